Background: an optimization exercise with open tools, aiming at small area. Do not read the settings as production practice. Where RTL was checked, it was by simulation tests only, not by an equivalence proof against the original. Order is by start time. A run may have started before the one above it ended, and the first run may already hold edits. Not every run is shown, and edits may drop behaviour that the tests do not exercise. Only the layout flow was run in runs 1, 2 and 7; the RTL was not checked for function there. No activity file was given, so power comes from the tool's default toggle rates.

==> design/flow/config.mk <==
export PLATFORM = sky130hd
export DESIGN_NAME = TopVGAGame
export DESIGN_NICKNAME = TopVGAGame
export VERILOG_FILES = /design/flow/design.v
export SDC_FILE = /design/flow/constraint.sdc
export NUM_CORES = 4
export LEC_CHECK = 0
export CAP_MARGIN = 20
export CORE_MARGIN = 2
export CORE_UTILIZATION = 40
export SLEW_MARGIN = 20
==> design/flow/constraint.sdc <==
create_clock -name core_clock -period 15.4 [get_ports {CLK_65MHz}]
set_input_delay 3.0800 -clock core_clock [delete_from_list [all_inputs] [get_ports {CLK_65MHz}]]
set_output_delay 3.0800 -clock core_clock [all_outputs]
set_load 0.01 [all_outputs]
==> design/flow/design.v <==
`timescale 1ns / 1ps
module Freqdiv(
    input Clk,
    input Clear,
    output Tick
    );
    reg [13:0] present_state,next_state;
    always@(posedge Clk)
       if(Clear)
          present_state<=0;
       else
          present_state<=next_state;
    always@(*)
       next_state=present_state+1;
    assign Tick=(present_state==14'h3FFF);
endmodule
`timescale 1ns / 1ps
module PBdeb(
    input Clk,
    input Clear,
    input Tick,
    input reset_pb,
    output reset_deb
    );
    reg FF1,FF2,FF3;
    always@(posedge Clk)
        if(Clear)
            FF1<=0;
        else if(Tick)
            FF1<=reset_pb;
    always@(posedge Clk)
        if(Clear)
            FF2<=0;
        else if(Tick)
            FF2<=FF1;
    always@(posedge Clk)
        if(Clear)
            FF3<=0;
        else if(Tick)
            FF3<=FF2;
    assign reset_deb=FF1 & FF2 & (~FF3);
endmodule
`timescale 1ns / 1ps
module VGA_CTRL(
    input CLK_65MHz,
    input Clear,
    output reg HSync, 
    output reg VSync,
    output reg VideoOn,
    output [16:0] HCount,  
    output [16:0] VCount
    );
    parameter HPIXELS = 1344; 
    parameter VLINES = 806;
    parameter HBP = 296;  
    parameter HFP = 1320; 
    parameter VBP = 35;  
    parameter VFP = 803;  
    parameter HSP = 136; 
    parameter VSP = 6;  
    reg [16:0]  H_present_state, H_next_state;
    always@(posedge CLK_65MHz)
        if(Clear)
            H_present_state <= 0;
        else
            H_present_state <= H_next_state;
     always@(*)
     begin
        if(H_present_state == HPIXELS-1)
            H_next_state = 0;
        else
            H_next_state = H_present_state + 1;
     end       
    assign HCount = H_present_state;
    always@(*)
        if(H_present_state < HSP)
            HSync = 0;
        else
            HSync = 1;
     reg VSync_flag;
     always@(*)
     begin
        if(H_present_state == HPIXELS-1)
            VSync_flag = 1;
        else
            VSync_flag = 0;
     end     
     reg [16:0] V_present_state, V_next_state;
     always@(posedge CLK_65MHz)
        if(Clear)
            V_present_state <= 0;
        else
            V_present_state <= V_next_state;
     always@(*)
     begin
        if(VSync_flag)
            if(V_present_state == VLINES-1)
                V_next_state = 0;
            else
                V_next_state = V_present_state + 1;             
       else
            V_next_state = V_present_state;
     end       
     assign VCount = V_present_state;
    always@(*)
        if(V_present_state < VSP)
            VSync = 0;
        else
            VSync = 1;
     always@(*)
     begin
        if((H_present_state > HBP) && (H_present_state < HFP) && (V_present_state > VBP)&& (V_present_state < VFP))
            VideoOn = 1;
        else
            VideoOn = 0;
     end
endmodule
`timescale 1ns / 1ps
module VGA_Graphic(
    input CLK_65MHz,
    input Clear,
    input GameOn,
    input VideoOn,
    input GameStartdb,
    input Bar_up,
    input Bar_down,
    input [16:0] HCount,
    input [16:0] VCount,
    output reg [3:0] Red,
    output reg [3:0] Green,
    output reg [3:0] Blue
    );
    parameter HPIXELS = 1344; 
    parameter VLINES = 806;
    parameter HBP = 296;  
    parameter HFP = 1320; 
    parameter VBP = 35;  
    parameter VFP = 803;  
    parameter HSP = 136; 
    parameter VSP = 6;  
    reg game_stop;
    reg refresh_time;
    reg WallOn;
    parameter WALL_R = 1080;
    parameter WALL_L = 1040;   
    always@(*)
    begin
        if(HCount > WALL_L && HCount < WALL_R)
            WallOn = 1;
        else 
            WallOn = 0;
    end
    reg BarOn;
    parameter BAR_L = 300;
    parameter BAR_R = 320;
    parameter BAR_U = 100;
    parameter BAR_S = 200;
    parameter BAR_Vel = 3;
    parameter dec=50;
    reg [16:0]  Bar_v_PS;  
    reg [16:0]  Bar_v_NS;  
    reg [16:0]  Bar_s_PS;
    reg [16:0]  Bar_s_NS;
    always@(*)
    begin
        if((HCount>BAR_L)&&(HCount<BAR_R)&&(VCount>Bar_v_PS)&&(VCount<Bar_v_PS+Bar_s_NS))
            BarOn=1;
        else
            BarOn=0;
    end
    always@(posedge CLK_65MHz) 
    if(Clear)
    begin
        Bar_v_PS<=BAR_U;
    end
    else
    begin
        Bar_v_PS<=Bar_v_NS;
    end
    always@(*)
    begin
      if(HIT_Counter_NS==2)
        Bar_s_NS = Bar_s_PS-dec;
      else if(GameStartdb == 1)
        Bar_s_NS = BAR_S;
      else if(game_stop)
        Bar_s_NS = BAR_S;
      else
        Bar_s_NS=Bar_s_PS;
    end
    always@(posedge CLK_65MHz)
    begin
        if(Clear)
                begin
                    Bar_s_PS <= BAR_S;
                end
            else
                begin
                    Bar_s_PS <= Bar_s_NS;
                end
    end
    always@(*)
    begin
      if(game_stop||~GameOn)
        Bar_v_NS=BAR_U;
      else if((Bar_up==1)&&(refresh_time==1) && (Bar_v_PS>VBP))
        Bar_v_NS=Bar_v_PS-BAR_Vel;
      else if((Bar_down==1)&&(refresh_time==1)&&(Bar_v_PS+Bar_s_NS<VFP))
        Bar_v_NS=Bar_v_PS+BAR_Vel;
      else 
        Bar_v_NS=Bar_v_PS;
    end
    reg BallOn;
    parameter BALL_L = 450;
    parameter BALL_U = 200;
    parameter BALL_S = 31;
    parameter BALL_Vel = 5;
    reg [16:0] Ball_h_PS, Ball_v_PS;  
    reg [16:0] Ball_h_NS, Ball_v_NS;  
    reg [16:0] Ball_hdir_PS, Ball_vdir_PS;  
    reg [16:0] Ball_hdir_NS, Ball_vdir_NS;  
    always@(*)
    begin
        if((HCount > Ball_h_PS) && (HCount < Ball_h_PS + BALL_S) && (VCount > Ball_v_PS) && (VCount < Ball_v_PS+BALL_S))
            BallOn = 1;
        else 
            BallOn = 0;
    end
    always@(posedge CLK_65MHz)
    begin
            if(Clear)
                begin
                    Ball_h_PS <= BALL_L;
                    Ball_v_PS <= BALL_U;
                end
            else
                begin
                    Ball_h_PS <= Ball_h_NS;
                    Ball_v_PS <= Ball_v_NS;
                end
    end
    always@(*)
    begin
        refresh_time = ((HCount ==0) && (VCount==0));
    end
    always@(*)
    begin
        if((refresh_time == 1) && (game_stop==0))
            begin
                Ball_h_NS = Ball_h_PS + Ball_hdir_PS;
                Ball_v_NS = Ball_v_PS + Ball_vdir_PS;
            end
       else if(game_stop)
            begin
                Ball_h_NS = BALL_L;
                Ball_v_NS = BALL_U;
            end
        else
            begin
                Ball_h_NS = Ball_h_PS;
                Ball_v_NS = Ball_v_PS;
            end
    end
   always@(posedge CLK_65MHz)
   begin
        if(Clear)
            begin
                Ball_hdir_PS <= BALL_Vel;
                Ball_vdir_PS <= BALL_Vel;
            end
        else
            begin
                Ball_hdir_PS <= Ball_hdir_NS;
                Ball_vdir_PS <= Ball_vdir_NS;
            end
   end
   reg[3:0] Ball_vel_PS,Ball_vel_NS;
   always@(*)
   begin
        if(Ball_h_PS+BALL_S >= WALL_L)
            begin
                Ball_hdir_NS = -Ball_vel_PS;
                Ball_vdir_NS = Ball_vdir_PS;
            end
        else if((Ball_h_PS <= BAR_R)&&(~((Ball_v_PS>Bar_v_PS+Bar_s_NS)||(Ball_v_PS+BALL_S<Bar_v_PS))))
            begin
                Ball_hdir_NS = Ball_vel_PS;
                Ball_vdir_NS = Ball_vdir_PS;
            end
        else if(Ball_v_PS <= VBP)
            begin
                Ball_hdir_NS = Ball_hdir_PS;
                Ball_vdir_NS = BALL_Vel;
            end
        else if(Ball_v_PS + BALL_S>= VFP)
            begin
                Ball_hdir_NS = Ball_hdir_PS;
                Ball_vdir_NS = -BALL_Vel;
            end
         else
            begin
                Ball_hdir_NS = Ball_hdir_PS;
                Ball_vdir_NS = Ball_vdir_PS;
            end
   end
   always@(posedge CLK_65MHz)
   begin
        if(Clear)
            Ball_vel_PS<=BALL_Vel;
        else
            Ball_vel_PS<=Ball_vel_NS;
   end
   reg [5:0] HIT_Counter_PS,HIT_Counter_NS;
   always@(posedge CLK_65MHz)
   begin
        if(Clear)
            HIT_Counter_PS <=0;
        else
            HIT_Counter_PS <= HIT_Counter_NS;
   end
   always@(*)
   begin
          if(HIT_Counter_PS==2)
                Ball_vel_NS=Ball_vel_PS+2;
          else if(game_stop)
                Ball_vel_NS = BALL_Vel;
          else if(GameStartdb)
                Ball_vel_NS =BALL_Vel;
          else
                Ball_vel_NS=Ball_vel_PS;
   end
   always@(*)
   begin
          if(HIT_Counter_PS>=2)
                HIT_Counter_NS=0;
          else if((Ball_h_PS+BALL_S >= WALL_L)  && (refresh_time==1))
                HIT_Counter_NS = HIT_Counter_PS +1;
          else if(game_stop)
                HIT_Counter_NS = 0;
          else if(GameStartdb)
                HIT_Counter_NS =0;
          else
                HIT_Counter_NS=HIT_Counter_PS;
   end
   always@(posedge CLK_65MHz)
   begin
        if(Clear)
            game_stop <=1;
        else if((Ball_h_PS <= BAR_R)&&((Ball_v_PS>Bar_v_PS+Bar_s_NS)||(Ball_v_PS+BALL_S<Bar_v_PS)))
            begin
               game_stop <=1;
            end
        else if(GameStartdb == 1)
            game_stop <= 0;
        else if(GameOn==0)
            game_stop<=1;
   end
   always@(*)
    begin
        Red = 4'b0000; 
        Green = 4'b0000; 
        Blue = 4'b0000;
        if (VideoOn == 1 && GameOn == 1 && BallOn==1)   
        begin
            Red = 4'b1111; 
            Green = 4'b0000; 
            Blue = 4'b0000;
        end   
        else if (VideoOn == 1 && GameOn == 1 && BarOn==1)   
        begin
            Red = 4'b0000; 
            Green = 4'b0000; 
            Blue = 4'b1111;
        end   
        else if (VideoOn == 1 && GameOn == 1 && WallOn==1)   
        begin
            Red = 4'b0000; 
            Green = 4'b0000; 
            Blue = 4'b1111;
        end     
        else if (VideoOn == 1 && GameOn == 1)   
        begin
            Red = 4'b1111; 
            Green = 4'b1111; 
            Blue = 4'b0000;
        end
        else if (VideoOn == 1)  
        begin
            Red = 4'b1111; 
            Green = 4'b1111; 
            Blue = 4'b1111;
        end
    end 
endmodule
`timescale 1ns / 1ps
module TopVGAGame(
    input CLK_65MHz,
    input Clear,
    input GameOn,
    input GameStart,
    input Bar_up,
    input Bar_down,
    output HSync,
    output VSync,
    output [3:0] Red,
    output [3:0] Green,
    output [3:0] Blue
    );
    wire [16:0] HCount,VCount;
    wire Tick, GameStartdb, VideoOn;
    localparam HPIXELS = 168, VLINES = 101, HBP = 37, HFP = 165, VBP = 4, VFP = 100, HSP = 17, VSP = 1;
    Freqdiv F1(.Clk(CLK_65MHz),.Clear(Clear),.Tick(Tick));
    PBdeb P1(.Clk(CLK_65MHz),.Clear(Clear),.Tick(Tick),.reset_pb(GameStart),.reset_deb(GameStartdb));
    VGA_CTRL #(.HPIXELS(HPIXELS),.VLINES(VLINES),.HBP(HBP),.HFP(HFP),.VBP(VBP),.VFP(VFP),.HSP(HSP),.VSP(VSP))
    V1(.CLK_65MHz(CLK_65MHz), .Clear(Clear), .HSync(HSync), .VSync(VSync),
    .VideoOn(VideoOn),.HCount(HCount),.VCount(VCount));
    VGA_Graphic #(.HPIXELS(HPIXELS),.VLINES(VLINES),.HBP(HBP),.HFP(HFP),.VBP(VBP),.VFP(VFP),.HSP(HSP),.VSP(VSP),
                  .WALL_R(135),.WALL_L(130),.BAR_L(37),.BAR_R(40),.BAR_U(12),.BAR_S(25),.BAR_Vel(6),.dec(6),
                  .BALL_L(56),.BALL_U(25),.BALL_S(4),.BALL_Vel(5))
    V2(.CLK_65MHz(CLK_65MHz),.Clear(Clear),.GameOn(GameOn),.GameStartdb(GameStartdb),
                         .VideoOn(VideoOn),.Bar_up(Bar_up),.Bar_down(Bar_down),.HCount(HCount), .VCount(VCount), .Red(Red),
                         .Green(Green),.Blue(Blue));
    endmodule
==> design/flow/run.sh <==
#!/bin/bash
# synth_recipe.tcl (not shown) runs the flow's synth.tcl, then flattens the netlist and writes it again
# the make line also repeats each setting of config.mk as NAME=value (left out here)
make -C /OpenROAD-flow-scripts/flow DESIGN_CONFIG=/design/flow/config.mk WORK_HOME=/design/flow/orfs CLKGATE_MAP_FILE= SYNTH_SCRIPT=/design/flow/synth_recipe.tcl finish
==> metrics.yaml, run 1 <==
run_status:
  status: "finished clean"
clock_network:
  htreeDepth: 4
  clk_pin_slew_ns: 0.07
  cts_made_buffers: 17
  ctsHoldBuffers: 0
  post_cts_resized: 0
  max-clock-path-buffers: 2
  clock_sinks: 138
  tritoncts: "done"
  post-cts-setup-buffer-count: 0
  worst_skew_pair.late_latency_ns: 0.45
  cts.root.buffer_cell: "sky130_fd_sc_hd__clkbuf_16"
detailed_routing:
  drt-vias-per-instance: 5.611
  detail_route.wirelength_microns: 35400
  drtPass1Iterations: 6
  drt_first_iter_violations: 736
  drc: 0
  detailroute.via_count: 11370
  route.antenna.remaining_nets: 0
  avgRoutedWirePerCell_microns: 17.47
synthesis:
  synth_top_family_by_area: "simple AND/OR/NAND/NOR gates"
  seq_area_frac_synth_pct: 21.60
  synthDominantCellAreaShare_pct: 21.60
  post-synth-top-area-cell: "sky130_fd_sc_hd__dfxtp_1"
  synth-adder-area-share_pct: 20.66
  synth-warning-count: 4
  synth.area.top_cells: "sky130_fd_sc_hd__dfxtp_1 22%, sky130_fd_sc_hd__ha_1 20%, sky130_fd_sc_hd__xnor2_1 4.8%"
  yosys.cell_types.count: 80
  postSynthCellCount: 1620
  yosys_most_used_dff: "sky130_fd_sc_hd__dfxtp_1"
  number_of_synthesized_register_bits: 138
  synth_enable_flop_cells: 0
  muxShareOfSynthArea_pct: 2.563
  synth_xor_xnor_area_share_pct: 8.216
  share_of_flip_flops_with_an_asynchronous_set_or_reset_pct: 0
  netlist_area_sq_um: 12790
  postSynthAreaPerCell_sq_um: 7.896
  post_synth_and_or_nand_nor_area_fraction_pct: 23.74
  synth_compound_gate_area_share_pct: 18.22
placement:
  numPortBuffers: 19
  gp_congestion: 0.9298
  placedCellCount: 1995
  sum_of_net_half_perimeters_after_detailed_placement_microns: 27580
critical_path:
  critPathRequiredTime_ns: 12.32
  critical_path_fanout_max: 35
  critical_path.endpoint_type: "output pin"
  ws_path_type: "flop to output pin"
  worstSetupStartpointType: "flop"
  arrival_ns: 8.94
floorplan:
  fp.coreArea_sq_um: 31560
  die_area_sq_um: 33430
  ioPinCount: 20
  rows: 65
  die_height_microns: 182.8
  floorplan.die.width_microns: 182.8
  initial_core_util_pct: 40.54
sta:
  worst_hold_margin_ns: 0.4459
  max_freq_ghz: 0.08317
  totalNegativeSetupSlack_ns: 0
  maxSlewViolCount: 0
  finalSetupViolations: 0
  worst_slew_pin_slew_ns: 1.055
  maxSlewHeadroom_pct: 29.16
  number_of_failing_hold_endpoints_at_the_final_stage: 0
  final_period_demand_of_the_worst_path_ns: 12.02
  setup_repair_after_global_routing_missed_its_margin: "false"
  finClkSkew_ns: 0.01288
  timing.final.crit_share_pct: 78.08
global_routing:
  gr_util_all_layers_pct: 21.44
  grt_remaining_overflow: 0
  grt_start_max_net_pins: 36
  antenna_found_initial: 0
  grt_first_pass_wirelength_microns: 57150
  grt_pass1_vias: 10820
power_and_ir_drop:
  post-layout-total-power_uw: 831.0
  max-vdd-ir-drop_uv: 76.74
  power.static_leakage_uw: 0.006000
  cellPowerDensity_nw_per_um2: 59.90
finish:
  fin_nets: 1826
  final_cell_count_no_fill: 2027
  diodes: 0
  layout_commonest_cell: "sky130_fd_sc_hd__ha_1"
  register_area_sq_um: 2763
  multi_input_comb_area_sq_um: 9413
  area_growth_syn_to_layout_pct: 8.461
  layout.filler_cells: 3161
  post_route_cells_drive_above_1_share_pct: 4.862
  most-common-layout-cells: "204 x sky130_fd_sc_hd__ha_1, 153 x sky130_fd_sc_hd__nor2_1, 138 x sky130_fd_sc_hd__dfxtp_1"
job:
  max-cap-violations: 0
hold_path:
  hold_path.class: "flop to flop"
[sequential cells by signal (all words and copies together) (netlist names)]
name	count
P1.FF3	1
V2.Bar_v_PS	16
V2.Bar_s_PS	17
V2.HIT_Counter_PS	6
V1.H_present_state	17
V2.Ball_vdir_PS	2
P1.FF1	1
V2.Ball_v_PS	17
V2.Ball_h_PS	17
V1.V_present_state	17
F1.present_state	14
V2.game_stop	1
V2.Ball_vel_PS	4
V2.Ball_hdir_PS	7
P1.FF2	1
[metrics by stage]
step / area (sq um) / setup slack [ns] / util, %
floorplan: 12800 / 5.917 / -
global placement: 13300 / 4.175 / 42.14
detailed placement: 13300 / 3.909 / 42.15
CTS: 13870 / 3.396 / 43.96
global route: 13870 / 2.538 / 43.97
finish: 13870 / 3.376 / 43.97
[area by class of cell]
cell class                 instances  area share, %
clock buffer                      18          3.165
clock inverter                    14         0.9469
inverter                         102          2.759
multi-input combinational       1327          67.84
sequential                       138          19.91
tap                              402          3.625
timing repair buffer              26          1.749
[Yosys cell counts, types with 26 or more instances]
master and count:
sky130_fd_sc_hd__ha_1 204, sky130_fd_sc_hd__xnor2_1 70, sky130_fd_sc_hd__o21ai_0 67, sky130_fd_sc_hd__inv_1 102
sky130_fd_sc_hd__dfxtp_1 138, sky130_fd_sc_hd__nand2_1 136, sky130_fd_sc_hd__clkbuf_1 38, sky130_fd_sc_hd__nor3_1 34
sky130_fd_sc_hd__a21o_1 35, sky130_fd_sc_hd__nand4_1 35, sky130_fd_sc_hd__nor2_1 154, sky130_fd_sc_hd__mux2i_1 26
sky130_fd_sc_hd__a21oi_1 120, sky130_fd_sc_hd__nand3_1 81, sky130_fd_sc_hd__xor2_1 50
[path summary, 6_finish.rpt]
| kind | start | to | slack, ns | depth (start not counted) |
|---|---|---|---|---|
| max | V1.V_present_state[12] | Red[2] | 3.38 | 22 |
| max reg2reg | V1.V_present_state[12] | V2.Ball_vdir_PS[2] | 7.38 | 24 |
| min | F1.present_state[0] | F1.present_state[0] | 0.45 | 1 |
| min reg2reg | F1.present_state[0] | F1.present_state[0] | 0.45 | 1 |
[metal layers]
| metal | vias to the layer above | track usage, % | routed length, microns |
|---|---|---|---|
| met5 | - | 0 | 0 |
| li1 | 5824 | - | - |
| met4 | 0 | 6.560 | 853 |
| met2 | 220 | 36.58 | 16520 |
| met3 | 50 | 3.276 | 1316 |
| met1 | 5279 | 27.92 | 16710 |
[cell families after synthesis]
kind of cell               after synthesis
muxes                                   32
xor gates and xnor gates               120
adders and majority gates              209
and+or+nand+nor                        606
DFF                                    138
other                                    1
AOI/OAI and AO/OA                      357
buffers and inverters                  157
[worst max-delay path: stages (launching register included)]
cell and delay [ns]:
sky130_fd_sc_hd__dfxtp_1 0.42, sky130_fd_sc_hd__nor4_1 0.48, sky130_fd_sc_hd__nand4_1 0.35, sky130_fd_sc_hd__or4_1 0.57, sky130_fd_sc_hd__buf_4 0.27, sky130_fd_sc_hd__nor3_4 0.67, sky130_fd_sc_hd__nand3_1 0.43, sky130_fd_sc_hd__o211ai_1 0.28
sky130_fd_sc_hd__o31ai_1 0.12, sky130_fd_sc_hd__ha_1 0.36, sky130_fd_sc_hd__and2_1 0.20, sky130_fd_sc_hd__o2bb2ai_1 0.25, sky130_fd_sc_hd__o21bai_1 0.16, sky130_fd_sc_hd__a2111oi_4 0.45, sky130_fd_sc_hd__nor4_1 0.10, sky130_fd_sc_hd__nor3b_1 0.50
sky130_fd_sc_hd__ha_1 0.35, sky130_fd_sc_hd__and4_1 0.19, sky130_fd_sc_hd__a2111oi_0 0.40, sky130_fd_sc_hd__nand4b_1 0.14, sky130_fd_sc_hd__a2111oi_1 0.83, sky130_fd_sc_hd__o21ai_0 0.36, sky130_fd_sc_hd__clkdlybuf4s50_1 0.58
[where the power goes]
group	internal, uW	total (uW)	switching [uW]
clock network	217	410	193
registers	358	361	2.49
logic	22.1	60.3	38.2
total	598	831	233
==> run 2: changes to the inputs <==
==> design/flow/design.v (replaced) <==
module Freqdiv(
    input Clk,
    input Clear,
    output Tick
    );
    reg [13:0] cnt;
    always @(posedge Clk)
        if (Clear) cnt <= 14'd0;
        else       cnt <= cnt + 14'd1;
    assign Tick = &cnt;
endmodule
module PBdeb(
    input Clk,
    input Clear,
    input Tick,
    input reset_pb,
    output reset_deb
    );
    reg FF1, FF2, FF3;
    always @(posedge Clk)
        if (Clear) begin
            FF1 <= 1'b0; FF2 <= 1'b0; FF3 <= 1'b0;
        end else if (Tick) begin
            FF1 <= reset_pb; FF2 <= FF1; FF3 <= FF2;
        end
    assign reset_deb = FF1 & FF2 & ~FF3;
endmodule
module VGA_CTRL(
    input CLK_65MHz,
    input Clear,
    output HSync,
    output VSync,
    output VideoOn,
    output reg [7:0] HCount,
    output reg [6:0] VCount
    );
    wire hend = (HCount == 8'd167);
    always @(posedge CLK_65MHz)
        if (Clear | hend) HCount <= 8'd0;
        else              HCount <= HCount + 8'd1;
    always @(posedge CLK_65MHz)
        if (Clear)     VCount <= 7'd0;
        else if (hend) VCount <= (VCount == 7'd100) ? 7'd0 : VCount + 7'd1;
    assign HSync = (HCount >= 8'd17);
    assign VSync = (VCount != 7'd0);
    assign VideoOn = (HCount > 8'd37) && (HCount < 8'd165) && (VCount > 7'd4) && (VCount < 7'd100);
endmodule
module VGA_Graphic(
    input CLK_65MHz,
    input Clear,
    input GameOn,
    input VideoOn,
    input GameStartdb,
    input Bar_up,
    input Bar_down,
    input [7:0] HCount,
    input [6:0] VCount,
    output [3:0] Red,
    output [3:0] Green,
    output [3:0] Blue
    );
    reg        game_stop;
    reg [6:0]  bv;
    reg [15:0] bs;
    reg [7:0]  bh;
    reg [16:0] bvp;
    reg        hneg, vneg;
    reg [2:0]  hmag, vel;
    reg [1:0]  hit;
    wire refresh = (HCount == 8'd0) && (VCount == 7'd0);
    wire atwall  = (bh >= 8'd126);
    wire atbar   = (bh <= 8'd40);
    wire hit2   = (hit == 2'd1) && atwall && refresh;
    reg [1:0] hit_ns;
    always @(*)
        if (hit[1])                         hit_ns = 2'd0;
        else if (atwall && refresh)         hit_ns = hit + 2'd1;
        else if (game_stop || GameStartdb)  hit_ns = 2'd0;
        else                                hit_ns = hit;
    reg [15:0] bs_ns;
    always @(*)
        if (hit2)                           bs_ns = bs - 16'd3;
        else if (GameStartdb || game_stop)  bs_ns = 16'd12;
        else                                bs_ns = bs;
    wire [15:0] sh = {9'd0, bv} + bs_ns;      
    wire [16:0] sbot = {sh, 1'b1};
    wire [7:0]  btop = {bv, 1'b0};
    reg [6:0] bv_ns;
    always @(*)
        if (game_stop || !GameOn)                       bv_ns = 7'd6;
        else if (Bar_up && refresh && (bv > 7'd2))      bv_ns = bv - 7'd3;
        else if (Bar_down && refresh && (sbot < 17'd100)) bv_ns = bv + 7'd3;
        else                                            bv_ns = bv;
    wire miss = (bvp > sbot) || ({1'b0, bvp} + 18'd4 < {10'd0, btop});
    wire [3:0] hstep = {1'b0, hmag, 1'b1};
    wire [3:0] vstep = {1'b0, vel, 1'b1};
    always @(posedge CLK_65MHz) begin
        if (Clear) begin
            bh <= 8'd56; bvp <= 17'd25;
        end else if (game_stop) begin
            bh <= 8'd56; bvp <= 17'd25;
        end else if (refresh) begin
            bh  <= hneg ? bh - hstep : bh + hstep;
            bvp <= vneg ? bvp - 17'd5 : bvp + 17'd5;
        end
    end
    always @(posedge CLK_65MHz) begin
        if (Clear) begin
            hneg <= 1'b0; hmag <= 3'd2; vneg <= 1'b0;
        end else if (atwall) begin
            hneg <= 1'b1; hmag <= vel;
        end else if (atbar && !miss) begin
            hneg <= 1'b0; hmag <= vel;
        end else if (bvp <= 17'd4)
            vneg <= 1'b0;
        else if (bvp >= 17'd96)
            vneg <= 1'b1;
    end
    always @(posedge CLK_65MHz) begin
        if (Clear) vel <= 3'd2;
        else if (hit == 2'd2) vel <= vel + 3'd1;
        else if (game_stop || GameStartdb) vel <= 3'd2;
    end
    always @(posedge CLK_65MHz) begin
        if (Clear) begin
            hit <= 2'd0; bs <= 16'd12; bv <= 7'd6;
        end else begin
            hit <= hit_ns; bs <= bs_ns; bv <= bv_ns;
        end
    end
    always @(posedge CLK_65MHz)
        if (Clear)                 game_stop <= 1'b1;
        else if (atbar && miss)    game_stop <= 1'b1;
        else if (GameStartdb)      game_stop <= 1'b0;
        else if (!GameOn)          game_stop <= 1'b1;
    wire [7:0] hd = HCount - bh;
    wire ball_h_on = (hd >= 8'd1) && (hd <= 8'd3) && (HCount > bh);
    wire ball_v_on = (bvp < {10'd0, VCount}) && ({10'd0, VCount} < bvp + 17'd4);
    wire BallOn = ball_h_on && ball_v_on;
    wire BarOn  = (HCount > 8'd37) && (HCount < 8'd40) && ({1'b0, VCount} > btop) && ({10'd0, VCount} < sbot);
    wire WallOn = (HCount > 8'd130) && (HCount < 8'd135);
    wire R = VideoOn & (~GameOn | BallOn | ~(BarOn | WallOn));
    wire G = VideoOn & (~GameOn | ~(BallOn | BarOn | WallOn));
    wire B = VideoOn & (~GameOn | (~BallOn & (BarOn | WallOn)));
    assign Red = {4{R}};
    assign Green = {4{G}};
    assign Blue = {4{B}};
endmodule
module TopVGAGame(
    input CLK_65MHz,
    input Clear,
    input GameOn,
    input GameStart,
    input Bar_up,
    input Bar_down,
    output HSync,
    output VSync,
    output [3:0] Red,
    output [3:0] Green,
    output [3:0] Blue
    );
    wire [7:0] HCount;
    wire [6:0] VCount;
    wire Tick, GameStartdb, VideoOn;
    Freqdiv F1(.Clk(CLK_65MHz), .Clear(Clear), .Tick(Tick));
    PBdeb P1(.Clk(CLK_65MHz), .Clear(Clear), .Tick(Tick), .reset_pb(GameStart), .reset_deb(GameStartdb));
    VGA_CTRL V1(.CLK_65MHz(CLK_65MHz), .Clear(Clear), .HSync(HSync), .VSync(VSync),
                .VideoOn(VideoOn), .HCount(HCount), .VCount(VCount));
    VGA_Graphic V2(.CLK_65MHz(CLK_65MHz), .Clear(Clear), .GameOn(GameOn), .VideoOn(VideoOn),
                   .GameStartdb(GameStartdb), .Bar_up(Bar_up), .Bar_down(Bar_down),
                   .HCount(HCount), .VCount(VCount), .Red(Red), .Green(Green), .Blue(Blue));
endmodule
==> metrics.yaml, run 2 <==
synthesis:
  synthDominantCellAreaShare_pct: 23.55
  seq_area_frac_synth_pct: 23.55
  synth_common_cells: "102 x sky130_fd_sc_hd__ha_1, 91 x sky130_fd_sc_hd__dfxtp_1, 89 x sky130_fd_sc_hd__nor2_1, 75 x sky130_fd_sc_hd__nand2_1, 72 x sky130_fd_sc_hd__a21oi_1"
  yosysMostFrequentCell: "sky130_fd_sc_hd__ha_1"
  synth_enable_flop_cells: 0
  yosys_most_used_dff: "sky130_fd_sc_hd__dfxtp_1"
  share_of_flip_flops_with_an_asynchronous_set_or_reset_pct: 0
  netlist_area_sq_um: 7735
  number_of_synthesized_register_bits: 91
  synth-warning-count: 4
  postSynthAreaPerCell_sq_um: 7.950
  post-synth-top-area-cell: "sky130_fd_sc_hd__dfxtp_1"
  yosys.cell_types.count: 69
  synth.area.top_cells: "sky130_fd_sc_hd__dfxtp_1 24%, sky130_fd_sc_hd__ha_1 16%, sky130_fd_sc_hd__a21oi_1 4.7%"
  postSynthCellCount: 973
detailed_routing:
  detailroute.via_count: 6623
  drt_first_iter_violations: 475
  route.antenna.remaining_nets: 0
  avgRoutedWirePerCell_microns: 15.21
  drc: 0
  drtPass1Iterations: 6
  detail_route.wirelength_microns: 18720
  drt-vias-per-instance: 5.380
sta:
  maxSlewHeadroom_pct: 34.57
  worst_slew_pin_slew_ns: 0.9692
  maxSlewViolCount: 0
  final_period_demand_of_the_worst_path_ns: 9.171
  finalSetupViolations: 0
  max_freq_ghz: 0.1090
  finClkSkew_ns: 0.01079
  setup_repair_after_global_routing_missed_its_margin: "false"
  number_of_failing_hold_endpoints_at_the_final_stage: 0
  timing.final.crit_share_pct: 59.55
  totalNegativeSetupSlack_ns: 0
placement:
  numPortBuffers: 19
  sum_of_net_half_perimeters_after_detailed_placement_microns: 14080
  gp_congestion: 0.8804
  placedCellCount: 1215
  dpl_cell_area_sq_um: 8059
finish:
  largest_registers: "V2.bvp: 17 flops, V2.bs: 16 flops, F1.cnt: 14 flops"
  area_growth_syn_to_layout_pct: 8.686
  largest-register: "V2.bvp"
  fin_nets: 1079
  layout.filler_cells: 1848
  layout_commonest_cell: "sky130_fd_sc_hd__ha_1"
  utilization_pct: 44.64
  post-route-cell-area_sq_um: 8407
  diodes: 0
  final_cell_count_no_fill: 1231
  most-common-layout-cells: "102 x sky130_fd_sc_hd__ha_1, 91 x sky130_fd_sc_hd__dfxtp_1, 89 x sky130_fd_sc_hd__nor2_1"
  post_route_cells_drive_above_1_share_pct: 4.634
  largest_register_ff_count: 17
global_routing:
  grt_first_pass_wirelength_microns: 31480
  grt_pass1_vias: 6216
  gr_util_all_layers_pct: 19.15
  antenna_found_initial: 0
  grt_remaining_overflow: 0
  grt_start_max_net_pins: 52
clock_network:
  ctsHoldBuffers: 0
  htreeDepth: 3
  post-cts-setup-buffer-count: 0
  worst_skew_pair.late_latency_ns: 0.35
  clock_sinks: 91
  cts_made_buffers: 9
  max-clock-path-buffers: 2
  clk_pin_slew_ns: 0.07
  post_cts_resized: 0
  tritoncts: "done"
  cts.root.buffer_cell: "sky130_fd_sc_hd__clkbuf_16"
critical_path:
  critical_path_fanout_max: 28
  worstSetupStartpointType: "flop"
  ws_path_type: "flop to output pin"
  arrival_ns: 6.09
  critical_path.endpoint_type: "output pin"
  critPathRequiredTime_ns: 12.32
run_status:
  status: "finished clean"
power_and_ir_drop:
  max-vdd-ir-drop_uv: 37.18
  post-layout-total-power_uw: 541.2
  power.static_leakage_uw: 0.003436
  cellPowerDensity_nw_per_um2: 64.38
floorplan:
  die_area_sq_um: 20470
  floorplan.die.width_microns: 143.1
  initial_core_util_pct: 41.08
  ioPinCount: 20
  fp.coreArea_sq_um: 18830
  rows: 50
  die_height_microns: 143.1
job:
  max-cap-violations: 0
hold_path:
  hold_path.class: "flop to flop"
## run 2: layout make-up
type	count	area, sq um	area share [%]
multi-input combinational	777	5453	64.86
inverter	63	236.5	2.813
clock inverter	7	122.6	1.459
timing repair buffer	24	222.7	2.649
tap	260	325.3	3.870
sequential	91	1822	21.67
clock buffer	9	225.2	2.679
## run 2: metrics by stage
step                      hold slack (ns)  setup slack (ns)
after floorplan                    0.4176             7.626
after global routing               0.4919             5.624
after CTS                          0.4527             6.205
after detailed placement           0.4416             6.618
after global placement             0.4310             6.741
final                              0.4515             6.229
## run 2: kinds of logic (layout without fill, tap and decap cells)
logic type | after synthesis | after routing | synth area share (%)
AND/OR/NAND/NOR | 354 | 354 | 23.60
AO/OA/AOI/OAI | 234 | 234 | 19.57
adder cells (fa/ha/maj) | 107 | 107 | 17.79
buffers and inverters | 105 | 103 | 5.953
flip-flops | 91 | 91 | 23.55
XOR/XNOR | 67 | 67 | 7.587
multiplexers | 15 | 15 | 1.941
## run 2: per-layer routing
metal | wire length, microns | up-vias | track usage [%]
li1 | - | 3452 | -
met1 | 9607 | 3044 | 26.67
met2 | 8045 | 101 | 29.89
met3 | 524 | 26 | 2.850
met4 | 546 | 0 | 7.139
met5 | 0 | - | 0
## run 2: path summary, 6_finish.rpt
kind	startpoint	endpoint	slack [ns]	cells past startpoint
max	V1.VCount[1]	Blue[2]	6.23	23
min reg2reg	F1.cnt[0]	F1.cnt[0]	0.45	1
min	F1.cnt[0]	F1.cnt[0]	0.45	1
max reg2reg	V1.VCount[1]	V2.hmag[1]	8.87	28
## run 2: where the power goes
part           internal [uW]  switching, uW
clock network            160            104
registers                236           2.25
logic                   14.8           23.9
total                    412            130
## run 2: worst max-delay path: stages, from the launching register on
cell                              delay (ns)
sky130_fd_sc_hd__dfxtp_1                0.48
sky130_fd_sc_hd__inv_1                  0.14
sky130_fd_sc_hd__ha_1                   0.22
sky130_fd_sc_hd__nor3b_2                0.17
sky130_fd_sc_hd__and4_1                 0.19
sky130_fd_sc_hd__buf_4                  0.24
sky130_fd_sc_hd__a31oi_2                0.50
sky130_fd_sc_hd__nand2_1                0.09
sky130_fd_sc_hd__o21ai_0                0.11
sky130_fd_sc_hd__ha_1                   0.20
sky130_fd_sc_hd__inv_1                  0.05
sky130_fd_sc_hd__fa_1                   0.39
sky130_fd_sc_hd__nor2b_1                0.11
sky130_fd_sc_hd__o21ai_0                0.07
sky130_fd_sc_hd__nand2b_1               0.12
sky130_fd_sc_hd__a21o_1                 0.14
sky130_fd_sc_hd__a31oi_1                0.15
sky130_fd_sc_hd__or3_1                  0.50
sky130_fd_sc_hd__nor4bb_1               0.19
sky130_fd_sc_hd__or3_1                  0.37
sky130_fd_sc_hd__o2111a_2               0.23
sky130_fd_sc_hd__a21bo_2                0.21
sky130_fd_sc_hd__a21oi_1                0.25
sky130_fd_sc_hd__clkdlybuf4s50_1        0.59
==> run 3: changes to the inputs <==
==> design/flow/design.v (replaced) <==
module Freqdiv(
    input Clk,
    input Clear,
    output Tick
    );
    localparam [13:0] INV = 14'h2AAA;
    localparam [13:0] RST = 14'h0001 ^ INV;
    reg [13:0] p;
    wire [13:0] s = p ^ INV;
    wire z = ~|s[12:0];
    wire f = s[13] ^ s[12] ^ s[11] ^ s[1] ^ z;
    always @(posedge Clk)
        if (Clear) p <= RST;
        else       p <= {s[12:0], f} ^ INV;
    assign Tick = z & ~s[13];
endmodule
module PBdeb(
    input Clk,
    input Clear,
    input Tick,
    input reset_pb,
    output reset_deb
    );
    reg FF1, FF2, FF3;
    always @(posedge Clk)
        if (Clear) begin
            FF1 <= 1'b0; FF2 <= 1'b0; FF3 <= 1'b0;
        end else if (Tick) begin
            FF1 <= reset_pb; FF2 <= FF1; FF3 <= FF2;
        end
    assign reset_deb = FF1 & FF2 & ~FF3;
endmodule
module VGA_CTRL(
    input CLK_65MHz,
    input Clear,
    output HSync,
    output VSync,
    output VideoOn,
    output reg [7:0] HCount,
    output reg [6:0] VCount
    );
    function [7:0] inc8;
        input [7:0] a;
        integer i;
        reg c;
        begin
            c = 1'b1;
            for (i = 0; i < 8; i = i + 1) begin
                inc8[i] = a[i] ^ c;
                c = a[i] & c;
            end
        end
    endfunction
    wire hend = HCount[7] & HCount[5] & HCount[2] & HCount[1] & HCount[0];    
    wire vend = VCount[6] & VCount[5] & VCount[2];                             
    wire [7:0] hinc = inc8(HCount);
    wire [7:0] vinc = inc8({1'b0, VCount});
    always @(posedge CLK_65MHz)
        if (Clear | hend) HCount <= 8'd0;
        else              HCount <= hinc;
    always @(posedge CLK_65MHz)
        if (Clear | (hend & vend)) VCount <= 7'd0;
        else if (hend)             VCount <= vinc[6:0];
    assign HSync = HCount[7] | HCount[6] | HCount[5] | (HCount[4] & (|HCount[3:0]));   
    assign VSync = |VCount;
    wire h_ge38  = HCount[7] | HCount[6] | (HCount[5] & (HCount[4] | HCount[3] | (HCount[2] & HCount[1])));
    wire h_ge165 = HCount[7] & HCount[5] & HCount[2] & (HCount[1] | HCount[0]);
    wire v_ge5   = VCount[6] | VCount[5] | VCount[4] | VCount[3] | (VCount[2] & (VCount[1] | VCount[0]));
    assign VideoOn = h_ge38 & ~h_ge165 & v_ge5 & ~vend;
endmodule
module VGA_Graphic(
    input CLK_65MHz,
    input Clear,
    input GameOn,
    input VideoOn,
    input GameStartdb,
    input Bar_up,
    input Bar_down,
    input [7:0] HCount,
    input [6:0] VCount,
    output [3:0] Red,
    output [3:0] Green,
    output [3:0] Blue
    );
    function [17:0] addf;
        input [16:0] a, b;
        input ci;
        integer i;
        reg c;
        begin
            c = ci;
            for (i = 0; i < 17; i = i + 1) begin
                addf[i] = a[i] ^ b[i] ^ c;
                c = (a[i] & b[i]) | (c & (a[i] | b[i]));
            end
            addf[17] = c;
        end
    endfunction
    function ge;
        input [16:0] a, b;
        integer i;
        reg c;
        begin
            c = 1'b1;
            for (i = 0; i < 17; i = i + 1)
                c = (a[i] & ~b[i]) | (c & (a[i] | ~b[i]));
            ge = c;
        end
    endfunction
    reg        game_stop;
    reg [6:0]  bv;
    reg [15:0] bs;
    reg [7:0]  bh;
    reg [16:0] bvp;
    reg        hneg, vneg;
    reg [2:0]  hmag, vel;
    reg [1:0]  hit;
    wire refresh = ~|HCount & ~|VCount;
    wire atwall  = bh[7] | (&bh[6:1]);                                    
    wire atbar   = ~bh[7] & ~bh[6] & (~bh[5] | (~bh[4] & (~bh[3] | ~|bh[2:0])));   
    wire hit2 = hit[0] & atwall & refresh;
    reg [1:0] hit_ns;
    always @(*)
        if (hit[1])                         hit_ns = 2'd0;
        else if (atwall && refresh)         hit_ns = {hit[0], ~hit[0]};
        else if (game_stop || GameStartdb)  hit_ns = 2'd0;
        else                                hit_ns = hit;
    wire G = GameStartdb | game_stop;
    wire [15:0] bs_eff = (G & ~hit2) ? 16'd12 : bs;
    wire [17:0] sh_w = addf({10'd0, bv}, {1'b0, bs_eff}, 1'b0);
    wire [15:0] sh = sh_w[15:0];                     
    wire sh_hi0 = ~|sh[15:6];
    wire sh_le49 = ~sh[5] | ~sh[4] | (~sh[3] & ~sh[2] & (~sh[1] | ~sh[0]));    
    wire sh_le52 = ~sh[5] | ~sh[4] | (~sh[3] & (~sh[2] | ~|sh[1:0]));          
    wire sh_ge3  = |sh[5:2] | (sh[1] & sh[0]);
    wire down_ok = sh_hi0 & (hit2 ? (sh_ge3 & sh_le52) : sh_le49);
    wire up_mv = Bar_up & refresh & (|bv[6:2] | (bv[1] & bv[0]));          
    wire dn_mv = Bar_down & refresh & down_ok;
    wire [17:0] bv_a = addf({10'd0, bv}, {10'd0, {5{up_mv}}, ~up_mv, 1'b1}, 1'b0);    
    wire [6:0] bv_ns = (game_stop | ~GameOn) ? 7'd6 : (up_mv | dn_mv) ? bv_a[6:0] : bv;
    wire below = ~ge({1'b0, sh}, {1'b0, bvp[16:1]});
    wire [17:0] ab = addf({10'd0, bv}, {10'd0, ~bvp[7:1]}, 1'b0);
    wire above = ~|bvp[16:8] & ab[7] & |ab[6:1];
    wire miss = below | above;
    wire [17:0] bh_a = addf({9'd0, bh}, {9'd0, {4{hneg}}, hmag ^ {3{hneg}}, 1'b1}, 1'b0);
    wire [17:0] bvp_a = addf(bvp, {{14{vneg}}, ~vneg, vneg, 1'b1}, 1'b0);
    always @(posedge CLK_65MHz) begin
        if (Clear | game_stop) begin
            bh <= 8'd56; bvp <= 17'd25;
        end else if (refresh) begin
            bh  <= bh_a[7:0];
            bvp <= bvp_a[16:0];
        end
    end
    always @(posedge CLK_65MHz) begin
        if (Clear) begin
            hneg <= 1'b0; hmag <= 3'd2; vneg <= 1'b0;
        end else if (atwall) begin
            hneg <= 1'b1; hmag <= vel;
        end else if (atbar && !miss) begin
            hneg <= 1'b0; hmag <= vel;
        end else if (~|bvp[16:3] & ~(bvp[2] & (bvp[1] | bvp[0])))    
            vneg <= 1'b0;
        else if (|bvp[16:7] | (bvp[6] & bvp[5]))                      
            vneg <= 1'b1;
    end
    always @(posedge CLK_65MHz) begin
        if (Clear) vel <= 3'd2;
        else if (hit[1]) vel <= {vel[2] ^ (vel[1] & vel[0]), vel[1] ^ vel[0], ~vel[0]};
        else if (G) vel <= 3'd2;
    end
    wire [17:0] bs_d = addf({1'b0, bs}, 17'h1FFFD, 1'b0);    
    always @(posedge CLK_65MHz) begin
        if (Clear) begin
            hit <= 2'd0; bs <= 16'd12; bv <= 7'd6;
        end else begin
            hit <= hit_ns;
            bs  <= hit2 ? bs_d[15:0] : G ? 16'd12 : bs;
            bv  <= bv_ns;
        end
    end
    always @(posedge CLK_65MHz)
        if (Clear)                 game_stop <= 1'b1;
        else if (atbar && miss)    game_stop <= 1'b1;
        else if (GameStartdb)      game_stop <= 1'b0;
        else if (!GameOn)          game_stop <= 1'b1;
    wire [17:0] hd = addf({9'd0, HCount}, {9'd0, ~bh}, 1'b0);          
    wire ball_h_on = hd[8] & ~|hd[7:2] & ~(hd[1] & hd[0]);
    wire [17:0] vd = addf({10'd0, VCount}, {10'd0, ~bvp[6:0]}, 1'b0);  
    wire ball_v_on = ~|bvp[16:7] & vd[7] & ~|vd[6:2] & ~(vd[1] & vd[0]);
    wire BallOn = ball_h_on & ball_v_on;
    wire bar_v_on = ~ge({9'd0, bv, 1'b0}, {10'd0, VCount}) & (~sh_hi0 | ge({10'd0, sh[5:0], 1'b0}, {10'd0, VCount}));
    wire BarOn  = ~HCount[7] & ~HCount[6] & ~(HCount[5] & (HCount[4] | HCount[3])) & bar_v_on;    
    wire WallOn = HCount[7] & ~|HCount[6:3] & ((HCount[2] & ~(HCount[1] & HCount[0])) | (~HCount[2] & HCount[1] & HCount[0]));
    wire R = VideoOn & (~GameOn | BallOn | ~(BarOn | WallOn));
    wire Gr = VideoOn & (~GameOn | ~(BallOn | BarOn | WallOn));
    wire B = VideoOn & (~GameOn | (~BallOn & (BarOn | WallOn)));
    assign Red = {4{R}};
    assign Green = {4{Gr}};
    assign Blue = {4{B}};
endmodule
module TopVGAGame(
    input CLK_65MHz,
    input Clear,
    input GameOn,
    input GameStart,
    input Bar_up,
    input Bar_down,
    output HSync,
    output VSync,
    output [3:0] Red,
    output [3:0] Green,
    output [3:0] Blue
    );
    wire [7:0] HCount;
    wire [6:0] VCount;
    wire Tick, GameStartdb, VideoOn;
    Freqdiv F1(.Clk(CLK_65MHz), .Clear(Clear), .Tick(Tick));
    PBdeb P1(.Clk(CLK_65MHz), .Clear(Clear), .Tick(Tick), .reset_pb(GameStart), .reset_deb(GameStartdb));
    VGA_CTRL V1(.CLK_65MHz(CLK_65MHz), .Clear(Clear), .HSync(HSync), .VSync(VSync),
                .VideoOn(VideoOn), .HCount(HCount), .VCount(VCount));
    VGA_Graphic V2(.CLK_65MHz(CLK_65MHz), .Clear(Clear), .GameOn(GameOn), .VideoOn(VideoOn),
                   .GameStartdb(GameStartdb), .Bar_up(Bar_up), .Bar_down(Bar_down),
                   .HCount(HCount), .VCount(VCount), .Red(Red), .Green(Green), .Blue(Blue));
endmodule
--- a/design/flow/config.mk
+++ b/design/flow/config.mk
@@ -5,6 +5,7 @@
 export SDC_FILE = /design/flow/constraint.sdc
 export NUM_CORES = 4
 export LEC_CHECK = 0
+export ABC_AREA = 1
 export CAP_MARGIN = 20
 export CORE_MARGIN = 2
 export CORE_UTILIZATION = 40
==> metrics.yaml, run 3 <==
run_status:
  status: "finished clean"
finish:
  register_area_sq_um: 1822
  largest_register_ff_count: 17
  layout_commonest_cell: "sky130_fd_sc_hd__nand2_1"
  most-common-layout-cells: "114 x sky130_fd_sc_hd__nand2_1, 107 x sky130_fd_sc_hd__inv_1, 91 x sky130_fd_sc_hd__dfxtp_1"
  largest-register: "V2.bvp"
  post_route_cells_drive_above_1_share_pct: 8.824
  post-route-cell-area_sq_um: 6641
  diodes: 0
  layout.filler_cells: 1465
  fin_nets: 840
  largest_registers: "V2.bvp: 17 flops, V2.bs: 16 flops, F1.p: 14 flops"
  area_growth_syn_to_layout_pct: 10.17
  multi_input_comb_area_sq_um: 3597
critical_path:
  critPathSlowestCell: "sky130_fd_sc_hd__clkdlybuf4s50_1"
  worstSetupEndpoint: "Red[2]"
  worstSetupStartpointType: "flop"
  setup_slack_reg_to_reg_ns: 7.40
  path_depth: 35
  arrival_ns: 8.19
  path_delay_family: "adder cells"
  regToRegStartpoint: "V2.vneg"
  critical_path.endpoint_type: "output pin"
  ws_path_type: "flop to output pin"
  reg2regPathDepth: 21
  setup.worst_path.start: "V1.HCount[1]"
  critical_path_fanout_max: 31
  critPathRequiredTime_ns: 12.32
  rr_endpoint: "V2.bvp[16]"
  critical_path_buf_inv_count: 6
  path_common_cell: "sky130_fd_sc_hd__ha_1"
  crit_path_max_incr_delay_ns: 0.61
placement:
  gp_congestion: 0.8933
  dpl_cell_area_sq_um: 6331
  sum_of_net_half_perimeters_after_detailed_placement_microns: 10530
  pre_cts_ws_ns: 4.479
  numPortBuffers: 19
sta:
  worst_slew_pin_slew_ns: 1.005
  post-route-worst-setup-slack_ns: 4.135
  max_freq_ghz: 0.08877
  number_of_failing_hold_endpoints_at_the_final_stage: 0
  worst_hold_margin_ns: 0.3880
  finClkSkew_ns: 0.008755
  maxSlewHeadroom_pct: 32.94
  timing.final.crit_share_pct: 73.15
  finalSetupViolations: 0
  totalNegativeSetupSlack_ns: 0
  maxSlewViolCount: 0
  final_period_demand_of_the_worst_path_ns: 11.27
  setup_repair_after_global_routing_missed_its_margin: "false"
synthesis:
  synthDominantCellAreaShare_pct: 30.22
  yosys.cell_types.count: 47
  yosys_most_used_dff: "sky130_fd_sc_hd__dfxtp_1"
  netlist_area_sq_um: 6028
  synth-warning-count: 4
  postSynthAreaPerCell_sq_um: 8.179
  post-synth-top-area-cell: "sky130_fd_sc_hd__dfxtp_1"
  synth.area.top_cells: "sky130_fd_sc_hd__dfxtp_1 30%, sky130_fd_sc_hd__fa_1 17%, sky130_fd_sc_hd__ha_1 8.3%"
  yosysMostFrequentCell: "sky130_fd_sc_hd__nand2_1"
  synth_common_cells: "114 x sky130_fd_sc_hd__nand2_1, 107 x sky130_fd_sc_hd__inv_1, 91 x sky130_fd_sc_hd__dfxtp_1, 73 x sky130_fd_sc_hd__nor2_1, 51 x sky130_fd_sc_hd__fa_1"
  seq_area_frac_synth_pct: 30.22
  share_of_flip_flops_with_an_asynchronous_set_or_reset_pct: 0
  postSynthCellCount: 737
  synth_enable_flop_cells: 0
  number_of_synthesized_register_bits: 91
global_routing:
  grt_start_max_net_pins: 32
  grt_remaining_overflow: 0
  antenna_found_initial: 0
  gr_util_all_layers_pct: 17.61
  grt_pass1_vias: 4733
  grt_first_pass_wirelength_microns: 22560
detailed_routing:
  avgRoutedWirePerCell_microns: 14.30
  drt-vias-per-instance: 5.104
  route.antenna.remaining_nets: 0
  drtPass1Iterations: 4
  detail_route.wirelength_microns: 13330
  detailroute.via_count: 4757
  drt_first_iter_violations: 269
  drc: 0
floorplan:
  die_height_microns: 126.8
  fp.coreArea_sq_um: 14640
  floorplan.die.width_microns: 126.8
  ioPinCount: 20
  rows: 44
  die_area_sq_um: 16070
  initial_core_util_pct: 41.17
clock_network:
  post_cts_resized: 0
  post-cts-setup-buffer-count: 0
  clock_sinks: 91
  ctsHoldBuffers: 0
  tritoncts: "done"
  htreeDepth: 3
  max-clock-path-buffers: 2
  cts_made_buffers: 9
  clk_pin_slew_ns: 0.07
  worst_skew_pair.late_latency_ns: 0.35
  cts.root.buffer_cell: "sky130_fd_sc_hd__clkbuf_16"
hold_path:
  hold_path.class: "flop to flop"
  timing.hold.worst.start: "F1.p[8]"
power_and_ir_drop:
  cellPowerDensity_nw_per_um2: 76.76
  power.static_leakage_uw: 0.002927
  max-vdd-ir-drop_uv: 70.55
job:
  max-cap-violations: 0
[run 3: cell types whose count changed in the layout (fill, tap and decap cells not counted), moves of 25 or more]
cell	previous run	this run
sky130_fd_sc_hd__a21o_1	35	0
sky130_fd_sc_hd__a21oi_1	72	44
sky130_fd_sc_hd__fa_1	5	51
sky130_fd_sc_hd__ha_1	102	40
sky130_fd_sc_hd__inv_1	63	107
sky130_fd_sc_hd__nand2_1	75	114
sky130_fd_sc_hd__nor2b_1	25	0
sky130_fd_sc_hd__xnor2_1	41	7
[run 3: through the flow]
stage	power [uW]	instances	utilization [%]
floorplan	273.5	737	-
global placement	282.2	916	43.23
detailed placement	283.3	916	43.23
CTS	517.3	932	45.35
global route	531.2	932	45.35
finish	509.8	932	45.35
[run 3: area by class of cell]
| type | instances | area share [%] |
|---|---|---|
| Multi-Input combinational cell | 497 | 54.16 |
| Sequential cell | 91 | 27.43 |
| Inverter | 120 | 6.839 |
| Clock buffer | 10 | 3.598 |
| Tap cell | 184 | 3.466 |
| Timing Repair Buffer | 24 | 3.429 |
| Clock inverter | 6 | 1.074 |
[run 3: where the power goes]
group          internal (uW)  switching (uW)
Clock                    132             100
Combinational           12.2            24.7
Sequential               238            2.74
Total                    382             128
[run 3: worst min-delay path by stage]
stage / cells past startpoint / slack, ns / to
CTS: 1 / 0.39 / F1.p[9]
floorplan: 1 / 0.36 / F1.p[3]
global placement: 1 / 0.37 / F1.p[3]
finish: 1 / 0.39 / F1.p[9]
detailed placement: 1 / 0.38 / F1.p[11]
global route: 1 / 0.41 / F1.p[9]
[run 3: routing by layer]
| metal | part of all wire [%] | GRT usage [%] |
|---|---|---|
| met5 | 0 | 0 |
| met4 | 2.7 | 7.886 |
| met3 | 4.1 | 3.501 |
| met2 | 47 | 28.71 |
| met1 | 46 | 22.72 |
[run 3: cell families (layout without fill, tap and decap cells)]
group / after synthesis / count (layout) / share of synthesized area (%)
AO/OA/AOI/OAI: 130 / 130 / 12.12
XOR/XNOR: 10 / 10 / 1.764
adder cells (fa/ha/maj): 91 / 91 / 25.24
buffers and inverters: 149 / 160 / 10.11
flip-flops: 91 / 91 / 30.22
AND/OR/NAND/NOR: 266 / 266 / 20.55
==> run 4: changes to the inputs <==
--- a/design/flow/design.v
+++ b/design/flow/design.v
@@ -41,10 +41,11 @@
     );
     function [7:0] inc8;
         input [7:0] a;
+        input ci;
         integer i;
         reg c;
         begin
-            c = 1'b1;
+            c = ci;
             for (i = 0; i < 8; i = i + 1) begin
                 inc8[i] = a[i] ^ c;
                 c = a[i] & c;
@@ -53,14 +54,14 @@
     endfunction
     wire hend = HCount[7] & HCount[5] & HCount[2] & HCount[1] & HCount[0];    
     wire vend = VCount[6] & VCount[5] & VCount[2];                             
-    wire [7:0] hinc = inc8(HCount);
-    wire [7:0] vinc = inc8({1'b0, VCount});
+    wire [7:0] hinc = inc8(HCount, 1'b1);
+    wire [7:0] vinc = inc8({1'b0, VCount}, hend);
     always @(posedge CLK_65MHz)
         if (Clear | hend) HCount <= 8'd0;
         else              HCount <= hinc;
     always @(posedge CLK_65MHz)
         if (Clear | (hend & vend)) VCount <= 7'd0;
-        else if (hend)             VCount <= vinc[6:0];
+        else                       VCount <= vinc[6:0];
     assign HSync = HCount[7] | HCount[6] | HCount[5] | (HCount[4] & (|HCount[3:0]));   
     assign VSync = |VCount;
     wire h_ge38  = HCount[7] | HCount[6] | (HCount[5] & (HCount[4] | HCount[3] | (HCount[2] & HCount[1])));
@@ -96,28 +97,29 @@
             addf[17] = c;
         end
     endfunction
-    function ge;
+    function carry;
         input [16:0] a, b;
+        input ci;
         integer i;
         reg c;
         begin
-            c = 1'b1;
+            c = ci;
             for (i = 0; i < 17; i = i + 1)
-                c = (a[i] & ~b[i]) | (c & (a[i] | ~b[i]));
-            ge = c;
+                c = (a[i] & b[i]) | (c & (a[i] | b[i]));
+            carry = c;
         end
     endfunction
     reg        game_stop;
     reg [6:0]  bv;
     reg [15:0] bs;
-    reg [7:0]  bh;
-    reg [16:0] bvp;
+    reg [7:0]  nbh;
+    reg [16:0] nbvp;
     reg        hneg, vneg;
     reg [2:0]  hmag, vel;
     reg [1:0]  hit;
     wire refresh = ~|HCount & ~|VCount;
-    wire atwall  = bh[7] | (&bh[6:1]);                                    
-    wire atbar   = ~bh[7] & ~bh[6] & (~bh[5] | (~bh[4] & (~bh[3] | ~|bh[2:0])));   
+    wire atwall = ~nbh[7] | (~nbh[6] & ~nbh[5] & ~nbh[4] & ~nbh[3] & ~nbh[2] & ~nbh[1]);
+    wire atbar  = nbh[7] & nbh[6] & (nbh[5] | (nbh[4] & (nbh[3] | (&nbh[2:0]))));
     wire hit2 = hit[0] & atwall & refresh;
     reg [1:0] hit_ns;
     always @(*)
@@ -135,21 +137,21 @@
     wire sh_ge3  = |sh[5:2] | (sh[1] & sh[0]);
     wire down_ok = sh_hi0 & (hit2 ? (sh_ge3 & sh_le52) : sh_le49);
     wire up_mv = Bar_up & refresh & (|bv[6:2] | (bv[1] & bv[0]));          
-    wire dn_mv = Bar_down & refresh & down_ok;
-    wire [17:0] bv_a = addf({10'd0, bv}, {10'd0, {5{up_mv}}, ~up_mv, 1'b1}, 1'b0);    
-    wire [6:0] bv_ns = (game_stop | ~GameOn) ? 7'd6 : (up_mv | dn_mv) ? bv_a[6:0] : bv;
-    wire below = ~ge({1'b0, sh}, {1'b0, bvp[16:1]});
-    wire [17:0] ab = addf({10'd0, bv}, {10'd0, ~bvp[7:1]}, 1'b0);
-    wire above = ~|bvp[16:8] & ab[7] & |ab[6:1];
+    wire dn_mv = Bar_down & refresh & down_ok & ~up_mv;
+    wire [17:0] bv_a = addf({10'd0, bv}, {10'd0, {5{up_mv}}, dn_mv, up_mv | dn_mv}, 1'b0);
+    wire [6:0] bv_ns = (game_stop | ~GameOn) ? 7'd6 : bv_a[6:0];
+    wire below = ~carry({1'b0, sh}, {1'b1, nbvp[16:1]}, 1'b1);
+    wire [17:0] ab = addf({10'd0, bv}, {10'd0, nbvp[7:1]}, 1'b0);
+    wire above = &nbvp[16:8] & ab[7] & |ab[6:1];
     wire miss = below | above;
-    wire [17:0] bh_a = addf({9'd0, bh}, {9'd0, {4{hneg}}, hmag ^ {3{hneg}}, 1'b1}, 1'b0);
-    wire [17:0] bvp_a = addf(bvp, {{14{vneg}}, ~vneg, vneg, 1'b1}, 1'b0);
+    wire [17:0] bh_a = addf({9'd0, nbh}, {9'd0, {4{refresh & ~hneg}}, {3{refresh}} & (hmag ^ {3{~hneg}}), refresh}, 1'b0);
+    wire [17:0] bvp_a = addf(nbvp, {{14{refresh & ~vneg}}, refresh & vneg, refresh & ~vneg, refresh}, 1'b0);
     always @(posedge CLK_65MHz) begin
         if (Clear | game_stop) begin
-            bh <= 8'd56; bvp <= 17'd25;
-        end else if (refresh) begin
-            bh  <= bh_a[7:0];
-            bvp <= bvp_a[16:0];
+            nbh <= ~8'd56; nbvp <= ~17'd25;
+        end else begin
+            nbh  <= bh_a[7:0];
+            nbvp <= bvp_a[16:0];
         end
     end
     always @(posedge CLK_65MHz) begin
@@ -159,9 +161,9 @@
             hneg <= 1'b1; hmag <= vel;
         end else if (atbar && !miss) begin
             hneg <= 1'b0; hmag <= vel;
-        end else if (~|bvp[16:3] & ~(bvp[2] & (bvp[1] | bvp[0])))    
+        end else if (&nbvp[16:3] & ~(~nbvp[2] & (~nbvp[1] | ~nbvp[0])))    
             vneg <= 1'b0;
-        else if (|bvp[16:7] | (bvp[6] & bvp[5]))                      
+        else if (~&nbvp[16:7] | (~nbvp[6] & ~nbvp[5]))                      
             vneg <= 1'b1;
     end
     always @(posedge CLK_65MHz) begin
@@ -169,13 +171,13 @@
         else if (hit[1]) vel <= {vel[2] ^ (vel[1] & vel[0]), vel[1] ^ vel[0], ~vel[0]};
         else if (G) vel <= 3'd2;
     end
-    wire [17:0] bs_d = addf({1'b0, bs}, 17'h1FFFD, 1'b0);    
+    wire [17:0] bs_d = addf({1'b0, bs}, {1'b0, {14{hit2}}, 1'b0, hit2}, 1'b0);
     always @(posedge CLK_65MHz) begin
         if (Clear) begin
             hit <= 2'd0; bs <= 16'd12; bv <= 7'd6;
         end else begin
             hit <= hit_ns;
-            bs  <= hit2 ? bs_d[15:0] : G ? 16'd12 : bs;
+            bs  <= (G & ~hit2) ? 16'd12 : bs_d[15:0];
             bv  <= bv_ns;
         end
     end
@@ -184,13 +186,14 @@
         else if (atbar && miss)    game_stop <= 1'b1;
         else if (GameStartdb)      game_stop <= 1'b0;
         else if (!GameOn)          game_stop <= 1'b1;
-    wire [17:0] hd = addf({9'd0, HCount}, {9'd0, ~bh}, 1'b0);          
+    wire [17:0] hd = addf({9'd0, HCount}, {9'd0, nbh}, 1'b0);           
     wire ball_h_on = hd[8] & ~|hd[7:2] & ~(hd[1] & hd[0]);
-    wire [17:0] vd = addf({10'd0, VCount}, {10'd0, ~bvp[6:0]}, 1'b0);  
-    wire ball_v_on = ~|bvp[16:7] & vd[7] & ~|vd[6:2] & ~(vd[1] & vd[0]);
+    wire [17:0] vd = addf({10'd0, VCount}, {10'd0, nbvp[6:0]}, 1'b0);   
+    wire ball_v_on = &nbvp[16:7] & vd[7] & ~|vd[6:2] & ~(vd[1] & vd[0]);
     wire BallOn = ball_h_on & ball_v_on;
-    wire bar_v_on = ~ge({9'd0, bv, 1'b0}, {10'd0, VCount}) & (~sh_hi0 | ge({10'd0, sh[5:0], 1'b0}, {10'd0, VCount}));
-    wire BarOn  = ~HCount[7] & ~HCount[6] & ~(HCount[5] & (HCount[4] | HCount[3])) & bar_v_on;    
+    wire bar_top = carry({10'd0, VCount}, {9'h1FF, ~bv, 1'b1}, 1'b0);
+    wire bar_bot = ~sh_hi0 | carry({10'd0, sh[5:0], 1'b0}, {10'h3FF, ~VCount}, 1'b1);
+    wire BarOn  = ~HCount[7] & ~HCount[6] & ~(HCount[5] & (HCount[4] | HCount[3])) & bar_top & bar_bot;    
     wire WallOn = HCount[7] & ~|HCount[6:3] & ((HCount[2] & ~(HCount[1] & HCount[0])) | (~HCount[2] & HCount[1] & HCount[0]));
     wire R = VideoOn & (~GameOn | BallOn | ~(BarOn | WallOn));
     wire Gr = VideoOn & (~GameOn | ~(BallOn | BarOn | WallOn));
--- a/design/flow/config.mk
+++ b/design/flow/config.mk
@@ -8,5 +8,5 @@
 export ABC_AREA = 1
 export CAP_MARGIN = 20
 export CORE_MARGIN = 2
-export CORE_UTILIZATION = 40
+export CORE_UTILIZATION = 80
 export SLEW_MARGIN = 20
==> metrics.yaml, run 4 <==
run_status:
  status: "finished clean"
critical_path:
  critPathRequiredTime_ns: 12.32
  ws_path_type: "flop to output pin"
  crit_path_max_incr_delay_ns: 0.60
  critPathSlowestCell: "sky130_fd_sc_hd__clkdlybuf4s50_1"
  path_common_cell: "sky130_fd_sc_hd__ha_1"
  critical_path.endpoint_type: "output pin"
  critical_path_fanout_max: 12
  arrival_ns: 7.91
  worstSetupStartpointType: "flop"
finish:
  largest_register_ff_count: 17
  area_growth_syn_to_layout_pct: 7.073
  multi_input_comb_area_sq_um: 3323
  largest-register: "V2.nbvp"
  fin_nets: 774
  diodes: 0
  layout.filler_cells: 320
  layout_commonest_cell: "sky130_fd_sc_hd__inv_1"
  most-common-layout-cells: "128 x sky130_fd_sc_hd__inv_1, 91 x sky130_fd_sc_hd__dfxtp_1, 90 x sky130_fd_sc_hd__nor2_1"
  post_route_cells_drive_above_1_share_pct: 8.555
  largest_registers: "V2.nbvp: 17 flops, V2.bs: 16 flops, F1.p: 14 flops"
  register_area_sq_um: 1822
clock_network:
  max-clock-path-buffers: 2
  post-cts-setup-buffer-count: 0
  tritoncts: "done"
  clock_sinks: 91
  post_cts_resized: 0
  htreeDepth: 3
  ctsHoldBuffers: 0
  clk_pin_slew_ns: 0.10
  cts.root.buffer_cell: "sky130_fd_sc_hd__clkbuf_8"
  cts_made_buffers: 9
  worst_skew_pair.late_latency_ns: 0.38
hold_path:
  hold_path.class: "flop to flop"
global_routing:
  gr_util_all_layers_pct: 38.84
  grt_pass1_vias: 4849
  antenna_found_initial: 0
  grt_first_pass_wirelength_microns: 22660
  grt_start_max_net_pins: 23
  grt_remaining_overflow: 0
detailed_routing:
  drt-vias-per-instance: 5.875
  route.antenna.remaining_nets: 0
  drtPass1Iterations: 7
  avgRoutedWirePerCell_microns: 18.09
  detailroute.via_count: 4547
  drt_first_iter_violations: 383
  detail_route.wirelength_microns: 14000
  drc: 0
power_and_ir_drop:
  power.static_leakage_uw: 0.002873
  max-vdd-ir-drop_uv: 64.28
  post-layout-total-power_uw: 474.1
  cellPowerDensity_nw_per_um2: 76.78
job:
  max-cap-violations: 0
placement:
  sum_of_net_half_perimeters_after_detailed_placement_microns: 9633
  gp_congestion: 0.9691
  numPortBuffers: 19
sta:
  finClkSkew_ns: 0.01310
  maxSlewHeadroom_pct: 51.51
  number_of_failing_hold_endpoints_at_the_final_stage: 0
  max_freq_ghz: 0.09095
  final_period_demand_of_the_worst_path_ns: 10.99
  totalNegativeSetupSlack_ns: 0
  setup_repair_after_global_routing_missed_its_margin: "false"
  finalSetupViolations: 0
  maxSlewViolCount: 0
  worst_slew_pin_slew_ns: 0.7250
  timing.final.crit_share_pct: 71.39
synthesis:
  yosys.cell_types.count: 48
  post-synth-top-area-cell: "sky130_fd_sc_hd__dfxtp_1"
  seq_area_frac_synth_pct: 31.59
  synth_common_cells: "128 x sky130_fd_sc_hd__inv_1, 91 x sky130_fd_sc_hd__dfxtp_1, 91 x sky130_fd_sc_hd__nor2_1, 79 x sky130_fd_sc_hd__nand2_1, 64 x sky130_fd_sc_hd__fa_1"
  postSynthAreaPerCell_sq_um: 8.724
  synth.area.top_cells: "sky130_fd_sc_hd__dfxtp_1 32%, sky130_fd_sc_hd__fa_1 22%, sky130_fd_sc_hd__inv_1 8.3%"
  synth_enable_flop_cells: 0
  yosysMostFrequentCell: "sky130_fd_sc_hd__inv_1"
  number_of_synthesized_register_bits: 91
  netlist_area_sq_um: 5767
  synth-warning-count: 4
  yosys_most_used_dff: "sky130_fd_sc_hd__dfxtp_1"
  share_of_flip_flops_with_an_asynchronous_set_or_reset_pct: 0
  postSynthCellCount: 661
  synthDominantCellAreaShare_pct: 31.59
floorplan:
  die_area_sq_um: 7903
  floorplan.die.width_microns: 88.90
  rows: 30
  ioPinCount: 20
  initial_core_util_pct: 83.95
  die_height_microns: 88.90
  fp.coreArea_sq_um: 6869
-- run 4: report_power, final --
part | switching (uW) | internal [uW]
logic | 36.0 | 21.5
registers | 3.24 | 238
clock network | 96.4 | 78.6
total | 136 | 338
-- run 4: logic make-up after synthesis --
family / after synthesis / share of synthesized area (%)
AOI/OAI and AO/OA: 59 / 6.227
xor gates and xnor gates: 16 / 2.560
adders and majority gates: 95 / 28.94
buffers and inverters: 154 / 10.83
DFF: 91 / 31.59
and+or+nand+nor: 246 / 19.85
-- run 4: through the flow --
stage / cell area (sq um) / hold slack [ns] / worst slack, ns / util, % / instances
CTS: 6175 / 0.4106 / 4.491 / 89.89 / 774
global route: 6175 / 0.4208 / 3.939 / 89.89 / 774
floorplan: 5767 / 0.3604 / 6.222 / - / 661
global placement: 5969 / 0.3690 / 5.449 / 86.90 / 758
detailed placement: 5969 / 0.3792 / 5.023 / 86.90 / 758
finish: 6175 / 0.4093 / 4.405 / 89.89 / 774
-- run 4: cell type report --
type                            count  share of cell area [%]
Multi-Input combinational cell    416                   53.82
Sequential cell                    91                   29.50
Inverter                          135                   8.207
Timing Repair Buffer               20                   3.202
Clock buffer                       10                   2.067
Tap cell                           96                   1.945
Clock inverter                      6                   1.256
-- run 4: worst max-delay path, delay by kind of cell (launching register included) --
kind            cells  cell delay [ns]
simple gates        9             1.72
flops               1             0.36
buf+inv             8             1.25
fa+ha+maj          15             3.55
compound gates      2             0.65
-- run 4: path summary, 6_finish.rpt --
path	to	depth (start not counted)	slack (ns)	from
worst max register to register	V2.bv[6]	43	6.48	V1.HCount[1]
worst max-delay path	Green[0]	34	4.41	V1.HCount[1]
worst min-delay path	F1.p[11]	1	0.41	F1.p[10]
worst min register to register	F1.p[11]	1	0.41	F1.p[10]
-- run 4: metal layers --
metal | vias to the layer above | share of wire (%) | GRT usage (%)
li1 | 2052 | - | -
met1 | 2142 | 37 | 44.40
met2 | 274 | 51 | 66.96
met3 | 79 | 8.0 | 10.16
met4 | 0 | 4.7 | 20.52
met5 | - | 0 | 0
==> run 5: changes to the inputs <==
--- a/design/flow/config.mk
+++ b/design/flow/config.mk
@@ -9,4 +9,5 @@
 export CAP_MARGIN = 20
 export CORE_MARGIN = 2
 export CORE_UTILIZATION = 80
+export CTS_BUF_LIST = sky130_fd_sc_hd__clkbuf_8
 export SLEW_MARGIN = 20
==> metrics.yaml, run 5 <==
floorplan:
  rows: 30
  ioPinCount: 20
  floorplan.die.width_microns: 88.90
  fp.coreArea_sq_um: 6869
  die_height_microns: 88.90
  initial_core_util_pct: 83.95
  die_area_sq_um: 7903
synthesis:
  share_of_flip_flops_with_an_asynchronous_set_or_reset_pct: 0
  yosysMostFrequentCell: "sky130_fd_sc_hd__inv_1"
  netlist_area_sq_um: 5767
  synth_common_cells: "128 x sky130_fd_sc_hd__inv_1, 91 x sky130_fd_sc_hd__dfxtp_1, 91 x sky130_fd_sc_hd__nor2_1, 79 x sky130_fd_sc_hd__nand2_1, 64 x sky130_fd_sc_hd__fa_1"
  post-synth-top-area-cell: "sky130_fd_sc_hd__dfxtp_1"
  synth_enable_flop_cells: 0
  postSynthCellCount: 661
  postSynthAreaPerCell_sq_um: 8.724
  number_of_synthesized_register_bits: 91
  yosys_most_used_dff: "sky130_fd_sc_hd__dfxtp_1"
  synth-warning-count: 4
  yosys.cell_types.count: 48
  seq_area_frac_synth_pct: 31.59
  synth.area.top_cells: "sky130_fd_sc_hd__dfxtp_1 32%, sky130_fd_sc_hd__fa_1 22%, sky130_fd_sc_hd__inv_1 8.3%"
  synthDominantCellAreaShare_pct: 31.59
hold_path:
  hold_path.class: "flop to flop"
sta:
  max_freq_ghz: 0.09104
  maxSlewViolCount: 0
  setup_repair_after_global_routing_missed_its_margin: "false"
  worst_hold_margin_ns: 0.4092
  timing.final.crit_share_pct: 71.33
  finClkSkew_ns: 0.01213
  worst_slew_pin_slew_ns: 0.7179
  totalNegativeSetupSlack_ns: 0
  final_period_demand_of_the_worst_path_ns: 10.98
  finalSetupViolations: 0
  maxSlewHeadroom_pct: 51.99
  number_of_failing_hold_endpoints_at_the_final_stage: 0
finish:
  diodes: 0
  multi_input_comb_area_sq_um: 3323
  largest_registers: "V2.nbvp: 17 flops, V2.bs: 16 flops, F1.p: 14 flops"
  largest-register: "V2.nbvp"
  area_growth_syn_to_layout_pct: 7.073
  register_area_sq_um: 1822
  most-common-layout-cells: "129 x sky130_fd_sc_hd__inv_1, 91 x sky130_fd_sc_hd__dfxtp_1, 90 x sky130_fd_sc_hd__nor2_1"
  layout.filler_cells: 320
  largest_register_ff_count: 17
  fin_nets: 774
  utilization_pct: 89.89
  post_route_cells_drive_above_1_share_pct: 8.555
  layout_commonest_cell: "sky130_fd_sc_hd__inv_1"
  post-route-cell-area_sq_um: 6175
global_routing:
  grt_use_met1_pct: 44.40
  gr_util_all_layers_pct: 38.84
  antenna_found_initial: 0
  grt_first_pass_wirelength_microns: 22660
  grt_start_max_net_pins: 23
  grt_pass1_vias: 4849
  use_met3_pct: 10.16
  grt_util_met2_pct: 66.96
  grt_remaining_overflow: 0
  globalRoute.busiestLayer: "met2"
placement:
  sum_of_net_half_perimeters_after_detailed_placement_microns: 9633
  dpl_cell_area_sq_um: 5969
  numPortBuffers: 19
  gp_congestion: 0.9691
detailed_routing:
  route.antenna.remaining_nets: 0
  detailroute.via_count: 4532
  drt_first_iter_violations: 379
  drc: 0
  drtPass1Iterations: 9
  avgRoutedWirePerCell_microns: 18.10
  drt-vias-per-instance: 5.855
  detail_route.wirelength_microns: 14010
clock_network:
  cts.root.buffer_cell: "sky130_fd_sc_hd__clkbuf_8"
  post-cts-setup-buffer-count: 0
  ctsHoldBuffers: 0
  max-clock-path-buffers: 2
  tritoncts: "done"
  worst_skew_pair.late_latency_ns: 0.38
  clk_pin_slew_ns: 0.09
  cts_made_buffers: 9
  clock_sinks: 91
  htreeDepth: 3
  post_cts_resized: 0
critical_path:
  worstSetupStartpointType: "flop"
  critPathSlowestCell: "sky130_fd_sc_hd__clkdlybuf4s50_1"
  critical_path.endpoint_type: "output pin"
  crit_path_max_incr_delay_ns: 0.60
  arrival_ns: 7.90
  critical_path_buf_inv_count: 8
  path_delay_family: "adder cells"
  path_common_cell: "sky130_fd_sc_hd__ha_1"
  ws_path_type: "flop to output pin"
  critical_path_fanout_max: 12
  critPathRequiredTime_ns: 12.32
power_and_ir_drop:
  cellPowerDensity_nw_per_um2: 76.66
  max-vdd-ir-drop_uv: 64.10
  power.static_leakage_uw: 0.002877
job:
  max-cap-violations: 0
run_status:
  status: "finished clean"
-- run 5: cell counts after synthesis --
Identical to the previous run, type by type.
-- run 5: kinds of logic after synthesis --
kind of cell | share of synthesized area (%)
DFF | 31.59
and+or+nand+nor | 19.85
adders and majority gates | 28.94
xor gates and xnor gates | 2.560
buffers and inverters | 10.83
AOI/OAI and AO/OA | 6.227
-- run 5: path summary, 6_finish.rpt --
path	cells after the start	startpoint	slack [ns]	to
worst max-delay path	34	V1.HCount[1]	4.42	Green[0]
worst min-delay path	1	F1.p[10]	0.41	F1.p[11]
worst min register to register	1	F1.p[10]	0.41	F1.p[11]
worst max register to register	43	V1.HCount[1]	6.49	V2.bv[6]
-- run 5: report_power, final --
part / switching, uW / total [uW] / internal, uW / leakage, uW
Sequential: 3.25 / 242 / 238 / 0.000736
Combinational: 36.0 / 57.5 / 21.5 / 0.00204
Clock: 96.4 / 174 / 77.9 / 0.000105
Total: 136 / 473 / 338 / 0.00288
-- run 5: routing by layer --
layer | vias up | routed length [microns]
li1 | 2048 | -
met4 | 0 | 694
met5 | - | 0
met3 | 82 | 1085
met2 | 253 | 7040
met1 | 2149 | 5186
-- run 5: cell type report --
type / instances / share of cell area (%)
flip-flops and latches: 91 / 29.50
multi-input cells: 416 / 53.82
well taps: 96 / 1.945
clock inverters: 7 / 1.317
repair buffers: 20 / 3.202
clock buffers: 9 / 2.006
inverters: 135 / 8.207
-- run 5: stage by stage --
stage	instances	setup WS (ns)	total power (uW)
6_report	774	4.416	473.4
5_1_grt	774	3.939	488.5
4_1_cts	774	4.491	470.9
3_5_place_dp	758	5.023	300.3
3_3_place_gp	758	5.449	295.3
2_1_floorplan	661	6.222	285.7
==> run 6: changes to the inputs <==
--- a/design/flow/config.mk
+++ b/design/flow/config.mk
@@ -8,6 +8,7 @@
 export ABC_AREA = 1
 export CAP_MARGIN = 20
 export CORE_MARGIN = 2
-export CORE_UTILIZATION = 80
-export CTS_BUF_LIST = sky130_fd_sc_hd__clkbuf_8
+export CORE_UTILIZATION = 85
+export CTS_CLUSTER_DIAMETER = 100
+export CTS_CLUSTER_SIZE = 50
 export SLEW_MARGIN = 20
==> metrics.yaml, run 6 <==
synthesis:
  netlist_area_sq_um: 5767
  yosysMostFrequentCell: "sky130_fd_sc_hd__inv_1"
  synthDominantCellAreaShare_pct: 31.59
  post-synth-top-area-cell: "sky130_fd_sc_hd__dfxtp_1"
  synth_common_cells: "128 x sky130_fd_sc_hd__inv_1, 91 x sky130_fd_sc_hd__dfxtp_1, 91 x sky130_fd_sc_hd__nor2_1, 79 x sky130_fd_sc_hd__nand2_1, 64 x sky130_fd_sc_hd__fa_1"
  postSynthAreaPerCell_sq_um: 8.724
  postSynthCellCount: 661
  synth-warning-count: 4
  synth.area.top_cells: "sky130_fd_sc_hd__dfxtp_1 32%, sky130_fd_sc_hd__fa_1 22%, sky130_fd_sc_hd__inv_1 8.3%"
  seq_area_frac_synth_pct: 31.59
  synth_enable_flop_cells: 0
  number_of_synthesized_register_bits: 91
  yosys_most_used_dff: "sky130_fd_sc_hd__dfxtp_1"
  share_of_flip_flops_with_an_asynchronous_set_or_reset_pct: 0
  yosys.cell_types.count: 48
global_routing:
  antenna_found_initial: 0
  grt_remaining_overflow: 0
  grt_pass1_vias: 5066
  grt_first_pass_wirelength_microns: 24720
  grt_start_max_net_pins: 23
  gr_util_all_layers_pct: 44.02
clock_network:
  cts_made_buffers: 9
  max-clock-path-buffers: 2
  clock_sinks: 91
  htreeDepth: 3
  tritoncts: "done"
  post-cts-setup-buffer-count: 0
  cts.root.buffer_cell: "sky130_fd_sc_hd__clkbuf_8"
  post_cts_resized: 0
  worst_skew_pair.late_latency_ns: 0.39
  ctsHoldBuffers: 0
  clk_pin_slew_ns: 0.11
sta:
  setup_repair_after_global_routing_missed_its_margin: "false"
  maxSlewHeadroom_pct: 45.97
  finClkSkew_ns: 0.01877
  max_freq_ghz: 0.08868
  finalSetupViolations: 0
  worst_slew_pin_slew_ns: 0.8080
  final_period_demand_of_the_worst_path_ns: 11.28
  maxSlewViolCount: 0
  totalNegativeSetupSlack_ns: 0
  timing.final.crit_share_pct: 73.23
  number_of_failing_hold_endpoints_at_the_final_stage: 0
power_and_ir_drop:
  power.static_leakage_uw: 0.002871
  max-vdd-ir-drop_uv: 74.09
  post-layout-total-power_uw: 470.4
  cellPowerDensity_nw_per_um2: 76.44
critical_path:
  path_common_cell: "sky130_fd_sc_hd__ha_1"
  critPathRequiredTime_ns: 12.32
  critical_path_fanout_max: 12
  crit_path_max_incr_delay_ns: 0.60
  ws_path_type: "flop to output pin"
  critPathSlowestCell: "sky130_fd_sc_hd__clkdlybuf4s50_1"
  path_delay_family: "adder cells"
  arrival_ns: 8.20
  worstSetupStartpointType: "flop"
  critical_path.endpoint_type: "output pin"
  critical_path_buf_inv_count: 7
placement:
  gp_congestion: 0.9587
  sum_of_net_half_perimeters_after_detailed_placement_microns: 9342
  numPortBuffers: 19
detailed_routing:
  detailroute.via_count: 4937
  drt_first_iter_violations: 604
  drtPass1Iterations: 14
  drt-vias-per-instance: 6.513
  avgRoutedWirePerCell_microns: 20.09
  drc: 0
  detail_route.wirelength_microns: 15230
  route.antenna.remaining_nets: 0
floorplan:
  ioPinCount: 20
  die_height_microns: 86.37
  fp.coreArea_sq_um: 6681
  rows: 30
  floorplan.die.width_microns: 86.37
  initial_core_util_pct: 86.31
  die_area_sq_um: 7459
finish:
  largest_register_ff_count: 17
  post_route_cells_drive_above_1_share_pct: 8.702
  area_growth_syn_to_layout_pct: 6.704
  most-common-layout-cells: "128 x sky130_fd_sc_hd__inv_1, 91 x sky130_fd_sc_hd__dfxtp_1, 90 x sky130_fd_sc_hd__nor2_1"
  layout_commonest_cell: "sky130_fd_sc_hd__inv_1"
  fin_nets: 774
  largest-register: "V2.nbvp"
  largest_registers: "V2.nbvp: 17 flops, V2.bs: 16 flops, F1.p: 14 flops"
  diodes: 0
hold_path:
  hold_path.class: "flop to flop"
job:
  max-cap-violations: 0
run_status:
  status: "finished clean"
-- run 6: cell counts after synthesis --
Identical to the previous run, type by type.
-- run 6: power by group --
| group | leakage, uW | internal (uW) | switching, uW |
|---|---|---|---|
| Combinational | 0.00204 | 22.0 | 37.1 |
| Sequential | 0.000736 | 238 | 3.20 |
| Clock | 0.0000994 | 64.5 | 105 |
| Total | 0.00287 | 325 | 146 |
-- run 6: logic make-up after synthesis --
logic type | share of synthesized area (%)
buffers and inverters | 10.83
adder cells (fa/ha/maj) | 28.94
AND/OR/NAND/NOR | 19.85
XOR/XNOR | 2.560
AO/OA/AOI/OAI | 6.227
flip-flops | 31.59
-- run 6: layer usage --
| layer | vias to the layer above | global-route usage, % | wire length (microns) |
|---|---|---|---|
| li1 | 2048 | - | - |
| met1 | 2295 | 50.26 | 5085 |
| met2 | 428 | 72.03 | 7402 |
| met3 | 166 | 13.33 | 1585 |
| met4 | 0 | 28.13 | 1156 |
| met5 | - | 0 | 0 |
-- run 6: worst paths after layout --
path                              startpoint       end  slack [ns]  depth (start not counted)
worst max-delay path            V1.VCount[0]  Green[3]        4.12                         33
worst min-delay path                 F1.p[8]   F1.p[9]        0.41                          1
worst max register to register  V1.VCount[0]  V2.bv[6]        6.23                         42
worst min register to register       F1.p[8]   F1.p[9]        0.41                          1
-- run 6: layout make-up --
class | instances | area [sq um]
Fill cell | 261 | 528.0
Clock inverter | 7 | 80.08
Tap cell | 80 | 100.1
Clock buffer | 9 | 123.9
Multi-Input combinational cell | 416 | 3323
Sequential cell | 91 | 1822
Timing Repair Buffer | 20 | 197.7
Inverter | 135 | 506.7
-- run 6: metrics by stage --
| stage | utilization (%) | instances | worst slack (ns) | hold slack, ns | area, sq um |
|---|---|---|---|---|---|
| floorplan | - | 661 | 6.222 | 0.3604 | 5767 |
| finish | 92.10 | 758 | 4.123 | 0.4113 | 6153 |
| global route | 92.10 | 758 | 3.799 | 0.4314 | 6153 |
| CTS | 92.10 | 758 | 4.316 | 0.4111 | 6153 |
| detailed placement | 89.04 | 742 | 4.943 | 0.3730 | 5949 |
| global placement | 89.04 | 742 | 5.454 | 0.3683 | 5949 |
-- run 6: worst reg2reg max path: cells and delay by family (launching register included) --
kind,cells,cell delay (ns)
AOI/OAI and AO/OA,1,0.12
xor gates and xnor gates,2,0.20
buffers and inverters,7,0.69
adders and majority gates,21,5.63
DFF,1,0.36
and+or+nand+nor,11,2.09
==> run 7: changes to the inputs <==
--- a/design/flow/design.v
+++ b/design/flow/design.v
@@ -36,9 +36,15 @@
     output HSync,
     output VSync,
     output VideoOn,
-    output reg [7:0] HCount,
-    output reg [6:0] VCount
-    );
+    output [7:0] HCount,
+    output [6:0] VCount
+    );
+    localparam [7:0] M_H = 8'h00;
+    localparam [6:0] M_V = 7'h00;
+    reg [7:0] h_q;
+    reg [6:0] v_q;
+    assign HCount = h_q ^ M_H;
+    assign VCount = v_q ^ M_V;
     function [7:0] inc8;
         input [7:0] a;
         input ci;
@@ -57,11 +63,11 @@
     wire [7:0] hinc = inc8(HCount, 1'b1);
     wire [7:0] vinc = inc8({1'b0, VCount}, hend);
     always @(posedge CLK_65MHz)
-        if (Clear | hend) HCount <= 8'd0;
-        else              HCount <= hinc;
+        if (Clear | hend) h_q <= M_H;
+        else              h_q <= hinc ^ M_H;
     always @(posedge CLK_65MHz)
-        if (Clear | (hend & vend)) VCount <= 7'd0;
-        else                       VCount <= vinc[6:0];
+        if (Clear | (hend & vend)) v_q <= M_V;
+        else                       v_q <= vinc[6:0] ^ M_V;
     assign HSync = HCount[7] | HCount[6] | HCount[5] | (HCount[4] & (|HCount[3:0]));   
     assign VSync = |VCount;
     wire h_ge38  = HCount[7] | HCount[6] | (HCount[5] & (HCount[4] | HCount[3] | (HCount[2] & HCount[1])));
@@ -109,14 +115,31 @@
             carry = c;
         end
     endfunction
-    reg        game_stop;
-    reg [6:0]  bv;
-    reg [15:0] bs;
-    reg [7:0]  nbh;
-    reg [16:0] nbvp;
-    reg        hneg, vneg;
-    reg [2:0]  hmag, vel;
-    reg [1:0]  hit;
+    localparam [6:0]  M_BV   = 7'h00;
+    localparam [15:0] M_BS   = 16'hffff;
+    localparam [7:0]  M_BH   = 8'h00;
+    localparam [16:0] M_BVP  = 17'h1ffff;
+    localparam [2:0]  M_HMAG = 3'h0;
+    localparam [2:0]  M_VEL  = 3'h7;
+    localparam [1:0]  M_HIT  = 2'h0;
+    localparam [3:0]  M_MISC = 4'h0;    
+    reg        game_stop_q, hneg_q, vneg_q;
+    reg [6:0]  bv_q;
+    reg [15:0] bs_q;
+    reg [7:0]  nbh_q;
+    reg [16:0] nbvp_q;
+    reg [2:0]  hmag_q, vel_q;
+    reg [1:0]  hit_q;
+    wire       game_stop = game_stop_q ^ M_MISC[0];
+    wire       hneg = hneg_q ^ M_MISC[1];
+    wire       vneg = vneg_q ^ M_MISC[2];
+    wire [6:0]  bv   = bv_q ^ M_BV;
+    wire [15:0] bs   = bs_q ^ M_BS;
+    wire [7:0]  nbh  = nbh_q ^ M_BH;
+    wire [16:0] nbvp = nbvp_q ^ M_BVP;
+    wire [2:0]  hmag = hmag_q ^ M_HMAG;
+    wire [2:0]  vel  = vel_q ^ M_VEL;
+    wire [1:0]  hit  = hit_q ^ M_HIT;
     wire refresh = ~|HCount & ~|VCount;
     wire atwall = ~nbh[7] | (~nbh[6] & ~nbh[5] & ~nbh[4] & ~nbh[3] & ~nbh[2] & ~nbh[1]);
     wire atbar  = nbh[7] & nbh[6] & (nbh[5] | (nbh[4] & (nbh[3] | (&nbh[2:0]))));
@@ -148,44 +171,55 @@
     wire [17:0] bvp_a = addf(nbvp, {{14{refresh & ~vneg}}, refresh & vneg, refresh & ~vneg, refresh}, 1'b0);
     always @(posedge CLK_65MHz) begin
         if (Clear | game_stop) begin
-            nbh <= ~8'd56; nbvp <= ~17'd25;
+            nbh_q <= ~8'd56 ^ M_BH; nbvp_q <= ~17'd25 ^ M_BVP;
         end else begin
-            nbh  <= bh_a[7:0];
-            nbvp <= bvp_a[16:0];
+            nbh_q  <= bh_a[7:0] ^ M_BH;
+            nbvp_q <= bvp_a[16:0] ^ M_BVP;
         end
     end
     always @(posedge CLK_65MHz) begin
         if (Clear) begin
-            hneg <= 1'b0; hmag <= 3'd2; vneg <= 1'b0;
+            hneg_q <= M_MISC[1]; hmag_q <= 3'd2 ^ M_HMAG; vneg_q <= M_MISC[2];
         end else if (atwall) begin
-            hneg <= 1'b1; hmag <= vel;
+            hneg_q <= ~M_MISC[1]; hmag_q <= vel ^ M_HMAG;
         end else if (atbar && !miss) begin
-            hneg <= 1'b0; hmag <= vel;
+            hneg_q <= M_MISC[1]; hmag_q <= vel ^ M_HMAG;
         end else if (&nbvp[16:3] & ~(~nbvp[2] & (~nbvp[1] | ~nbvp[0])))    
-            vneg <= 1'b0;
+            vneg_q <= M_MISC[2];
         else if (~&nbvp[16:7] | (~nbvp[6] & ~nbvp[5]))                      
-            vneg <= 1'b1;
-    end
-    always @(posedge CLK_65MHz) begin
-        if (Clear) vel <= 3'd2;
-        else if (hit[1]) vel <= {vel[2] ^ (vel[1] & vel[0]), vel[1] ^ vel[0], ~vel[0]};
-        else if (G) vel <= 3'd2;
-    end
-    wire [17:0] bs_d = addf({1'b0, bs}, {1'b0, {14{hit2}}, 1'b0, hit2}, 1'b0);
+            vneg_q <= ~M_MISC[2];
+    end
+    always @(posedge CLK_65MHz) begin
+        if (Clear) vel_q <= 3'd2 ^ M_VEL;
+        else if (hit[1]) vel_q <= {vel[2] ^ (vel[1] & vel[0]), vel[1] ^ vel[0], ~vel[0]} ^ M_VEL;
+        else if (G) vel_q <= 3'd2 ^ M_VEL;
+    end
+    reg [15:0] bs_d;
+    reg        br;
+    integer k;
+    always @(*) begin
+        bs_d[0] = bs[0] ^ hit2;
+        bs_d[1] = bs[1] ^ (hit2 & bs[0]);
+        br = hit2 & ~(bs[1] & bs[0]);
+        for (k = 2; k < 16; k = k + 1) begin
+            bs_d[k] = bs[k] ^ br;
+            br = br & ~bs[k];
+        end
+    end
     always @(posedge CLK_65MHz) begin
         if (Clear) begin
-            hit <= 2'd0; bs <= 16'd12; bv <= 7'd6;
+            hit_q <= M_HIT; bs_q <= 16'd12 ^ M_BS; bv_q <= 7'd6 ^ M_BV;
         end else begin
-            hit <= hit_ns;
-            bs  <= (G & ~hit2) ? 16'd12 : bs_d[15:0];
-            bv  <= bv_ns;
+            hit_q <= hit_ns ^ M_HIT;
+            bs_q <= ((G & ~hit2) ? 16'd12 : bs_d[15:0]) ^ M_BS;
+            bv_q <= bv_ns ^ M_BV;
         end
     end
     always @(posedge CLK_65MHz)
-        if (Clear)                 game_stop <= 1'b1;
-        else if (atbar && miss)    game_stop <= 1'b1;
-        else if (GameStartdb)      game_stop <= 1'b0;
-        else if (!GameOn)          game_stop <= 1'b1;
+        if (Clear)                 game_stop_q <= ~M_MISC[0];
+        else if (atbar && miss)    game_stop_q <= ~M_MISC[0];
+        else if (GameStartdb)      game_stop_q <= M_MISC[0];
+        else if (!GameOn)          game_stop_q <= ~M_MISC[0];
     wire [17:0] hd = addf({9'd0, HCount}, {9'd0, nbh}, 1'b0);           
     wire ball_h_on = hd[8] & ~|hd[7:2] & ~(hd[1] & hd[0]);
     wire [17:0] vd = addf({10'd0, VCount}, {10'd0, nbvp[6:0]}, 1'b0);   
==> design/flow/flow/run.sh (new file) <==
#!/bin/bash
# Own flow: the standard layout (standard synthesis unchanged), with the
# port buffers made of the smallest buffer cell. Each tool's output goes to
# standard.log in this folder.
set -euo pipefail
bash standard.sh BUFFER_PORTS_ARGS="-buffer_cell sky130_fd_sc_hd__buf_1" finish > standard.log 2>&1
==> design/flow/standard.sh (new file) <==
#!/bin/bash
# synth_recipe.tcl (not shown) runs the flow's synth.tcl, then flattens the netlist and writes it again
# the make line also repeats each setting of config.mk as NAME=value (left out here)
make -C /OpenROAD-flow-scripts/flow DESIGN_CONFIG=/design/flow/config.mk WORK_HOME=/design/flow/orfs CLKGATE_MAP_FILE= SYNTH_SCRIPT=/design/flow/synth_recipe.tcl "${@:-finish}"
--- a/design/flow/config.mk
+++ b/design/flow/config.mk
@@ -9,6 +9,4 @@
 export CAP_MARGIN = 20
 export CORE_MARGIN = 2
 export CORE_UTILIZATION = 85
-export CTS_CLUSTER_DIAMETER = 100
-export CTS_CLUSTER_SIZE = 50
 export SLEW_MARGIN = 20
removed: design/flow/run.sh
==> metrics.yaml, run 7 <==
clock_network:
  post-cts-setup-buffer-count: 0
  worst_skew_pair.late_latency_ns: 0.39
  max-clock-path-buffers: 2
  clock_sinks: 91
  tritoncts: "done"
  htreeDepth: 3
  cts_made_buffers: 9
  post_cts_resized: 0
  ctsHoldBuffers: 0
  cts.root.buffer_cell: "sky130_fd_sc_hd__clkbuf_8"
  clk_pin_slew_ns: 0.12
floorplan:
  fp.coreArea_sq_um: 6386
  die_area_sq_um: 7285
  die_height_microns: 85.35
  floorplan.die.width_microns: 85.35
  ioPinCount: 20
  rows: 29
  initial_core_util_pct: 88.09
placement:
  gp_congestion: 0.9887
  dpl_cell_area_sq_um: 5693
  numPortBuffers: 19
  sum_of_net_half_perimeters_after_detailed_placement_microns: 9531
critical_path:
  path_common_cell: "sky130_fd_sc_hd__ha_1"
  arrival_ns: 7.48
  setup_slack_reg_to_reg_ns: 6.39
  critPathSlowestCell: "sky130_fd_sc_hd__fa_1"
  critical_path_fanout_max: 15
  rr_endpoint: "V2.bv_q[6]"
  critPathRequiredTime_ns: 12.32
  regToRegStartpoint: "V1.h_q[1]"
  crit_path_max_incr_delay_ns: 0.43
  critical_path.endpoint_type: "output pin"
  ws_path_type: "flop to output pin"
  reg2regPathDepth: 43
  worstSetupStartpointType: "flop"
synthesis:
  number_of_synthesized_register_bits: 91
  share_of_flip_flops_with_an_asynchronous_set_or_reset_pct: 0
  synth_common_cells: "109 x sky130_fd_sc_hd__inv_1, 101 x sky130_fd_sc_hd__nor2_1, 91 x sky130_fd_sc_hd__dfxtp_1, 83 x sky130_fd_sc_hd__nand2_1, 51 x sky130_fd_sc_hd__fa_1"
  netlist_area_sq_um: 5625
  synth-warning-count: 4
  post-synth-top-area-cell: "sky130_fd_sc_hd__dfxtp_1"
  postSynthCellCount: 652
  yosys_most_used_dff: "sky130_fd_sc_hd__dfxtp_1"
  postSynthAreaPerCell_sq_um: 8.628
  synthDominantCellAreaShare_pct: 32.38
  yosysMostFrequentCell: "sky130_fd_sc_hd__inv_1"
  yosys.cell_types.count: 47
  synth.area.top_cells: "sky130_fd_sc_hd__dfxtp_1 32%, sky130_fd_sc_hd__fa_1 18%, sky130_fd_sc_hd__ha_1 9.6%"
  seq_area_frac_synth_pct: 32.38
  synth_enable_flop_cells: 0
global_routing:
  grt_first_pass_wirelength_microns: 23640
  antenna_found_initial: 0
  grt_start_max_net_pins: 22
  grt_pass1_vias: 4943
  grt_remaining_overflow: 0
  gr_util_all_layers_pct: 42.04
finish:
  fin_nets: 765
  area_growth_syn_to_layout_pct: 4.982
  utilization_pct: 92.48
  diodes: 0
  layout.filler_cells: 248
  largest_registers: "V2.nbvp_q: 17 flops, V2.bs_q: 16 flops, F1.p: 14 flops"
  post_route_cells_drive_above_1_share_pct: 7.761
  largest_register_ff_count: 17
  most-common-layout-cells: "109 x sky130_fd_sc_hd__inv_1, 100 x sky130_fd_sc_hd__nor2_1, 91 x sky130_fd_sc_hd__dfxtp_1"
  largest-register: "V2.nbvp_q"
  layout_commonest_cell: "sky130_fd_sc_hd__inv_1"
  post-route-cell-area_sq_um: 5906
sta:
  maxSlewViolCount: 0
  final_period_demand_of_the_worst_path_ns: 10.56
  setup_repair_after_global_routing_missed_its_margin: "false"
  worst_slew_pin_slew_ns: 1.178
  timing.final.crit_share_pct: 68.55
  finClkSkew_ns: 0.02155
  totalNegativeSetupSlack_ns: 0
  max_freq_ghz: 0.09473
  maxSlewHeadroom_pct: 19.47
  number_of_failing_hold_endpoints_at_the_final_stage: 0
  worst_hold_margin_ns: 0.4142
  finalSetupViolations: 0
power_and_ir_drop:
  post-layout-total-power_uw: 472.2
  max-vdd-ir-drop_uv: 92.41
  power.static_leakage_uw: 0.002716
  cellPowerDensity_nw_per_um2: 79.96
hold_path:
  whs_path_depth: 1
  timing.hold.worst.start: "F1.p[4]"
  min_to: "F1.p[5]"
  hold_path.class: "flop to flop"
detailed_routing:
  drc: 0
  avgRoutedWirePerCell_microns: 18.91
  route.antenna.remaining_nets: 0
  drt-vias-per-instance: 6.261
  drtPass1Iterations: 6
  detail_route.wirelength_microns: 14130
  met2_wirelength_microns: 6822
  drt_first_iter_violations: 514
  wl_met1_microns: 5141
  met3WireLength_microns: 1397
  detailroute.via_count: 4677
  top_layer: "met4"
run_status:
  status: "finished clean"
job:
  max-cap-violations: 0
-- run 7: cell types whose count changed after synthesis, sizes merged, moves of 4 or more --
cell   previous run  this run
nor4              9         5
or2              24        19
inv             134       115
nor2             92       103
nand2            85        89
o22ai             3         7
ha               31        43
fa               64        51
-- run 7: kinds of logic (layout without fill, tap and decap cells) --
family                   Yosys count  count (layout)  share of synthesized area [%]
AND/OR/NAND/NOR                  251             251                          20.33
flip-flops                        91              91                          32.38
XOR/XNOR                          16              16                          2.625
AO/OA/AOI/OAI                     62              62                          6.606
adder cells (fa/ha/maj)           94              94                          27.71
buffers and inverters            138             156                          10.34
-- run 7: worst max-delay path: cells and delay by family (launching register included) --
family	cells	cell delay (ns)
fa+ha+maj	16	3.77
simple gates	14	2.13
buf+inv	5	0.58
flops	1	0.36
compound gates	1	0.25
-- run 7: how the worst max path moves through the flow --
stage,from,to,slack [ns]
global placement,V1.h_q[1],Red[2],5.91
CTS,V1.h_q[1],Red[1],5.00
finish,V1.h_q[1],Green[1],4.84
floorplan,V1.h_q[1],Red[0],6.28
detailed placement,V1.h_q[1],Red[1],5.60
global route,V1.h_q[1],Red[1],4.47
-- run 7: through the flow --
| step | cells | setup slack (ns) |
|---|---|---|
| after global placement | 731 | 5.907 |
| after global routing | 747 | 4.470 |
| after detailed placement | 731 | 5.596 |
| after floorplan | 652 | 6.282 |
| final | 747 | 4.844 |
| after CTS | 747 | 5.004 |
-- run 7: area by class of cell --
class	count	area, sq um	area share (%)
Clock buffer	9	123.9	2.097
Clock inverter	7	88.84	1.504
Inverter	118	456.7	7.733
Multi-Input combinational cell	423	3224	54.60
Sequential cell	91	1822	30.85
Tap cell	77	96.34	1.631
Timing Repair Buffer	22	93.84	1.589
-- run 7: per-layer routing --
| layer | global-route usage [%] | vias to the layer above |
|---|---|---|
| met2 | 70.95 | 344 |
| met1 | 49.80 | 2179 |
| met4 | 22.37 | 0 |
| li1 | - | 2051 |
| met3 | 10.02 | 103 |
| met5 | 0 | - |
-- run 7: where the power goes --
part / total [uW] / switching (uW) / internal (uW)
Sequential: 241 / 2.56 / 238
Clock: 174 / 107 / 66.2
Combinational: 58.1 / 37.3 / 20.8
==> run 8: changes to the inputs <==
--- a/design/flow/design.v
+++ b/design/flow/design.v
@@ -115,12 +115,12 @@
             carry = c;
         end
     endfunction
-    localparam [6:0]  M_BV   = 7'h00;
+    localparam [6:0]  M_BV   = 7'h7f;
     localparam [15:0] M_BS   = 16'hffff;
     localparam [7:0]  M_BH   = 8'h00;
     localparam [16:0] M_BVP  = 17'h1ffff;
     localparam [2:0]  M_HMAG = 3'h0;
-    localparam [2:0]  M_VEL  = 3'h7;
+    localparam [2:0]  M_VEL  = 3'h0;
     localparam [1:0]  M_HIT  = 2'h0;
     localparam [3:0]  M_MISC = 4'h0;    
     reg        game_stop_q, hneg_q, vneg_q;
==> design/flow/run.sh (new file) <==
#!/bin/bash
# synth_recipe.tcl (not shown) runs the flow's synth.tcl, then flattens the netlist and writes it again
# the make line also repeats each setting of config.mk as NAME=value (left out here)
make -C /OpenROAD-flow-scripts/flow DESIGN_CONFIG=/design/flow/config.mk WORK_HOME=/design/flow/orfs CLKGATE_MAP_FILE= SYNTH_SCRIPT=/design/flow/synth_recipe.tcl finish
--- a/design/flow/config.mk
+++ b/design/flow/config.mk
@@ -8,5 +8,5 @@
 export ABC_AREA = 1
 export CAP_MARGIN = 20
 export CORE_MARGIN = 2
-export CORE_UTILIZATION = 85
+export CORE_UTILIZATION = 80
 export SLEW_MARGIN = 20
removed: design/flow/flow/run.sh
removed: design/flow/standard.sh
==> metrics.yaml, run 8 <==
clock_network:
  cts.root.buffer_cell: "sky130_fd_sc_hd__clkbuf_8"
  max-clock-path-buffers: 2
  post-cts-setup-buffer-count: 0
  tritoncts: "done"
  post_cts_resized: 0
  cts_made_buffers: 9
  clk_pin_slew_ns: 0.11
  ctsHoldBuffers: 0
  worst_skew_pair.late_latency_ns: 0.38
  clock_sinks: 91
  htreeDepth: 3
critical_path:
  worstSetupStartpointType: "flop"
  critPathRequiredTime_ns: 12.32
  crit_path_max_incr_delay_ns: 0.60
  critical_path_fanout_max: 15
  critical_path.endpoint_type: "output pin"
  critPathSlowestCell: "sky130_fd_sc_hd__clkdlybuf4s50_1"
  arrival_ns: 7.89
  ws_path_type: "flop to output pin"
  path_common_cell: "sky130_fd_sc_hd__ha_1"
detailed_routing:
  detail_route.wirelength_microns: 12550
  route.antenna.remaining_nets: 0
  drt-vias-per-instance: 6.010
  drt_first_iter_violations: 337
  drc: 0
  detailroute.via_count: 4393
  avgRoutedWirePerCell_microns: 17.16
  drtPass1Iterations: 6
finish:
  layout_commonest_cell: "sky130_fd_sc_hd__inv_1"
  post_route_cells_drive_above_1_share_pct: 8.602
  fin_nets: 746
  register_area_sq_um: 1822
  largest_registers: "V2.nbvp_q: 17 flops, V2.bs_q: 16 flops, F1.p: 14 flops"
  most-common-layout-cells: "99 x sky130_fd_sc_hd__inv_1, 91 x sky130_fd_sc_hd__dfxtp_1, 88 x sky130_fd_sc_hd__nor2_1"
  layout.filler_cells: 340
  largest_register_ff_count: 17
  largest-register: "V2.nbvp_q"
  multi_input_comb_area_sq_um: 3184
  area_growth_syn_to_layout_pct: 6.965
  diodes: 0
synthesis:
  synth_common_cells: "99 x sky130_fd_sc_hd__inv_1, 91 x sky130_fd_sc_hd__dfxtp_1, 89 x sky130_fd_sc_hd__nor2_1, 84 x sky130_fd_sc_hd__nand2_1, 51 x sky130_fd_sc_hd__fa_1"
  synth-warning-count: 4
  yosys.cell_types.count: 43
  synthDominantCellAreaShare_pct: 32.93
  postSynthCellCount: 635
  synth.area.top_cells: "sky130_fd_sc_hd__dfxtp_1 33%, sky130_fd_sc_hd__fa_1 18%, sky130_fd_sc_hd__ha_1 9.7%"
  seq_area_frac_synth_pct: 32.93
  synth_xor_xnor_area_share_pct: 2.691
  post_synth_and_or_nand_nor_area_fraction_pct: 20.19
  postSynthAreaPerCell_sq_um: 8.713
  post-synth-top-area-cell: "sky130_fd_sc_hd__dfxtp_1"
  number_of_synthesized_register_bits: 91
  synth_top_family_by_area: "adder cells"
  netlist_area_sq_um: 5533
  yosys_most_used_dff: "sky130_fd_sc_hd__dfxtp_1"
  yosysMostFrequentCell: "sky130_fd_sc_hd__inv_1"
  synth_compound_gate_area_share_pct: 6.445
  synth_enable_flop_cells: 0
  share_of_flip_flops_with_an_asynchronous_set_or_reset_pct: 0
  synth-adder-area-share_pct: 28.18
  muxShareOfSynthArea_pct: 0
global_routing:
  grt_remaining_overflow: 0
  antenna_found_initial: 0
  grt_first_pass_wirelength_microns: 21120
  grt_start_max_net_pins: 22
  grt_pass1_vias: 4604
  gr_util_all_layers_pct: 36.42
sta:
  setup_repair_after_global_routing_missed_its_margin: "false"
  totalNegativeSetupSlack_ns: 0
  maxSlewViolCount: 0
  max_freq_ghz: 0.09119
  final_period_demand_of_the_worst_path_ns: 10.97
  maxSlewHeadroom_pct: 40.88
  post-route-worst-setup-slack_ns: 4.434
  finClkSkew_ns: 0.01003
  number_of_failing_hold_endpoints_at_the_final_stage: 0
  timing.final.crit_share_pct: 71.21
  finalSetupViolations: 0
  worst_slew_pin_slew_ns: 0.8840
power_and_ir_drop:
  share_clk_of_total_power_pct: 36.1
  power_frac_comb_pct: 11.9
  post-layout-total-power_uw: 461.4
  internal_power_uw: 323.0
  cellPowerDensity_nw_per_um2: 77.97
  p_sw_uw: 138.4
  sequentialPowerShare_pct: 52.1
  switching_portion_of_total_power_pct: 29.99
  power.static_leakage_uw: 0.002685
  max-vdd-ir-drop_uv: 62.48
job:
  max-cap-violations: 0
floorplan:
  initial_core_util_pct: 81.89
  rows: 30
  floorplan.die.width_microns: 87.16
  die_area_sq_um: 7597
  ioPinCount: 20
  die_height_microns: 87.16
  fp.coreArea_sq_um: 6756
hold_path:
  hold_path.class: "flop to flop"
run_status:
  status: "finished clean"
placement:
  sum_of_net_half_perimeters_after_detailed_placement_microns: 9222
  numPortBuffers: 19
  pre_cts_ws_ns: 5.090
  gp_congestion: 0.9260
[run 8: cell families after synthesis]
family,Yosys count
AO/OA/AOI/OAI,58
adder cells (fa/ha/maj),94
buffers and inverters,129
AND/OR/NAND/NOR,246
flip-flops,91
XOR/XNOR,17
[run 8: metal layers]
metal	GRT usage, %	vias up	wire length, microns
li1	-	2015	-
met3	6.445	71	863
met4	16.92	0	557
met2	63.57	218	6336
met1	43.76	2089	4788
met5	0	-	0
[run 8: cell type report]
type                       instances  share of cell area [%]
inverter                         109                   6.913
clock inverter                     7                   1.374
timing repair buffer              20                   3.340
tap                               80                   1.691
clock buffer                       9                   2.093
sequential                        91                   30.78
multi-input combinational        415                   53.81
[run 8: worst max-delay path: cells and delay by family, from the launching register on]
family | cells | cell delay, ns
buf+inv | 5 | 1.03
simple gates | 12 | 1.43
fa+ha+maj | 16 | 4.33
compound gates | 1 | 0.27
flops | 1 | 0.42
[run 8: worst paths after layout]
| kind | end | start | slack [ns] | cells after the start |
|---|---|---|---|---|
| hold reg to reg | F1.p[5] | F1.p[4] | 0.40 | 1 |
| setup reg to reg | V2.bv_q[6] | V1.h_q[0] | 6.39 | 43 |
| hold / removal | F1.p[5] | F1.p[4] | 0.40 | 1 |
| setup / recovery | Green[3] | V1.h_q[0] | 4.43 | 34 |
[run 8: per-stage QoR]
step	area [sq um]	hold slack, ns	instances	utilization, %
final	5918	0.3998	731	87.59
after floorplan	5533	0.3663	635	-
after CTS	5918	0.4042	731	87.59
after global placement	5713	0.3703	715	84.56
after global routing	5918	0.4135	731	87.59
after detailed placement	5713	0.3842	715	84.56
[run 8: power groups by stage]
stage          clock network (uW)  logic (uW)  registers (uW)
6_report                      166        54.7             240
5_1_grt                       174        63.9             241
4_1_cts                       165        53.9             240
3_5_place_dp                    0        52.4             246
3_3_place_gp                    0        48.4             245
2_1_floorplan                   0        39.8             245
==> run 9: changes to the inputs <==
==> design/flow/flow/run.sh (new file) <==
#!/bin/bash
# Own flow: the standard layout (standard synthesis unchanged), with the
# port buffers made of the smallest buffer cell and larger clock-sink clusters.
# Each tool's output goes to standard.log in this folder.
set -euo pipefail
bash standard.sh BUFFER_PORTS_ARGS="-buffer_cell sky130_fd_sc_hd__buf_1" \
  CTS_ARGS="-sink_clustering_enable -sink_clustering_size 40 -sink_clustering_max_diameter 300 -buf_list sky130_fd_sc_hd__clkbuf_8 -repair_clock_nets" \
  finish > standard.log 2>&1
==> design/flow/standard.sh (new file) <==
#!/bin/bash
# synth_recipe.tcl (not shown) runs the flow's synth.tcl, then flattens the netlist and writes it again
# the make line also repeats each setting of config.mk as NAME=value (left out here)
make -C /OpenROAD-flow-scripts/flow DESIGN_CONFIG=/design/flow/config.mk WORK_HOME=/design/flow/orfs CLKGATE_MAP_FILE= SYNTH_SCRIPT=/design/flow/synth_recipe.tcl "${@:-finish}"
removed: design/flow/run.sh
==> metrics.yaml, run 9 <==
floorplan:
  rows: 30
  die_area_sq_um: 7597
  floorplan.die.width_microns: 87.16
  initial_core_util_pct: 81.89
  fp.coreArea_sq_um: 6756
  die_height_microns: 87.16
  ioPinCount: 20
run_status:
  status: "finished clean"
synthesis:
  synth_common_cells: "99 x sky130_fd_sc_hd__inv_1, 91 x sky130_fd_sc_hd__dfxtp_1, 89 x sky130_fd_sc_hd__nor2_1, 84 x sky130_fd_sc_hd__nand2_1, 51 x sky130_fd_sc_hd__fa_1"
  seq_area_frac_synth_pct: 32.93
  yosysMostFrequentCell: "sky130_fd_sc_hd__inv_1"
  postSynthAreaPerCell_sq_um: 8.713
  share_of_flip_flops_with_an_asynchronous_set_or_reset_pct: 0
  synthDominantCellAreaShare_pct: 32.93
  number_of_synthesized_register_bits: 91
  synth.area.top_cells: "sky130_fd_sc_hd__dfxtp_1 33%, sky130_fd_sc_hd__fa_1 18%, sky130_fd_sc_hd__ha_1 9.7%"
  post-synth-top-area-cell: "sky130_fd_sc_hd__dfxtp_1"
  synth-warning-count: 4
  synth_enable_flop_cells: 0
  yosys_most_used_dff: "sky130_fd_sc_hd__dfxtp_1"
  netlist_area_sq_um: 5533
  yosys.cell_types.count: 43
  postSynthCellCount: 635
sta:
  finalSetupViolations: 0
  worst_slew_pin_slew_ns: 0.6711
  setup_repair_after_global_routing_missed_its_margin: "false"
  final_period_demand_of_the_worst_path_ns: 10.51
  number_of_failing_hold_endpoints_at_the_final_stage: 0
  max_freq_ghz: 0.09513
  totalNegativeSetupSlack_ns: 0
  timing.final.crit_share_pct: 68.26
  maxSlewViolCount: 0
  finClkSkew_ns: 0.01669
  post-route-worst-setup-slack_ns: 4.888
  maxSlewHeadroom_pct: 55.21
global_routing:
  grt_pass1_vias: 4306
  gr_util_all_layers_pct: 33.21
  grt_util_met2_pct: 57.88
  grt_use_met1_pct: 39.02
  grt_first_pass_wirelength_microns: 19210
  use_met3_pct: 6.825
  grt_start_max_net_pins: 22
  antenna_found_initial: 0
  globalRoute.busiestLayer: "met2"
  grt_remaining_overflow: 0
placement:
  pre_cts_ws_ns: 5.435
  gp_congestion: 0.9551
  numPortBuffers: 19
  sum_of_net_half_perimeters_after_detailed_placement_microns: 8853
detailed_routing:
  drtPass1Iterations: 5
  detail_route.wirelength_microns: 11520
  drt_first_iter_violations: 285
  route.antenna.remaining_nets: 0
  drc: 0
  drt-vias-per-instance: 5.753
  detailroute.via_count: 4211
  avgRoutedWirePerCell_microns: 15.74
finish:
  register_area_sq_um: 1822
  fin_nets: 747
  largest_register_ff_count: 17
  largest_registers: "V2.nbvp_q: 17 flops, V2.bs_q: 16 flops, F1.p: 14 flops"
  multi_input_comb_area_sq_um: 3184
  layout_commonest_cell: "sky130_fd_sc_hd__inv_1"
  area_growth_syn_to_layout_pct: 4.907
  most-common-layout-cells: "99 x sky130_fd_sc_hd__inv_1, 91 x sky130_fd_sc_hd__dfxtp_1, 88 x sky130_fd_sc_hd__nor2_1"
  layout.filler_cells: 393
  post_route_cells_drive_above_1_share_pct: 8.742
  largest-register: "V2.nbvp_q"
  diodes: 0
critical_path:
  critical_path_fanout_max: 15
  critical_path_buf_inv_count: 5
  critPathRequiredTime_ns: 12.32
  arrival_ns: 7.43
  path_delay_family: "adder cells"
  crit_path_max_incr_delay_ns: 0.43
  ws_path_type: "flop to output pin"
  critical_path.endpoint_type: "output pin"
  path_common_cell: "sky130_fd_sc_hd__ha_1"
  worstSetupStartpointType: "flop"
  critPathSlowestCell: "sky130_fd_sc_hd__dfxtp_1"
clock_network:
  clock_sinks: 91
  clk_pin_slew_ns: 0.11
  cts_made_buffers: 9
  post_cts_resized: 0
  worst_skew_pair.late_latency_ns: 0.38
  tritoncts: "done"
  ctsHoldBuffers: 0
  max-clock-path-buffers: 2
  htreeDepth: 3
  post-cts-setup-buffer-count: 0
  cts.root.buffer_cell: "sky130_fd_sc_hd__clkbuf_8"
power_and_ir_drop:
  power.static_leakage_uw: 0.002644
  cellPowerDensity_nw_per_um2: 78.59
  max-vdd-ir-drop_uv: 79.95
hold_path:
  hold_path.class: "flop to flop"
job:
  max-cap-violations: 0
## run 9: where the power goes
| group | internal, uW | leakage [uW] | total, uW | switching, uW |
|---|---|---|---|---|
| registers | 238 | 0.000736 | 240 | 2.19 |
| logic | 19.8 | 0.00181 | 52.2 | 32.4 |
| clock network | 64.2 | 0.000102 | 164 | 99.7 |
## run 9: worst paths after layout
path | from | end | slack (ns) | depth (start not counted)
worst max-delay path | V1.h_q[0] | Red[1] | 4.89 | 34
worst min-delay path | F1.p[4] | F1.p[5] | 0.40 | 1
worst max register to register | V1.h_q[0] | V2.bv_q[6] | 6.44 | 43
worst min register to register | F1.p[4] | F1.p[5] | 0.40 | 1
## run 9: cell families (layout without fill, tap and decap cells)
kind of cell / Yosys count / count (layout) / synth area share (%)
xor gates and xnor gates: 17 / 17 / 2.691
DFF: 91 / 91 / 32.93
buffers and inverters: 129 / 146 / 9.566
AOI/OAI and AO/OA: 58 / 58 / 6.445
adders and majority gates: 94 / 94 / 28.18
and+or+nand+nor: 246 / 246 / 20.19
## run 9: per-layer routing
metal / share of wire [%] / up-vias
met5: 0 / -
met4: 4.5 / 0
met3: 5.6 / 54
met2: 50 / 144
met1: 40 / 2001
li1: - / 2012
## run 9: metrics by stage
step	cell area (sq um)	total power, uW	hold WS (ns)	utilization (%)	instances
2_1_floorplan	5533	284.7	0.3663	-	635
3_3_place_gp	5602	293.2	0.3694	82.91	716
3_5_place_dp	5602	297.7	0.3739	82.91	716
4_1_cts	5804	457.3	0.4063	85.91	732
5_1_grt	5804	474.8	0.4226	85.91	732
6_report	5804	456.2	0.4032	85.91	732
## run 9: area by class of cell
cell class / count / share of cell area (%)
multi-input combinational: 415 / 54.86
sequential: 91 / 31.39
inverter: 109 / 7.049
clock buffer: 9 / 2.134
tap: 80 / 1.725
timing repair buffer: 21 / 1.487
clock inverter: 7 / 1.358
==> run 10: changes to the inputs <==
==> design/flow/flow/run.sh (replaced) <==
#!/bin/bash
# Own flow: the standard layout (standard synthesis unchanged), with the
# port buffers made of the smallest buffer cell. Each tool's output goes to
# standard.log in this folder.
set -euo pipefail
bash standard.sh BUFFER_PORTS_ARGS="-buffer_cell sky130_fd_sc_hd__buf_1" finish > standard.log 2>&1
==> metrics.yaml, run 10 <==
job:
  max-cap-violations: 0
finish:
  most-common-layout-cells: "99 x sky130_fd_sc_hd__inv_1, 91 x sky130_fd_sc_hd__dfxtp_1, 88 x sky130_fd_sc_hd__nor2_1"
  fin_nets: 747
  area_growth_syn_to_layout_pct: 4.907
  utilization_pct: 85.91
  post-route-cell-area_sq_um: 5804
  largest_register_ff_count: 17
  largest-register: "V2.nbvp_q"
  post_route_cells_drive_above_1_share_pct: 8.742
  layout_commonest_cell: "sky130_fd_sc_hd__inv_1"
  largest_registers: "V2.nbvp_q: 17 flops, V2.bs_q: 16 flops, F1.p: 14 flops"
  diodes: 0
critical_path:
  critPathRequiredTime_ns: 12.32
  critical_path.endpoint_type: "output pin"
  critical_path_fanout_max: 15
  path_common_cell: "sky130_fd_sc_hd__ha_1"
  reg2regPathDepth: 43
  worstSetupStartpointType: "flop"
  arrival_ns: 7.43
  critPathSlowestCell: "sky130_fd_sc_hd__dfxtp_1"
  rr_endpoint: "V2.bv_q[6]"
  setup_slack_reg_to_reg_ns: 6.44
  regToRegStartpoint: "V1.h_q[0]"
  crit_path_max_incr_delay_ns: 0.43
  ws_path_type: "flop to output pin"
clock_network:
  cts.root.buffer_cell: "sky130_fd_sc_hd__clkbuf_8"
  htreeDepth: 3
  clock_sinks: 91
  tritoncts: "done"
  post_cts_resized: 0
  max-clock-path-buffers: 2
  worst_skew_pair.late_latency_ns: 0.38
  ctsHoldBuffers: 0
  post-cts-setup-buffer-count: 0
  cts_made_buffers: 9
  clk_pin_slew_ns: 0.11
sta:
  number_of_failing_hold_endpoints_at_the_final_stage: 0
  final_period_demand_of_the_worst_path_ns: 10.51
  timing.final.crit_share_pct: 68.26
  max_freq_ghz: 0.09513
  worst_slew_pin_slew_ns: 0.6711
  setup_repair_after_global_routing_missed_its_margin: "false"
  finClkSkew_ns: 0.01669
  maxSlewViolCount: 0
  maxSlewHeadroom_pct: 55.21
  finalSetupViolations: 0
  totalNegativeSetupSlack_ns: 0
hold_path:
  timing.hold.worst.start: "F1.p[4]"
  whs_path_depth: 1
  hold_path.class: "flop to flop"
  min_to: "F1.p[5]"
power_and_ir_drop:
  share_clk_of_total_power_pct: 35.9
  power_frac_comb_pct: 11.4
  internal_power_uw: 321.8
  cellPowerDensity_nw_per_um2: 78.59
  post-layout-total-power_uw: 456.2
  power.static_leakage_uw: 0.002644
  switching_portion_of_total_power_pct: 29.45
  sequentialPowerShare_pct: 52.6
  p_sw_uw: 134.3
  max-vdd-ir-drop_uv: 79.95
synthesis:
  postSynthCellCount: 635
  postSynthAreaPerCell_sq_um: 8.713
  synth_common_cells: "99 x sky130_fd_sc_hd__inv_1, 91 x sky130_fd_sc_hd__dfxtp_1, 89 x sky130_fd_sc_hd__nor2_1, 84 x sky130_fd_sc_hd__nand2_1, 51 x sky130_fd_sc_hd__fa_1"
  synthDominantCellAreaShare_pct: 32.93
  netlist_area_sq_um: 5533
  yosys_most_used_dff: "sky130_fd_sc_hd__dfxtp_1"
  yosysMostFrequentCell: "sky130_fd_sc_hd__inv_1"
  number_of_synthesized_register_bits: 91
  yosys.cell_types.count: 43
  synth.area.top_cells: "sky130_fd_sc_hd__dfxtp_1 33%, sky130_fd_sc_hd__fa_1 18%, sky130_fd_sc_hd__ha_1 9.7%"
  post-synth-top-area-cell: "sky130_fd_sc_hd__dfxtp_1"
  share_of_flip_flops_with_an_asynchronous_set_or_reset_pct: 0
  seq_area_frac_synth_pct: 32.93
  synth_enable_flop_cells: 0
  synth-warning-count: 4
global_routing:
  grt_pass1_vias: 4306
  grt_first_pass_wirelength_microns: 19210
  antenna_found_initial: 0
  gr_util_all_layers_pct: 33.21
  grt_remaining_overflow: 0
  grt_start_max_net_pins: 22
floorplan:
  die_height_microns: 87.16
  rows: 30
  floorplan.die.width_microns: 87.16
  die_area_sq_um: 7597
  fp.coreArea_sq_um: 6756
  initial_core_util_pct: 81.89
  ioPinCount: 20
detailed_routing:
  drc: 0
  avgRoutedWirePerCell_microns: 15.74
  detail_route.wirelength_microns: 11520
  route.antenna.remaining_nets: 0
  detailroute.via_count: 4211
  drt_first_iter_violations: 285
  drt-vias-per-instance: 5.753
  drtPass1Iterations: 5
placement:
  numPortBuffers: 19
  dpl_cell_area_sq_um: 5602
  sum_of_net_half_perimeters_after_detailed_placement_microns: 8853
  gp_congestion: 0.9551
run_status:
  status: "finished clean"
==> run 10: cell counts after synthesis <==
No cell type changed its count.
==> run 10: power by group through the flow <==
stage | combinational [uW] | sequential (uW) | clock (uW)
after floorplan | 39.8 | 245 | 0
after global placement | 47.8 | 245 | 0
after detailed placement | 52.2 | 246 | 0
after CTS | 52.8 | 240 | 164
after global routing | 61.5 | 241 | 173
final | 52.2 | 240 | 164
==> run 10: kinds of logic (layout without fill, tap and decap cells) <==
group	count (synthesis)	after routing	synth area share (%)
XOR/XNOR	17	17	2.691
AO/OA/AOI/OAI	58	58	6.445
adder cells (fa/ha/maj)	94	94	28.18
flip-flops	91	91	32.93
buffers and inverters	129	146	9.566
AND/OR/NAND/NOR	246	246	20.19
==> run 10: worst max-delay path by stage <==
stage / start / to / cells after the start
2_1_floorplan: V1.h_q[0] / Red[0] / 35
3_3_place_gp: V1.h_q[0] / Red[0] / 34
3_5_place_dp: V1.h_q[0] / Red[2] / 34
4_1_cts: V1.h_q[0] / Red[2] / 34
5_1_grt: V1.h_q[0] / Red[0] / 34
6_report: V1.h_q[0] / Red[1] / 34
==> run 10: worst max-delay path, delay by kind of cell, from the launching register on <==
kind / cells / cell delay [ns]
AOI/OAI and AO/OA: 1 / 0.26
xor gates and xnor gates: 1 / 0.28
and+or+nand+nor: 11 / 1.21
buffers and inverters: 5 / 0.63
DFF: 1 / 0.43
adders and majority gates: 16 / 4.25
==> run 10: per-layer routing <==
layer | up-vias | wire length, microns | GRT usage, %
li1 | 2012 | - | -
met4 | 0 | 517 | 16.22
met3 | 54 | 643 | 6.825
met1 | 2001 | 4617 | 39.02
met5 | - | 0 | 0
met2 | 144 | 5744 | 57.88
==> run 10: cell type report <==
| class | count | area [sq um] |
|---|---|---|
| Clock buffer | 9 | 123.9 |
| Clock inverter | 7 | 78.83 |
| Fill cell | 393 | 952.2 |
| Inverter | 109 | 409.1 |
| Multi-Input combinational cell | 415 | 3184 |
| Sequential cell | 91 | 1822 |
| Tap cell | 80 | 100.1 |
| Timing Repair Buffer | 21 | 86.33 |
==> run 10: through the flow <==
step	setup slack, ns	std cells	hold WS, ns
final	4.888	732	0.4032
after floorplan	5.870	635	0.3663
after global routing	4.435	732	0.4226
after global placement	5.812	716	0.3694
after detailed placement	5.435	716	0.3739
after CTS	4.927	732	0.4063
==> run 11: changes to the inputs <==
==> design/flow/flow/run.sh (replaced) <==
#!/bin/bash
# Own flow: the standard layout and standard synthesis, except that the
# final abc technology mapping runs flow/abc.script (an area-oriented script)
# in place of ORFS's abc_area.script; registers are mapped before abc, so they
# are unchanged. Port buffers use the smallest buffer cell.
# make's output goes to standard.log; ORFS keeps each step's log under orfs/logs.
set -euo pipefail
D=$(pwd)
{
  echo "proc abc {args} {"
  echo "  set i [lsearch -exact \$args -script]"
  echo "  if { \$i >= 0 } { set args [lreplace \$args [expr {\$i + 1}] [expr {\$i + 1}] $D/flow/abc.script] }"
  echo "  yosys abc {*}\$args"
  echo "}"
  cat synth_recipe.tcl
} > synth_abc.tcl
bash standard.sh SYNTH_SCRIPT="$D/synth_abc.tcl" BUFFER_PORTS_ARGS="-buffer_cell sky130_fd_sc_hd__buf_1" finish > standard.log 2>&1
==> design/flow/flow/abc.script (new file) <==
strash
&get -n
&st
&syn2
&dch -f
&nf -R 1000
&put
strash
&get -n
&st
&dch -f
&nf -R 1000
&put
topo
dnsize -c
==> metrics.yaml, run 11 <==
run_status:
  status: "finished clean"
sta:
  finalSetupViolations: 0
  timing.final.crit_share_pct: 71.20
  number_of_failing_hold_endpoints_at_the_final_stage: 0
  setup_repair_after_global_routing_missed_its_margin: "false"
  max_freq_ghz: 0.09120
  worst_hold_margin_ns: 0.3965
  maxSlewViolCount: 0
  final_period_demand_of_the_worst_path_ns: 10.96
  maxSlewHeadroom_pct: 36.20
  finClkSkew_ns: 0.01616
  worst_slew_pin_slew_ns: 0.9482
  totalNegativeSetupSlack_ns: 0
synthesis:
  synth_common_cells: "91 x sky130_fd_sc_hd__dfxtp_1, 68 x sky130_fd_sc_hd__nor2_1, 60 x sky130_fd_sc_hd__clkinv_1, 51 x sky130_fd_sc_hd__fa_1, 43 x sky130_fd_sc_hd__ha_1"
  synthDominantCellAreaShare_pct: 34.55
  post-synth-top-area-cell: "sky130_fd_sc_hd__dfxtp_1"
  synth_compound_gate_area_share_pct: 8.068
  muxShareOfSynthArea_pct: 0.7594
  yosys.cell_types.count: 40
  yosys_most_used_dff: "sky130_fd_sc_hd__dfxtp_1"
  synth_top_family_by_area: "adder cells"
  seq_area_frac_synth_pct: 34.55
  synth.area.top_cells: "sky130_fd_sc_hd__dfxtp_1 35%, sky130_fd_sc_hd__fa_1 19%, sky130_fd_sc_hd__ha_1 10%"
  yosysMostFrequentCell: "sky130_fd_sc_hd__dfxtp_1"
  post_synth_and_or_nand_nor_area_fraction_pct: 16.90
  synth_enable_flop_cells: 0
  synth-adder-area-share_pct: 31.09
  netlist_area_sq_um: 5273
  synth-warning-count: 4
  synth_xor_xnor_area_share_pct: 2.658
  number_of_synthesized_register_bits: 91
  postSynthAreaPerCell_sq_um: 9.782
  postSynthCellCount: 539
  share_of_flip_flops_with_an_asynchronous_set_or_reset_pct: 0
floorplan:
  rows: 29
  die_area_sq_um: 7256
  floorplan.die.width_microns: 85.19
  ioPinCount: 20
  initial_core_util_pct: 83.03
  fp.coreArea_sq_um: 6350
  die_height_microns: 85.19
clock_network:
  cts.root.buffer_cell: "sky130_fd_sc_hd__clkbuf_8"
  clk_pin_slew_ns: 0.11
  max-clock-path-buffers: 2
  clock_sinks: 91
  post_cts_resized: 0
  post-cts-setup-buffer-count: 0
  htreeDepth: 3
  cts_made_buffers: 9
  ctsHoldBuffers: 0
  worst_skew_pair.late_latency_ns: 0.37
  tritoncts: "done"
finish:
  post-route-cell-area_sq_um: 5595
  area_growth_syn_to_layout_pct: 6.123
  largest_register_ff_count: 17
  fin_nets: 661
  post_route_cells_drive_above_1_share_pct: 3.710
  most-common-layout-cells: "91 x sky130_fd_sc_hd__dfxtp_1, 67 x sky130_fd_sc_hd__nor2_1, 60 x sky130_fd_sc_hd__clkinv_1"
  largest-register: "V2.nbvp_q"
  utilization_pct: 88.12
  layout.filler_cells: 316
  layout_commonest_cell: "sky130_fd_sc_hd__dfxtp_1"
  diodes: 0
  largest_registers: "V2.nbvp_q: 17 flops, V2.bs_q: 16 flops, F1.p: 14 flops"
critical_path:
  path_common_cell: "sky130_fd_sc_hd__ha_1"
  critPathSlowestCell: "sky130_fd_sc_hd__dfxtp_1"
  critPathRequiredTime_ns: 12.32
  critical_path.endpoint_type: "output pin"
  critical_path_fanout_max: 25
  arrival_ns: 7.88
  ws_path_type: "flop to output pin"
  setup.worst_path.start: "V1.v_q[6]"
  regToRegStartpoint: "V1.v_q[6]"
  crit_path_max_incr_delay_ns: 0.54
  worstSetupStartpointType: "flop"
power_and_ir_drop:
  max-vdd-ir-drop_uv: 82.12
  cellPowerDensity_nw_per_um2: 79.81
  power.static_leakage_uw: 0.002253
detailed_routing:
  avgRoutedWirePerCell_microns: 18.18
  drt-vias-per-instance: 6.261
  drtPass1Iterations: 5
  drt_first_iter_violations: 292
  drc: 0
  detailroute.via_count: 4026
  route.antenna.remaining_nets: 0
  detail_route.wirelength_microns: 11690
job:
  max-cap-violations: 0
hold_path:
  hold_path.class: "flop to flop"
  timing.hold.worst.start: "F1.p[6]"
global_routing:
  grt_pass1_vias: 4199
  gr_util_all_layers_pct: 34.63
  grt_remaining_overflow: 0
  grt_start_max_net_pins: 39
  antenna_found_initial: 0
  grt_first_pass_wirelength_microns: 19490
placement:
  gp_congestion: 0.9347
  sum_of_net_half_perimeters_after_detailed_placement_microns: 9000
  dpl_cell_area_sq_um: 5383
  numPortBuffers: 19
## run 11: changes by cell type in the layout (fill, tap and decap cells not counted), moves of 13 or more
cell / before / now
sky130_fd_sc_hd__inv_1: 99 / 0
sky130_fd_sc_hd__nand2_1: 84 / 42
sky130_fd_sc_hd__and2_0: 0 / 20
sky130_fd_sc_hd__nand3_1: 18 / 5
sky130_fd_sc_hd__clkinv_1: 2 / 60
sky130_fd_sc_hd__nor2_1: 88 / 67
sky130_fd_sc_hd__or2_2: 17 / 0
sky130_fd_sc_hd__or3_1: 0 / 16
## run 11: per-layer routing
| metal | part of all wire (%) | GRT usage (%) | vias up | wire (microns) |
|---|---|---|---|---|
| li1 | - | - | 1855 | - |
| met1 | 38 | 40.64 | 1940 | 4464 |
| met2 | 51 | 60.01 | 182 | 5962 |
| met3 | 6.2 | 7.588 | 49 | 730 |
| met4 | 4.5 | 17.03 | 0 | 531 |
| met5 | 0 | 0 | - | 0 |
## run 11: power breakdown
part,internal (uW),switching (uW)
logic,16.4,26.4
clock network,66.1,98.5
registers,237,2.08
## run 11: final cells by class
| class | count | area (sq um) | share of cell area [%] |
|---|---|---|---|
| Timing Repair Buffer | 23 | 101.3 | 1.811 |
| Multi-Input combinational cell | 376 | 3138 | 56.08 |
| Sequential cell | 91 | 1822 | 32.56 |
| Tap cell | 77 | 96.34 | 1.722 |
| Clock inverter | 7 | 88.84 | 1.588 |
| Inverter | 60 | 225.2 | 4.025 |
| Clock buffer | 9 | 123.9 | 2.214 |
## run 11: kinds of logic after synthesis
kind of cell             after synthesis
AO/OA/AOI/OAI                         67
multiplexers                           4
XOR/XNOR                              16
flip-flops                            91
buffers and inverters                 72
AND/OR/NAND/NOR                      187
adder cells (fa/ha/maj)              102
## run 11: through the flow
stage	cells	worst slack [ns]	power (uW)
6_report	643	4.435	446.6
4_1_cts	643	4.510	447.8
3_5_place_dp	627	4.960	287.3
2_1_floorplan	539	5.060	274.3
3_3_place_gp	627	5.262	282.9
5_1_grt	643	3.935	464.9
## run 11: worst max-delay path: cells and delay by family (launching register included)
kind,cells,cell delay (ns)
simple gates,11,1.68
compound gates,3,0.61
flops,1,0.54
buf+inv,5,0.79
fa+ha+maj,14,3.88
## run 11: worst paths after layout
path                     end  slack, ns  cells after the start
setup / recovery    Green[0]       4.44                     33
hold / removal       F1.p[7]       0.40                      1
setup reg to reg  V2.bv_q[6]       5.69                     42
hold reg to reg      F1.p[7]       0.40                      1
==> run 12: changes to the inputs <==
==> design/flow/flow/run.sh (replaced) <==
#!/bin/bash
# Own flow: the standard layout and standard synthesis, except that
#  - yosys's extract_fa step is skipped, so adders stay plain logic for abc, and
#  - the final abc technology mapping runs flow/abc.script (an area-oriented
#    script) in place of ORFS's abc_area.script.
# Registers are mapped before either step, so they are the standard ones.
# Port buffers use the smallest buffer cell.
# make's output goes to standard.log; ORFS keeps each step's log under orfs/logs.
set -euo pipefail
D=$(pwd)
{
  echo "proc extract_fa {args} { }"
  echo "proc abc {args} {"
  echo "  set i [lsearch -exact \$args -script]"
  echo "  if { \$i >= 0 } { set args [lreplace \$args [expr {\$i + 1}] [expr {\$i + 1}] $D/flow/abc.script] }"
  echo "  yosys abc {*}\$args"
  echo "}"
  cat synth_recipe.tcl
} > synth_abc.tcl
bash standard.sh SYNTH_SCRIPT="$D/synth_abc.tcl" BUFFER_PORTS_ARGS="-buffer_cell sky130_fd_sc_hd__buf_1" finish > standard.log 2>&1
==> design/flow/flow/abc.script (replaced) <==
strash
&get -n
&deepsyn -T 60
&put
strash
&get -n
&st
&dch -f
&nf -R 1000
&put
topo
dnsize -c
==> metrics.yaml, run 12 <==
clock_network:
  htreeDepth: 3
  tritoncts: "done"
  cts.root.buffer_cell: "sky130_fd_sc_hd__clkbuf_8"
  max-clock-path-buffers: 2
  cts_made_buffers: 9
  clock_sinks: 91
  clk_pin_slew_ns: 0.11
  post_cts_resized: 0
  ctsHoldBuffers: 0
  worst_skew_pair.late_latency_ns: 0.38
  post-cts-setup-buffer-count: 0
global_routing:
  grt_start_max_net_pins: 36
  gr_util_all_layers_pct: 38.76
  antenna_found_initial: 0
  grt_use_met1_pct: 46.18
  globalRoute.busiestLayer: "met2"
  grt_first_pass_wirelength_microns: 22170
  grt_pass1_vias: 4855
  use_met3_pct: 9.742
  grt_util_met2_pct: 64.88
  grt_remaining_overflow: 0
floorplan:
  die_height_microns: 83.34
  rows: 28
  initial_core_util_pct: 84.06
  ioPinCount: 20
  die_area_sq_um: 6946
  floorplan.die.width_microns: 83.34
  fp.coreArea_sq_um: 5991
sta:
  totalNegativeSetupSlack_ns: 0
  worst_slew_pin_slew_ns: 0.9260
  maxSlewHeadroom_pct: 38.04
  number_of_failing_hold_endpoints_at_the_final_stage: 0
  final_period_demand_of_the_worst_path_ns: 10.42
  timing.final.crit_share_pct: 67.68
  max_freq_ghz: 0.09594
  finalSetupViolations: 0
  maxSlewViolCount: 0
  setup_repair_after_global_routing_missed_its_margin: "false"
  finClkSkew_ns: 0.01271
synthesis:
  postSynthAreaPerCell_sq_um: 7.700
  synth-adder-area-share_pct: 1.789
  synth-warning-count: 4
  yosysMostFrequentCell: "sky130_fd_sc_hd__dfxtp_1"
  postSynthCellCount: 654
  synth_xor_xnor_area_share_pct: 9.391
  seq_area_frac_synth_pct: 36.17
  yosys_most_used_dff: "sky130_fd_sc_hd__dfxtp_1"
  share_of_flip_flops_with_an_asynchronous_set_or_reset_pct: 0
  synth.area.top_cells: "sky130_fd_sc_hd__dfxtp_1 36%, sky130_fd_sc_hd__o21ai_0 6.5%, sky130_fd_sc_hd__a21oi_1 6.3%"
  synth_compound_gate_area_share_pct: 21.96
  post-synth-top-area-cell: "sky130_fd_sc_hd__dfxtp_1"
  synth_top_family_by_area: "simple AND/OR/NAND/NOR gates"
  synthDominantCellAreaShare_pct: 36.17
  synth_enable_flop_cells: 0
  post_synth_and_or_nand_nor_area_fraction_pct: 27.75
  synth_common_cells: "91 x sky130_fd_sc_hd__dfxtp_1, 83 x sky130_fd_sc_hd__nor2_1, 65 x sky130_fd_sc_hd__o21ai_0, 64 x sky130_fd_sc_hd__nand2_1, 63 x sky130_fd_sc_hd__a21oi_1"
  number_of_synthesized_register_bits: 91
  muxShareOfSynthArea_pct: 0.3975
  yosys.cell_types.count: 49
  netlist_area_sq_um: 5036
critical_path:
  reg2regPathDepth: 26
  setup_slack_reg_to_reg_ns: 7.84
  crit_path_max_incr_delay_ns: 0.58
  ws_path_type: "flop to output pin"
  setup.worst_path.start: "V1.v_q[3]"
  critPathRequiredTime_ns: 12.32
  regToRegStartpoint: "V1.v_q[3]"
  critPathSlowestCell: "sky130_fd_sc_hd__or4_1"
  series_of_cell_instances_along_the_critical_path: "or4_1 -> nor2_1 -> nand2_1 -> nor3_1 -> buf_4 -> and3_1 -> or2_0 -> a21oi_1 -> or3_1 -> a21oi_1 -> maj3_1 -> o21ai_0 -> or3_1 -> or2_0 -> or4_1 -> or3_1 -> or2_0 -> o211ai_1 -> nand3_1 -> or3_1 -> a21oi_1 -> nand2_1 -> a21oi_1 -> buf_1"
  critical_path.endpoint_type: "output pin"
  arrival_ns: 7.34
  worstSetupStartpointType: "flop"
  critical_path_fanout_max: 14
  rr_endpoint: "V2.bv_q[4]"
power_and_ir_drop:
  post-layout-total-power_uw: 424.0
  max-vdd-ir-drop_uv: 75.96
  power.static_leakage_uw: 0.001942
  cellPowerDensity_nw_per_um2: 79.64
finish:
  post_route_cells_drive_above_1_share_pct: 2.798
  fin_nets: 680
  largest_registers: "V2.nbvp_q: 17 flops, V2.bs_q: 16 flops, F1.p: 14 flops"
  layout_commonest_cell: "sky130_fd_sc_hd__dfxtp_1"
  most-common-layout-cells: "91 x sky130_fd_sc_hd__dfxtp_1, 82 x sky130_fd_sc_hd__nor2_1, 65 x sky130_fd_sc_hd__o21ai_0"
  largest-register: "V2.nbvp_q"
  post-route-cell-area_sq_um: 5324
  largest_register_ff_count: 17
  diodes: 0
  area_growth_syn_to_layout_pct: 5.714
detailed_routing:
  avgRoutedWirePerCell_microns: 17.52
  drtPass1Iterations: 8
  drt-vias-per-instance: 6.830
  drt_first_iter_violations: 705
  detailroute.via_count: 5150
  drc: 0
  route.antenna.remaining_nets: 0
  detail_route.wirelength_microns: 13210
hold_path:
  whs_path_depth: 1
  timing.hold.worst.start: "F1.p[0]"
  min_to: "F1.p[1]"
  hold_path.class: "flop to flop"
run_status:
  status: "finished clean"
placement:
  sum_of_net_half_perimeters_after_detailed_placement_microns: 8437
  dpl_cell_area_sq_um: 5126
  gp_congestion: 0.8727
  numPortBuffers: 19
job:
  max-cap-violations: 0
run 12: cell count changes in the layout (fill, tap and decap cells not counted), moves of 13 or more:
cell,change
sky130_fd_sc_hd__nor3_1,+18
sky130_fd_sc_hd__o21ai_0,+50
sky130_fd_sc_hd__nand2b_1,+13
sky130_fd_sc_hd__xnor2_1,+22
sky130_fd_sc_hd__ha_1,-43
sky130_fd_sc_hd__clkinv_1,-50
sky130_fd_sc_hd__xor2_1,+16
sky130_fd_sc_hd__a21oi_1,+45
sky130_fd_sc_hd__nor2_1,+15
sky130_fd_sc_hd__fa_1,-51
sky130_fd_sc_hd__nand2_1,+22
sky130_fd_sc_hd__nand3_1,+13
run 12: worst max-delay path, delay by kind of cell (launching register included):
kind / cells / cell delay (ns)
buf+inv: 2 / 0.42
fa+ha+maj: 1 / 0.25
flops: 1 / 0.41
compound gates: 6 / 1.18
simple gates: 15 / 4.69
run 12: per-layer routing:
metal,share of wire (%),wire length (microns),vias up
met5,0,0,-
met4,4.0,534,0
met3,11,1444,63
met2,48,6283,362
met1,37,4948,2331
li1,-,-,2394
run 12: how the worst max path moves through the flow:
stage / slack [ns] / end
floorplan: 5.88 / Green[0]
global placement: 6.09 / Green[0]
detailed placement: 5.80 / Green[0]
CTS: 5.13 / Green[0]
global route: 4.47 / Green[1]
finish: 4.98 / Green[0]
run 12: cell type report:
type	instances	area (sq um)
well taps	75	93.84
inverters	10	37.54
repair buffers	21	86.33
clock buffers	9	123.9
clock inverters	7	71.32
fillers	318	666.9
multi-input cells	541	3089
flip-flops and latches	91	1822
run 12: through the flow:
stage	std cells	worst slack (ns)	utilization, %	hold slack, ns
6_report	754	4.977	88.87	0.4091
5_1_grt	754	4.465	88.87	0.4182
4_1_cts	754	5.129	88.83	0.4116
3_5_place_dp	738	5.803	85.57	0.3895
3_3_place_gp	738	6.089	85.57	0.3736
2_1_floorplan	654	5.878	-	0.3693
run 12: where the power goes:
part	internal (uW)	switching, uW	leakage, uW
combinational	8.14	13.8	0.00111
sequential	237	1.57	0.000736
clock	63.4	100	0.0000979
total	308	116	0.00194
run 12: cell families after synthesis:
group | after synthesis
adder cells (fa/ha/maj) | 9
AND/OR/NAND/NOR | 287
flip-flops | 91
XOR/XNOR | 54
multiplexers | 2
AO/OA/AOI/OAI | 189
buffers and inverters | 22
==> run 13: changes to the inputs <==
==> design/flow/design.v: back to that of run 4 <==
==> metrics.yaml, run 13 <==
detailed_routing:
  detail_route.wirelength_microns: 13210
  drt_first_iter_violations: 827
  route.antenna.remaining_nets: 0
  detailroute.via_count: 5103
  avgRoutedWirePerCell_microns: 17.60
  drt-vias-per-instance: 6.795
  drtPass1Iterations: 6
  drc: 0
synthesis:
  synth_xor_xnor_area_share_pct: 9.114
  number_of_synthesized_register_bits: 91
  muxShareOfSynthArea_pct: 0.4006
  synth_enable_flop_cells: 0
  yosys_most_used_dff: "sky130_fd_sc_hd__dfxtp_1"
  synth_top_family_by_area: "simple AND/OR/NAND/NOR gates"
  synth_compound_gate_area_share_pct: 22.41
  synth-adder-area-share_pct: 1.602
  yosys.cell_types.count: 49
  synthDominantCellAreaShare_pct: 36.45
  post_synth_and_or_nand_nor_area_fraction_pct: 26.79
  synth-warning-count: 4
  seq_area_frac_synth_pct: 36.45
  share_of_flip_flops_with_an_asynchronous_set_or_reset_pct: 0
  synth.area.top_cells: "sky130_fd_sc_hd__dfxtp_1 36%, sky130_fd_sc_hd__a21oi_1 7.4%, sky130_fd_sc_hd__o21ai_0 6.1%"
  post-synth-top-area-cell: "sky130_fd_sc_hd__dfxtp_1"
  yosysMostFrequentCell: "sky130_fd_sc_hd__dfxtp_1"
  postSynthAreaPerCell_sq_um: 7.665
  postSynthCellCount: 652
  netlist_area_sq_um: 4997
  synth_common_cells: "91 x sky130_fd_sc_hd__dfxtp_1, 78 x sky130_fd_sc_hd__nor2_1, 74 x sky130_fd_sc_hd__a21oi_1, 64 x sky130_fd_sc_hd__nand2_1, 61 x sky130_fd_sc_hd__o21ai_0"
placement:
  gp_congestion: 0.9022
  numPortBuffers: 19
  sum_of_net_half_perimeters_after_detailed_placement_microns: 9246
  placedCellCount: 735
  dpl_cell_area_sq_um: 5080
finish:
  utilization_pct: 88.03
  post-route-cell-area_sq_um: 5274
  largest-register: "V2.nbvp"
  area_growth_syn_to_layout_pct: 5.533
  layout_commonest_cell: "sky130_fd_sc_hd__dfxtp_1"
  final_cell_count_no_fill: 751
  largest_registers: "V2.nbvp: 17 flops, V2.bs: 16 flops, F1.p: 14 flops"
  largest_register_ff_count: 17
  diodes: 0
  most-common-layout-cells: "91 x sky130_fd_sc_hd__dfxtp_1, 78 x sky130_fd_sc_hd__nor2_1, 74 x sky130_fd_sc_hd__a21oi_1"
  fin_nets: 677
  post_route_cells_drive_above_1_share_pct: 2.515
clock_network:
  clk_pin_slew_ns: 0.11
  cts_made_buffers: 9
  ctsHoldBuffers: 0
  post_cts_resized: 0
  htreeDepth: 3
  tritoncts: "done"
  post-cts-setup-buffer-count: 0
  clock_sinks: 91
  max-clock-path-buffers: 2
  cts.root.buffer_cell: "sky130_fd_sc_hd__clkbuf_8"
  worst_skew_pair.late_latency_ns: 0.38
global_routing:
  grt_remaining_overflow: 0
  grt_start_max_net_pins: 33
  grt_pass1_vias: 4818
  grt_first_pass_wirelength_microns: 21600
  gr_util_all_layers_pct: 37.58
  antenna_found_initial: 0
critical_path:
  worstSetupStartpointType: "flop"
  path_common_cell: "sky130_fd_sc_hd__nor2_1"
  critical_path.endpoint_type: "output pin"
  critPathRequiredTime_ns: 12.32
  crit_path_max_incr_delay_ns: 0.65
  arrival_ns: 8.23
  critical_path_fanout_max: 13
  critPathSlowestCell: "sky130_fd_sc_hd__or2_0"
  ws_path_type: "flop to output pin"
sta:
  totalNegativeSetupSlack_ns: 0
  setup_repair_after_global_routing_missed_its_margin: "false"
  maxSlewHeadroom_pct: 22.56
  worst_hold_margin_ns: 0.4146
  final_period_demand_of_the_worst_path_ns: 11.31
  timing.final.crit_share_pct: 73.47
  maxSlewViolCount: 0
  number_of_failing_hold_endpoints_at_the_final_stage: 0
  finalSetupViolations: 0
  max_freq_ghz: 0.08838
  finClkSkew_ns: 0.01572
  worst_slew_pin_slew_ns: 1.162
floorplan:
  floorplan.die.width_microns: 83.04
  initial_core_util_pct: 83.42
  fp.coreArea_sq_um: 5991
  die_height_microns: 83.04
  ioPinCount: 20
  rows: 28
  die_area_sq_um: 6895
power_and_ir_drop:
  power.static_leakage_uw: 0.001833
  max-vdd-ir-drop_uv: 89.94
  cellPowerDensity_nw_per_um2: 80.37
hold_path:
  hold_path.class: "flop to flop"
run_status:
  status: "finished clean"
job:
  max-cap-violations: 0
run 13: changes by cell type in the layout (fill, tap and decap cells not counted), sizes merged, moves of 4 or more:
cell    before  now
nor2b        8    4
clkinv      13   20
nor2        83   78
o21ai       65   61
a21oi       63   74
run 13: layout make-up:
class / instances / area [sq um]
Sequential cell: 91 / 1822
Timing Repair Buffer: 20 / 78.83
Fill cell: 311 / 716.9
Inverter: 19 / 71.32
Clock inverter: 7 / 70.07
Tap cell: 75 / 93.84
Multi-Input combinational cell: 530 / 3014
Clock buffer: 9 / 123.9
run 13: per-layer routing:
metal | wire (microns) | track usage (%) | up-vias
met5 | 0 | 0 | -
met4 | 498 | 17.73 | 0
met3 | 1129 | 5.467 | 64
met2 | 6437 | 65.03 | 325
met1 | 5149 | 45.93 | 2337
li1 | - | - | 2377
run 13: kinds of logic after synthesis:
kind of cell | after synthesis
buffers and inverters | 31
AOI/OAI and AO/OA | 193
adders and majority gates | 8
muxes | 2
DFF | 91
xor gates and xnor gates | 52
and+or+nand+nor | 275
run 13: per-stage QoR:
step / setup slack (ns) / power, uW
final: 4.086 / 423.9
after global routing: 3.385 / 433.3
after CTS: 4.222 / 420.2
after detailed placement: 4.830 / 267.9
after global placement: 5.193 / 265.9
after floorplan: 5.863 / 261.2
run 13: worst paths after layout:
kind / start / endpoint / slack (ns) / cells past startpoint
max reg2reg: V1.VCount[3] / V2.bv[6] / 6.64 / 32
min reg2reg: F1.p[4] / F1.p[5] / 0.41 / 1
min: F1.p[4] / F1.p[5] / 0.41 / 1
max: V1.VCount[3] / Green[2] / 4.09 / 29
run 13: where the power goes:
| part | total [uW] | internal (uW) | switching (uW) |
|---|---|---|---|
| clock | 160 | 62.7 | 97.3 |
| sequential | 240 | 237 | 2.53 |
| combinational | 24.0 | 8.34 | 15.6 |
| total | 424 | 308 | 115 |
run 13: worst max-delay path: cells and delay by family (launching register included):
family                   cells  cell delay, ns
adder cells (fa/ha/maj)      2            0.78
buffers and inverters        1            0.18
AO/OA/AOI/OAI                7            0.99
AND/OR/NAND/NOR             17            5.03
flip-flops                   1            0.40
XOR/XNOR                     2            0.45
==> run 14: changes to the inputs <==
==> design/flow/flow/abc.script (replaced) <==
strash
&get -n
&deepsyn -T 60
&put
strash
&get -n
&st
&dch -f
&nf -R 1000 -F 16 -A 8 -C 32
&put
topo
dnsize -c
==> metrics.yaml, run 14 <==
run_status:
  status: "finished clean"
global_routing:
  antenna_found_initial: 0
  grt_remaining_overflow: 0
  grt_start_max_net_pins: 19
  grt_pass1_vias: 4508
  grt_first_pass_wirelength_microns: 21150
  gr_util_all_layers_pct: 40.60
synthesis:
  synth.area.top_cells: "sky130_fd_sc_hd__dfxtp_1 37%, sky130_fd_sc_hd__xnor2_1 7.8%, sky130_fd_sc_hd__a21oi_1 7.5%"
  seq_area_frac_synth_pct: 36.82
  number_of_synthesized_register_bits: 91
  yosys_most_used_dff: "sky130_fd_sc_hd__dfxtp_1"
  synth-warning-count: 4
  synth_common_cells: "91 x sky130_fd_sc_hd__dfxtp_1, 74 x sky130_fd_sc_hd__a21oi_1, 73 x sky130_fd_sc_hd__nand2_1, 67 x sky130_fd_sc_hd__o21ai_0, 66 x sky130_fd_sc_hd__nor2_1"
  netlist_area_sq_um: 4947
  yosysMostFrequentCell: "sky130_fd_sc_hd__dfxtp_1"
  postSynthAreaPerCell_sq_um: 7.754
  post-synth-top-area-cell: "sky130_fd_sc_hd__dfxtp_1"
  synth_enable_flop_cells: 0
  synthDominantCellAreaShare_pct: 36.82
  share_of_flip_flops_with_an_asynchronous_set_or_reset_pct: 0
  yosys.cell_types.count: 45
  postSynthCellCount: 638
finish:
  largest_register_ff_count: 17
  diodes: 0
  most-common-layout-cells: "91 x sky130_fd_sc_hd__dfxtp_1, 74 x sky130_fd_sc_hd__a21oi_1, 73 x sky130_fd_sc_hd__nand2_1"
  final_cell_count_no_fill: 738
  utilization_pct: 88.09
  fin_nets: 664
  layout_commonest_cell: "sky130_fd_sc_hd__dfxtp_1"
  area_growth_syn_to_layout_pct: 6.044
  layout.filler_cells: 312
  largest-register: "V2.nbvp"
  post_route_cells_drive_above_1_share_pct: 2.715
  largest_registers: "V2.nbvp: 17 flops, V2.bs: 16 flops, F1.p: 14 flops"
clock_network:
  tritoncts: "done"
  post-cts-setup-buffer-count: 0
  ctsHoldBuffers: 0
  clock_sinks: 91
  cts_made_buffers: 9
  htreeDepth: 3
  max-clock-path-buffers: 2
  post_cts_resized: 0
  clk_pin_slew_ns: 0.10
  worst_skew_pair.late_latency_ns: 0.38
  cts.root.buffer_cell: "sky130_fd_sc_hd__clkbuf_8"
sta:
  maxSlewViolCount: 0
  final_period_demand_of_the_worst_path_ns: 11.36
  finClkSkew_ns: 0.006652
  maxSlewHeadroom_pct: 26.66
  post-route-worst-setup-slack_ns: 4.042
  finalSetupViolations: 0
  number_of_failing_hold_endpoints_at_the_final_stage: 0
  max_freq_ghz: 0.08804
  timing.final.crit_share_pct: 73.75
  totalNegativeSetupSlack_ns: 0
  worst_slew_pin_slew_ns: 1.100
  setup_repair_after_global_routing_missed_its_margin: "false"
critical_path:
  critical_path_buf_inv_count: 2
  critPathRequiredTime_ns: 12.32
  crit_path_max_incr_delay_ns: 0.65
  worstSetupStartpointType: "flop"
  critical_path_fanout_max: 15
  path_delay_family: "simple AND/OR/NAND/NOR gates"
  critical_path.endpoint_type: "output pin"
  ws_path_type: "flop to output pin"
  critPathSlowestCell: "sky130_fd_sc_hd__or4_1"
  arrival_ns: 8.28
  path_common_cell: "sky130_fd_sc_hd__a21oi_1"
detailed_routing:
  drc: 0
  route.antenna.remaining_nets: 0
  drt-vias-per-instance: 7.000
  drtPass1Iterations: 6
  detail_route.wirelength_microns: 13240
  drt_first_iter_violations: 872
  avgRoutedWirePerCell_microns: 17.94
  detailroute.via_count: 5166
job:
  max-cap-violations: 0
placement:
  sum_of_net_half_perimeters_after_detailed_placement_microns: 9108
  gp_congestion: 0.9907
  pre_cts_ws_ns: 4.857
  placedCellCount: 722
  numPortBuffers: 19
floorplan:
  die_height_microns: 82.64
  floorplan.die.width_microns: 82.64
  initial_core_util_pct: 83.07
  rows: 28
  die_area_sq_um: 6829
  fp.coreArea_sq_um: 5956
  ioPinCount: 20
hold_path:
  hold_path.class: "flop to flop"
power_and_ir_drop:
  cellPowerDensity_nw_per_um2: 83.16
  max-vdd-ir-drop_uv: 82.34
  post-layout-total-power_uw: 436.3
  power.static_leakage_uw: 0.001792
[run 14: cell types whose count changed in the layout (fill, tap and decap cells not counted), moves of 3 or more]
cell and delta:
sky130_fd_sc_hd__xnor2_1 +13, sky130_fd_sc_hd__nor2_1 -12, sky130_fd_sc_hd__nand2b_1 -11, sky130_fd_sc_hd__nand2_1 +9
sky130_fd_sc_hd__clkinv_1 -7, sky130_fd_sc_hd__o21ai_0 +6, sky130_fd_sc_hd__xor2_1 -6, sky130_fd_sc_hd__and2_0 -5
sky130_fd_sc_hd__maj3_1 +3
[run 14: cell families (layout without fill, tap and decap cells)]
kind of cell               Yosys count  in the layout  share of synthesized area, %
adders and majority gates           11             11                         2.226
AOI/OAI and AO/OA                  196            196                         22.76
muxes                                3              3                        0.6323
xor gates and xnor gates            59             59                         10.45
buffers and inverters               24             49                         2.731
and+or+nand+nor                    254            254                         24.38
DFF                                 91             91                         36.82
[run 14: layout make-up]
type / count / area (sq um) / share of cell area (%)
flip-flops and latches: 91 / 1822 / 34.72
repair buffers: 21 / 86.33 / 1.646
clock buffers: 9 / 123.9 / 2.361
multi-input cells: 523 / 2990 / 57.00
clock inverters: 7 / 85.08 / 1.622
inverters: 12 / 45.04 / 0.8586
well taps: 75 / 93.84 / 1.789
[run 14: path summary, 6_finish.rpt]
kind	start	slack [ns]	depth (start not counted)	to
max	V1.VCount[4]	4.04	31	Green[1]
min	F1.p[8]	0.39	1	F1.p[9]
min reg2reg	F1.p[8]	0.39	1	F1.p[9]
max reg2reg	V1.VCount[4]	6.64	34	V2.bv[6]
[run 14: routing by layer]
metal | track usage, % | routed length (microns) | vias to the layer above
li1 | - | - | 2364
met1 | 52.24 | 5241 | 2353
met2 | 64.11 | 5983 | 366
met3 | 9.239 | 1366 | 83
met4 | 20.00 | 650 | 0
met5 | 0 | 0 | -
[run 14: through the flow]
stage / instance area (sq um) / hold slack, ns
after global routing: 5246 / 0.4073
after floorplan: 4947 / 0.3576
after detailed placement: 5037 / 0.3641
final: 5246 / 0.3906
after global placement: 5037 / 0.3628
after CTS: 5246 / 0.3928
[run 14: where the power goes]
group | switching, uW | leakage (uW) | internal, uW
combinational | 15.1 | 0.000956 | 8.23
clock | 95.1 | 0.0000999 | 78.1
sequential | 2.43 | 0.000736 | 237
total | 113 | 0.00179 | 324
==> run 15: changes to the inputs <==
--- a/design/flow/flow/run.sh
+++ b/design/flow/flow/run.sh
@@ -17,4 +17,4 @@
   echo "}"
   cat synth_recipe.tcl
 } > synth_abc.tcl
-bash standard.sh SYNTH_SCRIPT="$D/synth_abc.tcl" BUFFER_PORTS_ARGS="-buffer_cell sky130_fd_sc_hd__buf_1" finish > standard.log 2>&1
+bash standard.sh SYNTH_SCRIPT="$D/synth_abc.tcl" BUFFER_PORTS_ARGS="-buffer_cell sky130_fd_sc_hd__buf_1" CTS_ARGS="-sink_clustering_enable -buf_list {sky130_fd_sc_hd__clkbuf_4 sky130_fd_sc_hd__clkbuf_8} -root_buf sky130_fd_sc_hd__clkbuf_8 -repair_clock_nets" finish > standard.log 2>&1
==> metrics.yaml, run 15 <==
clock_network:
  clk_pin_slew_ns: 0.10
  worst_skew_pair.late_latency_ns: 0.38
  tritoncts: "done"
  post_cts_resized: 0
  clock_sinks: 91
  ctsHoldBuffers: 0
  cts.root.buffer_cell: "sky130_fd_sc_hd__clkbuf_8"
  htreeDepth: 3
  cts_made_buffers: 9
  max-clock-path-buffers: 2
  post-cts-setup-buffer-count: 0
finish:
  diodes: 0
  post_route_cells_drive_above_1_share_pct: 2.715
  register_area_sq_um: 1822
  most-common-layout-cells: "91 x sky130_fd_sc_hd__dfxtp_1, 74 x sky130_fd_sc_hd__a21oi_1, 73 x sky130_fd_sc_hd__nand2_1"
  largest-register: "V2.nbvp"
  largest_registers: "V2.nbvp: 17 flops, V2.bs: 16 flops, F1.p: 14 flops"
  layout_commonest_cell: "sky130_fd_sc_hd__dfxtp_1"
  largest_register_ff_count: 17
  fin_nets: 664
  multi_input_comb_area_sq_um: 2990
  area_growth_syn_to_layout_pct: 6.044
  layout.filler_cells: 312
synthesis:
  seq_area_frac_synth_pct: 36.82
  synth_common_cells: "91 x sky130_fd_sc_hd__dfxtp_1, 74 x sky130_fd_sc_hd__a21oi_1, 73 x sky130_fd_sc_hd__nand2_1, 67 x sky130_fd_sc_hd__o21ai_0, 66 x sky130_fd_sc_hd__nor2_1"
  number_of_synthesized_register_bits: 91
  post-synth-top-area-cell: "sky130_fd_sc_hd__dfxtp_1"
  postSynthAreaPerCell_sq_um: 7.754
  synth.area.top_cells: "sky130_fd_sc_hd__dfxtp_1 37%, sky130_fd_sc_hd__xnor2_1 7.8%, sky130_fd_sc_hd__a21oi_1 7.5%"
  synth_enable_flop_cells: 0
  share_of_flip_flops_with_an_asynchronous_set_or_reset_pct: 0
  postSynthCellCount: 638
  yosys.cell_types.count: 45
  yosysMostFrequentCell: "sky130_fd_sc_hd__dfxtp_1"
  yosys_most_used_dff: "sky130_fd_sc_hd__dfxtp_1"
  netlist_area_sq_um: 4947
  synth-warning-count: 4
  synthDominantCellAreaShare_pct: 36.82
sta:
  timing.final.crit_share_pct: 73.75
  final_period_demand_of_the_worst_path_ns: 11.36
  maxSlewViolCount: 0
  max_freq_ghz: 0.08804
  setup_repair_after_global_routing_missed_its_margin: "false"
  totalNegativeSetupSlack_ns: 0
  number_of_failing_hold_endpoints_at_the_final_stage: 0
  finalSetupViolations: 0
  worst_slew_pin_slew_ns: 1.100
  maxSlewHeadroom_pct: 26.66
  finClkSkew_ns: 0.006652
detailed_routing:
  drtPass1Iterations: 6
  detailroute.via_count: 5166
  top_layer: "met4"
  wl_met1_microns: 5241
  route.antenna.remaining_nets: 0
  met3WireLength_microns: 1366
  drt-vias-per-instance: 7.000
  detail_route.wirelength_microns: 13240
  drc: 0
  avgRoutedWirePerCell_microns: 17.94
  met2_wirelength_microns: 5983
  drt_first_iter_violations: 872
floorplan:
  rows: 28
  fp.coreArea_sq_um: 5956
  floorplan.die.width_microns: 82.64
  initial_core_util_pct: 83.07
  ioPinCount: 20
  die_area_sq_um: 6829
  die_height_microns: 82.64
power_and_ir_drop:
  power.static_leakage_uw: 0.001792
  post-layout-total-power_uw: 436.3
  cellPowerDensity_nw_per_um2: 83.16
  max-vdd-ir-drop_uv: 82.34
global_routing:
  antenna_found_initial: 0
  grt_remaining_overflow: 0
  grt_start_max_net_pins: 19
  grt_pass1_vias: 4508
  gr_util_all_layers_pct: 40.60
  grt_first_pass_wirelength_microns: 21150
placement:
  sum_of_net_half_perimeters_after_detailed_placement_microns: 9108
  gp_congestion: 0.9907
  numPortBuffers: 19
hold_path:
  hold_path.class: "flop to flop"
critical_path:
  critical_path_fanout_max: 15
  arrival_ns: 8.28
  critical_path.endpoint_type: "output pin"
  critical_path_buf_inv_count: 2
  worstSetupStartpointType: "flop"
  critPathSlowestCell: "sky130_fd_sc_hd__or4_1"
  path_delay_family: "simple AND/OR/NAND/NOR gates"
  critPathRequiredTime_ns: 12.32
  crit_path_max_incr_delay_ns: 0.65
  path_common_cell: "sky130_fd_sc_hd__a21oi_1"
  ws_path_type: "flop to output pin"
job:
  max-cap-violations: 0
run_status:
  status: "finished clean"
[run 15: path summary, 6_finish.rpt]
check               startpoint  endpoint  slack [ns]  cells after the start
setup / recovery  V1.VCount[4]  Green[1]        4.04                     31
hold / removal         F1.p[8]   F1.p[9]        0.39                      1
hold reg to reg        F1.p[8]   F1.p[9]        0.39                      1
setup reg to reg  V1.VCount[4]  V2.bv[6]        6.64                     34
[run 15: worst reg2reg max path: cells and delay by family (launching register included)]
family | cells | cell delay (ns)
buf+inv | 1 | 0.21
compound gates | 10 | 1.49
fa+ha+maj | 1 | 0.39
flops | 1 | 0.44
xor+xnor | 4 | 0.86
simple gates | 18 | 5.30
[run 15: logic make-up (layout without fill, tap and decap cells)]
logic type	Yosys count	in the layout	share of synthesized area, %
flops	91	91	36.82
buf+inv	24	49	2.731
xor+xnor	59	59	10.45
simple gates	254	254	24.38
compound gates	196	196	22.76
mux	3	3	0.6323
fa+ha+maj	11	11	2.226
[run 15: metrics by stage]
stage / worst slack [ns] / area (sq um) / cells / hold slack [ns] / util, %
2_1_floorplan: 5.478 / 4947 / 638 / 0.3576 / -
5_1_grt: 3.351 / 5246 / 738 / 0.4073 / 88.09
3_3_place_gp: 5.279 / 5037 / 722 / 0.3628 / 84.58
4_1_cts: 4.334 / 5246 / 738 / 0.3928 / 88.09
3_5_place_dp: 4.857 / 5037 / 722 / 0.3641 / 84.58
6_report: 4.042 / 5246 / 738 / 0.3906 / 88.09
[run 15: cell type report]
cell class,count,area share [%]
clock inverters,7,1.622
well taps,75,1.789
clock buffers,9,2.361
repair buffers,21,1.646
multi-input cells,523,57.00
inverters,12,0.8586
flip-flops and latches,91,34.72
[run 15: power by group]
part	switching (uW)	internal, uW
clock network	95.1	78.1
registers	2.43	237
logic	15.1	8.23
total	113	324
[run 15: routing by layer]
layer	up-vias	GRT usage (%)
met3	83	9.239
met2	366	64.11
met1	2353	52.24
met4	0	20.00
li1	2364	-
met5	-	0
==> run 16: changes to the inputs <==
--- a/design/flow/flow/run.sh
+++ b/design/flow/flow/run.sh
@@ -17,4 +17,4 @@
   echo "}"
   cat synth_recipe.tcl
 } > synth_abc.tcl
-bash standard.sh SYNTH_SCRIPT="$D/synth_abc.tcl" BUFFER_PORTS_ARGS="-buffer_cell sky130_fd_sc_hd__buf_1" CTS_ARGS="-sink_clustering_enable -buf_list {sky130_fd_sc_hd__clkbuf_4 sky130_fd_sc_hd__clkbuf_8} -root_buf sky130_fd_sc_hd__clkbuf_8 -repair_clock_nets" finish > standard.log 2>&1
+bash standard.sh SYNTH_SCRIPT="$D/synth_abc.tcl" BUFFER_PORTS_ARGS="-buffer_cell sky130_fd_sc_hd__buf_1" CTS_ARGS="-sink_clustering_enable -buf_list {sky130_fd_sc_hd__clkbuf_2 sky130_fd_sc_hd__clkbuf_4 sky130_fd_sc_hd__clkbuf_8} -root_buf sky130_fd_sc_hd__clkbuf_8 -tree_buf sky130_fd_sc_hd__clkbuf_8 -repair_clock_nets" finish > standard.log 2>&1
==> metrics.yaml, run 16 <==
run_status:
  status: "finished clean"
detailed_routing:
  drt-vias-per-instance: 7.000
  avgRoutedWirePerCell_microns: 17.94
  drt_first_iter_violations: 872
  drtPass1Iterations: 6
  route.antenna.remaining_nets: 0
  detailroute.via_count: 5166
  drc: 0
  detail_route.wirelength_microns: 13240
floorplan:
  die_area_sq_um: 6829
  die_height_microns: 82.64
  initial_core_util_pct: 83.07
  ioPinCount: 20
  rows: 28
  floorplan.die.width_microns: 82.64
  fp.coreArea_sq_um: 5956
sta:
  max_freq_ghz: 0.08804
  worst_slew_pin_slew_ns: 1.100
  maxSlewViolCount: 0
  final_period_demand_of_the_worst_path_ns: 11.36
  finalSetupViolations: 0
  post-route-worst-setup-slack_ns: 4.042
  setup_repair_after_global_routing_missed_its_margin: "false"
  totalNegativeSetupSlack_ns: 0
  number_of_failing_hold_endpoints_at_the_final_stage: 0
  finClkSkew_ns: 0.006652
  maxSlewHeadroom_pct: 26.66
  timing.final.crit_share_pct: 73.75
finish:
  largest_registers: "V2.nbvp: 17 flops, V2.bs: 16 flops, F1.p: 14 flops"
  final_cell_count_no_fill: 738
  area_growth_syn_to_layout_pct: 6.044
  layout.filler_cells: 312
  fin_nets: 664
  layout_commonest_cell: "sky130_fd_sc_hd__dfxtp_1"
  diodes: 0
  register_area_sq_um: 1822
  largest-register: "V2.nbvp"
  multi_input_comb_area_sq_um: 2990
  most-common-layout-cells: "91 x sky130_fd_sc_hd__dfxtp_1, 74 x sky130_fd_sc_hd__a21oi_1, 73 x sky130_fd_sc_hd__nand2_1"
  largest_register_ff_count: 17
  post_route_cells_drive_above_1_share_pct: 2.715
synthesis:
  synth_common_cells: "91 x sky130_fd_sc_hd__dfxtp_1, 74 x sky130_fd_sc_hd__a21oi_1, 73 x sky130_fd_sc_hd__nand2_1, 67 x sky130_fd_sc_hd__o21ai_0, 66 x sky130_fd_sc_hd__nor2_1"
  seq_area_frac_synth_pct: 36.82
  netlist_area_sq_um: 4947
  yosys.cell_types.count: 45
  synth-warning-count: 4
  synth_enable_flop_cells: 0
  yosysMostFrequentCell: "sky130_fd_sc_hd__dfxtp_1"
  share_of_flip_flops_with_an_asynchronous_set_or_reset_pct: 0
  number_of_synthesized_register_bits: 91
  synthDominantCellAreaShare_pct: 36.82
  postSynthCellCount: 638
  post-synth-top-area-cell: "sky130_fd_sc_hd__dfxtp_1"
  yosys_most_used_dff: "sky130_fd_sc_hd__dfxtp_1"
  synth.area.top_cells: "sky130_fd_sc_hd__dfxtp_1 37%, sky130_fd_sc_hd__xnor2_1 7.8%, sky130_fd_sc_hd__a21oi_1 7.5%"
  postSynthAreaPerCell_sq_um: 7.754
critical_path:
  arrival_ns: 8.28
  crit_path_max_incr_delay_ns: 0.65
  critPathRequiredTime_ns: 12.32
  path_delay_family: "simple AND/OR/NAND/NOR gates"
  critPathSlowestCell: "sky130_fd_sc_hd__or4_1"
  critical_path.endpoint_type: "output pin"
  critical_path_buf_inv_count: 2
  critical_path_fanout_max: 15
  path_common_cell: "sky130_fd_sc_hd__a21oi_1"
  worstSetupStartpointType: "flop"
  ws_path_type: "flop to output pin"
hold_path:
  hold_path.class: "flop to flop"
clock_network:
  clk_pin_slew_ns: 0.10
  ctsHoldBuffers: 0
  cts_made_buffers: 9
  post-cts-setup-buffer-count: 0
  tritoncts: "done"
  max-clock-path-buffers: 2
  cts.root.buffer_cell: "sky130_fd_sc_hd__clkbuf_8"
  htreeDepth: 3
  post_cts_resized: 0
  worst_skew_pair.late_latency_ns: 0.38
  clock_sinks: 91
global_routing:
  grt_start_max_net_pins: 19
  grt_remaining_overflow: 0
  grt_pass1_vias: 4508
  gr_util_all_layers_pct: 40.60
  grt_first_pass_wirelength_microns: 21150
  antenna_found_initial: 0
placement:
  numPortBuffers: 19
  pre_cts_ws_ns: 4.857
  placedCellCount: 722
  gp_congestion: 0.9907
  sum_of_net_half_perimeters_after_detailed_placement_microns: 9108
job:
  max-cap-violations: 0
power_and_ir_drop:
  cellPowerDensity_nw_per_um2: 83.16
  max-vdd-ir-drop_uv: 82.34
  post-layout-total-power_uw: 436.3
  power.static_leakage_uw: 0.001792
run 16: final cells by class:
| cell class | instances | area share [%] |
|---|---|---|
| clock buffer | 9 | 2.361 |
| clock inverter | 7 | 1.622 |
| inverter | 12 | 0.8586 |
| multi-input combinational | 523 | 57.00 |
| sequential | 91 | 34.72 |
| tap | 75 | 1.789 |
| timing repair buffer | 21 | 1.646 |
run 16: stage by stage:
step                hold slack, ns  instance area (sq um)  util (%)
finish                      0.3906                   5246     88.09
floorplan                   0.3576                   4947         -
detailed placement          0.3641                   5037     84.58
global route                0.4073                   5246     88.09
CTS                         0.3928                   5246     88.09
global placement            0.3628                   5037     84.58
run 16: worst register-to-register path, delay by kind of cell (launching register included):
family	cells	cell delay, ns
AO/OA/AOI/OAI	10	1.49
adder cells (fa/ha/maj)	1	0.39
flip-flops	1	0.44
XOR/XNOR	4	0.86
buffers and inverters	1	0.21
AND/OR/NAND/NOR	18	5.30
run 16: logic make-up (layout without fill, tap and decap cells):
logic type	count (synthesis)	in the layout	share of synthesized area [%]
and+or+nand+nor	254	254	24.38
AOI/OAI and AO/OA	196	196	22.76
DFF	91	91	36.82
xor gates and xnor gates	59	59	10.45
buffers and inverters	24	49	2.731
adders and majority gates	11	11	2.226
muxes	3	3	0.6323
run 16: path summary, 6_finish.rpt:
| kind | start | to | slack [ns] | cells after the start |
|---|---|---|---|---|
| worst max-delay path | V1.VCount[4] | Green[1] | 4.04 | 31 |
| worst min register to register | F1.p[8] | F1.p[9] | 0.39 | 1 |
| worst max register to register | V1.VCount[4] | V2.bv[6] | 6.64 | 34 |
| worst min-delay path | F1.p[8] | F1.p[9] | 0.39 | 1 |
run 16: routing by layer:
layer  vias to the layer above  GRT usage, %  wire length [microns]
li1                       2364             -                      -
met1                      2353         52.24                   5241
met2                       366         64.11                   5983
met3                        83         9.239                   1366
met4                         0         20.00                    650
met5                         -             0                      0
run 16: where the power goes:
part | total (uW) | leakage (uW) | internal, uW | switching (uW)
clock network | 173 | 0.0000999 | 78.1 | 95.1
registers | 240 | 0.000736 | 237 | 2.43
logic | 23.3 | 0.000956 | 8.23 | 15.1

==> re-timing with driven ports <==
The results above use ideal ports. As a check the final layouts listed here were re-extracted and re-timed, cells and wires unchanged. Step 1, drivers: a clkbuf_16 drives CLK_65MHz and a buf_2 each remaining input, both assumed. Step 2 adds t to the input delays and takes it off the output delays; t is the mean of the earliest and latest rising clock arrival at the registers after step 1. Input paths then give back, and output paths get back, about the clock's delay inside the block. a / b / c = ideal / step 1 / step 2; a / b = the first two.
| run | t, ns | setup WS [ns] | worst setup path after step 2 | clock arrival spread, ns | cell pins on the clock port's net |
|---|---|---|---|---|---|
| run 1 | 0.486 | 3.376 / 3.330 / 3.816 | register to output | 0.012 / 0.013 | 1 |
| run 2 | 0.392 | 6.229 / 6.184 / 6.576 | register to output | 0.011 / 0.011 | 1 |
| run 3 | 0.389 | 4.135 / 4.095 / 4.484 | register to output | 0.009 / 0.009 | 1 |
| run 4 | 0.409 | 4.405 / 4.371 / 4.780 | register to output | 0.014 / 0.014 | 1 |
| run 5 | 0.408 | 4.416 / 4.381 / 4.790 | register to output | 0.013 / 0.013 | 1 |
| run 6 | 0.419 | 4.123 / 4.088 / 4.507 | register to output | 0.020 / 0.019 | 1 |
| run 7 | 0.413 | 4.844 / 4.814 / 5.227 | register to output | 0.023 / 0.022 | 1 |
| run 8 | 0.405 | 4.434 / 4.402 / 4.807 | register to output | 0.011 / 0.010 | 1 |
| run 9 | 0.405 | 4.888 / 4.857 / 5.263 | register to output | 0.017 / 0.017 | 1 |
| run 10 | 0.405 | 4.888 / 4.857 / 5.263 | register to output | 0.017 / 0.017 | 1 |
| run 11 | 0.395 | 4.435 / 4.403 / 4.798 | register to output | 0.017 / 0.017 | 1 |
| run 12 | 0.402 | 4.977 / 4.947 / 5.350 | register to output | 0.012 / 0.013 | 1 |
| run 13 | 0.402 | 4.086 / 4.055 / 4.457 | register to output | 0.017 / 0.016 | 1 |
| run 14 | 0.403 | 4.042 / 4.012 / 4.414 | register to output | 0.007 / 0.007 | 1 |
| run 15 | 0.403 | 4.042 / 4.012 / 4.414 | register to output | 0.007 / 0.007 | 1 |
| run 16 | 0.403 | 4.042 / 4.012 / 4.414 | register to output | 0.007 / 0.007 | 1 |
After both steps setup and hold are still met in every run listed.
